Source: an optimization exercise on an open RTL-to-GDS flow (aim: small area). Production flows keep margins and buffers that such runs may drop.
At most, simulation tests tie the RTL to the original design; equivalence was not proved.
Runs are listed by start time; runs that overlapped did not see each other's results, and the first one shown may already differ from the original design.
Some runs may be left out. An edit can pass the tests and still lose a function that they never use.
No functional check of the RTL was part of runs 7 and 8.
Power and IR drop assume default switching activity.

$ cat design/flow/design.v
module WS2812_module #(
	parameter FAMILY          = "LIFCL",
	parameter LED_COUNT       = 32,
	parameter CLOCK_FREQUENCY = 38000000
)
(
	input wire				clk_i,
	input wire				resetn_i,
	output reg				led_ctl_o,					 
	output reg				int_o,						 
	output wire				debug_o,
	input wire				apb_penable_i,				 
	input wire				apb_psel_i,					 
	input wire				apb_pwrite_i,				 
	input wire [5:0]  	apb_paddr_i,
	input wire [31:0]	apb_pwdata_i,
	output reg [31:0]	apb_prdata_o,
	output reg				apb_pslverr_o,				 
	output reg				apb_pready_o
);
reg [7:0]  led_number;									 
reg [23:0] led_colour[LED_COUNT - 1:0];			 
reg         auto_send;
reg         int_enable;
reg         trigger_transmit;
reg         led_sending;
reg [8:0]  clk_counter;
reg [8:0]  led_counter;
reg [8:0]  led_bit_counter;
reg [8:0]  clock_counter;
localparam STATUS_REG    = 6'h0;		 
localparam CONTROL_REG   = 6'h4;		 
localparam COLOUR_WR_REG = 6'h8;		 
localparam COLOUR_RD_REG = 6'hC;		 
localparam [8:0] CLOCK_DIVIDER = CLOCK_FREQUENCY / 2380000;
reg [1:0] SM_APB;
localparam sm_idle   = 2'b00;
localparam sm_access = 2'b01;
always @(posedge clk_i or negedge resetn_i) begin
	if (~resetn_i) begin
		SM_APB <= sm_idle;
		apb_prdata_o     <= 32'b0;
		apb_pready_o     <= 1'b0;
		apb_pslverr_o    <= 1'b0;
		auto_send        <= 1'b1;
		int_enable       <= 1'b0;
		trigger_transmit <= 1'b0;
		led_number       <= 8'h0;
	end
	else begin
		case (SM_APB)
			sm_idle:
				begin
					if (led_sending)
						trigger_transmit <= 1'b0;
					if (apb_psel_i && apb_penable_i) begin
						SM_APB <= sm_access;
						apb_pready_o <= 1'b1;
						if (apb_pwrite_i) begin
							case (apb_paddr_i)
								STATUS_REG:
									apb_pslverr_o <= 1'b1;														 
								CONTROL_REG:
									begin
										auto_send <= apb_pwdata_i[0];
										int_enable <= apb_pwdata_i[2];
										if (apb_pwdata_i[1])
											trigger_transmit <= 1'b1;
									end
								COLOUR_WR_REG:
									begin
										trigger_transmit <= auto_send;										 
										if (apb_pwdata_i[31:24] < LED_COUNT)								 
											led_colour[apb_pwdata_i[31:24]] <= apb_pwdata_i[23:0];		 
									end
								COLOUR_RD_REG:
									led_number <= apb_pwdata_i[31:24];										 
							endcase
						end
						else begin
							case (apb_paddr_i)
								STATUS_REG:
									apb_prdata_o  <= {31'b0, led_sending};
								CONTROL_REG:
									apb_prdata_o  <= 32'b0 | (int_enable << 2) | (auto_send << 0);
								COLOUR_WR_REG:
									apb_pslverr_o <= 1'b1;														 
								COLOUR_RD_REG:
									apb_prdata_o  <= {led_number, (led_number < LED_COUNT) ? led_colour[led_number] : 24'h0};			 
							endcase
						end			
					end
				end
			sm_access:
				begin
					apb_pslverr_o <= 1'b0;
					apb_pready_o <= 1'b0;
					SM_APB <= sm_idle;
				end
		endcase
	end
end
reg [2:0] SM_Led;
localparam sm_led_idle   = 3'b000;
localparam sm_led_phase1 = 3'b001;			 
localparam sm_led_phase2 = 3'b010;			 
localparam sm_led_phase3 = 3'b011;			 
localparam sm_led_reset  = 3'b100;			 
always @(posedge clk_i or negedge resetn_i) begin
	if (~resetn_i) begin
		led_ctl_o <= 1'b0;
		led_counter <= 8'b0;
		led_bit_counter <= 8'b0;
		clock_counter <= CLOCK_DIVIDER;
		int_o <= 1'b0;
		led_sending <= 1'b0;
		SM_Led <= sm_led_idle;
	end
	else begin
		int_o <= 1'b0;				 
		if (SM_Led == sm_led_idle && trigger_transmit) begin
			led_bit_counter <= 8'd23;
			led_counter <= 8'b0;
			led_ctl_o <= 1'b1;
			SM_Led <= sm_led_phase2;
			clock_counter <= CLOCK_DIVIDER;
			led_sending <= 1'b1;
		end
		else
			if (led_sending) begin
				if (clock_counter == 8'h0) begin
					clock_counter <= CLOCK_DIVIDER;
					case (SM_Led)
						sm_led_phase1:
							begin
								led_ctl_o <= 1'b1;
								SM_Led <= sm_led_phase2;
							end
						sm_led_phase2:
							begin
								led_ctl_o <= led_colour[led_counter][led_bit_counter];		 
								led_bit_counter <= led_bit_counter - 8'b1;
								SM_Led <= sm_led_phase3;
								if (led_bit_counter <= 8'h0) begin
									if (led_counter == LED_COUNT - 1'b1) begin					 
										SM_Led <= sm_led_reset;
									end
									else begin
										led_bit_counter <= 8'd23;
										led_counter <= led_counter + 8'b1;							 
									end
								end
							end
						sm_led_phase3:
							begin
								led_ctl_o <= 1'b0;
								SM_Led <= sm_led_phase1;
							end
						sm_led_reset:
							begin
								led_ctl_o <= 1'b0;
								led_counter <= led_counter + 1'b1;
								if (led_counter == 250) begin										 
									led_sending <= 1'b0;
									int_o <= int_enable;													 
									SM_Led <= sm_led_idle;
								end
							end
					endcase
				end
				else begin
					clock_counter <= clock_counter - 8'h1;			
				end
			end
	end
end
assign debug_o = auto_send;
endmodule
$ cat design/flow/run.sh
#!/bin/bash
# synth_recipe.tcl (not shown) runs the flow's synth.tcl, then flattens the netlist and writes it again
# the make line also repeats each setting of config.mk as NAME=value (left out here)
make -C /OpenROAD-flow-scripts/flow DESIGN_CONFIG=/design/flow/config.mk WORK_HOME=/design/flow/orfs CLKGATE_MAP_FILE= SYNTH_SCRIPT=/design/flow/synth_recipe.tcl finish
$ cat design/flow/config.mk
export PLATFORM = sky130hd
export DESIGN_NAME = WS2812_module
export DESIGN_NICKNAME = WS2812_module
export VERILOG_FILES = /design/flow/design.v
export SDC_FILE = /design/flow/constraint.sdc
export NUM_CORES = 4
export LEC_CHECK = 0
export CAP_MARGIN = 20
export CORE_MARGIN = 2
export CORE_UTILIZATION = 30
export SLEW_MARGIN = 20
$ cat design/flow/constraint.sdc
create_clock -name core_clock -period 26.0 [get_ports {clk_i}]
set_input_delay 5.2000 -clock core_clock [delete_from_list [all_inputs] [get_ports {clk_i}]]
set_output_delay 5.2000 -clock core_clock [all_outputs]
set_load 0.01 [all_outputs]
==> results of run 1 <==
==> registers in the layout (all words and copies together) (netlist names), 3 cells and up <==
signal	count
led_bit_counter	9
led_colour	768
SM_Led	3
clock_counter	9
led_counter	9
apb_prdata_o	32
led_number	8
==> logic make-up after synthesis <==
kind of cell | synth area share
xor+xnor | 0.002612
flops | 0.6784
mux | 0.01628
fa+ha+maj | 0.002714
simple gates | 0.09574
compound gates | 0.1821
buf+inv | 0.02212
==> final timing paths <==
check	startpoint	to	cells past startpoint
max in group asynchronous	resetn_i	apb_prdata_o[28]$_DFFE_PN0P_	2
worst min register to register	apb_prdata_o[8]$_DFFE_PN0P_	apb_prdata_o[8]$_DFFE_PN0P_	2
worst max-delay path	apb_paddr_i[1]	led_colour[27][23]$_DFFE_PP_	7
min in group asynchronous	resetn_i	led_counter[5]$_DFFE_PN0P_	1
worst max register to register	led_counter[2]$_DFFE_PN0P_	led_ctl_o$_DFFE_PN0P_	12
worst min-delay path	apb_prdata_o[8]$_DFFE_PN0P_	apb_prdata_o[8]$_DFFE_PN0P_	2
==> layout make-up <==
cell class | count | share of cell area
flip-flops and latches | 846 | 0.5711
multi-input cells | 1694 | 0.2678
clock buffers | 102 | 0.05409
well taps | 1625 | 0.04639
repair buffers | 207 | 0.04102
clock inverters | 61 | 0.01773
inverters | 14 | 0.001199
diodes | 12 | 0.0006851
==> power by group <==
part | internal, mW | switching, mW | leakage [nW]
clock | 0.818 | 0.567 | 1.54
sequential | 1.50 | 0.0138 | 7.92
combinational | 0.0539 | 0.150 | 4.52
total | 2.37 | 0.732 | 14.0
==> stage by stage <==
step                      hold WS [ps]  cell area [um2]
after detailed placement         471.4            40620
final                            480.4            43830
after floorplan                  462.8            36880
after global placement           465.4            40550
after global routing             508.7            43810
after CTS                        485.4            43770
==> per-layer routing <==
metal / global-route usage / share of wire / wire (um) / up-vias
met4: 0.1819 / 0.083 / 15320 / 28
met2: 0.3892 / 0.39 / 72580 / 3671
li1: - / - / - / 11490
met1: 0.3399 / 0.33 / 61510 / 15120
met5: 0.01962 / 0.0027 / 506 / -
met3: 0.1530 / 0.19 / 34770 / 1073
==> worst max-delay path, delay by kind of cell <==
| family | cells | cell delay [ps] |
|---|---|---|
| buffers and inverters | 2 | 960 |
| and+or+nand+nor | 5 | 2700 |
==> layout by cell type (no fill, tap or decap), drive strengths merged, types with 8 or more instances in the layout <==
cell           count
mux2i             15
buf              141
nor4              35
or3               10
o2111ai            8
nor2             119
nand3             44
nand2            300
a221oi            75
mux2              38
o21ai             76
a22o              51
ha                 8
inv               19
bufinv            16
clkinv            38
edfxtp           768
a22oi            501
a222oi            13
clkdlybuf4s50     66
nand4             69
a211oi             9
nand2b            16
o22ai              9
nor4bb            11
and2               9
dfrtp             73
a32oi             17
a2111oi           10
nor2b             13
diode             12
clkbuf           102
a32o              13
nor3              41
o211ai            26
a21oi             57
and4b             11
==> impl_metrics.env, run 1 <==
export IMPL_final_max_slew_violation_count=0
export IMPL_path_clk_slew_ps=60
export IMPL_maxCapViolCount=0
export IMPL_required_ps=26300
export IMPL_dp_slack_ps=16990
export IMPL_cts_root_buf="clkbuf_16"
export IMPL_p_leak_nw=13.98
export IMPL_post_cts_buffers=0
export IMPL_place_gp_congestion=0.9785
export IMPL_clock_fmax_mhz=116.4
export IMPL_async_flop_share=0.09220
export IMPL_wl_per_cell_um=40.49
export IMPL_max_stage_delay_ps=910
export IMPL_cts_sinks=846
export IMPL_end_kind="register"
export IMPL_drtPass1Iterations=10
export IMPL_drc=0
export IMPL_grt_max_degree=64
export IMPL_yosysMostFrequentCell="edfxtp_1"
export IMPL_crit_type="input pin to register"
export IMPL_tritoncts="built"
export IMPL_num_vias=31380
export IMPL_clk_insertion_delay_late_ps=660
export IMPL_worst_slack_ps=17410
export IMPL_postSynthAreaPerCell_um2=13.41
export IMPL_tightest_slew_ps=1337
export IMPL_startpoint_type="input pin"
export IMPL_synth_nets=2801
export IMPL_rows=128
export IMPL_dp_cells=4383
export IMPL_fillers=11490
export IMPL_synth_area_um2=36880
export IMPL_yosysTopAreaCell="edfxtp_1"
export IMPL_h_tree_depth=3
export IMPL_hold_viol_final=0
export IMPL_cts_hold_buffers_added=0
export IMPL_layout_drive_gt1_share=0.1457
export IMPL_utilization=0.3596
export IMPL_antenna_found_initial=21
export IMPL_cp_max_fo=13
export IMPL_postSynthCellCount=2750
export IMPL_irDropWorstVdd_mv=0.05416
export IMPL_setup_viol=0
export IMPL_die_w_um=354.6
export IMPL_rsz0062_at_grt="false"
export IMPL_multiInputGateArea_um2=11740
export IMPL_initial_core_util=0.3026
export IMPL_synthTopCellsByCount="768 x edfxtp_1, 501 x a22oi_1, 300 x nand2_1, 171 x clkbuf_1, 119 x nor2_1"
export IMPL_grt_total_usage=0.2831
export IMPL_yosys_warnings=2
export IMPL_grt_pass1_vias=29550
export IMPL_final_cells=4561
export IMPL_hold_path_class="register to register"
export IMPL_worst_r2r_setup_slack_ps=20400
export IMPL_hpwl_mm=108.4
export IMPL_vias_per_cell=6.879
export IMPL_chipHeight_um=354.6
export IMPL_routed_wl_mm=184.7
export IMPL_clock_skew_ps=26.05
export IMPL_synth_seq_area_share=0.6784
export IMPL_ys_flop_type="edfxtp_1"
export IMPL_arrival_ps=8890
export IMPL_final_seq_area_um2=25030
export IMPL_synth_seq_cells=846
export IMPL_cts_resized=0
export IMPL_power_total_mw=3.099
export IMPL_overflow=0
export IMPL_drtIter0Drc=7103
export IMPL_path_cells="clkdlybuf4s50_1, nor4_1, nand2b_1, nor3_1, nand3_1, nor2_4, buf_4"
export IMPL_fin_nets=2903
export IMPL_ioPinCount=80
export IMPL_synth_edf_count=768
export IMPL_cts_inserted_buffers=89
export IMPL_pwr_density_cell_nw_per_um2=70.70
export IMPL_clockBufferDepth=3
export IMPL_min_period_over_period=0.3305
export IMPL_ant_nets=0
export IMPL_slew_headroom=0.1062
export IMPL_synth_top_area_share=0.6253
export IMPL_status="no timing/DRC/antenna violations"
export IMPL_areaGrowthSynthToFinish_pct=18.85
export IMPL_layout_min_cycle_time_ps=8593
export IMPL_dieArea_um2=125800
export IMPL_portBuffers=79
export IMPL_grt_pass1_wl_mm=246.7
export IMPL_yosys_top_cells_area="edfxtp_1 63%, a22oi_1 10%, dfrtp_1 5.0%, nand2_1 3.1%, a221oi_1 1.8%"
export IMPL_fin_setup_tns_ps=0
export IMPL_synth_cell_types=75
export IMPL_core_area_um2=121900
export IMPL_cp_slowest_cell="nor2_4"
==> inputs of run 2 (changes only) <==
==> design/flow/design.v (replaced) <==
module WS2812_module #(
	parameter FAMILY          = "LIFCL",
	parameter LED_COUNT       = 32,
	parameter CLOCK_FREQUENCY = 38000000
)
(
	input wire				clk_i,
	input wire				resetn_i,
	output reg				led_ctl_o,					 
	output reg				int_o,						 
	output wire				debug_o,
	input wire				apb_penable_i,				 
	input wire				apb_psel_i,					 
	input wire				apb_pwrite_i,				 
	input wire [5:0]  	apb_paddr_i,
	input wire [31:0]	apb_pwdata_i,
	output reg [31:0]	apb_prdata_o,
	output reg				apb_pslverr_o,				 
	output reg				apb_pready_o
);
reg [7:0]   led_number;
reg         auto_send;
reg         int_enable;
reg         trigger_transmit;
reg         led_sending;
reg         sending_q;									 
reg         nb;											 
reg [23:0]  shadow;										 
reg         fetch_pend;									 
reg [1:0]   phase;										 
reg [3:0]   cc;
reg [4:0]   bitc;
reg [4:0]   ledc;
wire strobe  = resetn_i & apb_psel_i & apb_penable_i & ~apb_pready_o;	 
wire wr      = strobe & apb_pwrite_i;
wire wr_ctrl = wr & (apb_paddr_i == 6'h4);
wire wr_col  = wr & (apb_paddr_i == 6'h8);
wire wr_num  = wr & (apb_paddr_i == 6'hC);
always @(posedge clk_i or negedge resetn_i) begin
	if (~resetn_i) begin
		apb_pready_o     <= 1'b0;
		auto_send        <= 1'b1;
		int_enable       <= 1'b0;
		trigger_transmit <= 1'b0;
		led_number       <= 8'h0;
	end
	else begin
		apb_pready_o <= strobe;
		if (wr_ctrl) begin
			auto_send  <= apb_pwdata_i[0];
			int_enable <= apb_pwdata_i[2];
		end
		if (wr_num)
			led_number <= apb_pwdata_i[31:24];
		if (~apb_pready_o) begin
			if (led_sending)
				trigger_transmit <= 1'b0;
			if (wr_ctrl & apb_pwdata_i[1])
				trigger_transmit <= 1'b1;
			if (wr_col)
				trigger_transmit <= auto_send;
		end
	end
end
wire col_we = wr_col & (apb_pwdata_i[31:29] == 3'b0);
reg [767:0] slots;					 
reg [23:0]  wbuf;						 
reg [4:0]   wtgt;						 
reg [1:0]   ph3;						 
reg         ph2;						 
always @(posedge clk_i) begin
	ph3 <= ph3[1] ? 2'd0 : ph3 + 2'd1;
	ph2 <= ~ph2;
	if (col_we) begin
		wbuf <= apb_pwdata_i[23:0];
		wtgt <= apb_pwdata_i[28:24];
	end
end
wire [10:0] ins, ins_n;
ws2812_ins u_ins (.wtgt(wtgt), .ph3(ph3), .ph2(ph2), .ins(ins), .ins_n(ins_n));
always @(posedge clk_i) begin
	slots[0 +: 24] <= ({24{ins[0]}} & wbuf) | ({24{ins_n[0]}} & slots[48 +: 24]);
	slots[24 +: 24] <= slots[0 +: 24];
	slots[48 +: 24] <= slots[24 +: 24];
end
always @(posedge clk_i) begin
	slots[72 +: 24] <= ({24{ins[1]}} & wbuf) | ({24{ins_n[1]}} & slots[120 +: 24]);
	slots[96 +: 24] <= slots[72 +: 24];
	slots[120 +: 24] <= slots[96 +: 24];
end
always @(posedge clk_i) begin
	slots[144 +: 24] <= ({24{ins[2]}} & wbuf) | ({24{ins_n[2]}} & slots[192 +: 24]);
	slots[168 +: 24] <= slots[144 +: 24];
	slots[192 +: 24] <= slots[168 +: 24];
end
always @(posedge clk_i) begin
	slots[216 +: 24] <= ({24{ins[3]}} & wbuf) | ({24{ins_n[3]}} & slots[264 +: 24]);
	slots[240 +: 24] <= slots[216 +: 24];
	slots[264 +: 24] <= slots[240 +: 24];
end
always @(posedge clk_i) begin
	slots[288 +: 24] <= ({24{ins[4]}} & wbuf) | ({24{ins_n[4]}} & slots[336 +: 24]);
	slots[312 +: 24] <= slots[288 +: 24];
	slots[336 +: 24] <= slots[312 +: 24];
end
always @(posedge clk_i) begin
	slots[360 +: 24] <= ({24{ins[5]}} & wbuf) | ({24{ins_n[5]}} & slots[408 +: 24]);
	slots[384 +: 24] <= slots[360 +: 24];
	slots[408 +: 24] <= slots[384 +: 24];
end
always @(posedge clk_i) begin
	slots[432 +: 24] <= ({24{ins[6]}} & wbuf) | ({24{ins_n[6]}} & slots[480 +: 24]);
	slots[456 +: 24] <= slots[432 +: 24];
	slots[480 +: 24] <= slots[456 +: 24];
end
always @(posedge clk_i) begin
	slots[504 +: 24] <= ({24{ins[7]}} & wbuf) | ({24{ins_n[7]}} & slots[552 +: 24]);
	slots[528 +: 24] <= slots[504 +: 24];
	slots[552 +: 24] <= slots[528 +: 24];
end
always @(posedge clk_i) begin
	slots[576 +: 24] <= ({24{ins[8]}} & wbuf) | ({24{ins_n[8]}} & slots[624 +: 24]);
	slots[600 +: 24] <= slots[576 +: 24];
	slots[624 +: 24] <= slots[600 +: 24];
end
always @(posedge clk_i) begin
	slots[648 +: 24] <= ({24{ins[9]}} & wbuf) | ({24{ins_n[9]}} & slots[696 +: 24]);
	slots[672 +: 24] <= slots[648 +: 24];
	slots[696 +: 24] <= slots[672 +: 24];
end
always @(posedge clk_i) begin
	slots[720 +: 24] <= ({24{ins[10]}} & wbuf) | ({24{ins_n[10]}} & slots[744 +: 24]);
	slots[744 +: 24] <= slots[720 +: 24];
end
reg        v_apb, v_led;
always @* begin
	case (led_number[4:0])
		5'd0: v_apb = (ph3 == 2'd0);
		5'd1: v_apb = (ph3 == 2'd2);
		5'd2: v_apb = (ph3 == 2'd1);
		5'd3: v_apb = (ph3 == 2'd0);
		5'd4: v_apb = (ph3 == 2'd2);
		5'd5: v_apb = (ph3 == 2'd1);
		5'd6: v_apb = (ph3 == 2'd0);
		5'd7: v_apb = (ph3 == 2'd2);
		5'd8: v_apb = (ph3 == 2'd1);
		5'd9: v_apb = (ph3 == 2'd0);
		5'd10: v_apb = (ph3 == 2'd2);
		5'd11: v_apb = (ph3 == 2'd1);
		5'd12: v_apb = (ph3 == 2'd0);
		5'd13: v_apb = (ph3 == 2'd2);
		5'd14: v_apb = (ph3 == 2'd1);
		5'd15: v_apb = (ph3 == 2'd0);
		5'd16: v_apb = (ph3 == 2'd2);
		5'd17: v_apb = (ph3 == 2'd1);
		5'd18: v_apb = (ph3 == 2'd0);
		5'd19: v_apb = (ph3 == 2'd2);
		5'd20: v_apb = (ph3 == 2'd1);
		5'd21: v_apb = (ph3 == 2'd0);
		5'd22: v_apb = (ph3 == 2'd2);
		5'd23: v_apb = (ph3 == 2'd1);
		5'd24: v_apb = (ph3 == 2'd0);
		5'd25: v_apb = (ph3 == 2'd2);
		5'd26: v_apb = (ph3 == 2'd1);
		5'd27: v_apb = (ph3 == 2'd0);
		5'd28: v_apb = (ph3 == 2'd2);
		5'd29: v_apb = (ph3 == 2'd1);
		5'd30: v_apb = (ph2 == 1'b0);
		5'd31: v_apb = (ph2 == 1'b1);
		default: v_apb = 1'b0;
	endcase
end
always @* begin
	case (ledc)
		5'd0: v_led = (ph3 == 2'd0);
		5'd1: v_led = (ph3 == 2'd2);
		5'd2: v_led = (ph3 == 2'd1);
		5'd3: v_led = (ph3 == 2'd0);
		5'd4: v_led = (ph3 == 2'd2);
		5'd5: v_led = (ph3 == 2'd1);
		5'd6: v_led = (ph3 == 2'd0);
		5'd7: v_led = (ph3 == 2'd2);
		5'd8: v_led = (ph3 == 2'd1);
		5'd9: v_led = (ph3 == 2'd0);
		5'd10: v_led = (ph3 == 2'd2);
		5'd11: v_led = (ph3 == 2'd1);
		5'd12: v_led = (ph3 == 2'd0);
		5'd13: v_led = (ph3 == 2'd2);
		5'd14: v_led = (ph3 == 2'd1);
		5'd15: v_led = (ph3 == 2'd0);
		5'd16: v_led = (ph3 == 2'd2);
		5'd17: v_led = (ph3 == 2'd1);
		5'd18: v_led = (ph3 == 2'd0);
		5'd19: v_led = (ph3 == 2'd2);
		5'd20: v_led = (ph3 == 2'd1);
		5'd21: v_led = (ph3 == 2'd0);
		5'd22: v_led = (ph3 == 2'd2);
		5'd23: v_led = (ph3 == 2'd1);
		5'd24: v_led = (ph3 == 2'd0);
		5'd25: v_led = (ph3 == 2'd2);
		5'd26: v_led = (ph3 == 2'd1);
		5'd27: v_led = (ph3 == 2'd0);
		5'd28: v_led = (ph3 == 2'd2);
		5'd29: v_led = (ph3 == 2'd1);
		5'd30: v_led = (ph2 == 1'b0);
		5'd31: v_led = (ph2 == 1'b1);
		default: v_led = 1'b0;
	endcase
end
wire       num_ok    = (led_number[7:5] == 3'b0);
wire       apb_valid = ~num_ok | v_apb | (led_number[4:0] == wtgt);
wire       fetch_now = fetch_pend & apb_valid;
wire [4:0] rd_word   = fetch_now ? led_number[4:0] : ledc;
wire       rd_ok     = ~fetch_now | num_ok;
wire       rd_wbuf   = rd_ok & (rd_word == wtgt);
reg  [3:0] rd_ring;
always @* begin
	case (rd_word)
		5'd0: rd_ring = 4'd0;
		5'd1: rd_ring = 4'd0;
		5'd2: rd_ring = 4'd0;
		5'd3: rd_ring = 4'd1;
		5'd4: rd_ring = 4'd1;
		5'd5: rd_ring = 4'd1;
		5'd6: rd_ring = 4'd2;
		5'd7: rd_ring = 4'd2;
		5'd8: rd_ring = 4'd2;
		5'd9: rd_ring = 4'd3;
		5'd10: rd_ring = 4'd3;
		5'd11: rd_ring = 4'd3;
		5'd12: rd_ring = 4'd4;
		5'd13: rd_ring = 4'd4;
		5'd14: rd_ring = 4'd4;
		5'd15: rd_ring = 4'd5;
		5'd16: rd_ring = 4'd5;
		5'd17: rd_ring = 4'd5;
		5'd18: rd_ring = 4'd6;
		5'd19: rd_ring = 4'd6;
		5'd20: rd_ring = 4'd6;
		5'd21: rd_ring = 4'd7;
		5'd22: rd_ring = 4'd7;
		5'd23: rd_ring = 4'd7;
		5'd24: rd_ring = 4'd8;
		5'd25: rd_ring = 4'd8;
		5'd26: rd_ring = 4'd8;
		5'd27: rd_ring = 4'd9;
		5'd28: rd_ring = 4'd9;
		5'd29: rd_ring = 4'd9;
		5'd30: rd_ring = 4'd10;
		5'd31: rd_ring = 4'd10;
		default: rd_ring = 4'd0;
	endcase
end
wire [11:0] rd_sel;
wire [23:0] word_out;
assign rd_sel[0] = rd_ok & ~rd_wbuf & (rd_ring == 4'd0);
assign rd_sel[1] = rd_ok & ~rd_wbuf & (rd_ring == 4'd1);
assign rd_sel[2] = rd_ok & ~rd_wbuf & (rd_ring == 4'd2);
assign rd_sel[3] = rd_ok & ~rd_wbuf & (rd_ring == 4'd3);
assign rd_sel[4] = rd_ok & ~rd_wbuf & (rd_ring == 4'd4);
assign rd_sel[5] = rd_ok & ~rd_wbuf & (rd_ring == 4'd5);
assign rd_sel[6] = rd_ok & ~rd_wbuf & (rd_ring == 4'd6);
assign rd_sel[7] = rd_ok & ~rd_wbuf & (rd_ring == 4'd7);
assign rd_sel[8] = rd_ok & ~rd_wbuf & (rd_ring == 4'd8);
assign rd_sel[9] = rd_ok & ~rd_wbuf & (rd_ring == 4'd9);
assign rd_sel[10] = rd_ok & ~rd_wbuf & (rd_ring == 4'd10);
assign rd_sel[11] = rd_wbuf;
genvar gb;
generate
	for (gb = 0; gb < 24; gb = gb + 1) begin : g_rd
		wire [11:0] d;
		assign d[0] = slots[24*0 + gb];
		assign d[1] = slots[24*3 + gb];
		assign d[2] = slots[24*6 + gb];
		assign d[3] = slots[24*9 + gb];
		assign d[4] = slots[24*12 + gb];
		assign d[5] = slots[24*15 + gb];
		assign d[6] = slots[24*18 + gb];
		assign d[7] = slots[24*21 + gb];
		assign d[8] = slots[24*24 + gb];
		assign d[9] = slots[24*27 + gb];
		assign d[10] = slots[24*30 + gb];
		assign d[11] = wbuf[gb];
		ws2812_rd_bit u_rd (.sel(rd_sel), .d(d), .y(word_out[gb]));
	end
endgenerate
wire wt_hit = col_we & (apb_pwdata_i[28:24] == led_number[4:0]) & num_ok;
always @(posedge clk_i or negedge resetn_i) begin
	if (~resetn_i)
		fetch_pend <= 1'b1;
	else if (wr_num)
		fetch_pend <= 1'b1;
	else if (fetch_now | wt_hit)
		fetch_pend <= 1'b0;
end
always @(posedge clk_i) begin
	if (wt_hit)
		shadow <= apb_pwdata_i[23:0];
	else if (fetch_now)
		shadow <= word_out;
	sending_q <= led_sending;
end
always @* begin
	apb_prdata_o     = {led_number, shadow} & {32{apb_paddr_i[3]}};
	apb_prdata_o[0]  = (apb_paddr_i[3] & shadow[0]) | (~apb_paddr_i[3] & (apb_paddr_i[2] ? auto_send : sending_q));
	apb_prdata_o[2]  = (apb_paddr_i[3] & shadow[2]) | (~apb_paddr_i[3] & apb_paddr_i[2] & int_enable);
	apb_pslverr_o    = apb_pwrite_i ? (apb_paddr_i == 6'h0) : (apb_paddr_i == 6'h8);
end
wire led_ok  = ~fetch_now & (v_led | (ledc == wtgt));		 
wire cur_bit = word_out[bitc];
always @(posedge clk_i)
	if (led_ok)
		nb <= cur_bit;
wire led_bit = led_ok ? cur_bit : nb;
wire tick     = (cc == 4'h0);
wire start    = ~led_sending & trigger_transmit;
wire last_bit = (bitc == 5'd0);
wire gap_end  = (ledc == 5'd9) & (bitc == 5'd20);
always @(posedge clk_i or negedge resetn_i) begin
	if (~resetn_i) begin
		led_ctl_o   <= 1'b0;
		int_o       <= 1'b0;
		led_sending <= 1'b0;
	end
	else begin
		int_o <= 1'b0;
		if (start) begin
			led_ctl_o   <= 1'b1;
			led_sending <= 1'b1;
		end
		else if (led_sending & tick) begin
			case (phase)
				2'd1: led_ctl_o <= 1'b1;
				2'd2: led_ctl_o <= led_bit;
				2'd3: led_ctl_o <= 1'b0;
				2'd0: begin
					led_ctl_o <= 1'b0;
					if (gap_end) begin
						led_sending <= 1'b0;
						int_o       <= int_enable;
					end
				end
			endcase
		end
	end
end
always @(posedge clk_i) begin
	if (start) begin
		phase <= 2'd2;
		cc    <= 4'd15;
		bitc  <= 5'd23;
		ledc  <= 5'd0;
	end
	else if (led_sending) begin
		cc <= cc - 4'd1;
		if (tick) begin
			case (phase)
				2'd1: phase <= 2'd2;
				2'd2: phase <= (last_bit && ledc == 5'd31) ? 2'd0 : 2'd3;
				2'd3: phase <= 2'd1;
				default: ;
			endcase
			if (phase == 2'd2 || phase == 2'd0) begin
				bitc <= last_bit ? 5'd23 : bitc - 5'd1;
				if (last_bit)
					ledc <= ledc + 5'd1;
			end
		end
	end
end
assign debug_o = auto_send;
endmodule
module ws2812_rd_bit (
	input wire [11:0] sel,
	input wire [11:0] d,
	output wire       y
);
assign y = |(sel & d);
endmodule
module ws2812_ins (
	input wire [4:0] wtgt,
	input wire [1:0] ph3,
	input wire       ph2,
	output wire [10:0] ins,
	output wire [10:0] ins_n
);
reg        w_last;
reg  [3:0] w_ring;
always @* begin
	case (wtgt)
		5'd0: w_last = (ph3 == 2'd2);
		5'd1: w_last = (ph3 == 2'd1);
		5'd2: w_last = (ph3 == 2'd0);
		5'd3: w_last = (ph3 == 2'd2);
		5'd4: w_last = (ph3 == 2'd1);
		5'd5: w_last = (ph3 == 2'd0);
		5'd6: w_last = (ph3 == 2'd2);
		5'd7: w_last = (ph3 == 2'd1);
		5'd8: w_last = (ph3 == 2'd0);
		5'd9: w_last = (ph3 == 2'd2);
		5'd10: w_last = (ph3 == 2'd1);
		5'd11: w_last = (ph3 == 2'd0);
		5'd12: w_last = (ph3 == 2'd2);
		5'd13: w_last = (ph3 == 2'd1);
		5'd14: w_last = (ph3 == 2'd0);
		5'd15: w_last = (ph3 == 2'd2);
		5'd16: w_last = (ph3 == 2'd1);
		5'd17: w_last = (ph3 == 2'd0);
		5'd18: w_last = (ph3 == 2'd2);
		5'd19: w_last = (ph3 == 2'd1);
		5'd20: w_last = (ph3 == 2'd0);
		5'd21: w_last = (ph3 == 2'd2);
		5'd22: w_last = (ph3 == 2'd1);
		5'd23: w_last = (ph3 == 2'd0);
		5'd24: w_last = (ph3 == 2'd2);
		5'd25: w_last = (ph3 == 2'd1);
		5'd26: w_last = (ph3 == 2'd0);
		5'd27: w_last = (ph3 == 2'd2);
		5'd28: w_last = (ph3 == 2'd1);
		5'd29: w_last = (ph3 == 2'd0);
		5'd30: w_last = (ph2 == 1'b1);
		5'd31: w_last = (ph2 == 1'b0);
		default: w_last = 1'b0;
	endcase
end
always @* begin
	case (wtgt)
		5'd0: w_ring = 4'd0;
		5'd1: w_ring = 4'd0;
		5'd2: w_ring = 4'd0;
		5'd3: w_ring = 4'd1;
		5'd4: w_ring = 4'd1;
		5'd5: w_ring = 4'd1;
		5'd6: w_ring = 4'd2;
		5'd7: w_ring = 4'd2;
		5'd8: w_ring = 4'd2;
		5'd9: w_ring = 4'd3;
		5'd10: w_ring = 4'd3;
		5'd11: w_ring = 4'd3;
		5'd12: w_ring = 4'd4;
		5'd13: w_ring = 4'd4;
		5'd14: w_ring = 4'd4;
		5'd15: w_ring = 4'd5;
		5'd16: w_ring = 4'd5;
		5'd17: w_ring = 4'd5;
		5'd18: w_ring = 4'd6;
		5'd19: w_ring = 4'd6;
		5'd20: w_ring = 4'd6;
		5'd21: w_ring = 4'd7;
		5'd22: w_ring = 4'd7;
		5'd23: w_ring = 4'd7;
		5'd24: w_ring = 4'd8;
		5'd25: w_ring = 4'd8;
		5'd26: w_ring = 4'd8;
		5'd27: w_ring = 4'd9;
		5'd28: w_ring = 4'd9;
		5'd29: w_ring = 4'd9;
		5'd30: w_ring = 4'd10;
		5'd31: w_ring = 4'd10;
		default: w_ring = 4'd0;
	endcase
end
genvar gr;
generate
	for (gr = 0; gr < 11; gr = gr + 1) begin : g_ins
		assign ins[gr]   = w_last & (w_ring == gr);
		assign ins_n[gr] = ~ins[gr];
	end
endgenerate
endmodule
--- a/design/flow/config.mk
+++ b/design/flow/config.mk
@@ -9,3 +9,4 @@
 export CORE_MARGIN = 2
-export CORE_UTILIZATION = 30
+export CORE_UTILIZATION = 60
 export SLEW_MARGIN = 20
+export SYNTH_HIERARCHICAL = 1
==> impl_metrics.env, run 2 <==
export IMPL_cts_resized=0
export IMPL_synth_top_area_share=0.6138
export IMPL_cts_sinks=858
export IMPL_post_cts_buffers=0
export IMPL_ioPinCount=80
export IMPL_clock_skew_ps=23.93
export IMPL_place_gp_congestion=0.7923
export IMPL_dieArea_um2=44560
export IMPL_stdcell_area_um2=29580
export IMPL_p_sw_frac=0.2459
export IMPL_startpoint_type="input pin"
export IMPL_rsz0062_at_grt="false"
export IMPL_grt_pass1_wl_mm=96.68
export IMPL_synth_seq_area_share=0.6913
export IMPL_setup_viol=0
export IMPL_synth_area_um2=25730
export IMPL_final_max_slew_violation_count=0
export IMPL_yosys_warnings=8
export IMPL_synth_seq_cells=858
export IMPL_p_int_mw=2.079
export IMPL_fillers=2954
export IMPL_chipHeight_um=211.1
export IMPL_ant_nets=0
export IMPL_die_w_um=211.1
export IMPL_synth_cell_types=81
export IMPL_diodes=0
export IMPL_utilization=0.7020
export IMPL_overflow=0
export IMPL_clkPwrFrac=0.400
export IMPL_pwr_density_cell_nw_per_um2=93.21
export IMPL_h_tree_depth=3
export IMPL_path_clk_slew_ps=60
export IMPL_fin_nets=1984
export IMPL_cts_hold_buffers_added=0
export IMPL_core_area_um2=42130
export IMPL_tritoncts="built"
export IMPL_cts_root_buf="clkbuf_16"
export IMPL_routed_wl_mm=63.82
export IMPL_num_vias=15310
export IMPL_yosysTopAreaCell="dfxtp_1"
export IMPL_arrival_ps=6650
export IMPL_clk_insertion_delay_late_ps=620
export IMPL_antenna_found_initial=0
export IMPL_clockBufferDepth=3
export IMPL_grt_pass1_vias=15580
export IMPL_cts_inserted_buffers=79
export IMPL_p_leak_nw=11.98
export IMPL_layout_min_cycle_time_ps=11850
export IMPL_irDropWorstVdd_mv=0.05623
export IMPL_synth_edf_count=53
export IMPL_hold_viol_final=0
export IMPL_yosysMostFrequentCell="dfxtp_1"
export IMPL_synthTopCellsByCount="789 x dfxtp_1, 336 x a22o_1, 84 x clkbuf_1, 72 x a221oi_2, 53 x edfxtp_1"
export IMPL_synth_nets=1899
export IMPL_end_kind="primary output"
export IMPL_grt_max_degree=39
export IMPL_crit_type="input pin to primary output"
export IMPL_areaGrowthSynthToFinish_pct=14.94
export IMPL_maxCapViolCount=0
export IMPL_drc=0
export IMPL_vias_per_cell=6.073
export IMPL_postSynthCellCount=1842
export IMPL_rows=75
export IMPL_mostFrequentLayoutCell="dfxtp_1"
export IMPL_portBuffers=79
export IMPL_postSynthAreaPerCell_um2=13.97
export IMPL_slew_headroom=0.2786
export IMPL_ys_flop_type="dfxtp_1"
export IMPL_initial_core_util=0.6107
export IMPL_drtIter0Drc=1180
export IMPL_min_period_over_period=0.4558
export IMPL_grt_total_usage=0.2898
export IMPL_hold_path_class="register to register"
export IMPL_cp_max_fo=2
export IMPL_async_flop_share=0.01865
export IMPL_fin_setup_tns_ps=0
export IMPL_status="no timing/DRC/antenna violations"
export IMPL_post_dp_cell_area_um2=27130
export IMPL_yosys_top_cells_area="dfxtp_1 61%, a22o_1 11%, edfxtp_1 6.2%, a221oi_2 4.2%, mux2_2 1.6%"
export IMPL_final_cell_mix="789 x dfxtp_1, 336 x a22o_1, 80 x clkbuf_16"
export IMPL_drtPass1Iterations=5
export IMPL_tightest_slew_ps=1082
export IMPL_power_frac_comb=0.103
export IMPL_sequentialPowerShare=0.497
export IMPL_clock_fmax_mhz=84.39
export IMPL_required_ps=20800
export IMPL_layout_drive_gt1_share=0.1635
export IMPL_hpwl_mm=36.71
export IMPL_wl_per_cell_um=25.31
export IMPL_largest_reg_flops=768
export IMPL_switchingPower_mw=0.6780
run 2: worst max-delay path, stage by stage:
cell,delay (ps)
clkdlybuf4s50_1,400
nor4_1,330
nand2_1,90
nor2_1,90
clkdlybuf4s50_1,540
run 2: final timing paths:
kind	start	endpoint	slack [ps]	cells past startpoint
max	apb_paddr_i[1]	apb_pslverr_o	14150	5
min	slots[479]$_DFF_P_	slots[503]$_DFF_P_	310	0
max reg2reg	wtgt[3]$_DFFE_PP_	led_ctl_o$_DFFE_PN0P_	19210	19
min reg2reg	slots[479]$_DFF_P_	slots[503]$_DFF_P_	310	0
max in group asynchronous	resetn_i	led_number[1]$_DFFE_PN0P_	20450	1
min in group asynchronous	resetn_i	trigger_transmit$_DFFE_PN0P_	5050	1
run 2: area by class of cell:
cell class / instances / area [um2] / area share
sequential: 858 / 17790 / 0.6014
inverter: 24 / 90.09 / 0.003046
timing repair buffer: 114 / 1049 / 0.03545
clock inverter: 19 / 206.4 / 0.006980
tap: 539 / 674.4 / 0.02280
multi-input combinational: 850 / 7518 / 0.2542
clock buffer: 117 / 2251 / 0.07610
run 2: logic make-up (layout without fill, tap and decap cells):
group | Yosys count | count (layout) | share of synthesized area
fa+ha+maj | 14 | 14 | 0.006807
flops | 858 | 858 | 0.6913
xor+xnor | 33 | 33 | 0.01123
compound gates | 514 | 514 | 0.1870
buf+inv | 134 | 274 | 0.02324
simple gates | 231 | 231 | 0.05232
mux | 58 | 58 | 0.02815
run 2: power by group through the flow:
| stage | clock (mW) | sequential (mW) | combinational [mW] |
|---|---|---|---|
| after floorplan | 0 | 1.38 | 0.187 |
| after detailed placement | 0 | 1.40 | 0.281 |
| after global placement | 0 | 1.40 | 0.276 |
| after global routing | 1.17 | 1.37 | 0.302 |
| after CTS | 1.11 | 1.37 | 0.282 |
| final | 1.10 | 1.37 | 0.283 |
run 2: per-stage QoR:
stage | hold WS, ps | std cells | setup slack [ps] | power [mW]
floorplan | 309.6 | 1842 | 14940 | 1.568
global placement | 309.5 | 2385 | 13480 | 1.676
detailed placement | 312.1 | 2385 | 13430 | 1.682
CTS | 317.6 | 2521 | 13430 | 2.766
global route | 323.7 | 2521 | 14060 | 2.843
finish | 312.4 | 2521 | 14150 | 2.757
run 2: layer usage:
layer / up-vias / track usage / part of all wire
met2: 500 / 0.4564 / 0.45
met5: - / 0 / 0
met1: 7715 / 0.4077 / 0.46
li1: 6982 / - / -
met3: 113 / 0.05962 / 0.062
met4: 0 / 0.08086 / 0.021
run 2: Yosys stat by module (local to each module, per instance):
module / cells inside / area [um2] / flops+latches
ws2812_rd_bit: 7 / 76.32 / 0
ws2812_ins: 96 / 718.2 / 0
WS2812_module: 1578 / 23180 / 858
==> inputs of run 3 (changes only) <==
--- a/design/flow/config.mk
+++ b/design/flow/config.mk
@@ -10,2 +10,5 @@
 export CORE_UTILIZATION = 60
+export CTS_BUF_LIST = sky130_fd_sc_hd__clkbuf_8
+export CTS_CLUSTER_DIAMETER = 60
+export CTS_CLUSTER_SIZE = 20
 export SLEW_MARGIN = 20
==> impl_metrics.env, run 3 <==
export IMPL_final_max_slew_violation_count=0
export IMPL_synth_top_area_share=0.6138
export IMPL_yosysMostFrequentCell="dfxtp_1"
export IMPL_place_gp_congestion=0.7923
export IMPL_grt_total_usage=0.2846
export IMPL_p_int_mw=1.643
export IMPL_grt_max_degree=39
export IMPL_yosys_top_cells_area="dfxtp_1 61%, a22o_1 11%, edfxtp_1 6.2%, a221oi_2 4.2%, mux2_2 1.6%"
export IMPL_synthTopCellsByCount="789 x dfxtp_1, 336 x a22o_1, 84 x clkbuf_1, 72 x a221oi_2, 53 x edfxtp_1"
export IMPL_fin_setup_tns_ps=0
export IMPL_p_leak_nw=11.21
export IMPL_pwr_density_cell_nw_per_um2=79.86
export IMPL_post_cts_buffers=0
export IMPL_synth_edf_count=53
export IMPL_layout_min_cycle_time_ps=11850
export IMPL_clk_insertion_delay_late_ps=690
export IMPL_switchingPower_mw=0.5874
export IMPL_overflow=0
export IMPL_path_clk_slew_ps=110
export IMPL_worstHoldPathCells=0
export IMPL_grt_pass1_wl_mm=95.13
export IMPL_routed_wl_mm=62.39
export IMPL_antenna_found_initial=0
export IMPL_postSynthAreaPerCell_um2=13.97
export IMPL_rows=75
export IMPL_cts_hold_buffers_added=0
export IMPL_dieArea_um2=44560
export IMPL_portBuffers=79
export IMPL_synth_seq_cells=858
export IMPL_hold_path_class="register to register"
export IMPL_die_w_um=211.1
export IMPL_synth_nets=1899
export IMPL_rsz0062_at_grt="false"
export IMPL_areaGrowthSynthToFinish_pct=8.538
export IMPL_min_from="slots[254]$_DFF_P_"
export IMPL_hpwl_mm=36.71
export IMPL_clock_fmax_mhz=84.40
export IMPL_clock_skew_ps=32.17
export IMPL_rr_startpoint="wtgt[3]$_DFFE_PP_"
export IMPL_slew_headroom=0.2690
export IMPL_irDropWorstVdd_mv=0.05740
export IMPL_maxCapViolCount=0
export IMPL_grt_pass1_vias=15170
export IMPL_layout_drive_gt1_share=0.1435
export IMPL_ioPinCount=80
export IMPL_synth_seq_area_share=0.6913
export IMPL_final_cell_mix="789 x dfxtp_1, 336 x a22o_1, 78 x clkdlybuf4s50_1"
export IMPL_postSynthCellCount=1842
export IMPL_end_kind="primary output"
export IMPL_sequentialPowerShare=0.614
export IMPL_required_ps=20800
export IMPL_dp_slack_ps=13430
export IMPL_tightest_slew_ps=1096
export IMPL_async_flop_share=0.01865
export IMPL_dp_cells=2385
export IMPL_status="no timing/DRC/antenna violations"
export IMPL_cts_root_buf="clkbuf_8"
export IMPL_ant_nets=0
export IMPL_power_frac_comb=0.128
export IMPL_cts_sinks=858
export IMPL_core_area_um2=42130
export IMPL_fillers=3145
export IMPL_crit_type="input pin to primary output"
export IMPL_setup_viol=0
export IMPL_initial_core_util=0.6107
export IMPL_vias_per_cell=6.136
export IMPL_synth_cell_types=81
export IMPL_drc=0
export IMPL_reg2reg_to="led_ctl_o$_DFFE_PN0P_"
export IMPL_wl_per_cell_um=25.48
export IMPL_mostFrequentLayoutCell="dfxtp_1"
export IMPL_clkPwrFrac=0.258
export IMPL_clockBufferDepth=3
export IMPL_worst_slack_ps=14150
export IMPL_num_vias=15030
export IMPL_yosys_warnings=8
export IMPL_tritoncts="built"
export IMPL_whs_endpoint="slots[278]$_DFF_P_"
export IMPL_worst_r2r_setup_slack_ps=19220
export IMPL_cts_inserted_buffers=50
export IMPL_chipHeight_um=211.1
export IMPL_drtPass1Iterations=5
export IMPL_final_cells=2449
export IMPL_h_tree_depth=2
export IMPL_hold_viol_final=0
export IMPL_reg2regPathDepth=19
export IMPL_synth_area_um2=25730
export IMPL_largest_reg_flops=768
export IMPL_p_sw_frac=0.2634
export IMPL_cp_max_fo=2
export IMPL_cts_resized=0
export IMPL_ys_flop_type="dfxtp_1"
export IMPL_arrival_ps=6650
export IMPL_fin_nets=1955
export IMPL_diodes=0
export IMPL_startpoint_type="input pin"
export IMPL_yosysTopAreaCell="dfxtp_1"
export IMPL_timing_hold_ws_ps=321.9
export IMPL_min_period_over_period=0.4557
export IMPL_utilization=0.6629
export IMPL_drtIter0Drc=1165
[run 3: cell counts after synthesis]
No cell type changed its count.
[run 3: through the flow]
stage	total power, mW	cell area (um2)
2_1_floorplan	1.568	25730
3_5_place_dp	1.682	27130
4_1_cts	2.240	27940
6_report	2.231	27930
3_3_place_gp	1.676	27130
5_1_grt	2.313	27930
[run 3: how the worst max path moves through the flow]
stage | startpoint | slack, ps | to | depth (start not counted)
floorplan | apb_paddr_i[3] | 14940 | apb_prdata_o[23] | 3
global placement | apb_paddr_i[3] | 13480 | apb_pslverr_o | 5
detailed placement | apb_paddr_i[3] | 13430 | apb_pslverr_o | 5
CTS | apb_paddr_i[3] | 13430 | apb_pslverr_o | 5
global route | apb_paddr_i[1] | 14060 | apb_pslverr_o | 5
finish | apb_paddr_i[1] | 14150 | apb_pslverr_o | 5
[run 3: critical path, stage by stage]
cell	delay [ps]
clkdlybuf4s50_1	400
nor4_1	330
nand2_1	90
nor2_1	90
clkdlybuf4s50_1	540
[run 3: cell families (layout without fill, tap and decap cells)]
kind of cell | count (synthesis) | after routing | share of synthesized area
multiplexers | 58 | 58 | 0.02815
flip-flops | 858 | 858 | 0.6913
AO/OA/AOI/OAI | 514 | 514 | 0.1870
AND/OR/NAND/NOR | 231 | 231 | 0.05232
adder cells (fa/ha/maj) | 14 | 14 | 0.006807
buffers and inverters | 134 | 202 | 0.02324
XOR/XNOR | 33 | 33 | 0.01123
[run 3: layout make-up]
type | count | area [um2] | area share
flip-flops and latches | 858 | 17790 | 0.6369
multi-input cells | 850 | 7518 | 0.2692
repair buffers | 114 | 1049 | 0.03754
clock buffers | 52 | 715.7 | 0.02562
well taps | 539 | 674.4 | 0.02415
clock inverters | 12 | 93.84 | 0.003360
inverters | 24 | 90.09 | 0.003225
[run 3: power by group through the flow]
stage	Clock (mW)	Sequential (mW)	Combinational, mW
floorplan	0	1.38	0.187
global placement	0	1.40	0.276
detailed placement	0	1.40	0.281
CTS	0.588	1.37	0.281
global route	0.637	1.37	0.302
finish	0.576	1.37	0.285
[run 3: modules after synthesis (local to each module, per instance)]
module	cells inside	flip-flops and latches	area [um2]	copies in the design
WS2812_module	1578	858	23180	1
ws2812_ins	96	0	718.2	1
ws2812_rd_bit	7	0	76.32	24
[run 3: routing by layer]
| metal | vias up | part of all wire | GRT usage |
|---|---|---|---|
| met4 | 0 | 0.020 | 0.07261 |
| met1 | 7604 | 0.46 | 0.4061 |
| met2 | 434 | 0.45 | 0.4469 |
| met3 | 93 | 0.062 | 0.05575 |
| li1 | 6895 | - | - |
| met5 | - | 0 | 0 |
==> inputs of run 4 (changes only) <==
==> design/flow/design.v (replaced) <==
module WS2812_module #(
	parameter FAMILY          = "LIFCL",
	parameter LED_COUNT       = 32,
	parameter CLOCK_FREQUENCY = 38000000
)
(
	input wire				clk_i,
	input wire				resetn_i,
	output reg				led_ctl_o,					 
	output reg				int_o,						 
	output wire				debug_o,
	input wire				apb_penable_i,				 
	input wire				apb_psel_i,					 
	input wire				apb_pwrite_i,				 
	input wire [5:0]  	apb_paddr_i,
	input wire [31:0]	apb_pwdata_i,
	output reg [31:0]	apb_prdata_o,
	output reg				apb_pslverr_o,				 
	output reg				apb_pready_o
);
reg [7:0]   led_number;
reg         auto_send;
reg         int_enable;
reg         trigger_transmit;
reg         led_sending;
reg         sending_q;									 
reg         nb;											 
reg [23:0]  shadow;										 
reg         fetch_pend;									 
reg [1:0]   phase;										 
reg [3:0]   cc;
reg [4:0]   bitc;
reg [3:0]   lr;											 
reg [1:0]   lj;											 
wire strobe  = resetn_i & apb_psel_i & apb_penable_i & ~apb_pready_o;	 
wire wr      = strobe & apb_pwrite_i;
wire wr_ctrl = wr & (apb_paddr_i == 6'h4);
wire wr_col  = wr & (apb_paddr_i == 6'h8);
wire wr_num  = wr & (apb_paddr_i == 6'hC);
wire col_we  = wr_col & (apb_pwdata_i[31:29] == 3'b0);
always @(posedge clk_i or negedge resetn_i) begin
	if (~resetn_i) begin
		apb_pready_o     <= 1'b0;
		auto_send        <= 1'b1;
		int_enable       <= 1'b0;
		trigger_transmit <= 1'b0;
		led_number       <= 8'h0;
	end
	else begin
		apb_pready_o <= strobe;
		if (wr_ctrl) begin
			auto_send  <= apb_pwdata_i[0];
			int_enable <= apb_pwdata_i[2];
		end
		if (wr_num)
			led_number <= apb_pwdata_i[31:24];
		if (~apb_pready_o) begin
			if (led_sending)
				trigger_transmit <= 1'b0;
			if (wr_ctrl & apb_pwdata_i[1])
				trigger_transmit <= 1'b1;
			if (wr_col)
				trigger_transmit <= auto_send;
		end
	end
end
reg [767:0] slots;										 
reg [23:0]  wbuf;										 
reg [3:0]   wr_r;										 
reg [1:0]   wr_j;										 
reg [1:0]   ph3;										 
reg         ph2;										 
function [5:0] coord;
	input [4:0] x;
	case (x)
		5'd0: coord = {4'd0, 2'd0};
		5'd1: coord = {4'd0, 2'd1};
		5'd2: coord = {4'd0, 2'd2};
		5'd3: coord = {4'd1, 2'd0};
		5'd4: coord = {4'd1, 2'd1};
		5'd5: coord = {4'd1, 2'd2};
		5'd6: coord = {4'd2, 2'd0};
		5'd7: coord = {4'd2, 2'd1};
		5'd8: coord = {4'd2, 2'd2};
		5'd9: coord = {4'd3, 2'd0};
		5'd10: coord = {4'd3, 2'd1};
		5'd11: coord = {4'd3, 2'd2};
		5'd12: coord = {4'd4, 2'd0};
		5'd13: coord = {4'd4, 2'd1};
		5'd14: coord = {4'd4, 2'd2};
		5'd15: coord = {4'd5, 2'd0};
		5'd16: coord = {4'd5, 2'd1};
		5'd17: coord = {4'd5, 2'd2};
		5'd18: coord = {4'd6, 2'd0};
		5'd19: coord = {4'd6, 2'd1};
		5'd20: coord = {4'd6, 2'd2};
		5'd21: coord = {4'd7, 2'd0};
		5'd22: coord = {4'd7, 2'd1};
		5'd23: coord = {4'd7, 2'd2};
		5'd24: coord = {4'd8, 2'd0};
		5'd25: coord = {4'd8, 2'd1};
		5'd26: coord = {4'd8, 2'd2};
		5'd27: coord = {4'd9, 2'd0};
		5'd28: coord = {4'd9, 2'd1};
		5'd29: coord = {4'd9, 2'd2};
		5'd30: coord = {4'd10, 2'd0};
		5'd31: coord = {4'd10, 2'd1};
	endcase
endfunction
always @(posedge clk_i) begin
	ph3 <= ph3[1] ? 2'd0 : ph3 + 2'd1;
	ph2 <= ~ph2;
	if (col_we) begin
		wbuf         <= apb_pwdata_i[23:0];
		{wr_r, wr_j} <= coord(apb_pwdata_i[28:24]);
	end
end
wire [10:0] ins, ins_n;
ws2812_ins u_ins (.wr_r(wr_r), .wr_j(wr_j), .ph3(ph3), .ph2(ph2), .ins(ins), .ins_n(ins_n));
always @(posedge clk_i) begin
	slots[0 +: 24] <= ({24{ins[0]}} & wbuf) | ({24{ins_n[0]}} & slots[48 +: 24]);
	slots[24 +: 24] <= slots[0 +: 24];
	slots[48 +: 24] <= slots[24 +: 24];
end
always @(posedge clk_i) begin
	slots[72 +: 24] <= ({24{ins[1]}} & wbuf) | ({24{ins_n[1]}} & slots[120 +: 24]);
	slots[96 +: 24] <= slots[72 +: 24];
	slots[120 +: 24] <= slots[96 +: 24];
end
always @(posedge clk_i) begin
	slots[144 +: 24] <= ({24{ins[2]}} & wbuf) | ({24{ins_n[2]}} & slots[192 +: 24]);
	slots[168 +: 24] <= slots[144 +: 24];
	slots[192 +: 24] <= slots[168 +: 24];
end
always @(posedge clk_i) begin
	slots[216 +: 24] <= ({24{ins[3]}} & wbuf) | ({24{ins_n[3]}} & slots[264 +: 24]);
	slots[240 +: 24] <= slots[216 +: 24];
	slots[264 +: 24] <= slots[240 +: 24];
end
always @(posedge clk_i) begin
	slots[288 +: 24] <= ({24{ins[4]}} & wbuf) | ({24{ins_n[4]}} & slots[336 +: 24]);
	slots[312 +: 24] <= slots[288 +: 24];
	slots[336 +: 24] <= slots[312 +: 24];
end
always @(posedge clk_i) begin
	slots[360 +: 24] <= ({24{ins[5]}} & wbuf) | ({24{ins_n[5]}} & slots[408 +: 24]);
	slots[384 +: 24] <= slots[360 +: 24];
	slots[408 +: 24] <= slots[384 +: 24];
end
always @(posedge clk_i) begin
	slots[432 +: 24] <= ({24{ins[6]}} & wbuf) | ({24{ins_n[6]}} & slots[480 +: 24]);
	slots[456 +: 24] <= slots[432 +: 24];
	slots[480 +: 24] <= slots[456 +: 24];
end
always @(posedge clk_i) begin
	slots[504 +: 24] <= ({24{ins[7]}} & wbuf) | ({24{ins_n[7]}} & slots[552 +: 24]);
	slots[528 +: 24] <= slots[504 +: 24];
	slots[552 +: 24] <= slots[528 +: 24];
end
always @(posedge clk_i) begin
	slots[576 +: 24] <= ({24{ins[8]}} & wbuf) | ({24{ins_n[8]}} & slots[624 +: 24]);
	slots[600 +: 24] <= slots[576 +: 24];
	slots[624 +: 24] <= slots[600 +: 24];
end
always @(posedge clk_i) begin
	slots[648 +: 24] <= ({24{ins[9]}} & wbuf) | ({24{ins_n[9]}} & slots[696 +: 24]);
	slots[672 +: 24] <= slots[648 +: 24];
	slots[696 +: 24] <= slots[672 +: 24];
end
always @(posedge clk_i) begin
	slots[720 +: 24] <= ({24{ins[10]}} & wbuf) | ({24{ins_n[10]}} & slots[744 +: 24]);
	slots[744 +: 24] <= slots[720 +: 24];
end
wire [5:0] ln      = coord(led_number[4:0]);
wire       num_ok  = (led_number[7:5] == 3'b0);
wire       v_apb   = (ln[5:2] == 4'd10) ? (ph2 == ln[0]) : (ph3 == {ln[0], ln[1]});
wire       v_led   = (lr == 4'd10) ? (ph2 == lj[0]) : (ph3 == {lj[0], lj[1]});
wire       fetch_now = fetch_pend & (~num_ok | v_apb);
wire [3:0] sel_r   = fetch_now ? ln[5:2] : lr;
wire [1:0] sel_j   = fetch_now ? ln[1:0] : lj;
wire       rd_ok   = ~fetch_now | num_ok;
wire       rd_wbuf = rd_ok & (sel_r == wr_r) & (sel_j == wr_j);
wire [11:0] rd_sel;
wire [23:0] word_out;
assign rd_sel[0] = rd_ok & ~rd_wbuf & (sel_r == 4'd0);
assign rd_sel[1] = rd_ok & ~rd_wbuf & (sel_r == 4'd1);
assign rd_sel[2] = rd_ok & ~rd_wbuf & (sel_r == 4'd2);
assign rd_sel[3] = rd_ok & ~rd_wbuf & (sel_r == 4'd3);
assign rd_sel[4] = rd_ok & ~rd_wbuf & (sel_r == 4'd4);
assign rd_sel[5] = rd_ok & ~rd_wbuf & (sel_r == 4'd5);
assign rd_sel[6] = rd_ok & ~rd_wbuf & (sel_r == 4'd6);
assign rd_sel[7] = rd_ok & ~rd_wbuf & (sel_r == 4'd7);
assign rd_sel[8] = rd_ok & ~rd_wbuf & (sel_r == 4'd8);
assign rd_sel[9] = rd_ok & ~rd_wbuf & (sel_r == 4'd9);
assign rd_sel[10] = rd_ok & ~rd_wbuf & (sel_r == 4'd10);
assign rd_sel[11] = rd_wbuf;
genvar gb;
generate
	for (gb = 0; gb < 24; gb = gb + 1) begin : g_rd
		wire [11:0] d;
		assign d[0] = slots[0 + gb];
		assign d[1] = slots[72 + gb];
		assign d[2] = slots[144 + gb];
		assign d[3] = slots[216 + gb];
		assign d[4] = slots[288 + gb];
		assign d[5] = slots[360 + gb];
		assign d[6] = slots[432 + gb];
		assign d[7] = slots[504 + gb];
		assign d[8] = slots[576 + gb];
		assign d[9] = slots[648 + gb];
		assign d[10] = slots[720 + gb];
		assign d[11] = wbuf[gb];
		ws2812_rd_bit u_rd (.sel(rd_sel), .d(d), .y(word_out[gb]));
	end
endgenerate
wire wt_hit = col_we & (apb_pwdata_i[28:24] == led_number[4:0]) & num_ok;
always @(posedge clk_i or negedge resetn_i) begin
	if (~resetn_i)
		fetch_pend <= 1'b1;
	else if (wr_num)
		fetch_pend <= 1'b1;
	else if (fetch_now | wt_hit)
		fetch_pend <= 1'b0;
end
wire [23:0] shadow_d;
ws2812_sh_d u_shd (.wt(wt_hit), .fe(~wt_hit & fetch_now), .pwd(apb_pwdata_i[23:0]), .wo(word_out), .y(shadow_d));
always @(posedge clk_i) begin
	if (wt_hit | fetch_now)
		shadow <= shadow_d;
	sending_q <= led_sending;
end
always @* begin
	apb_prdata_o     = {led_number, shadow} & {32{apb_paddr_i[3]}};
	apb_prdata_o[0]  = (apb_paddr_i[3] & shadow[0]) | (~apb_paddr_i[3] & (apb_paddr_i[2] ? auto_send : sending_q));
	apb_prdata_o[2]  = (apb_paddr_i[3] & shadow[2]) | (~apb_paddr_i[3] & apb_paddr_i[2] & int_enable);
	apb_pslverr_o    = apb_pwrite_i ? (apb_paddr_i == 6'h0) : (apb_paddr_i == 6'h8);
end
wire led_ok  = ~fetch_now & (v_led | rd_wbuf);				 
wire cur_bit = word_out[bitc];
always @(posedge clk_i)
	if (led_ok)
		nb <= cur_bit;
wire led_bit = led_ok ? cur_bit : nb;
wire tick      = (cc == 4'h0);
wire start     = ~led_sending & trigger_transmit;
wire last_bit  = (bitc == 5'd0);
wire last_led  = (lr == 4'd10) & (lj == 2'd1);				 
wire gap_end   = (lr == 4'd3) & (lj == 2'd0) & (bitc == 5'd20);	 
always @(posedge clk_i or negedge resetn_i) begin
	if (~resetn_i) begin
		led_ctl_o   <= 1'b0;
		int_o       <= 1'b0;
		led_sending <= 1'b0;
	end
	else begin
		int_o <= 1'b0;
		if (start) begin
			led_ctl_o   <= 1'b1;
			led_sending <= 1'b1;
		end
		else if (led_sending & tick) begin
			case (phase)
				2'd1: led_ctl_o <= 1'b1;
				2'd2: led_ctl_o <= led_bit;
				2'd3: led_ctl_o <= 1'b0;
				2'd0: begin
					led_ctl_o <= 1'b0;
					if (gap_end) begin
						led_sending <= 1'b0;
						int_o       <= int_enable;
					end
				end
			endcase
		end
	end
end
always @(posedge clk_i) begin
	if (start) begin
		phase <= 2'd2;
		cc    <= 4'd15;
		bitc  <= 5'd23;
		lr    <= 4'd0;
		lj    <= 2'd0;
	end
	else if (led_sending) begin
		cc <= cc - 4'd1;
		if (tick) begin
			case (phase)
				2'd1: phase <= 2'd2;
				2'd2: phase <= (last_bit & last_led) ? 2'd0 : 2'd3;
				2'd3: phase <= 2'd1;
				default: ;
			endcase
			if (phase == 2'd2 || phase == 2'd0) begin
				bitc <= last_bit ? 5'd23 : bitc - 5'd1;
				if (last_bit) begin
					if (last_led) begin
						lr <= 4'd0;
						lj <= 2'd0;
					end
					else if (lj == 2'd2) begin
						lr <= lr + 4'd1;
						lj <= 2'd0;
					end
					else
						lj <= lj + 2'd1;
				end
			end
		end
	end
end
assign debug_o = auto_send;
endmodule
module ws2812_rd_bit (
	input wire [11:0] sel,
	input wire [11:0] d,
	output wire        y
);
wire [3:0] n;
ws2812_aoi222 u0 (.a(sel[0]), .b(d[0]), .c(sel[1]), .d(d[1]), .e(sel[2]),  .f(d[2]),  .y(n[0]));
ws2812_aoi222 u1 (.a(sel[3]), .b(d[3]), .c(sel[4]), .d(d[4]), .e(sel[5]),  .f(d[5]),  .y(n[1]));
ws2812_aoi222 u2 (.a(sel[6]), .b(d[6]), .c(sel[7]), .d(d[7]), .e(sel[8]),  .f(d[8]),  .y(n[2]));
ws2812_aoi222 u3 (.a(sel[9]), .b(d[9]), .c(sel[10]), .d(d[10]), .e(sel[11]), .f(d[11]), .y(n[3]));
assign y = ~&n;
endmodule
module ws2812_aoi222 (input wire a, b, c, d, e, f, output wire y);
assign y = ~((a & b) | (c & d) | (e & f));
endmodule
module ws2812_sh_d (
	input wire        wt,
	input wire        fe,
	input wire [23:0] pwd,
	input wire [23:0] wo,
	output wire [23:0] y
);
assign y = ({24{wt}} & pwd) | ({24{fe}} & wo);
endmodule
module ws2812_ins (
	input wire [3:0] wr_r,
	input wire [1:0] wr_j,
	input wire [1:0] ph3,
	input wire       ph2,
	output wire [10:0] ins,
	output wire [10:0] ins_n
);
wire last3 = (ph3 == {~wr_j[0] & ~wr_j[1], wr_j[0]});
wire last2 = (ph2 != wr_j[0]);
assign ins[0] = (wr_r == 4'd0) & last3;
assign ins[1] = (wr_r == 4'd1) & last3;
assign ins[2] = (wr_r == 4'd2) & last3;
assign ins[3] = (wr_r == 4'd3) & last3;
assign ins[4] = (wr_r == 4'd4) & last3;
assign ins[5] = (wr_r == 4'd5) & last3;
assign ins[6] = (wr_r == 4'd6) & last3;
assign ins[7] = (wr_r == 4'd7) & last3;
assign ins[8] = (wr_r == 4'd8) & last3;
assign ins[9] = (wr_r == 4'd9) & last3;
assign ins[10] = (wr_r == 4'd10) & last2;
assign ins_n = ~ins;
endmodule
==> impl_metrics.env, run 4 <==
export IMPL_status="no timing/DRC/antenna violations"
export IMPL_core_area_um2=40650
export IMPL_chipHeight_um=206.4
export IMPL_wl_met3_mm=5.632
export IMPL_synth_cell_types=73
export IMPL_postSynthCellCount=1773
export IMPL_yosysMostFrequentCell="dfxtp_1"
export IMPL_postSynthAreaPerCell_um2=13.87
export IMPL_h_tree_depth=2
export IMPL_cts_resized=0
export IMPL_rows=74
export IMPL_synth_seq_area_share=0.7256
export IMPL_grt_max_degree=38
export IMPL_fin_setup_tns_ps=0
export IMPL_path_common_cell="clkdlybuf4s50_1"
export IMPL_highest_layer="met4"
export IMPL_rsz0062_at_grt="false"
export IMPL_arrival_ps=6720
export IMPL_ioPinCount=80
export IMPL_tritoncts="built"
export IMPL_overflow=0
export IMPL_irDropWorstVdd_mv=0.04242
export IMPL_ys_flop_type="dfxtp_1"
export IMPL_tightest_slew_ps=925.1
export IMPL_yosysTopAreaCell="dfxtp_1"
export IMPL_post_cts_buffers=0
export IMPL_cts_root_buf="clkbuf_8"
export IMPL_mostFrequentLayoutCell="dfxtp_1"
export IMPL_grt_pass1_vias=14840
export IMPL_synth_top_area_share=0.6432
export IMPL_ant_nets=0
export IMPL_hold_viol_final=0
export IMPL_antenna_found_initial=1
export IMPL_end_kind="primary output"
export IMPL_fin_nets=1906
export IMPL_areaGrowthSynthToFinish_pct=9.170
export IMPL_portBuffers=79
export IMPL_synth_edf_count=54
export IMPL_hpwl_mm=35.67
export IMPL_die_w_um=206.4
export IMPL_wl_per_cell_um=26.93
export IMPL_min_period_over_period=0.4583
export IMPL_dp_slack_ps=13340
export IMPL_drc=0
export IMPL_layout_min_cycle_time_ps=11920
export IMPL_drtPass1Iterations=6
export IMPL_p_leak_nw=10.55
export IMPL_hold_path_class="register to register"
export IMPL_cts_sinks=860
export IMPL_startpoint_type="input pin"
export IMPL_layout_drive_gt1_share=0.08097
export IMPL_grt_total_usage=0.3051
export IMPL_cts_inserted_buffers=51
export IMPL_required_ps=20800
export IMPL_pwr_density_cell_nw_per_um2=78.11
export IMPL_largest_reg_flops=768
export IMPL_clk_insertion_delay_late_ps=700
export IMPL_crit_type="input pin to primary output"
export IMPL_clock_fmax_mhz=83.93
export IMPL_drt_met1_wl_mm=28.38
export IMPL_max_stage_delay_ps=570
export IMPL_synthTopCellsByCount="790 x dfxtp_1, 285 x a22o_1, 96 x a222oi_1, 86 x clkbuf_1, 54 x edfxtp_1"
export IMPL_fillers=2978
export IMPL_path_cells="clkdlybuf4s50_1, nor2b_1, a22o_1, clkdlybuf4s50_1"
export IMPL_cp_max_fo=6
export IMPL_path_clk_slew_ps=110
export IMPL_yosys_warnings=7
export IMPL_drtIter0Drc=1648
export IMPL_wl_met2_mm=28.90
export IMPL_initial_core_util=0.6049
export IMPL_num_vias=15070
export IMPL_worst_slack_ps=14080
export IMPL_grt_pass1_wl_mm=94.90
export IMPL_synth_nets=1833
export IMPL_clockBufferDepth=3
export IMPL_setup_viol=0
export IMPL_synth_area_um2=24590
export IMPL_cp_slowest_cell="clkdlybuf4s50_1"
export IMPL_timing_hold_ws_ps=318.8
export IMPL_final_cell_mix="790 x dfxtp_1, 285 x a22o_1, 96 x a222oi_1"
export IMPL_dieArea_um2=42610
export IMPL_synth_seq_cells=860
export IMPL_async_flop_share=0.01860
export IMPL_yosys_top_cells_area="dfxtp_1 64%, a22o_1 10%, edfxtp_1 6.6%, a222oi_1 3.9%, dfrtp_1 1.4%"
export IMPL_maxCapViolCount=0
export IMPL_place_gp_congestion=0.8689
export IMPL_power_total_mw=2.097
export IMPL_vias_per_cell=6.282
export IMPL_slew_headroom=0.3820
export IMPL_clock_skew_ps=37.17
export IMPL_final_max_slew_violation_count=0
export IMPL_routed_wl_mm=64.57
export IMPL_cts_hold_buffers_added=0
run 4: cell count changes after synthesis, moves of 7 or more:
cell      change
nand2_1       +9
buf_2         -8
a222oi_1     +96
a22o_1       -51
nand3_1       -9
a21boi_1      -8
o21ai_1       -7
a221oi_2     -71
nor3b_1       -8
mux2_2       -29
nor2_1       +17
nand4_1      +25
and3_1        +9
run 4: critical path, delay by kind of cell:
kind	cells	cell delay [ps]
buffers and inverters	2	1110
AOI/OAI and AO/OA	1	160
and+or+nand+nor	1	240
run 4: path summary, 6_finish.rpt:
kind                                           startpoint                         to  slack [ps]  depth (start not counted)
worst max-delay path                       apb_paddr_i[2]            apb_prdata_o[2]       14080                          4
worst min-delay path                   slots[469]$_DFF_P_         slots[493]$_DFF_P_         320                          0
worst max register to register  led_number[1]$_DFFE_PN0P_      led_ctl_o$_DFFE_PN0P_       18290                         23
worst min register to register         slots[469]$_DFF_P_         slots[493]$_DFF_P_         320                          0
max in group asynchronous                        resetn_i  led_number[1]$_DFFE_PN0P_       20500                          1
min in group asynchronous                        resetn_i    led_sending$_DFFE_PN0P_        4980                          1
run 4: area by class of cell:
type                            count  area (um2)  share of cell area
Sequential cell                   860       17840              0.6646
Multi-Input combinational cell    792        6294              0.2345
Timing Repair Buffer              116        1064             0.03962
Clock buffer                       55       757.0             0.02820
Tap cell                          532       665.6             0.02480
Clock inverter                     17       126.4            0.004708
Inverter                           25       93.84            0.003496
Antenna cell                        1       2.502          0.00009323
run 4: cells by family (layout without fill, tap and decap cells):
logic type / Yosys count / count (layout) / synth area share
flops: 860 / 860 / 0.7256
buf+inv: 121 / 213 / 0.02056
xor+xnor: 27 / 27 / 0.009923
mux: 23 / 23 / 0.01333
simple gates: 253 / 253 / 0.05409
fa+ha+maj: 17 / 17 / 0.008651
other cells: 0 / 1 / 0
compound gates: 472 / 472 / 0.1679
run 4: modules after synthesis, one instance, submodules excluded:
module	copies in the design	cells
WS2812_module	1	1588
ws2812_aoi222	96	1
ws2812_ins	1	37
ws2812_rd_bit	24	1
ws2812_sh_d	1	28
run 4: power by group:
| group | total (mW) | switching (mW) | internal [mW] |
|---|---|---|---|
| Sequential | 1.37 | 0.0242 | 1.34 |
| Clock | 0.596 | 0.397 | 0.199 |
| Combinational | 0.131 | 0.0767 | 0.0546 |
| Total | 2.10 | 0.498 | 1.60 |
run 4: per-stage QoR:
| stage | cell area, um2 | cells | utilization |
|---|---|---|---|
| 2_1_floorplan | 24590 | 1773 | - |
| 3_3_place_gp | 25960 | 2325 | 0.6387 |
| 3_5_place_dp | 25960 | 2325 | 0.6387 |
| 4_1_cts | 26840 | 2397 | 0.6604 |
| 5_1_grt | 26840 | 2397 | 0.6603 |
| 6_report | 26840 | 2398 | 0.6604 |
run 4: metal layers:
metal / track usage / vias up
met5: 0 / -
met4: 0.09082 / 0
met3: 0.06039 / 132
met2: 0.4724 / 713
met1: 0.4349 / 7471
li1: - / 6749
==> inputs of run 5 (changes only) <==
==> design/flow/flow/run.sh (new file) <==
#!/bin/bash
# The standard layout (standard.sh, all ORFS steps), with two changes:
#  - port buffers are buf_1 instead of the flow's default choice;
#  - CTS inserts no dummy loads.
# Each tool's output is in the ORFS logs under orfs/logs; make's output in standard.log.
set -e
export BUFFER_PORTS_ARGS="-buffer_cell sky130_fd_sc_hd__buf_1"
export CTS_ARGS="-sink_clustering_enable -repair_clock_nets -dont_use_dummy_load -buf_list sky130_fd_sc_hd__clkbuf_8 -sink_clustering_size 20 -sink_clustering_max_diameter 60"
bash standard.sh > standard.log 2>&1
==> design/flow/standard.sh (new file) <==
#!/bin/bash
# synth_recipe.tcl (not shown) runs the flow's synth.tcl, then flattens the netlist and writes it again
# the make line also repeats each setting of config.mk as NAME=value (left out here)
make -C /OpenROAD-flow-scripts/flow DESIGN_CONFIG=/design/flow/config.mk WORK_HOME=/design/flow/orfs CLKGATE_MAP_FILE= SYNTH_SCRIPT=/design/flow/synth_recipe.tcl "${@:-finish}"
removed: design/flow/run.sh
==> impl_metrics.env, run 5 <==
export IMPL_status="no timing/DRC/antenna violations"
export IMPL_worst_r2r_setup_slack_ps=18230
export IMPL_post_cts_buffers=0
export IMPL_ys_flop_type="dfxtp_1"
export IMPL_dieArea_um2=42610
export IMPL_utilization=0.6438
export IMPL_clk_insertion_delay_late_ps=690
export IMPL_cts_resized=0
export IMPL_cp_slowest_cell="buf_1"
export IMPL_grt_pass1_vias=14740
export IMPL_grt_max_degree=32
export IMPL_yosys_warnings=7
export IMPL_chipHeight_um=206.4
export IMPL_areaGrowthSynthToFinish_pct=6.427
export IMPL_min_period_over_period=0.4461
export IMPL_clock_fmax_mhz=86.21
export IMPL_vias_per_cell=6.290
export IMPL_slew_headroom=0.3555
export IMPL_end_kind="primary output"
export IMPL_num_vias=14940
export IMPL_synth_area_um2=24590
export IMPL_cp_top_family="buffers and inverters"
export IMPL_fillers=3089
export IMPL_path_clk_slew_ps=110
export IMPL_h_tree_depth=2
export IMPL_die_w_um=206.4
export IMPL_clockBufferDepth=3
export IMPL_crit_buf_inv=3
export IMPL_overflow=0
export IMPL_wl_per_cell_um=26.80
export IMPL_tightest_slew_ps=966.8
export IMPL_final_max_slew_violation_count=0
export IMPL_p_leak_nw=10.22
export IMPL_hold_viol_final=0
export IMPL_routed_wl_mm=63.67
export IMPL_mostFrequentLayoutCell="dfxtp_1"
export IMPL_antenna_found_initial=1
export IMPL_clock_skew_ps=104.5
export IMPL_postSynthAreaPerCell_um2=13.87
export IMPL_synth_seq_area_share=0.7256
export IMPL_rsz0062_at_grt="false"
export IMPL_pwr_density_cell_nw_per_um2=77.92
export IMPL_cp_max_fo=22
export IMPL_drtIter0Drc=1772
export IMPL_yosysMostFrequentCell="dfxtp_1"
export IMPL_fin_setup_tns_ps=0
export IMPL_cts_hold_buffers_added=0
export IMPL_multiInputGateArea_um2=6299
export IMPL_max_stage_delay_ps=510
export IMPL_hold_path_class="register to register"
export IMPL_hpwl_mm=35.43
export IMPL_required_ps=20800
export IMPL_final_cell_mix="790 x dfxtp_1, 285 x a22o_1, 96 x a222oi_1"
export IMPL_place_gp_congestion=0.8483
export IMPL_synth_edf_count=54
export IMPL_portBuffers=79
export IMPL_cts_root_buf="clkbuf_8"
export IMPL_synth_nets=1833
export IMPL_core_area_um2=40650
export IMPL_final_seq_area_um2=17840
export IMPL_ioPinCount=80
export IMPL_maxCapViolCount=0
export IMPL_async_flop_share=0.01860
export IMPL_yosysTopAreaCell="dfxtp_1"
export IMPL_postSynthCellCount=1773
export IMPL_synthTopCellsByCount="790 x dfxtp_1, 285 x a22o_1, 96 x a222oi_1, 86 x clkbuf_1, 54 x edfxtp_1"
export IMPL_cts_sinks=860
export IMPL_layout_drive_gt1_share=0.07430
export IMPL_startpoint_type="input pin"
export IMPL_path_common_cell="buf_1"
export IMPL_synth_top_area_share=0.6432
export IMPL_grt_total_usage=0.3011
export IMPL_synth_cell_types=73
export IMPL_largest_reg_flops=768
export IMPL_layout_min_cycle_time_ps=11600
export IMPL_drtPass1Iterations=6
export IMPL_path_cells="buf_1, buf_4, and2_1, buf_1"
export IMPL_irDropWorstVdd_mv=0.05034
export IMPL_yosys_top_cells_area="dfxtp_1 64%, a22o_1 10%, edfxtp_1 6.6%, a222oi_1 3.9%, dfrtp_1 1.4%"
export IMPL_fin_nets=1906
export IMPL_synth_seq_cells=860
export IMPL_grt_pass1_wl_mm=93.59
export IMPL_diodes=0
export IMPL_initial_core_util=0.6049
export IMPL_crit_type="input pin to primary output"
export IMPL_arrival_ps=6400
export IMPL_rows=74
export IMPL_cts_inserted_buffers=50
export IMPL_setup_viol=0
export IMPL_drc=0
export IMPL_ant_nets=0
export IMPL_tritoncts="built"
[run 5: cell counts after synthesis]
No cell type changed its count.
[run 5: modules after synthesis (local to each module, per instance)]
| module | times used | flops+latches | area [um2] | cells inside |
|---|---|---|---|---|
| WS2812_module | 1 | 860 | 22990 | 1588 |
| ws2812_sh_d | 1 | 0 | 260.2 | 28 |
| ws2812_ins | 1 | 0 | 222.7 | 37 |
| ws2812_aoi222 | 96 | 0 | 10.01 | 1 |
| ws2812_rd_bit | 24 | 0 | 6.256 | 1 |
[run 5: area by class of cell]
cell class,instances,share of cell area
multi-input combinational,792,0.2407
timing repair buffer,117,0.02223
inverter,25,0.003586
clock buffer,50,0.02630
tap,532,0.02544
sequential,860,0.6817
[run 5: cells by family (layout without fill, tap and decap cells)]
kind of cell             Yosys count  count (layout)  synth area share
AO/OA/AOI/OAI                    472             472            0.1679
AND/OR/NAND/NOR                  253             253           0.05409
buffers and inverters            121             192           0.02056
adder cells (fa/ha/maj)           17              17          0.008651
multiplexers                      23              23           0.01333
flip-flops                       860             860            0.7256
XOR/XNOR                          27              27          0.009923
[run 5: metrics by stage]
stage / setup slack [ps] / power (mW) / instance area (um2) / hold slack, ps / cells
global route: 14250 / 2.108 / 26170 / 292.2 / 2376
CTS: 14380 / 2.048 / 26170 / 283.7 / 2376
finish: 14400 / 2.039 / 26170 / 277.1 / 2376
detailed placement: 14380 / 1.520 / 25480 / 312.1 / 2326
floorplan: 14940 / 1.470 / 24590 / 309.6 / 1773
global placement: 14450 / 1.517 / 25470 / 309.7 / 2326
[run 5: worst paths after layout]
path | start | endpoint | depth (start not counted)
hold / removal | slots[186]$_DFF_P_ | slots[210]$_DFF_P_ | 0
setup / recovery | apb_paddr_i[3] | apb_prdata_o[21] | 4
setup reg to reg | led_number[1]$_DFFE_PN0P_ | led_ctl_o$_DFFE_PN0P_ | 23
min in group asynchronous | resetn_i | trigger_transmit$_DFFE_PN0P_ | 2
hold reg to reg | slots[186]$_DFF_P_ | slots[210]$_DFF_P_ | 0
max in group asynchronous | resetn_i | fetch_pend$_DFFE_PN1P_ | 2
[run 5: power breakdown]
part           leakage (nW)  switching, mW  internal, mW
Clock                 0.359          0.374         0.174
Combinational          2.71         0.0758        0.0464
Sequential             7.15         0.0241          1.34
[run 5: per-layer routing]
metal | part of all wire | track usage
met2 | 0.44 | 0.4683
met1 | 0.44 | 0.4171
met3 | 0.083 | 0.07285
met4 | 0.029 | 0.09260
met5 | 0.00014 | 0
==> inputs of run 6 (changes only) <==
--- a/design/flow/flow/run.sh
+++ b/design/flow/flow/run.sh
@@ -3,3 +3,3 @@
 #  - port buffers are buf_1 instead of the flow's default choice;
-#  - CTS inserts no dummy loads.
+#  - CTS settings below (no dummy loads).
 # Each tool's output is in the ORFS logs under orfs/logs; make's output in standard.log.
==> design/flow/config.mk (replaced) <==
export PLATFORM = sky130hd
export DESIGN_NAME = WS2812_module
export DESIGN_NICKNAME = WS2812_module
export VERILOG_FILES = /design/flow/design.v
export SDC_FILE = /design/flow/constraint.sdc
export NUM_CORES = 4
export LEC_CHECK = 0
export CAP_MARGIN = 0
export CORE_MARGIN = 2
export CORE_UTILIZATION = 60
export SLEW_MARGIN = 0
export SYNTH_HIERARCHICAL = 1
==> impl_metrics.env, run 6 <==
export IMPL_initial_core_util=0.6049
export IMPL_fin_nets=1906
export IMPL_fin_setup_tns_ps=0
export IMPL_arrival_ps=6400
export IMPL_diodes=0
export IMPL_power_frac_comb=0.060
export IMPL_postSynthCellCount=1773
export IMPL_slew_headroom=0.1806
export IMPL_p_leak_nw=10.22
export IMPL_ioPinCount=80
export IMPL_h_tree_depth=2
export IMPL_grt_total_usage=0.3019
export IMPL_reg2regPathDepth=23
export IMPL_yosys_top_cells_area="dfxtp_1 64%, a22o_1 10%, edfxtp_1 6.6%, a222oi_1 3.9%, dfrtp_1 1.4%"
export IMPL_grt_pass1_vias=14630
export IMPL_startpoint_type="input pin"
export IMPL_path_depth=5
export IMPL_clk_insertion_delay_late_ps=690
export IMPL_synth_top_family_by_area="compound AO/OA/AOI/OAI gates"
export IMPL_yosys_area_share_adder=0.008651
export IMPL_rsz0062_at_grt="false"
export IMPL_clock_fmax_mhz=86.23
export IMPL_tightest_slew_ps=1228
export IMPL_cts_hold_buffers_added=0
export IMPL_final_max_slew_violation_count=0
export IMPL_core_area_um2=40650
export IMPL_yosysTopAreaCell="dfxtp_1"
export IMPL_overflow=0
export IMPL_synth_edf_count=54
export IMPL_status="no timing/DRC/antenna violations"
export IMPL_yosys_warnings=7
export IMPL_place_gp_congestion=0.8483
export IMPL_layout_min_cycle_time_ps=11600
export IMPL_cts_resized=0
export IMPL_synth_seq_area_share=0.7256
export IMPL_synthSimpleGateAreaFrac=0.05409
export IMPL_hold_viol_final=0
export IMPL_synth_cell_types=73
export IMPL_maxCapViolCount=0
export IMPL_synth_top_area_share=0.6432
export IMPL_num_vias=14840
export IMPL_path_cells="buf_1, buf_4, nand2_1, o21ai_0, buf_1"
export IMPL_chipHeight_um=206.4
export IMPL_path_clk_slew_ps=110
export IMPL_routed_wl_mm=63.78
export IMPL_tritoncts="built"
export IMPL_synth_xor_area_frac=0.009923
export IMPL_rows=74
export IMPL_grt_max_degree=32
export IMPL_grt_pass1_wl_mm=93.67
export IMPL_clkPwrFrac=0.269
export IMPL_layout_drive_gt1_share=0.07430
export IMPL_postSynthAreaPerCell_um2=13.87
export IMPL_fillers=3087
export IMPL_die_w_um=206.4
export IMPL_synth_area_um2=24590
export IMPL_worstHoldPathCells=0
export IMPL_clock_skew_ps=94.15
export IMPL_pwr_density_cell_nw_per_um2=77.97
export IMPL_synth_compound_area_frac=0.1679
export IMPL_synth_seq_cells=860
export IMPL_p_int_mw=1.565
export IMPL_wl_per_cell_um=26.84
export IMPL_drc=0
export IMPL_yosysMostFrequentCell="dfxtp_1"
export IMPL_cts_inserted_buffers=50
export IMPL_p_sw_frac=0.2329
export IMPL_portBuffers=79
export IMPL_ys_flop_type="dfxtp_1"
export IMPL_final_cell_mix="790 x dfxtp_1, 285 x a22o_1, 96 x a222oi_1"
export IMPL_cp_max_fo=22
export IMPL_ant_nets=0
export IMPL_drtIter0Drc=1719
export IMPL_switchingPower_mw=0.4750
export IMPL_timing_hold_ws_ps=292.7
export IMPL_vias_per_cell=6.246
export IMPL_irDropWorstVdd_mv=0.05228
export IMPL_mostFrequentLayoutCell="dfxtp_1"
export IMPL_synthTopCellsByCount="790 x dfxtp_1, 285 x a22o_1, 96 x a222oi_1, 86 x clkbuf_1, 54 x edfxtp_1"
export IMPL_crit_buf_inv=3
export IMPL_drtPass1Iterations=6
export IMPL_synth_nets=1833
export IMPL_cp_slowest_cell="buf_1"
export IMPL_cp_top_family="buffers and inverters"
export IMPL_largest_reg_flops=768
export IMPL_clockBufferDepth=3
export IMPL_crit_type="input pin to primary output"
export IMPL_synth_mux_area_frac=0.01333
export IMPL_cts_sinks=860
export IMPL_required_ps=20800
export IMPL_setup_viol=0
export IMPL_end_kind="primary output"
export IMPL_antenna_found_initial=0
export IMPL_min_period_over_period=0.4461
export IMPL_post_cts_buffers=0
export IMPL_areaGrowthSynthToFinish_pct=6.407
export IMPL_sequentialPowerShare=0.671
export IMPL_async_flop_share=0.01860
export IMPL_hold_path_class="register to register"
export IMPL_max_stage_delay_ps=510
export IMPL_cts_root_buf="clkbuf_8"
export IMPL_hpwl_mm=35.44
export IMPL_path_common_cell="buf_1"
export IMPL_dieArea_um2=42610
[run 6: routing by layer]
layer  global-route usage  part of all wire
met5                    0                 0
met4              0.08571             0.026
met3              0.07915             0.094
met2               0.4652              0.44
met1               0.4212              0.44
[run 6: worst paths after layout]
kind / slack [ps] / endpoint / start
worst min-delay path: 290 / slots[430]$_DFF_P_ / slots[406]$_DFF_P_
worst min register to register: 290 / slots[430]$_DFF_P_ / slots[406]$_DFF_P_
worst max register to register: 18180 / led_ctl_o$_DFFE_PN0P_ / led_number[1]$_DFFE_PN0P_
worst max-delay path: 14400 / apb_prdata_o[0] / apb_paddr_i[3]
max in group asynchronous: 21230 / fetch_pend$_DFFE_PN1P_ / resetn_i
min in group asynchronous: 4490 / led_sending$_DFFE_PN0P_ / resetn_i
[run 6: power by group through the flow]
stage / registers, mW / clock network [mW] / logic (mW)
6_report: 1.37 / 0.549 / 0.122
2_1_floorplan: 1.38 / 0 / 0.0876
5_1_grt: 1.37 / 0.605 / 0.134
3_3_place_gp: 1.40 / 0 / 0.118
4_1_cts: 1.37 / 0.558 / 0.121
3_5_place_dp: 1.40 / 0 / 0.120
[run 6: Yosys stat by module (local to each module, per instance)]
module	cell area, um2	times used
WS2812_module	22990	1
ws2812_sh_d	260.2	1
ws2812_ins	222.7	1
ws2812_aoi222	10.01	96
ws2812_rd_bit	6.256	24
[run 6: logic make-up (layout without fill, tap and decap cells)]
| group | after synthesis | count (layout) |
|---|---|---|
| mux | 23 | 23 |
| buf+inv | 121 | 192 |
| compound gates | 472 | 472 |
| fa+ha+maj | 17 | 17 |
| flops | 860 | 860 |
| simple gates | 253 | 253 |
| xor+xnor | 27 | 27 |
[run 6: through the flow]
step                        util  std cells  area (um2)  power [mW]  setup WS (ps)
after floorplan                -       1773       24590       1.470          14940
after global placement    0.6267       2326       25470       1.517          14450
after detailed placement  0.6267       2326       25470       1.520          14380
after CTS                 0.6437       2376       26160       2.048          14370
after global routing      0.6437       2376       26160       2.111          14260
final                     0.6437       2376       26160       2.040          14400
[run 6: final cells by class]
type / instances / area [um2] / area share
timing repair buffer: 117 / 581.8 / 0.02224
clock buffer: 50 / 688.2 / 0.02630
tap: 532 / 665.6 / 0.02544
sequential: 860 / 17840 / 0.6819
inverter: 25 / 93.84 / 0.003587
multi-input combinational: 792 / 6294 / 0.2406
==> inputs of run 7 (changes only) <==
--- a/design/flow/design.v
+++ b/design/flow/design.v
@@ -27,3 +27,3 @@
 reg         nb;											 
-reg [23:0]  shadow;										 
+reg [23:0]  shadow_n;									 
 reg         fetch_pend;									 
@@ -224,7 +224,7 @@
 end
-wire [23:0] shadow_d;
-ws2812_sh_d u_shd (.wt(wt_hit), .fe(~wt_hit & fetch_now), .pwd(apb_pwdata_i[23:0]), .wo(word_out), .y(shadow_d));
+wire [23:0] shadow_d_n;
+ws2812_sh_d u_shd (.wt(wt_hit), .fe(~wt_hit & fetch_now), .pwd(apb_pwdata_i[23:0]), .wo(word_out), .y_n(shadow_d_n));
 always @(posedge clk_i) begin
 	if (wt_hit | fetch_now)
-		shadow <= shadow_d;
+		shadow_n <= shadow_d_n;
 	sending_q <= led_sending;
@@ -232,5 +232,5 @@
 always @* begin
-	apb_prdata_o     = {led_number, shadow} & {32{apb_paddr_i[3]}};
-	apb_prdata_o[0]  = (apb_paddr_i[3] & shadow[0]) | (~apb_paddr_i[3] & (apb_paddr_i[2] ? auto_send : sending_q));
-	apb_prdata_o[2]  = (apb_paddr_i[3] & shadow[2]) | (~apb_paddr_i[3] & apb_paddr_i[2] & int_enable);
+	apb_prdata_o     = {led_number, ~shadow_n} & {32{apb_paddr_i[3]}};
+	apb_prdata_o[0]  = (apb_paddr_i[3] & ~shadow_n[0]) | (~apb_paddr_i[3] & (apb_paddr_i[2] ? auto_send : sending_q));
+	apb_prdata_o[2]  = (apb_paddr_i[3] & ~shadow_n[2]) | (~apb_paddr_i[3] & apb_paddr_i[2] & int_enable);
 	apb_pslverr_o    = apb_pwrite_i ? (apb_paddr_i == 6'h0) : (apb_paddr_i == 6'h8);
@@ -333,5 +333,5 @@
 	input wire [23:0] wo,
-	output wire [23:0] y
+	output wire [23:0] y_n
 );
-assign y = ({24{wt}} & pwd) | ({24{fe}} & wo);
+assign y_n = ~(({24{wt}} & pwd) | ({24{fe}} & wo));
 endmodule
--- a/design/flow/config.mk
+++ b/design/flow/config.mk
@@ -7,6 +7,6 @@
 export LEC_CHECK = 0
-export CAP_MARGIN = 0
+export CAP_MARGIN = 20
 export CORE_MARGIN = 2
 export CORE_UTILIZATION = 60
-export SLEW_MARGIN = 0
+export SLEW_MARGIN = 20
 export SYNTH_HIERARCHICAL = 1
==> impl_metrics.env, run 7 <==
export IMPL_status="no timing/DRC/antenna violations"
export IMPL_yosysMostFrequentCell="dfxtp_1"
export IMPL_drc=0
export IMPL_clk_insertion_delay_late_ps=680
export IMPL_final_max_slew_violation_count=0
export IMPL_stdcell_area_um2=26130
export IMPL_chipHeight_um=206.3
export IMPL_place_gp_congestion=0.8418
export IMPL_worstHoldPathCells=0
export IMPL_tightest_slew_ps=1165
export IMPL_p_leak_nw=10.08
export IMPL_synth_mux_area_frac=0.01243
export IMPL_setup_viol=0
export IMPL_wl_per_cell_um=26.72
export IMPL_yosys_warnings=7
export IMPL_required_ps=20800
export IMPL_fin_setup_tns_ps=0
export IMPL_cts_root_buf="clkbuf_8"
export IMPL_die_w_um=206.3
export IMPL_irDropWorstVdd_mv=0.05347
export IMPL_antenna_found_initial=0
export IMPL_final_seq_area_um2=17840
export IMPL_min_period_over_period=0.4480
export IMPL_drtPass1Iterations=8
export IMPL_ioPinCount=80
export IMPL_path_clk_slew_ps=110
export IMPL_yosysTopAreaCell="dfxtp_1"
export IMPL_yosys_area_share_adder=0.008663
export IMPL_end_kind="primary output"
export IMPL_vias_per_cell=6.297
export IMPL_power_total_mw=2.038
export IMPL_portBuffers=79
export IMPL_postSynthAreaPerCell_um2=13.80
export IMPL_num_vias=14990
export IMPL_post_cts_buffers=0
export IMPL_final_cell_mix="790 x dfxtp_1, 264 x a22o_1, 96 x a222oi_1"
export IMPL_clock_skew_ps=95.52
export IMPL_clock_fmax_mhz=85.86
export IMPL_cts_inserted_buffers=50
export IMPL_yosys_top_cells_area="dfxtp_1 64%, a22o_1 9.4%, edfxtp_1 6.6%, a222oi_1 3.9%, dfrtp_1 1.4%"
export IMPL_largest_reg_flops=768
export IMPL_synthSimpleGateAreaFrac=0.05524
export IMPL_tritoncts="built"
export IMPL_ant_nets=0
export IMPL_rr_startpoint="led_number[3]$_DFFE_PN0P_"
export IMPL_multiInputGateArea_um2=6260
export IMPL_synth_nets=1839
export IMPL_layout_drive_gt1_share=0.07089
export IMPL_core_area_um2=40650
export IMPL_clockBufferDepth=3
export IMPL_synth_seq_area_share=0.7266
export IMPL_dieArea_um2=42560
export IMPL_routed_wl_mm=63.62
export IMPL_async_flop_share=0.01860
export IMPL_mostFrequentLayoutCell="dfxtp_1"
export IMPL_synth_xor_area_frac=0.009937
export IMPL_synthTopCellsByCount="790 x dfxtp_1, 264 x a22o_1, 96 x a222oi_1, 87 x clkbuf_1, 54 x edfxtp_1"
export IMPL_cp_max_fo=37
export IMPL_synth_top_family_by_area="compound AO/OA/AOI/OAI gates"
export IMPL_min_from="slots[479]$_DFF_P_"
export IMPL_crit_type="input pin to primary output"
export IMPL_reg2regPathDepth=21
export IMPL_grt_total_usage=0.3001
export IMPL_timing_hold_ws_ps=299.8
export IMPL_post_dp_cell_area_um2=25440
export IMPL_grt_pass1_vias=14560
export IMPL_synth_compound_area_frac=0.1666
export IMPL_fillers=3088
export IMPL_grt_pass1_wl_mm=93.15
export IMPL_maxCapViolCount=0
export IMPL_synth_edf_count=54
export IMPL_worst_slack_ps=14350
export IMPL_dp_slack_ps=14350
export IMPL_reg2reg_to="led_ctl_o$_DFFE_PN0P_"
export IMPL_cts_hold_buffers_added=0
export IMPL_synth_cell_types=72
export IMPL_grt_max_degree=38
export IMPL_cp_slowest_cell="clkbuf_2"
export IMPL_pwr_density_cell_nw_per_um2=77.99
export IMPL_initial_core_util=0.6041
export IMPL_postSynthCellCount=1779
export IMPL_drtIter0Drc=1587
export IMPL_rows=74
export IMPL_startpoint_type="input pin"
export IMPL_hpwl_mm=36.45
export IMPL_h_tree_depth=2
export IMPL_startpoint="apb_paddr_i[3]"
export IMPL_hold_path_class="register to register"
export IMPL_path_cells="clkbuf_2, xor2_1, nand2_1, nor2_1, buf_1"
export IMPL_cts_sinks=860
export IMPL_cts_resized=0
export IMPL_hold_viol_final=0
export IMPL_max_stage_delay_ps=720
export IMPL_layout_min_cycle_time_ps=11650
export IMPL_rsz0062_at_grt="false"
export IMPL_synth_top_area_share=0.6441
export IMPL_synth_area_um2=24550
export IMPL_synth_seq_cells=860
export IMPL_areaGrowthSynthToFinish_pct=6.416
export IMPL_ys_flop_type="dfxtp_1"
export IMPL_arrival_ps=6450
export IMPL_whs_endpoint="slots[503]$_DFF_P_"
export IMPL_overflow=0
export IMPL_slew_headroom=0.2227
export IMPL_fin_nets=1910
export IMPL_worst_r2r_setup_slack_ps=17700
run 7: worst max-delay path, delay by kind of cell:
kind / cells / cell delay, ps
and+or+nand+nor: 2 / 160
xor gates and xnor gates: 1 / 210
buffers and inverters: 2 / 870
run 7: per-module statistics from Yosys, one instance, submodules excluded:
| module | cell area [um2] | cells inside | times used |
|---|---|---|---|
| ws2812_sh_d | 217.7 | 28 | 1 |
| ws2812_ins | 222.7 | 37 | 1 |
| WS2812_module | 23000 | 1594 | 1 |
| ws2812_rd_bit | 6.256 | 1 | 24 |
| ws2812_aoi222 | 10.01 | 1 | 96 |
run 7: worst max path at each step:
stage                      end  slack [ps]  cells past startpoint
2_1_floorplan  apb_prdata_o[2]       14800                      3
3_3_place_gp     apb_pslverr_o       14360                      5
3_5_place_dp     apb_pslverr_o       14350                      5
4_1_cts          apb_pslverr_o       14350                      5
5_1_grt          apb_pslverr_o       14230                      5
6_report         apb_pslverr_o       14350                      5
run 7: final cells by class:
type                            instances  area share
Sequential cell                       860      0.6828
Multi-Input combinational cell        796      0.2396
Clock buffer                           50     0.02634
Tap cell                              532     0.02548
Timing Repair Buffer                  116     0.02203
Inverter                               26    0.003735
Antenna cell                            1  0.00009577
run 7: through the flow:
stage / cells / utilization
after floorplan: 1779 / -
after global placement: 2330 / 0.6258
after detailed placement: 2330 / 0.6258
after CTS: 2380 / 0.6428
after global routing: 2380 / 0.6428
final: 2381 / 0.6428
run 7: kinds of logic (layout without fill, tap and decap cells):
kind of cell | Yosys count | in the layout
AO/OA/AOI/OAI | 472 | 472
adder cells (fa/ha/maj) | 17 | 17
buffers and inverters | 123 | 192
multiplexers | 21 | 21
flip-flops | 860 | 860
XOR/XNOR | 27 | 27
other | 0 | 1
AND/OR/NAND/NOR | 259 | 259
run 7: report_power, final:
group	switching, mW	leakage [nW]	internal, mW	total, mW
Combinational	0.0731	2.63	0.0455	0.119
Clock	0.373	0.360	0.174	0.547
Sequential	0.0285	7.10	1.34	1.37
run 7: per-layer routing:
metal | track usage | vias to the layer above | share of wire
met1 | 0.4406 | 7581 | 0.46
met3 | 0.05030 | 106 | 0.071
met2 | 0.4627 | 553 | 0.45
li1 | - | 6754 | -
met5 | 0 | - | 0
met4 | 0.07832 | 0 | 0.022
==> inputs of run 8 (changes only) <==
--- a/design/flow/config.mk
+++ b/design/flow/config.mk
@@ -9,3 +9,4 @@
 export CORE_MARGIN = 2
-export CORE_UTILIZATION = 60
+export CORE_UTILIZATION = 80
+export PLACE_DENSITY = 0.85
 export SLEW_MARGIN = 20
==> impl_metrics.env, run 8 <==
export IMPL_yosysTopAreaCell="dfxtp_1"
export IMPL_final_cell_mix="790 x dfxtp_1, 264 x a22o_1, 96 x a222oi_1"
export IMPL_slew_headroom=0.2456
export IMPL_clock_skew_ps=94.50
export IMPL_portBuffers=79
export IMPL_synthTopCellsByCount="790 x dfxtp_1, 264 x a22o_1, 96 x a222oi_1, 87 x clkbuf_1, 54 x edfxtp_1"
export IMPL_place_gp_congestion=0.9194
export IMPL_yosys_top_cells_area="dfxtp_1 64%, a22o_1 9.4%, edfxtp_1 6.6%, a222oi_1 3.9%, dfrtp_1 1.4%"
export IMPL_postSynthAreaPerCell_um2=13.80
export IMPL_drtPass1Iterations=9
export IMPL_synth_cell_types=72
export IMPL_postSynthCellCount=1779
export IMPL_fillers=1544
export IMPL_grt_total_usage=0.3969
export IMPL_cts_resized=0
export IMPL_rsz0062_at_grt="false"
export IMPL_p_leak_nw=10.02
export IMPL_cp_max_fo=37
export IMPL_irDropWorstVdd_mv=0.07206
export IMPL_setup_viol=0
export IMPL_diodes=0
export IMPL_h_tree_depth=2
export IMPL_hold_viol_final=0
export IMPL_drc=0
export IMPL_fin_nets=1898
export IMPL_clock_fmax_mhz=85.92
export IMPL_clk_insertion_delay_late_ps=640
export IMPL_startpoint="apb_paddr_i[3]"
export IMPL_yosysMostFrequentCell="dfxtp_1"
export IMPL_startpoint_type="input pin"
export IMPL_overflow=0
export IMPL_num_vias=15680
export IMPL_layout_min_cycle_time_ps=11640
export IMPL_dp_cells=2182
export IMPL_final_seq_area_um2=17840
export IMPL_drtIter0Drc=2470
export IMPL_final_max_slew_violation_count=0
export IMPL_synth_seq_cells=860
export IMPL_crit_type="input pin to primary output"
export IMPL_post_cts_buffers=0
export IMPL_wl_per_cell_um=28.49
export IMPL_core_area_um2=30430
export IMPL_async_flop_share=0.01860
export IMPL_arrival_ps=6440
export IMPL_tightest_slew_ps=1130
export IMPL_tritoncts="built"
export IMPL_clockBufferDepth=3
export IMPL_ant_nets=0
export IMPL_ys_flop_type="dfxtp_1"
export IMPL_rr_startpoint="led_number[1]$_DFFE_PN0P_"
export IMPL_synth_top_area_share=0.6441
export IMPL_antenna_found_initial=2
export IMPL_min_from="slots[177]$_DFF_P_"
export IMPL_initial_core_util=0.8069
export IMPL_largest_reg_flops=768
export IMPL_stdcell_area_um2=25900
export IMPL_dieArea_um2=32110
export IMPL_maxCapViolCount=0
export IMPL_required_ps=20800
export IMPL_grt_max_degree=38
export IMPL_cts_sinks=860
export IMPL_synth_edf_count=54
export IMPL_post_dp_cell_area_um2=25210
export IMPL_grt_pass1_wl_mm=93.38
export IMPL_multiInputGateArea_um2=6292
export IMPL_grt_pass1_vias=15580
export IMPL_fin_setup_tns_ps=0
export IMPL_vias_per_cell=7.024
export IMPL_chipHeight_um=179.2
export IMPL_cts_hold_buffers_added=0
export IMPL_areaGrowthSynthToFinish_pct=5.483
export IMPL_path_clk_slew_ps=120
export IMPL_power_total_mw=2.029
export IMPL_routed_wl_mm=63.58
export IMPL_die_w_um=179.2
export IMPL_rows=64
export IMPL_utilization=0.8512
export IMPL_synth_seq_area_share=0.7266
export IMPL_hpwl_mm=35.67
export IMPL_min_period_over_period=0.4477
export IMPL_synth_area_um2=24550
export IMPL_layout_drive_gt1_share=0.07081
export IMPL_cts_inserted_buffers=49
export IMPL_ioPinCount=80
export IMPL_pwr_density_cell_nw_per_um2=78.32
export IMPL_cts_root_buf="clkbuf_8"
export IMPL_final_cells=2232
export IMPL_end_kind="primary output"
export IMPL_hold_path_class="register to register"
export IMPL_status="no timing/DRC/antenna violations"
export IMPL_synth_nets=1839
export IMPL_mostFrequentLayoutCell="dfxtp_1"
export IMPL_yosys_warnings=7
==> run 8: cell types whose count changed in the layout (fill, tap and decap cells not counted) <==
cell | previous run | this run
or3_1 | 3 | 4
and3_2 | 0 | 7
and3_1 | 13 | 6
nand3_1 | 23 | 18
diode_2 | 1 | 0
or3_2 | 1 | 0
nand3_2 | 0 | 5
buf_8 | 0 | 1
buf_4 | 37 | 25
clkbuf_8 | 50 | 49
==> run 8: kinds of logic (layout without fill, tap and decap cells) <==
| group | count (synthesis) | in the layout | share of synthesized area |
|---|---|---|---|
| compound gates | 472 | 472 | 0.1666 |
| flops | 860 | 860 | 0.7266 |
| xor+xnor | 27 | 27 | 0.009937 |
| fa+ha+maj | 17 | 17 | 0.008663 |
| simple gates | 259 | 259 | 0.05524 |
| buf+inv | 123 | 180 | 0.02059 |
| mux | 21 | 21 | 0.01243 |
==> run 8: stage by stage <==
stage          hold slack (ps)  setup WS, ps
6_report                 297.2         14360
5_1_grt                  292.7         14230
4_1_cts                  282.7         14380
3_5_place_dp             312.1         14380
3_3_place_gp             309.9         14440
2_1_floorplan            309.6         14800
==> run 8: where the power goes <==
| part | internal [mW] | switching (mW) | total [mW] | leakage, nW |
|---|---|---|---|---|
| logic | 0.0456 | 0.0747 | 0.120 | 2.57 |
| clock network | 0.171 | 0.366 | 0.537 | 0.352 |
| registers | 1.34 | 0.0277 | 1.37 | 7.10 |
| total | 1.56 | 0.469 | 2.03 | 10.0 |
==> run 8: metal layers <==
layer,global-route usage,wire length [um],vias to the layer above
met5,0,13,-
met4,0.1687,2767,2
met3,0.1009,7614,230
met2,0.6280,29070,1080
met1,0.5242,24110,7649
li1,-,-,6717
==> run 8: critical path, cell delays in order <==
cell and delay, ps:
clkbuf_2 700, xor2_1 210, nand2_1 80, nor2_1 90
buf_1 160
==> run 8: worst paths after layout <==
kind	to	cells after the start	slack (ps)
worst max-delay path	apb_pslverr_o	5	14360
worst min-delay path	slots[201]$_DFF_P_	0	300
worst max register to register	led_ctl_o$_DFFE_PN0P_	22	18490
worst min register to register	slots[201]$_DFF_P_	0	300
max in group asynchronous	int_enable$_DFFE_PN0P_	1	20730
min in group asynchronous	apb_pready_o$_DFF_PN0_	1	4660
==> run 8: area by class of cell <==
type,count,area share
tap,396,0.01913
multi-input combinational,796,0.2429
timing repair buffer,105,0.01932
clock buffer,49,0.02604
sequential,860,0.6888
inverter,26,0.003768
==> run 8: modules after synthesis, one instance, submodules excluded <==
module	cell area, um2	flip-flops and latches
ws2812_sh_d	217.7	0
ws2812_ins	222.7	0
ws2812_aoi222	10.01	0
ws2812_rd_bit	6.256	0
WS2812_module	23000	860
==> inputs of run 9 (changes only) <==
--- a/design/flow/design.v
+++ b/design/flow/design.v
@@ -32,4 +32,3 @@
 reg [4:0]   bitc;
-reg [3:0]   lr;											 
-reg [1:0]   lj;											 
+reg [4:0]   ledc;										 
 wire strobe  = resetn_i & apb_psel_i & apb_penable_i & ~apb_pready_o;	 
@@ -74,36 +73,8 @@
 	input [4:0] x;
-	case (x)
-		5'd0: coord = {4'd0, 2'd0};
-		5'd1: coord = {4'd0, 2'd1};
-		5'd2: coord = {4'd0, 2'd2};
-		5'd3: coord = {4'd1, 2'd0};
-		5'd4: coord = {4'd1, 2'd1};
-		5'd5: coord = {4'd1, 2'd2};
-		5'd6: coord = {4'd2, 2'd0};
-		5'd7: coord = {4'd2, 2'd1};
-		5'd8: coord = {4'd2, 2'd2};
-		5'd9: coord = {4'd3, 2'd0};
-		5'd10: coord = {4'd3, 2'd1};
-		5'd11: coord = {4'd3, 2'd2};
-		5'd12: coord = {4'd4, 2'd0};
-		5'd13: coord = {4'd4, 2'd1};
-		5'd14: coord = {4'd4, 2'd2};
-		5'd15: coord = {4'd5, 2'd0};
-		5'd16: coord = {4'd5, 2'd1};
-		5'd17: coord = {4'd5, 2'd2};
-		5'd18: coord = {4'd6, 2'd0};
-		5'd19: coord = {4'd6, 2'd1};
-		5'd20: coord = {4'd6, 2'd2};
-		5'd21: coord = {4'd7, 2'd0};
-		5'd22: coord = {4'd7, 2'd1};
-		5'd23: coord = {4'd7, 2'd2};
-		5'd24: coord = {4'd8, 2'd0};
-		5'd25: coord = {4'd8, 2'd1};
-		5'd26: coord = {4'd8, 2'd2};
-		5'd27: coord = {4'd9, 2'd0};
-		5'd28: coord = {4'd9, 2'd1};
-		5'd29: coord = {4'd9, 2'd2};
-		5'd30: coord = {4'd10, 2'd0};
-		5'd31: coord = {4'd10, 2'd1};
-	endcase
+	if (x[1:0] != 2'd3)
+		coord = {1'b0, x[4:2], x[1:0]};
+	else if (x[3:2] != 2'd3)
+		coord = {3'b100, x[4], x[3:2]};
+	else
+		coord = {4'd10, 1'b0, x[4]};
 endfunction
@@ -176,6 +147,7 @@
 wire       v_apb   = (ln[5:2] == 4'd10) ? (ph2 == ln[0]) : (ph3 == {ln[0], ln[1]});
-wire       v_led   = (lr == 4'd10) ? (ph2 == lj[0]) : (ph3 == {lj[0], lj[1]});
+wire [5:0] lc      = coord(ledc);
+wire       v_led   = (lc[5:2] == 4'd10) ? (ph2 == lc[0]) : (ph3 == {lc[0], lc[1]});
 wire       fetch_now = fetch_pend & (~num_ok | v_apb);
-wire [3:0] sel_r   = fetch_now ? ln[5:2] : lr;
-wire [1:0] sel_j   = fetch_now ? ln[1:0] : lj;
+wire [3:0] sel_r   = fetch_now ? ln[5:2] : lc[5:2];
+wire [1:0] sel_j   = fetch_now ? ln[1:0] : lc[1:0];
 wire       rd_ok   = ~fetch_now | num_ok;
@@ -246,4 +218,4 @@
 wire last_bit  = (bitc == 5'd0);
-wire last_led  = (lr == 4'd10) & (lj == 2'd1);				 
-wire gap_end   = (lr == 4'd3) & (lj == 2'd0) & (bitc == 5'd20);	 
+wire last_led  = (ledc == 5'd31);
+wire gap_end   = (ledc == 5'd9) & (bitc == 5'd20);				 
 always @(posedge clk_i or negedge resetn_i) begin
@@ -281,4 +253,3 @@
 		bitc  <= 5'd23;
-		lr    <= 4'd0;
-		lj    <= 2'd0;
+		ledc  <= 5'd0;
 	end
@@ -295,14 +266,4 @@
 				bitc <= last_bit ? 5'd23 : bitc - 5'd1;
-				if (last_bit) begin
-					if (last_led) begin
-						lr <= 4'd0;
-						lj <= 2'd0;
-					end
-					else if (lj == 2'd2) begin
-						lr <= lr + 4'd1;
-						lj <= 2'd0;
-					end
-					else
-						lj <= lj + 2'd1;
-				end
+				if (last_bit)
+					ledc <= ledc + 5'd1;
 			end
==> impl_metrics.env, run 9 <==
export IMPL_startpoint_type="input pin"
export IMPL_cp_max_fo=37
export IMPL_cp_top_family="buffers and inverters"
export IMPL_drc=0
export IMPL_grt_total_usage=0.4046
export IMPL_arrival_ps=6420
export IMPL_clockBufferDepth=3
export IMPL_wl_per_cell_um=29.81
export IMPL_final_cell_mix="789 x dfxtp_1, 264 x a22o_1, 96 x a222oi_1"
export IMPL_ioPinCount=80
export IMPL_die_w_um=177.5
export IMPL_synth_edf_count=54
export IMPL_clock_fmax_mhz=86.04
export IMPL_p_leak_nw=9.880
export IMPL_async_flop_share=0.01863
export IMPL_synthTopCellsByCount="789 x dfxtp_1, 264 x a22o_1, 96 x a222oi_1, 78 x clkbuf_1, 54 x edfxtp_1"
export IMPL_grt_pass1_vias=15230
export IMPL_postSynthCellCount=1690
export IMPL_vias_per_cell=7.076
export IMPL_tightest_slew_ps=1135
export IMPL_routed_wl_mm=63.91
export IMPL_overflow=0
export IMPL_fin_nets=1809
export IMPL_core_area_um2=29640
export IMPL_grt_max_degree=38
export IMPL_areaGrowthSynthToFinish_pct=5.648
export IMPL_antenna_found_initial=2
export IMPL_grt_pass1_wl_mm=93.32
export IMPL_synth_nets=1743
export IMPL_largest_reg_flops=768
export IMPL_cts_inserted_buffers=49
export IMPL_ant_nets=0
export IMPL_drtPass1Iterations=8
export IMPL_cp_slowest_cell="clkbuf_2"
export IMPL_clk_insertion_delay_late_ps=630
export IMPL_min_period_over_period=0.4470
export IMPL_slew_headroom=0.2417
export IMPL_multiInputGateArea_um2=5884
export IMPL_hold_path_class="register to register"
export IMPL_synth_top_area_share=0.6559
export IMPL_cts_root_buf="clkbuf_8"
export IMPL_chipHeight_um=177.5
export IMPL_fin_setup_tns_ps=0
export IMPL_cts_hold_buffers_added=0
export IMPL_required_ps=20800
export IMPL_layout_drive_gt1_share=0.08267
export IMPL_portBuffers=79
export IMPL_timing_hold_ws_ps=298.7
export IMPL_yosysMostFrequentCell="dfxtp_1"
export IMPL_final_max_slew_violation_count=0
export IMPL_clock_skew_ps=118.5
export IMPL_crit_buf_inv=2
export IMPL_yosys_top_cells_area="dfxtp_1 66%, a22o_1 9.6%, edfxtp_1 6.7%, a222oi_1 4.0%, dfrtp_1 1.5%"
export IMPL_synth_seq_area_share=0.7400
export IMPL_post_cts_buffers=0
export IMPL_hold_viol_final=0
export IMPL_tritoncts="built"
export IMPL_synth_seq_cells=859
export IMPL_mostFrequentLayoutCell="dfxtp_1"
export IMPL_max_stage_delay_ps=690
export IMPL_place_gp_congestion=0.8879
export IMPL_rows=63
export IMPL_dieArea_um2=31510
export IMPL_irDropWorstVdd_mv=0.06296
export IMPL_cts_resized=0
export IMPL_yosysTopAreaCell="dfxtp_1"
export IMPL_diodes=0
export IMPL_path_cells="clkbuf_2, xor2_1, nand2_1, nor2_1, buf_1"
export IMPL_layout_min_cycle_time_ps=11620
export IMPL_drtIter0Drc=2219
export IMPL_h_tree_depth=2
export IMPL_initial_core_util=0.8125
export IMPL_pwr_density_cell_nw_per_um2=77.06
export IMPL_crit_type="input pin to primary output"
export IMPL_fillers=1416
export IMPL_path_clk_slew_ps=120
export IMPL_setup_viol=0
export IMPL_end_kind="primary output"
export IMPL_maxCapViolCount=0
export IMPL_yosys_warnings=7
export IMPL_rsz0062_at_grt="false"
export IMPL_postSynthAreaPerCell_um2=14.25
export IMPL_synth_area_um2=24080
export IMPL_final_seq_area_um2=17820
export IMPL_num_vias=15170
export IMPL_synth_cell_types=74
export IMPL_status="no timing/DRC/antenna violations"
export IMPL_cts_sinks=859
export IMPL_ys_flop_type="dfxtp_1"
export IMPL_hpwl_mm=35.63
## run 9: cell types whose count changed after synthesis, moves of 7 or more
| cell | delta |
|---|---|
| nor3_1 | -7 |
| o21ai_0 | -10 |
| nor2_1 | -15 |
| ha_1 | -7 |
| nand2_1 | -16 |
| clkbuf_1 | -9 |
| a21oi_1 | -7 |
## run 9: modules after synthesis (local to each module, per instance)
module | area [um2] | flip-flops and latches
WS2812_module | 22530 | 859
ws2812_aoi222 | 10.01 | 0
ws2812_ins | 222.7 | 0
ws2812_rd_bit | 6.256 | 0
ws2812_sh_d | 217.7 | 0
## run 9: path summary, 6_finish.rpt
kind                                      startpoint               endpoint  slack, ps  cells after the start
hold / removal                    slots[243]$_DFF_P_     slots[267]$_DFF_P_        300                      0
hold reg to reg                   slots[243]$_DFF_P_     slots[267]$_DFF_P_        300                      0
min in group asynchronous                   resetn_i        int_o$_DFF_PN0_       4680                      1
setup reg to reg           led_number[0]$_DFFE_PN0P_  led_ctl_o$_DFFE_PN0P_      19740                     19
setup / recovery                      apb_paddr_i[3]          apb_pslverr_o      14380                      5
max in group asynchronous                   resetn_i  led_ctl_o$_DFFE_PN0P_      20720                      1
## run 9: power breakdown
group / total, mW / internal, mW / switching, mW
Sequential: 1.36 / 1.34 / 0.0191
Combinational: 0.0660 / 0.0269 / 0.0392
Clock: 0.537 / 0.171 / 0.366
Total: 1.96 / 1.54 / 0.424
## run 9: final cells by class
class                      instances  share of cell area
sequential                       859              0.7004
multi-input combinational        720              0.2313
clock buffer                      49             0.02651
timing repair buffer             105             0.01952
tap                              390             0.01918
inverter                          21            0.003098
## run 9: logic make-up (layout without fill, tap and decap cells)
kind of cell             count (synthesis)  in the layout  share of synthesized area
AO/OA/AOI/OAI                          445            445                     0.1622
flip-flops                             859            859                     0.7400
adder cells (fa/ha/maj)                 10             10                   0.005196
AND/OR/NAND/NOR                        224            224                    0.05305
buffers and inverters                  111            175                    0.01954
XOR/XNOR                                21             21                   0.007638
multiplexers                            20             20                    0.01247
## run 9: routing by layer
layer | wire length (um) | track usage | vias to the layer above
met1 | 24150 | 0.5463 | 7409
met5 | 0 | 0 | -
li1 | - | - | 6393
met2 | 28840 | 0.6284 | 1107
met3 | 7475 | 0.08419 | 261
met4 | 3443 | 0.2005 | 0
## run 9: stage by stage
| stage | cells | power [mW] | setup WS (ps) | util | cell area [um2] |
|---|---|---|---|---|---|
| after floorplan | 1690 | 1.423 | 14800 | - | 24080 |
| after global placement | 2094 | 1.447 | 14420 | 0.8351 | 24750 |
| after detailed placement | 2095 | 1.451 | 14390 | 0.8357 | 24770 |
| after CTS | 2144 | 1.957 | 14380 | 0.8584 | 25440 |
| after global routing | 2144 | 2.009 | 14310 | 0.8584 | 25440 |
| final | 2144 | 1.961 | 14380 | 0.8584 | 25440 |
## run 9: worst register-to-register path, stage by stage (launching register included)
cell and delay (ps):
dfrtp_1 600, and2_1 260, a41o_1 250, nand2_2 140, nand2_2 150, mux2i_2 380, xor2_1 200, o31ai_1 400
nand2b_1 300, nor2_2 180, buf_4 320, a222oi_1 480, nand4_1 260, mux4_2 610, mux4_2 510, mux2i_1 190
nand2_1 80, or4_1 420, and3_4 200, o21a_1 180
==> inputs of run 10 (changes only) <==
--- a/design/flow/config.mk
+++ b/design/flow/config.mk
@@ -9,4 +9,3 @@
 export CORE_MARGIN = 2
-export CORE_UTILIZATION = 80
-export PLACE_DENSITY = 0.85
+export CORE_UTILIZATION = 60
 export SLEW_MARGIN = 20
==> impl_metrics.env, run 10 <==
export IMPL_clkPwrFrac=0.280
export IMPL_antenna_found_initial=0
export IMPL_synth_cell_types=74
export IMPL_fin_setup_tns_ps=0
export IMPL_ioPinCount=80
export IMPL_routed_wl_mm=62.62
export IMPL_hold_path_class="register to register"
export IMPL_yosys_top_cells_area="dfxtp_1 66%, a22o_1 9.6%, edfxtp_1 6.7%, a222oi_1 4.0%, dfrtp_1 1.5%"
export IMPL_synth_edf_count=54
export IMPL_reg2regPathDepth=19
export IMPL_worst_slack_ps=14340
export IMPL_final_cell_mix="789 x dfxtp_1, 264 x a22o_1, 96 x a222oi_1"
export IMPL_min_period_over_period=0.4485
export IMPL_grt_pass1_vias=14070
export IMPL_rows=73
export IMPL_cts_inserted_buffers=51
export IMPL_h_tree_depth=2
export IMPL_status="no timing/DRC/antenna violations"
export IMPL_core_area_um2=39640
export IMPL_hpwl_mm=33.86
export IMPL_place_gp_congestion=0.7986
export IMPL_post_cts_buffers=0
export IMPL_switchingPower_mw=0.4347
export IMPL_path_cells="clkbuf_2, xor2_1, nand2_1, nor2_1, buf_1"
export IMPL_sequentialPowerShare=0.688
export IMPL_drc=0
export IMPL_path_clk_slew_ps=110
export IMPL_utilization=0.6484
export IMPL_clockBufferDepth=3
export IMPL_stdcell_area_um2=25700
export IMPL_tightest_slew_ps=1097
export IMPL_min_from="slots[433]$_DFF_P_"
export IMPL_synth_nets=1743
export IMPL_cts_hold_buffers_added=0
export IMPL_vias_per_cell=6.287
export IMPL_hold_viol_final=0
export IMPL_setup_viol=0
export IMPL_grt_pass1_wl_mm=91.49
export IMPL_synth_seq_area_share=0.7400
export IMPL_die_w_um=204.3
export IMPL_max_stage_delay_ps=700
export IMPL_portBuffers=79
export IMPL_clock_fmax_mhz=85.75
export IMPL_dp_slack_ps=14290
export IMPL_pwr_density_cell_nw_per_um2=76.94
export IMPL_drtIter0Drc=1527
export IMPL_p_sw_frac=0.2198
export IMPL_wl_per_cell_um=27.31
export IMPL_dieArea_um2=41750
export IMPL_p_int_mw=1.543
export IMPL_ant_nets=0
export IMPL_diodes=0
export IMPL_crit_type="input pin to primary output"
export IMPL_layout_drive_gt1_share=0.08541
export IMPL_synth_top_area_share=0.6559
export IMPL_required_ps=20800
export IMPL_worstHoldPathCells=0
export IMPL_tritoncts="built"
export IMPL_overflow=0
export IMPL_yosysMostFrequentCell="dfxtp_1"
export IMPL_slew_headroom=0.2678
export IMPL_synthTopCellsByCount="789 x dfxtp_1, 264 x a22o_1, 96 x a222oi_1, 78 x clkbuf_1, 54 x edfxtp_1"
export IMPL_dp_cells=2240
export IMPL_chipHeight_um=204.3
export IMPL_largest_reg_flops=768
export IMPL_initial_core_util=0.6075
export IMPL_rsz0062_at_grt="false"
export IMPL_cts_root_buf="clkbuf_8"
export IMPL_postSynthCellCount=1690
export IMPL_ys_flop_type="dfxtp_1"
export IMPL_cts_resized=0
export IMPL_timing_hold_ws_ps=274.4
export IMPL_grt_max_degree=38
export IMPL_arrival_ps=6460
export IMPL_startpoint_type="input pin"
export IMPL_areaGrowthSynthToFinish_pct=6.729
export IMPL_rr_startpoint="led_number[3]$_DFFE_PN0P_"
export IMPL_fin_nets=1823
export IMPL_cp_max_fo=37
export IMPL_layout_min_cycle_time_ps=11660
export IMPL_yosys_warnings=7
export IMPL_num_vias=14420
export IMPL_mostFrequentLayoutCell="dfxtp_1"
export IMPL_clk_insertion_delay_late_ps=710
export IMPL_post_dp_cell_area_um2=24970
export IMPL_yosysTopAreaCell="dfxtp_1"
export IMPL_maxCapViolCount=0
export IMPL_synth_seq_cells=859
export IMPL_cp_slowest_cell="clkbuf_2"
export IMPL_final_cells=2293
export IMPL_power_total_mw=1.978
export IMPL_synth_area_um2=24080
export IMPL_p_leak_nw=9.962
export IMPL_startpoint="apb_paddr_i[3]"
export IMPL_drtPass1Iterations=6
export IMPL_end_kind="primary output"
export IMPL_async_flop_share=0.01863
export IMPL_power_frac_comb=0.032
export IMPL_irDropWorstVdd_mv=0.05690
export IMPL_final_max_slew_violation_count=0
export IMPL_cts_sinks=859
export IMPL_clock_skew_ps=96.24
export IMPL_postSynthAreaPerCell_um2=14.25
export IMPL_grt_total_usage=0.3002
==> run 10: changes by cell type in the layout (fill, tap and decap cells not counted) <==
| cell | before | now |
|---|---|---|
| and3_2 | 7 | 1 |
| clkbuf_8 | 49 | 51 |
| buf_6 | 1 | 0 |
| nand3_1 | 17 | 19 |
| buf_4 | 25 | 36 |
| nor2_2 | 8 | 12 |
| and3_1 | 6 | 12 |
| nor2_4 | 4 | 0 |
| buf_8 | 0 | 2 |
| nand3_2 | 2 | 0 |
==> run 10: worst paths after layout <==
kind | end | slack, ps
setup / recovery | apb_pslverr_o | 14340
hold / removal | slots[457]$_DFF_P_ | 270
setup reg to reg | led_ctl_o$_DFFE_PN0P_ | 19770
hold reg to reg | slots[457]$_DFF_P_ | 270
max in group asynchronous | led_number[2]$_DFFE_PN0P_ | 20770
min in group asynchronous | int_o$_DFF_PN0_ | 4660
==> run 10: cells by family (layout without fill, tap and decap cells) <==
family | Yosys count | count (layout) | synth area share
xor+xnor | 21 | 21 | 0.007638
buf+inv | 111 | 189 | 0.01954
compound gates | 445 | 445 | 0.1622
fa+ha+maj | 10 | 10 | 0.005196
flops | 859 | 859 | 0.7400
mux | 20 | 20 | 0.01247
simple gates | 224 | 224 | 0.05305
==> run 10: area by class of cell <==
cell class	count	area (um2)
sequential	859	17820
fill	3011	13940
multi-input combinational	720	5847
clock buffer	51	701.9
tap	525	656.9
timing repair buffer	117	598.1
inverter	21	78.83
==> run 10: routing by layer <==
metal  GRT usage  routed length (um)  vias to the layer above  share of wire
li1            -                   -                     6429              -
met1      0.4372               27740                     7237           0.44
met2      0.4510               27530                      628           0.44
met3     0.05867                5389                      122          0.086
met4      0.1007                1959                        0          0.031
met5           0                   0                        -              0
==> run 10: critical path: cells and delay by family <==
family	cells	cell delay (ps)
buf+inv	2	860
simple gates	2	180
xor+xnor	1	210
==> run 10: per-module statistics from Yosys (local to each module, per instance) <==
module / flip-flops and latches / times used
WS2812_module: 859 / 1
ws2812_ins: 0 / 1
ws2812_sh_d: 0 / 1
ws2812_aoi222: 0 / 96
ws2812_rd_bit: 0 / 24
==> run 10: power groups by stage <==
stage / Clock [mW] / Sequential, mW / Combinational (mW)
floorplan: 0 / 1.37 / 0.0488
global placement: 0 / 1.39 / 0.0614
detailed placement: 0 / 1.39 / 0.0632
CTS: 0.560 / 1.36 / 0.0636
global route: 0.607 / 1.36 / 0.0703
finish: 0.554 / 1.36 / 0.0639
==> inputs of run 11 (changes only) <==
--- a/design/flow/flow/run.sh
+++ b/design/flow/flow/run.sh
@@ -7,3 +7,3 @@
 export BUFFER_PORTS_ARGS="-buffer_cell sky130_fd_sc_hd__buf_1"
-export CTS_ARGS="-sink_clustering_enable -repair_clock_nets -dont_use_dummy_load -buf_list sky130_fd_sc_hd__clkbuf_8 -sink_clustering_size 20 -sink_clustering_max_diameter 60"
+export CTS_ARGS="-sink_clustering_enable -repair_clock_nets -dont_use_dummy_load -buf_list sky130_fd_sc_hd__clkbuf_8 -sink_clustering_size 18 -sink_clustering_max_diameter 50"
 bash standard.sh > standard.log 2>&1
--- a/design/flow/config.mk
+++ b/design/flow/config.mk
@@ -9,3 +9,4 @@
 export CORE_MARGIN = 2
-export CORE_UTILIZATION = 60
+export CORE_UTILIZATION = 80
+export PLACE_DENSITY = 0.85
 export SLEW_MARGIN = 20
==> impl_metrics.env, run 11 <==
export IMPL_power_total_mw=1.981
export IMPL_arrival_ps=6420
export IMPL_clk_insertion_delay_late_ps=660
export IMPL_path_cells="clkbuf_2, xor2_1, nand2_1, nor2_1, buf_1"
export IMPL_h_tree_depth=2
export IMPL_cp_slowest_cell="clkbuf_2"
export IMPL_final_cell_mix="789 x dfxtp_1, 264 x a22o_1, 96 x a222oi_1"
export IMPL_wl_per_cell_um=29.76
export IMPL_worst_slack_ps=14380
export IMPL_dieArea_um2=31510
export IMPL_yosysMostFrequentCell="dfxtp_1"
export IMPL_cp_max_fo=37
export IMPL_portBuffers=79
export IMPL_hold_path_class="register to register"
export IMPL_grt_pass1_vias=15270
export IMPL_max_stage_delay_ps=690
export IMPL_largest_reg_flops=768
export IMPL_clockBufferDepth=3
export IMPL_final_max_slew_violation_count=0
export IMPL_setup_viol=0
export IMPL_synth_seq_cells=859
export IMPL_end_kind="primary output"
export IMPL_diodes=0
export IMPL_grt_pass1_wl_mm=93.38
export IMPL_slew_headroom=0.2507
export IMPL_ant_nets=0
export IMPL_synth_seq_area_share=0.7400
export IMPL_grt_total_usage=0.4054
export IMPL_num_vias=15260
export IMPL_cts_root_buf="clkbuf_8"
export IMPL_synth_cell_types=74
export IMPL_required_ps=20800
export IMPL_irDropWorstVdd_mv=0.06140
export IMPL_sequentialPowerShare=0.685
export IMPL_maxCapViolCount=0
export IMPL_yosysTopAreaCell="dfxtp_1"
export IMPL_pwr_density_cell_nw_per_um2=77.66
export IMPL_antenna_found_initial=0
export IMPL_ioPinCount=80
export IMPL_startpoint_type="input pin"
export IMPL_fin_setup_tns_ps=0
export IMPL_ys_flop_type="dfxtp_1"
export IMPL_cts_inserted_buffers=54
export IMPL_async_flop_share=0.01863
export IMPL_vias_per_cell=7.102
export IMPL_synth_area_um2=24080
export IMPL_clock_fmax_mhz=86.07
export IMPL_drtPass1Iterations=8
export IMPL_yosys_top_cells_area="dfxtp_1 66%, a22o_1 9.6%, edfxtp_1 6.7%, a222oi_1 4.0%, dfrtp_1 1.5%"
export IMPL_synth_nets=1743
export IMPL_final_cells=2149
export IMPL_hpwl_mm=35.63
export IMPL_tritoncts="built"
export IMPL_synthTopCellsByCount="789 x dfxtp_1, 264 x a22o_1, 96 x a222oi_1, 78 x clkbuf_1, 54 x edfxtp_1"
export IMPL_synth_edf_count=54
export IMPL_layout_drive_gt1_share=0.08528
export IMPL_p_int_mw=1.552
export IMPL_switchingPower_mw=0.4290
export IMPL_cts_hold_buffers_added=0
export IMPL_clkPwrFrac=0.281
export IMPL_dp_cells=2095
export IMPL_synth_top_area_share=0.6559
export IMPL_fin_nets=1814
export IMPL_clock_skew_ps=100.7
export IMPL_fillers=1393
export IMPL_multiInputGateArea_um2=5884
export IMPL_overflow=0
export IMPL_postSynthAreaPerCell_um2=14.25
export IMPL_dp_slack_ps=14390
export IMPL_die_w_um=177.5
export IMPL_power_frac_comb=0.033
export IMPL_mostFrequentLayoutCell="dfxtp_1"
export IMPL_rsz0062_at_grt="false"
export IMPL_drc=0
export IMPL_crit_type="input pin to primary output"
export IMPL_yosys_warnings=7
export IMPL_cts_sinks=859
export IMPL_p_sw_frac=0.2165
export IMPL_rows=63
export IMPL_routed_wl_mm=63.95
export IMPL_post_cts_buffers=0
export IMPL_min_period_over_period=0.4469
export IMPL_grt_max_degree=38
export IMPL_utilization=0.8607
export IMPL_p_leak_nw=9.916
export IMPL_tightest_slew_ps=1121
export IMPL_postSynthCellCount=1690
export IMPL_core_area_um2=29640
export IMPL_initial_core_util=0.8125
export IMPL_cts_resized=0
export IMPL_final_seq_area_um2=17820
export IMPL_path_clk_slew_ps=100
export IMPL_layout_min_cycle_time_ps=11620
export IMPL_chipHeight_um=177.5
export IMPL_place_gp_congestion=0.8879
export IMPL_hold_viol_final=0
export IMPL_areaGrowthSynthToFinish_pct=5.933
export IMPL_status="no timing/DRC/antenna violations"
export IMPL_drtIter0Drc=2219
run 11: final timing paths:
kind	startpoint	slack (ps)	depth (start not counted)	to
min in group asynchronous	resetn_i	4690	1	trigger_transmit$_DFFE_PN0P_
min	slots[315]$_DFF_P_	280	0	slots[339]$_DFF_P_
max	apb_paddr_i[3]	14380	5	apb_pslverr_o
max reg2reg	led_number[0]$_DFFE_PN0P_	19760	19	led_ctl_o$_DFFE_PN0P_
min reg2reg	slots[315]$_DFF_P_	280	0	slots[339]$_DFF_P_
max in group asynchronous	resetn_i	20770	1	int_enable$_DFFE_PN0P_
run 11: routing by layer:
layer	share of wire	vias up	track usage
met5	0	-	0
met4	0.053	0	0.2008
met3	0.12	258	0.1022
met2	0.45	1116	0.6282
met1	0.37	7475	0.5367
li1	-	6414	-
run 11: stage by stage:
| stage | hold slack, ps | area, um2 |
|---|---|---|
| 3_5_place_dp | 312.1 | 24770 |
| 6_report | 278.4 | 25510 |
| 3_3_place_gp | 309.7 | 24750 |
| 4_1_cts | 285.5 | 25510 |
| 5_1_grt | 280.2 | 25510 |
| 2_1_floorplan | 309.6 | 24080 |
run 11: power groups by stage:
stage / clock network [mW] / logic (mW) / registers, mW
6_report: 0.558 / 0.0658 / 1.36
5_1_grt: 0.601 / 0.0706 / 1.36
4_1_cts: 0.556 / 0.0639 / 1.36
3_5_place_dp: 0 / 0.0636 / 1.39
3_3_place_gp: 0 / 0.0598 / 1.39
2_1_floorplan: 0 / 0.0488 / 1.37
run 11: per-module statistics from Yosys, one instance, submodules excluded:
module         flip-flops and latches  copies in the design  cells
ws2812_aoi222                       0                    96      1
WS2812_module                     859                     1   1505
ws2812_ins                          0                     1     37
ws2812_sh_d                         0                     1     28
ws2812_rd_bit                       0                    24      1
run 11: kinds of logic (layout without fill, tap and decap cells):
| kind of cell | after synthesis | after routing | synth area share |
|---|---|---|---|
| AO/OA/AOI/OAI | 445 | 445 | 0.1622 |
| XOR/XNOR | 21 | 21 | 0.007638 |
| adder cells (fa/ha/maj) | 10 | 10 | 0.005196 |
| buffers and inverters | 111 | 180 | 0.01954 |
| flip-flops | 859 | 859 | 0.7400 |
| multiplexers | 20 | 20 | 0.01247 |
| AND/OR/NAND/NOR | 224 | 224 | 0.05305 |
run 11: layout make-up:
class,count,share of cell area
Inverter,21,0.003090
Clock buffer,54,0.02913
Timing Repair Buffer,105,0.01947
Sequential cell,859,0.6985
Tap cell,390,0.01913
Multi-Input combinational cell,720,0.2307
run 11: critical path, delay by kind of cell:
family	cells	cell delay, ps
and+or+nand+nor	2	170
xor gates and xnor gates	1	200
buffers and inverters	2	840
==> inputs of run 12 (changes only) <==
--- a/design/flow/design.v
+++ b/design/flow/design.v
@@ -187,2 +187,4 @@
 endgenerate
+wire a3_n;												 
+ws2812_inv u_a3n (.a(apb_paddr_i[3]), .y(a3_n));
 wire wt_hit = col_we & (apb_pwdata_i[28:24] == led_number[4:0]) & num_ok;
@@ -197,6 +199,6 @@
 wire [23:0] shadow_d_n;
-ws2812_sh_d u_shd (.wt(wt_hit), .fe(~wt_hit & fetch_now), .pwd(apb_pwdata_i[23:0]), .wo(word_out), .y_n(shadow_d_n));
+ws2812_sh_d u_shd (.wt(wt_hit), .fe(~wt_hit & fetch_now), .hold(~wt_hit & ~fetch_now),
+                   .pwd(apb_pwdata_i[23:0]), .wo(word_out), .cur(~shadow_n), .y_n(shadow_d_n));
 always @(posedge clk_i) begin
-	if (wt_hit | fetch_now)
-		shadow_n <= shadow_d_n;
+	shadow_n <= shadow_d_n;
 	sending_q <= led_sending;
@@ -204,5 +206,5 @@
 always @* begin
-	apb_prdata_o     = {led_number, ~shadow_n} & {32{apb_paddr_i[3]}};
-	apb_prdata_o[0]  = (apb_paddr_i[3] & ~shadow_n[0]) | (~apb_paddr_i[3] & (apb_paddr_i[2] ? auto_send : sending_q));
-	apb_prdata_o[2]  = (apb_paddr_i[3] & ~shadow_n[2]) | (~apb_paddr_i[3] & apb_paddr_i[2] & int_enable);
+	apb_prdata_o     = {led_number & ~{8{a3_n}}, ~(shadow_n | {24{a3_n}})};
+	apb_prdata_o[0]  = ~(shadow_n[0] | a3_n) | (a3_n & (apb_paddr_i[2] ? auto_send : sending_q));
+	apb_prdata_o[2]  = ~(shadow_n[2] | a3_n) | (a3_n & apb_paddr_i[2] & int_enable);
 	apb_pslverr_o    = apb_pwrite_i ? (apb_paddr_i == 6'h0) : (apb_paddr_i == 6'h8);
@@ -292,7 +294,12 @@
 	input wire        fe,
+	input wire        hold,
 	input wire [23:0] pwd,
 	input wire [23:0] wo,
+	input wire [23:0] cur,
 	output wire [23:0] y_n
 );
-assign y_n = ~(({24{wt}} & pwd) | ({24{fe}} & wo));
+assign y_n = ~(({24{wt}} & pwd) | ({24{fe}} & wo) | ({24{hold}} & cur));
+endmodule
+module ws2812_inv (input wire a, output wire y);
+assign y = ~a;
 endmodule
--- a/design/flow/flow/run.sh
+++ b/design/flow/flow/run.sh
@@ -7,3 +7,3 @@
 export BUFFER_PORTS_ARGS="-buffer_cell sky130_fd_sc_hd__buf_1"
-export CTS_ARGS="-sink_clustering_enable -repair_clock_nets -dont_use_dummy_load -buf_list sky130_fd_sc_hd__clkbuf_8 -sink_clustering_size 18 -sink_clustering_max_diameter 50"
+export CTS_ARGS="-sink_clustering_enable -repair_clock_nets -dont_use_dummy_load -buf_list sky130_fd_sc_hd__clkbuf_8 -sink_clustering_size 20 -sink_clustering_max_diameter 50"
 bash standard.sh > standard.log 2>&1
==> impl_metrics.env, run 12 <==
export IMPL_ant_nets=0
export IMPL_grt_use_met1=0.5265
export IMPL_postSynthCellCount=1721
export IMPL_mostFrequentLayoutCell="dfxtp_1"
export IMPL_max_stage_delay_ps=460
export IMPL_yosys_warnings=7
export IMPL_num_vias=15220
export IMPL_path_clk_slew_ps=110
export IMPL_synth_cell_types=65
export IMPL_portBuffers=79
export IMPL_cts_inserted_buffers=51
export IMPL_p_leak_nw=10.18
export IMPL_synth_area_um2=23940
export IMPL_drc=0
export IMPL_fin_nets=1845
export IMPL_path_common_cell="buf_1"
export IMPL_clock_fmax_mhz=84.67
export IMPL_dieArea_um2=31330
export IMPL_cts_hold_buffers_added=0
export IMPL_grtUsageMet2=0.6425
export IMPL_grt_pass1_wl_mm=93.29
export IMPL_yosys_area_share_adder=0.005226
export IMPL_grt_pass1_vias=15380
export IMPL_layout_min_cycle_time_ps=11810
export IMPL_ys_flop_type="dfxtp_1"
export IMPL_overflow=0
export IMPL_synth_edf_count=30
export IMPL_worst_slack_ps=14190
export IMPL_dp_slack_ps=14270
export IMPL_diodes=0
export IMPL_final_cells=2180
export IMPL_antenna_found_initial=0
export IMPL_cts_root_buf="clkbuf_8"
export IMPL_core_area_um2=29560
export IMPL_chipHeight_um=177.0
export IMPL_vias_per_cell=6.983
export IMPL_die_w_um=177.0
export IMPL_busiest_layer="met2"
export IMPL_layout_drive_gt1_share=0.07374
export IMPL_clockBufferDepth=3
export IMPL_synth_top_family_by_area="compound AO/OA/AOI/OAI gates"
export IMPL_initial_core_util=0.8099
export IMPL_post_cts_buffers=0
export IMPL_hold_viol_final=0
export IMPL_use_met3=0.09923
export IMPL_stdcell_area_um2=25350
export IMPL_timing_hold_ws_ps=313.1
export IMPL_synth_seq_area_share=0.7343
export IMPL_crit_type="input pin to primary output"
export IMPL_final_max_slew_violation_count=0
export IMPL_synth_xor_area_frac=0.006951
export IMPL_yosysTopAreaCell="dfxtp_1"
export IMPL_postSynthAreaPerCell_um2=13.91
export IMPL_min_period_over_period=0.4543
export IMPL_async_flop_share=0.01863
export IMPL_utilization=0.8576
export IMPL_cp_max_fo=29
export IMPL_post_dp_cell_area_um2=24650
export IMPL_status="no timing/DRC/antenna violations"
export IMPL_ioPinCount=80
export IMPL_grt_total_usage=0.4047
export IMPL_drtPass1Iterations=9
export IMPL_synthTopCellsByCount="813 x dfxtp_1, 264 x a22o_1, 120 x a222oi_1, 80 x clkbuf_1, 62 x nor2_1"
export IMPL_setup_viol=0
export IMPL_clk_insertion_delay_late_ps=630
export IMPL_synth_compound_area_frac=0.1644
export IMPL_place_gp_congestion=0.8801
export IMPL_dp_cells=2129
export IMPL_synth_mux_area_frac=0.01458
export IMPL_cp_slowest_cell="buf_4"
export IMPL_tritoncts="built"
export IMPL_final_cell_mix="813 x dfxtp_1, 264 x a22o_1, 120 x a222oi_1"
export IMPL_maxCapViolCount=0
export IMPL_pwr_density_cell_nw_per_um2=77.97
export IMPL_largest_reg_flops=768
export IMPL_tightest_slew_ps=1148
export IMPL_path_cells="buf_1, inv_1, buf_4, nand3_1, o21ai_0, buf_1"
export IMPL_synth_top_area_share=0.6798
export IMPL_rsz0062_at_grt="false"
export IMPL_cts_resized=0
export IMPL_clock_skew_ps=82.12
export IMPL_hold_path_class="register to register"
export IMPL_fin_setup_tns_ps=0
export IMPL_startpoint_type="input pin"
export IMPL_arrival_ps=6610
export IMPL_wl_per_cell_um=29.05
export IMPL_power_total_mw=1.977
export IMPL_yosysMostFrequentCell="dfxtp_1"
export IMPL_yosys_top_cells_area="dfxtp_1 68%, a22o_1 9.7%, a222oi_1 5.0%, edfxtp_1 3.8%, dfrtp_1 1.5%"
export IMPL_synthSimpleGateAreaFrac=0.05158
export IMPL_end_kind="primary output"
export IMPL_h_tree_depth=2
export IMPL_drtIter0Drc=2064
export IMPL_required_ps=20800
export IMPL_areaGrowthSynthToFinish_pct=5.890
export IMPL_slew_headroom=0.2301
export IMPL_synth_nets=1774
export IMPL_grt_max_degree=31
export IMPL_cts_sinks=859
export IMPL_synth_seq_cells=859
export IMPL_rows=63
export IMPL_hpwl_mm=35.11
export IMPL_irDropWorstVdd_mv=0.06325
export IMPL_routed_wl_mm=63.33
run 12: worst max-delay path, delay by kind of cell:
| family | cells | cell delay [ps] |
|---|---|---|
| AOI/OAI and AO/OA | 1 | 120 |
| buffers and inverters | 4 | 1140 |
| and+or+nand+nor | 1 | 140 |
run 12: power by group:
part | internal (mW) | leakage (nW) | total (mW) | switching (mW)
Sequential | 1.34 | 7.15 | 1.36 | 0.0239
Clock | 0.177 | 0.367 | 0.546 | 0.369
Combinational | 0.0305 | 2.67 | 0.0695 | 0.0389
run 12: cells by family (layout without fill, tap and decap cells):
family	Yosys count	count (layout)
fa+ha+maj	10	10
flops	859	859
mux	25	25
simple gates	230	230
xor+xnor	19	19
buf+inv	134	203
compound gates	444	444
run 12: final timing paths:
check / from / end / slack, ps / depth (start not counted)
min in group asynchronous: resetn_i / trigger_transmit$_DFFE_PN0P_ / 4670 / 1
worst max register to register: led_number[4]$_DFFE_PN0P_ / led_ctl_o$_DFFE_PN0P_ / 18490 / 21
worst min register to register: slots[243]$_DFF_P_ / slots[267]$_DFF_P_ / 310 / 0
worst min-delay path: slots[243]$_DFF_P_ / slots[267]$_DFF_P_ / 310 / 0
worst max-delay path: apb_paddr_i[3] / apb_prdata_o[2] / 14190 / 6
max in group asynchronous: resetn_i / led_number[3]$_DFFE_PN0P_ / 20720 / 1
run 12: Yosys stat by module (local to each module, per instance):
| module | flops+latches | times used | cells | cell area, um2 |
|---|---|---|---|---|
| WS2812_module | 859 | 1 | 1533 | 22310 |
| ws2812_aoi222 | 0 | 96 | 1 | 10.01 |
| ws2812_ins | 0 | 1 | 37 | 222.7 |
| ws2812_inv | 0 | 1 | 1 | 3.754 |
| ws2812_rd_bit | 0 | 24 | 1 | 6.256 |
| ws2812_sh_d | 0 | 1 | 30 | 295.3 |
run 12: routing by layer:
metal  vias to the layer above  part of all wire
met1                      7421              0.38
met5                         -                 0
li1                       6513                 -
met4                         0             0.052
met2                      1054              0.46
met3                       235              0.12
run 12: area by class of cell:
cell class	count	area, um2
fill	1493	4209
multi-input combinational	728	5894
inverter	42	157.7
timing repair buffer	110	529.3
clock buffer	51	701.9
sequential	859	17580
tap	390	488.0
==> inputs of run 13 (changes only) <==
--- a/design/flow/flow/run.sh
+++ b/design/flow/flow/run.sh
@@ -7,3 +7,3 @@
 export BUFFER_PORTS_ARGS="-buffer_cell sky130_fd_sc_hd__buf_1"
-export CTS_ARGS="-sink_clustering_enable -repair_clock_nets -dont_use_dummy_load -buf_list sky130_fd_sc_hd__clkbuf_8 -sink_clustering_size 20 -sink_clustering_max_diameter 50"
+export CTS_ARGS="-sink_clustering_enable -repair_clock_nets -dont_use_dummy_load -buf_list sky130_fd_sc_hd__clkbuf_8 -sink_clustering_size 18 -sink_clustering_max_diameter 50"
 bash standard.sh > standard.log 2>&1
==> impl_metrics.env, run 13 <==
export IMPL_status="no timing/DRC/antenna violations"
export IMPL_final_cell_mix="813 x dfxtp_1, 264 x a22o_1, 120 x a222oi_1"
export IMPL_cts_hold_buffers_added=0
export IMPL_initial_core_util=0.8099
export IMPL_synth_nets=1774
export IMPL_whs_endpoint="slots[212]$_DFF_P_"
export IMPL_diodes=0
export IMPL_grt_max_degree=31
export IMPL_startpoint_type="input pin"
export IMPL_areaGrowthSynthToFinish_pct=6.120
export IMPL_tightest_slew_ps=964.8
export IMPL_synth_seq_cells=859
export IMPL_crit_type="input pin to primary output"
export IMPL_clk_insertion_delay_late_ps=640
export IMPL_pwr_density_cell_nw_per_um2=78.35
export IMPL_h_tree_depth=2
export IMPL_chipHeight_um=177.0
export IMPL_maxCapViolCount=0
export IMPL_wl_per_cell_um=28.94
export IMPL_cp_max_fo=29
export IMPL_layout_drive_gt1_share=0.07637
export IMPL_num_vias=15340
export IMPL_synth_edf_count=30
export IMPL_clockBufferDepth=3
export IMPL_arrival_ps=6640
export IMPL_power_total_mw=1.991
export IMPL_synth_seq_area_share=0.7343
export IMPL_layout_min_cycle_time_ps=11840
export IMPL_grtUsageMet2=0.6373
export IMPL_cts_inserted_buffers=55
export IMPL_fin_setup_tns_ps=0
export IMPL_hold_path_class="register to register"
export IMPL_postSynthCellCount=1721
export IMPL_dieArea_um2=31330
export IMPL_reg2reg_to="led_ctl_o$_DFFE_PN0P_"
export IMPL_ioPinCount=80
export IMPL_p_leak_nw=10.22
export IMPL_slew_headroom=0.3568
export IMPL_rr_startpoint="led_number[4]$_DFFE_PN0P_"
export IMPL_min_period_over_period=0.4555
export IMPL_rows=63
export IMPL_mostFrequentLayoutCell="dfxtp_1"
export IMPL_hold_viol_final=0
export IMPL_overflow=0
export IMPL_drc=0
export IMPL_yosys_warnings=7
export IMPL_vias_per_cell=7.022
export IMPL_ant_nets=0
export IMPL_hpwl_mm=35.11
export IMPL_irDropWorstVdd_mv=0.06125
export IMPL_reg2regPathDepth=21
export IMPL_synth_top_area_share=0.6798
export IMPL_drtPass1Iterations=8
export IMPL_path_clk_slew_ps=110
export IMPL_postSynthAreaPerCell_um2=13.91
export IMPL_tritoncts="built"
export IMPL_worst_r2r_setup_slack_ps=18410
export IMPL_grt_pass1_wl_mm=92.60
export IMPL_worst_slack_ps=14160
export IMPL_portBuffers=79
export IMPL_end_kind="primary output"
export IMPL_core_area_um2=29560
export IMPL_clock_skew_ps=92.59
export IMPL_yosysTopAreaCell="dfxtp_1"
export IMPL_grt_use_met1=0.5338
export IMPL_setup_viol=0
export IMPL_cts_root_buf="clkbuf_8"
export IMPL_drtIter0Drc=2262
export IMPL_min_from="slots[188]$_DFF_P_"
export IMPL_grt_pass1_vias=15150
export IMPL_timing_hold_ws_ps=313.5
export IMPL_fin_nets=1849
export IMPL_yosys_top_cells_area="dfxtp_1 68%, a22o_1 9.7%, a222oi_1 5.0%, edfxtp_1 3.8%, dfrtp_1 1.5%"
export IMPL_async_flop_share=0.01863
export IMPL_synth_cell_types=65
export IMPL_grt_total_usage=0.4016
export IMPL_rsz0062_at_grt="false"
export IMPL_largest_reg_flops=768
export IMPL_utilization=0.8595
export IMPL_ys_flop_type="dfxtp_1"
export IMPL_final_max_slew_violation_count=0
export IMPL_place_gp_congestion=0.8801
export IMPL_synthTopCellsByCount="813 x dfxtp_1, 264 x a22o_1, 120 x a222oi_1, 80 x clkbuf_1, 62 x nor2_1"
export IMPL_use_met3=0.09300
export IMPL_antenna_found_initial=0
export IMPL_die_w_um=177.0
export IMPL_routed_wl_mm=63.21
export IMPL_post_cts_buffers=0
export IMPL_busiest_layer="met2"
export IMPL_required_ps=20800
export IMPL_dp_slack_ps=14270
export IMPL_clock_fmax_mhz=84.43
export IMPL_cts_sinks=859
export IMPL_yosysMostFrequentCell="dfxtp_1"
export IMPL_worstHoldPathCells=0
export IMPL_cts_resized=0
export IMPL_synth_area_um2=23940
[run 13: final cells by class]
type | instances | area, um2
sequential | 859 | 17580
multi-input combinational | 728 | 5894
fill | 1466 | 4154
clock buffer | 55 | 757.0
timing repair buffer | 110 | 529.3
tap | 390 | 488.0
inverter | 42 | 157.7
[run 13: per-layer routing]
| layer | wire length, um | vias to the layer above |
|---|---|---|
| met5 | 0 | - |
| met1 | 23780 | 7477 |
| met4 | 2776 | 0 |
| met3 | 7563 | 217 |
| li1 | - | 6526 |
| met2 | 29090 | 1115 |
[run 13: how the worst max path moves through the flow]
stage,startpoint,to,cells past startpoint
6_report,apb_paddr_i[3],apb_prdata_o[2],6
4_1_cts,apb_paddr_i[3],apb_prdata_o[2],6
5_1_grt,apb_paddr_i[3],apb_prdata_o[2],6
2_1_floorplan,apb_paddr_i[3],apb_prdata_o[0],3
3_5_place_dp,apb_paddr_i[3],apb_prdata_o[2],6
3_3_place_gp,apb_paddr_i[3],apb_prdata_o[0],5
[run 13: Yosys stat by module, one instance, submodules excluded]
module         cells inside  flip-flops and latches
WS2812_module          1533                     859
ws2812_aoi222             1                       0
ws2812_ins               37                       0
ws2812_inv                1                       0
ws2812_rd_bit             1                       0
ws2812_sh_d              30                       0
[run 13: power by group]
part           internal (mW)  switching, mW  total [mW]
clock network          0.190          0.371       0.561
logic                 0.0305         0.0389      0.0695
registers               1.34         0.0237        1.36
[run 13: metrics by stage]
| step | cells | area, um2 |
|---|---|---|
| 3_3_place_gp | 2129 | 24640 |
| 2_1_floorplan | 1721 | 23940 |
| 6_report | 2184 | 25410 |
| 3_5_place_dp | 2129 | 24650 |
| 4_1_cts | 2184 | 25410 |
| 5_1_grt | 2184 | 25410 |
[run 13: cell families (layout without fill, tap and decap cells)]
family / after synthesis / after routing / share of synthesized area
adders and majority gates: 10 / 10 / 0.005226
AOI/OAI and AO/OA: 444 / 444 / 0.1644
DFF: 859 / 859 / 0.7343
and+or+nand+nor: 230 / 230 / 0.05158
muxes: 25 / 25 / 0.01458
buffers and inverters: 134 / 207 / 0.02300
xor gates and xnor gates: 19 / 19 / 0.006951
[run 13: worst max-delay path: stages]
cell and delay, ps:
buf_1 150, inv_1 370, buf_4 480, nand3_1 140
o21ai_0 120, buf_1 180
==> inputs of run 14 (changes only) <==
--- a/design/flow/flow/run.sh
+++ b/design/flow/flow/run.sh
@@ -7,3 +7,3 @@
 export BUFFER_PORTS_ARGS="-buffer_cell sky130_fd_sc_hd__buf_1"
-export CTS_ARGS="-sink_clustering_enable -repair_clock_nets -dont_use_dummy_load -buf_list sky130_fd_sc_hd__clkbuf_8 -sink_clustering_size 18 -sink_clustering_max_diameter 50"
+export CTS_ARGS="-sink_clustering_enable -repair_clock_nets -dont_use_dummy_load -buf_list sky130_fd_sc_hd__clkbuf_16 -sink_clustering_size 30 -sink_clustering_max_diameter 45"
 bash standard.sh > standard.log 2>&1
==> impl_metrics.env, run 14 <==
export IMPL_final_cell_mix="813 x dfxtp_1, 264 x a22o_1, 120 x a222oi_1"
export IMPL_final_max_slew_violation_count=0
export IMPL_antenna_found_initial=1
export IMPL_end_kind="primary output"
export IMPL_routed_wl_mm=70.75
export IMPL_grt_pass1_wl_mm=99.84
export IMPL_reg2reg_to="led_ctl_o$_DFFE_PN0P_"
export IMPL_hold_path_class="register to register"
export IMPL_slew_headroom=0.2824
export IMPL_min_from="slots[673]$_DFF_P_"
export IMPL_worst_slack_ps=14160
export IMPL_ant_nets=0
export IMPL_grt_max_degree=31
export IMPL_worstHoldPathCells=0
export IMPL_cts_resized=0
export IMPL_cts_hold_buffers_added=0
export IMPL_utilization=0.8754
export IMPL_clk_insertion_delay_late_ps=600
export IMPL_synth_cell_types=65
export IMPL_max_stage_delay_ps=480
export IMPL_h_tree_depth=2
export IMPL_async_flop_share=0.01863
export IMPL_die_w_um=177.0
export IMPL_chipHeight_um=177.0
export IMPL_clock_fmax_mhz=84.49
export IMPL_path_common_cell="buf_1"
export IMPL_rr_startpoint="led_number[4]$_DFFE_PN0P_"
export IMPL_cts_sinks=859
export IMPL_tightest_slew_ps=1076
export IMPL_synth_area_um2=23940
export IMPL_overflow=0
export IMPL_synth_seq_area_share=0.7343
export IMPL_hpwl_mm=35.11
export IMPL_tritoncts="built"
export IMPL_path_clk_slew_ps=100
export IMPL_dp_slack_ps=14270
export IMPL_crit_type="input pin to primary output"
export IMPL_startpoint_type="input pin"
export IMPL_crit_buf_inv=4
export IMPL_wl_per_cell_um=32.48
export IMPL_status="no timing/DRC/antenna violations"
export IMPL_core_area_um2=29560
export IMPL_rsz0062_at_grt="false"
export IMPL_fin_nets=1843
export IMPL_yosys_top_cells_area="dfxtp_1 68%, a22o_1 9.7%, a222oi_1 5.0%, edfxtp_1 3.8%, dfrtp_1 1.5%"
export IMPL_cp_max_fo=29
export IMPL_num_vias=16040
export IMPL_postSynthCellCount=1721
export IMPL_cts_root_buf="clkbuf_16"
export IMPL_synth_edf_count=30
export IMPL_yosysTopAreaCell="dfxtp_1"
export IMPL_p_leak_nw=10.42
export IMPL_yosys_warnings=7
export IMPL_synth_seq_cells=859
export IMPL_clock_skew_ps=87.06
export IMPL_min_period_over_period=0.4552
export IMPL_post_dp_cell_area_um2=24650
export IMPL_arrival_ps=6640
export IMPL_irDropWorstVdd_mv=0.06182
export IMPL_vias_per_cell=7.365
export IMPL_drtPass1Iterations=8
export IMPL_grt_total_usage=0.4363
export IMPL_maxCapViolCount=0
export IMPL_setup_viol=0
export IMPL_drtIter0Drc=2310
export IMPL_post_cts_buffers=0
export IMPL_path_cells="buf_1, inv_1, buf_4, nand3_1, o21ai_0, buf_1"
export IMPL_synth_nets=1774
export IMPL_clockBufferDepth=3
export IMPL_drc=0
export IMPL_largest_reg_flops=768
export IMPL_fin_setup_tns_ps=0
export IMPL_cp_slowest_cell="buf_4"
export IMPL_hold_viol_final=0
export IMPL_rows=63
export IMPL_cp_top_family="buffers and inverters"
export IMPL_diodes=0
export IMPL_areaGrowthSynthToFinish_pct=8.090
export IMPL_whs_endpoint="slots[697]$_DFF_P_"
export IMPL_synthTopCellsByCount="813 x dfxtp_1, 264 x a22o_1, 120 x a222oi_1, 80 x clkbuf_1, 62 x nor2_1"
export IMPL_postSynthAreaPerCell_um2=13.91
export IMPL_stdcell_area_um2=25880
export IMPL_grt_pass1_vias=16160
export IMPL_layout_min_cycle_time_ps=11840
export IMPL_cts_inserted_buffers=48
export IMPL_reg2regPathDepth=21
export IMPL_place_gp_congestion=0.8801
export IMPL_pwr_density_cell_nw_per_um2=83.49
export IMPL_worst_r2r_setup_slack_ps=18350
export IMPL_required_ps=20800
export IMPL_dieArea_um2=31330
export IMPL_mostFrequentLayoutCell="dfxtp_1"
export IMPL_portBuffers=79
export IMPL_initial_core_util=0.8099
export IMPL_yosysMostFrequentCell="dfxtp_1"
export IMPL_ioPinCount=80
export IMPL_timing_hold_ws_ps=287.5
export IMPL_ys_flop_type="dfxtp_1"
export IMPL_synth_top_area_share=0.6798
export IMPL_layout_drive_gt1_share=0.07271
run 14: cell counts after synthesis:
No cell type changed its count.
run 14: how the worst max path moves through the flow:
stage	start	to	slack (ps)	depth (start not counted)
3_5_place_dp	apb_paddr_i[3]	apb_prdata_o[2]	14270	6
3_3_place_gp	apb_paddr_i[3]	apb_prdata_o[0]	14350	5
4_1_cts	apb_paddr_i[3]	apb_prdata_o[2]	14250	6
2_1_floorplan	apb_paddr_i[3]	apb_prdata_o[0]	14890	3
6_report	apb_paddr_i[3]	apb_prdata_o[2]	14160	6
5_1_grt	apb_paddr_i[3]	apb_prdata_o[2]	14110	6
run 14: kinds of logic (layout without fill, tap and decap cells):
group,after synthesis,after routing,share of synthesized area
buffers and inverters,134,201,0.02300
DFF,859,859,0.7343
muxes,25,25,0.01458
AOI/OAI and AO/OA,444,444,0.1644
xor gates and xnor gates,19,19,0.006951
and+or+nand+nor,230,230,0.05158
adders and majority gates,10,10,0.005226
run 14: metal layers:
layer | GRT usage | vias up | routed length [um] | part of all wire
met4 | 0.2335 | 0 | 4435 | 0.063
met5 | 0 | - | 0 | 0
li1 | - | 6538 | - | -
met3 | 0.1117 | 356 | 8604 | 0.12
met1 | 0.5459 | 7785 | 24760 | 0.35
met2 | 0.7009 | 1363 | 32940 | 0.47
run 14: cell type report:
class                      count  area, um2
clock buffer                  48       1201
inverter                      42      157.7
sequential                   859      17580
tap                          390      488.0
timing repair buffer         111      556.8
fill                        1308       3682
multi-input combinational    728       5894
run 14: worst reg2reg max path: stages (launching register included):
cell	delay (ps)
dfrtp_1	510
and3b_1	240
or4_4	480
o211a_1	230
o21a_1	260
or4_4	490
a2111oi_2	540
nor4b_4	270
buf_4	470
nand3b_1	310
nor3_4	170
buf_4	310
a222oi_1	500
nand4_1	390
mux4_2	600
mux4_2	500
mux2i_1	280
nand2_1	100
a2111oi_0	400
mux2i_1	120
and3_1	180
o21a_1	180
run 14: modules after synthesis, one instance, submodules excluded:
module | area (um2) | flip-flops and latches | cells | copies in the design
ws2812_rd_bit | 6.256 | 0 | 1 | 24
ws2812_sh_d | 295.3 | 0 | 30 | 1
ws2812_ins | 222.7 | 0 | 37 | 1
ws2812_inv | 3.754 | 0 | 1 | 1
ws2812_aoi222 | 10.01 | 0 | 1 | 96
WS2812_module | 22310 | 859 | 1533 | 1
run 14: where the power goes:
group | switching [mW] | internal (mW)
Combinational | 0.0409 | 0.0307
Clock | 0.400 | 0.328
Sequential | 0.0236 | 1.34
Total | 0.465 | 1.70
run 14: metrics by stage:
stage / power [mW] / cells
6_report: 2.160 / 2178
3_5_place_dp: 1.457 / 2129
4_1_cts: 2.148 / 2177
3_3_place_gp: 1.453 / 2129
2_1_floorplan: 1.430 / 1721
5_1_grt: 2.207 / 2178
==> inputs of run 15 (changes only) <==
--- a/design/flow/flow/run.sh
+++ b/design/flow/flow/run.sh
@@ -7,3 +7,3 @@
 export BUFFER_PORTS_ARGS="-buffer_cell sky130_fd_sc_hd__buf_1"
-export CTS_ARGS="-sink_clustering_enable -repair_clock_nets -dont_use_dummy_load -buf_list sky130_fd_sc_hd__clkbuf_16 -sink_clustering_size 30 -sink_clustering_max_diameter 45"
+export CTS_ARGS="-sink_clustering_enable -repair_clock_nets -dont_use_dummy_load -buf_list {sky130_fd_sc_hd__clkbuf_4 sky130_fd_sc_hd__clkbuf_8} -sink_clustering_size 18 -sink_clustering_max_diameter 50"
 bash standard.sh > standard.log 2>&1
==> impl_metrics.env, run 15 <==
export IMPL_initial_core_util=0.8099
export IMPL_p_leak_nw=10.22
export IMPL_final_cell_mix="813 x dfxtp_1, 264 x a22o_1, 120 x a222oi_1"
export IMPL_rsz0062_at_grt="false"
export IMPL_clock_skew_ps=92.59
export IMPL_power_frac_comb=0.035
export IMPL_status="no timing/DRC/antenna violations"
export IMPL_clock_fmax_mhz=84.43
export IMPL_synthTopCellsByCount="813 x dfxtp_1, 264 x a22o_1, 120 x a222oi_1, 80 x clkbuf_1, 62 x nor2_1"
export IMPL_largest_reg_flops=768
export IMPL_grtUsageMet2=0.6373
export IMPL_grt_total_usage=0.4016
export IMPL_grt_use_met1=0.5338
export IMPL_wl_per_cell_um=28.94
export IMPL_postSynthCellCount=1721
export IMPL_layout_min_cycle_time_ps=11840
export IMPL_busiest_layer="met2"
export IMPL_stdcell_area_um2=25410
export IMPL_synth_area_um2=23940
export IMPL_drtIter0Drc=2262
export IMPL_fillers=1466
export IMPL_drtPass1Iterations=8
export IMPL_dieArea_um2=31330
export IMPL_vias_per_cell=7.022
export IMPL_utilization=0.8595
export IMPL_path_clk_slew_ps=110
export IMPL_min_period_over_period=0.4555
export IMPL_post_dp_cell_area_um2=24650
export IMPL_synth_seq_area_share=0.7343
export IMPL_yosys_top_cells_area="dfxtp_1 68%, a22o_1 9.7%, a222oi_1 5.0%, edfxtp_1 3.8%, dfrtp_1 1.5%"
export IMPL_hold_viol_final=0
export IMPL_worst_slack_ps=14160
export IMPL_areaGrowthSynthToFinish_pct=6.120
export IMPL_p_int_mw=1.557
export IMPL_clockBufferDepth=3
export IMPL_ant_nets=0
export IMPL_yosysMostFrequentCell="dfxtp_1"
export IMPL_final_max_slew_violation_count=0
export IMPL_synth_seq_cells=859
export IMPL_drc=0
export IMPL_async_flop_share=0.01863
export IMPL_dp_slack_ps=14270
export IMPL_setup_viol=0
export IMPL_postSynthAreaPerCell_um2=13.91
export IMPL_irDropWorstVdd_mv=0.06125
export IMPL_mostFrequentLayoutCell="dfxtp_1"
export IMPL_switchingPower_mw=0.4334
export IMPL_startpoint_type="input pin"
export IMPL_tightest_slew_ps=964.8
export IMPL_clkPwrFrac=0.282
export IMPL_tritoncts="built"
export IMPL_fin_setup_tns_ps=0
export IMPL_sequentialPowerShare=0.683
export IMPL_routed_wl_mm=63.21
export IMPL_power_total_mw=1.991
export IMPL_num_vias=15340
export IMPL_hold_path_class="register to register"
export IMPL_place_gp_congestion=0.8801
export IMPL_diodes=0
export IMPL_end_kind="primary output"
export IMPL_synth_edf_count=30
export IMPL_cp_max_fo=29
export IMPL_cts_sinks=859
export IMPL_arrival_ps=6640
export IMPL_ys_flop_type="dfxtp_1"
export IMPL_cts_root_buf="clkbuf_8"
export IMPL_cts_hold_buffers_added=0
export IMPL_yosysTopAreaCell="dfxtp_1"
export IMPL_yosys_warnings=7
export IMPL_fin_nets=1849
export IMPL_hpwl_mm=35.11
export IMPL_p_sw_frac=0.2177
export IMPL_required_ps=20800
export IMPL_crit_type="input pin to primary output"
export IMPL_grt_pass1_vias=15150
export IMPL_slew_headroom=0.3568
export IMPL_overflow=0
export IMPL_clk_insertion_delay_late_ps=640
export IMPL_final_cells=2184
export IMPL_chipHeight_um=177.0
export IMPL_h_tree_depth=2
export IMPL_core_area_um2=29560
export IMPL_pwr_density_cell_nw_per_um2=78.35
export IMPL_dp_cells=2129
export IMPL_cts_inserted_buffers=55
export IMPL_ioPinCount=80
export IMPL_maxCapViolCount=0
export IMPL_die_w_um=177.0
export IMPL_antenna_found_initial=0
export IMPL_rows=63
export IMPL_cts_resized=0
export IMPL_use_met3=0.09300
export IMPL_synth_top_area_share=0.6798
export IMPL_grt_pass1_wl_mm=92.60
export IMPL_layout_drive_gt1_share=0.07637
export IMPL_portBuffers=79
export IMPL_post_cts_buffers=0
export IMPL_timing_hold_ws_ps=313.5
export IMPL_grt_max_degree=31
export IMPL_synth_nets=1774
export IMPL_synth_cell_types=65
[run 15: routing by layer]
| layer | wire (um) | up-vias |
|---|---|---|
| li1 | - | 6526 |
| met1 | 23780 | 7477 |
| met2 | 29090 | 1115 |
| met3 | 7563 | 217 |
| met4 | 2776 | 0 |
| met5 | 0 | - |
[run 15: worst max-delay path: stages]
cell and delay, ps:
buf_1 150, inv_1 370, buf_4 480, nand3_1 140, o21ai_0 120, buf_1 180
[run 15: area by class of cell]
type                    count  area, um2  share of cell area
flip-flops and latches    859      17580              0.6919
clock buffers              55      757.0             0.02980
inverters                  42      157.7            0.006205
multi-input cells         728       5894              0.2320
well taps                 390      488.0             0.01921
repair buffers            110      529.3             0.02083
[run 15: Yosys stat by module, one instance, submodules excluded]
module / flip-flops and latches / cells inside
ws2812_aoi222: 0 / 1
WS2812_module: 859 / 1533
ws2812_ins: 0 / 37
ws2812_rd_bit: 0 / 1
ws2812_inv: 0 / 1
ws2812_sh_d: 0 / 30
[run 15: power groups by stage]
stage	clock network (mW)	registers (mW)	logic (mW)
after floorplan	0	1.37	0.0550
after global placement	0	1.39	0.0637
after detailed placement	0	1.39	0.0676
after CTS	0.559	1.36	0.0680
after global routing	0.604	1.36	0.0755
final	0.561	1.36	0.0695
[run 15: kinds of logic (layout without fill, tap and decap cells)]
kind of cell / count (synthesis) / in the layout / synth area share
XOR/XNOR: 19 / 19 / 0.006951
AO/OA/AOI/OAI: 444 / 444 / 0.1644
flip-flops: 859 / 859 / 0.7343
multiplexers: 25 / 25 / 0.01458
AND/OR/NAND/NOR: 230 / 230 / 0.05158
buffers and inverters: 134 / 207 / 0.02300
adder cells (fa/ha/maj): 10 / 10 / 0.005226
[run 15: final timing paths]
path | from | to | slack [ps] | depth (start not counted)
setup / recovery | apb_paddr_i[3] | apb_prdata_o[2] | 14160 | 6
hold / removal | slots[188]$_DFF_P_ | slots[212]$_DFF_P_ | 310 | 0
setup reg to reg | led_number[4]$_DFFE_PN0P_ | led_ctl_o$_DFFE_PN0P_ | 18410 | 21
hold reg to reg | slots[188]$_DFF_P_ | slots[212]$_DFF_P_ | 310 | 0
max in group asynchronous | resetn_i | led_number[3]$_DFFE_PN0P_ | 20730 | 1
min in group asynchronous | resetn_i | int_enable$_DFFE_PN0P_ | 4650 | 1
==> inputs of run 16 (changes only) <==
--- a/design/flow/design.v
+++ b/design/flow/design.v
@@ -39,2 +39,4 @@
 wire col_we  = wr_col & (apb_pwdata_i[31:29] == 3'b0);
+wire [7:0] led_number_d;
+ws2812_ld #(8) u_ld_num (.ld(wr_num), .ld_n(~wr_num), .d(apb_pwdata_i[31:24]), .q(led_number), .y(led_number_d));
 always @(posedge clk_i or negedge resetn_i) begin
@@ -53,4 +55,3 @@
 		end
-		if (wr_num)
-			led_number <= apb_pwdata_i[31:24];
+		led_number <= led_number_d;
 		if (~apb_pready_o) begin
@@ -80,2 +81,5 @@
 endfunction
+wire [29:0] wbuf_d;
+ws2812_ld #(30) u_ld_wbuf (.ld(col_we), .ld_n(~col_we), .d({apb_pwdata_i[23:0], coord(apb_pwdata_i[28:24])}),
+                          .q({wbuf, wr_r, wr_j}), .y(wbuf_d));
 always @(posedge clk_i) begin
@@ -83,6 +87,3 @@
 	ph2 <= ~ph2;
-	if (col_we) begin
-		wbuf         <= apb_pwdata_i[23:0];
-		{wr_r, wr_j} <= coord(apb_pwdata_i[28:24]);
-	end
+	{wbuf, wr_r, wr_j} <= wbuf_d;
 end
@@ -302,2 +303,11 @@
 endmodule
+module ws2812_ld #(parameter W = 1) (
+	input wire         ld,
+	input wire         ld_n,
+	input wire [W-1:0] d,
+	input wire [W-1:0] q,
+	output wire [W-1:0] y
+);
+assign y = ({W{ld}} & d) | ({W{ld_n}} & q);
+endmodule
 module ws2812_inv (input wire a, output wire y);
--- a/design/flow/flow/run.sh
+++ b/design/flow/flow/run.sh
@@ -7,3 +7,3 @@
 export BUFFER_PORTS_ARGS="-buffer_cell sky130_fd_sc_hd__buf_1"
-export CTS_ARGS="-sink_clustering_enable -repair_clock_nets -dont_use_dummy_load -buf_list {sky130_fd_sc_hd__clkbuf_4 sky130_fd_sc_hd__clkbuf_8} -sink_clustering_size 18 -sink_clustering_max_diameter 50"
+export CTS_ARGS="-sink_clustering_enable -repair_clock_nets -dont_use_dummy_load -buf_list sky130_fd_sc_hd__clkbuf_8 -sink_clustering_size 19 -sink_clustering_max_diameter 45"
 bash standard.sh > standard.log 2>&1
==> impl_metrics.env, run 16 <==
export IMPL_status="no timing/DRC/antenna violations"
export IMPL_drc=0
export IMPL_layout_min_cycle_time_ps=11390
export IMPL_max_stage_delay_ps=380
export IMPL_path_cells="buf_1, inv_1, buf_4, mux2i_1, buf_1"
export IMPL_drtPass1Iterations=7
export IMPL_crit_type="input pin to primary output"
export IMPL_core_area_um2=29560
export IMPL_synth_top_area_share=0.7063
export IMPL_tightest_slew_ps=1116
export IMPL_final_cells=2214
export IMPL_postSynthAreaPerCell_um2=13.63
export IMPL_cts_hold_buffers_added=0
export IMPL_clockBufferDepth=3
export IMPL_synth_edf_count=0
export IMPL_required_ps=20800
export IMPL_rsz0062_at_grt="false"
export IMPL_cp_slowest_cell="buf_4"
export IMPL_overflow=0
export IMPL_hold_path_class="register to register"
export IMPL_yosysMostFrequentCell="dfxtp_1"
export IMPL_initial_core_util=0.8083
export IMPL_maxCapViolCount=0
export IMPL_synth_seq_area_share=0.7232
export IMPL_grt_total_usage=0.4005
export IMPL_clk_insertion_delay_late_ps=640
export IMPL_hold_viol_final=0
export IMPL_grt_max_degree=34
export IMPL_rows=63
export IMPL_yosysTopAreaCell="dfxtp_1"
export IMPL_p_leak_nw=9.979
export IMPL_post_cts_buffers=0
export IMPL_startpoint_type="input pin"
export IMPL_slew_headroom=0.2540
export IMPL_ant_nets=0
export IMPL_irDropWorstVdd_mv=0.06658
export IMPL_clock_fmax_mhz=87.81
export IMPL_grt_pass1_vias=15550
export IMPL_largest_reg_flops=768
export IMPL_synth_nets=1806
export IMPL_areaGrowthSynthToFinish_pct=6.079
export IMPL_end_kind="primary output"
export IMPL_post_dp_cell_area_um2=24560
export IMPL_async_flop_share=0.01863
export IMPL_ys_flop_type="dfxtp_1"
export IMPL_layout_drive_gt1_share=0.07237
export IMPL_dp_cells=2158
export IMPL_cts_resized=0
export IMPL_synth_cell_types=61
export IMPL_timing_hold_ws_ps=248.5
export IMPL_setup_viol=0
export IMPL_ioPinCount=80
export IMPL_clock_skew_ps=76.10
export IMPL_postSynthCellCount=1753
export IMPL_stdcell_area_um2=25350
export IMPL_cts_sinks=859
export IMPL_mostFrequentLayoutCell="dfxtp_1"
export IMPL_num_vias=15630
export IMPL_fin_setup_tns_ps=0
export IMPL_wl_per_cell_um=28.64
export IMPL_crit_buf_inv=4
export IMPL_drtIter0Drc=2308
export IMPL_synth_seq_cells=859
export IMPL_portBuffers=79
export IMPL_cp_top_family="buffers and inverters"
export IMPL_h_tree_depth=2
export IMPL_cts_inserted_buffers=55
export IMPL_antenna_found_initial=1
export IMPL_vias_per_cell=7.058
export IMPL_final_max_slew_violation_count=0
export IMPL_dieArea_um2=31270
export IMPL_min_period_over_period=0.4380
export IMPL_final_cell_mix="843 x dfxtp_1, 302 x a22o_1, 120 x a222oi_1"
export IMPL_path_clk_slew_ps=110
export IMPL_pwr_density_cell_nw_per_um2=78.15
export IMPL_power_total_mw=1.981
export IMPL_place_gp_congestion=0.8796
export IMPL_die_w_um=176.8
export IMPL_grt_pass1_wl_mm=93.56
export IMPL_cts_root_buf="clkbuf_8"
export IMPL_yosys_top_cells_area="dfxtp_1 71%, a22o_1 11%, a222oi_1 5.0%, dfrtp_1 1.5%, clkbuf_1 1.3%"
export IMPL_arrival_ps=6190
export IMPL_hpwl_mm=36.14
export IMPL_cp_max_fo=33
export IMPL_chipHeight_um=176.8
export IMPL_diodes=0
export IMPL_tritoncts="built"
export IMPL_yosys_warnings=7
export IMPL_synth_area_um2=23890
export IMPL_path_common_cell="buf_1"
export IMPL_synthTopCellsByCount="843 x dfxtp_1, 302 x a22o_1, 120 x a222oi_1, 80 x clkbuf_1, 52 x nor2_1"
export IMPL_routed_wl_mm=63.42
export IMPL_fin_nets=1879
==> run 16: cell types whose count changed after synthesis, moves of 4 or more <==
cell	before	now
a22o_1	264	302
dfxtp_1	813	843
edfxtp_1	30	0
inv_1	42	46
mux2_2	9	2
mux2i_1	9	5
nand3_1	19	26
nor2_1	62	52
o211ai_1	7	3
o21ai_0	10	14
==> run 16: logic make-up (layout without fill, tap and decap cells) <==
| group | count (synthesis) | after routing | synth area share |
|---|---|---|---|
| flops | 859 | 859 | 0.7232 |
| xor+xnor | 19 | 19 | 0.006964 |
| simple gates | 225 | 225 | 0.04996 |
| fa+ha+maj | 10 | 10 | 0.005236 |
| mux | 14 | 14 | 0.009635 |
| compound gates | 483 | 483 | 0.1793 |
| buf+inv | 143 | 214 | 0.02576 |
==> run 16: worst paths after layout <==
path,depth (start not counted),from,slack (ps),to
min reg2reg,0,slots[97]$_DFF_P_,250,slots[121]$_DFF_P_
max in group asynchronous,2,resetn_i,21200,auto_send$_DFFE_PN1P_
max reg2reg,19,led_number[0]$_DFF_PN0_,20030,led_ctl_o$_DFFE_PN0P_
min in group asynchronous,2,resetn_i,4540,led_number[0]$_DFF_PN0_
max,5,apb_paddr_i[3],14610,apb_prdata_o[0]
min,0,slots[97]$_DFF_P_,250,slots[121]$_DFF_P_
==> run 16: report_power, final <==
group          total (mW)  internal [mW]  switching [mW]
sequential           1.35           1.33          0.0186
clock               0.564          0.190           0.373
combinational      0.0721         0.0264          0.0457
total                1.98           1.54           0.438
==> run 16: stage by stage <==
stage,util,setup WS [ps]
after floorplan,-,14890
after global placement,0.8309,14650
after detailed placement,0.8309,14610
after CTS,0.8566,14620
after global routing,0.8575,14520
final,0.8575,14610
==> run 16: per-layer routing <==
metal | share of wire | global-route usage
met1 | 0.38 | 0.5275
met2 | 0.46 | 0.6408
met3 | 0.11 | 0.08054
met4 | 0.046 | 0.1928
met5 | 0.00019 | 0
==> run 16: per-module statistics from Yosys (local to each module, per instance), excerpt <==
module         copies in the design  cells
WS2812_module                     1   1519
ws2812_aoi222                    96      1
ws2812_ins                        1     37
ws2812_inv                        1      1
ws2812_rd_bit                    24      1
ws2812_sh_d                       1     30
==> run 16: cell type report <==
cell class / count / area [um2]
clock buffers: 55 / 757.0
fillers: 1468 / 4213
inverters: 46 / 172.7
multi-input cells: 751 / 6078
flip-flops and latches: 859 / 17280
well taps: 390 / 488.0
repair buffers: 113 / 571.8
==> inputs of run 17 (changes only) <==
--- a/design/flow/flow/run.sh
+++ b/design/flow/flow/run.sh
@@ -7,3 +7,3 @@
 export BUFFER_PORTS_ARGS="-buffer_cell sky130_fd_sc_hd__buf_1"
-export CTS_ARGS="-sink_clustering_enable -repair_clock_nets -dont_use_dummy_load -buf_list sky130_fd_sc_hd__clkbuf_8 -sink_clustering_size 19 -sink_clustering_max_diameter 45"
+export CTS_ARGS="-sink_clustering_enable -repair_clock_nets -dont_use_dummy_load -buf_list sky130_fd_sc_hd__clkbuf_8 -sink_clustering_size 18 -sink_clustering_max_diameter 50"
 bash standard.sh > standard.log 2>&1
==> impl_metrics.env, run 17 <==
export IMPL_hold_viol_final=0
export IMPL_rows=63
export IMPL_drc=0
export IMPL_worst_slack_ps=14600
export IMPL_portBuffers=79
export IMPL_diodes=0
export IMPL_clock_skew_ps=67.68
export IMPL_die_w_um=176.8
export IMPL_drtIter0Drc=2260
export IMPL_ant_nets=0
export IMPL_async_flop_share=0.01863
export IMPL_yosysTopAreaCell="dfxtp_1"
export IMPL_setup_viol=0
export IMPL_cts_sinks=859
export IMPL_largest_reg_flops=768
export IMPL_overflow=0
export IMPL_postSynthCellCount=1753
export IMPL_hold_path_class="register to register"
export IMPL_rsz0062_at_grt="false"
export IMPL_chipHeight_um=176.8
export IMPL_yosys_top_cells_area="dfxtp_1 71%, a22o_1 11%, a222oi_1 5.0%, dfrtp_1 1.5%, clkbuf_1 1.3%"
export IMPL_clock_fmax_mhz=87.72
export IMPL_wl_per_cell_um=28.43
export IMPL_tritoncts="built"
export IMPL_postSynthAreaPerCell_um2=13.63
export IMPL_final_max_slew_violation_count=0
export IMPL_clockBufferDepth=3
export IMPL_startpoint_type="input pin"
export IMPL_final_cell_mix="843 x dfxtp_1, 302 x a22o_1, 120 x a222oi_1"
export IMPL_vias_per_cell=7.042
export IMPL_ys_flop_type="dfxtp_1"
export IMPL_grt_max_degree=34
export IMPL_h_tree_depth=2
export IMPL_clk_insertion_delay_late_ps=640
export IMPL_cts_inserted_buffers=55
export IMPL_arrival_ps=6200
export IMPL_cts_hold_buffers_added=0
export IMPL_synth_nets=1806
export IMPL_grt_pass1_vias=15390
export IMPL_irDropWorstVdd_mv=0.07262
export IMPL_post_cts_buffers=0
export IMPL_grt_pass1_wl_mm=93.01
export IMPL_synth_edf_count=0
export IMPL_synth_top_area_share=0.7063
export IMPL_dp_slack_ps=14610
export IMPL_tightest_slew_ps=1058
export IMPL_synth_area_um2=23890
export IMPL_fin_setup_tns_ps=0
export IMPL_synth_cell_types=61
export IMPL_hpwl_mm=36.14
export IMPL_synth_seq_area_share=0.7232
export IMPL_yosys_warnings=7
export IMPL_slew_headroom=0.2931
export IMPL_cts_resized=0
export IMPL_core_area_um2=29560
export IMPL_dieArea_um2=31270
export IMPL_drtPass1Iterations=8
export IMPL_crit_type="input pin to primary output"
export IMPL_cp_max_fo=33
export IMPL_pwr_density_cell_nw_per_um2=78.14
export IMPL_p_leak_nw=9.979
export IMPL_yosysMostFrequentCell="dfxtp_1"
export IMPL_path_clk_slew_ps=110
export IMPL_required_ps=20800
export IMPL_power_total_mw=1.981
export IMPL_min_period_over_period=0.4385
export IMPL_fin_nets=1879
export IMPL_status="no timing/DRC/antenna violations"
export IMPL_antenna_found_initial=0
export IMPL_end_kind="primary output"
export IMPL_areaGrowthSynthToFinish_pct=6.079
export IMPL_layout_drive_gt1_share=0.07237
export IMPL_ioPinCount=80
export IMPL_synth_seq_cells=859
export IMPL_synthTopCellsByCount="843 x dfxtp_1, 302 x a22o_1, 120 x a222oi_1, 80 x clkbuf_1, 52 x nor2_1"
export IMPL_mostFrequentLayoutCell="dfxtp_1"
export IMPL_maxCapViolCount=0
export IMPL_initial_core_util=0.8083
export IMPL_cts_root_buf="clkbuf_8"
export IMPL_routed_wl_mm=62.94
export IMPL_place_gp_congestion=0.8796
export IMPL_grt_total_usage=0.3992
export IMPL_utilization=0.8575
export IMPL_layout_min_cycle_time_ps=11400
export IMPL_num_vias=15590
run 17: cell counts in the layout (fill, tap and decap cells not counted):
Identical to the previous run, type by type.
run 17: final cells by class:
type / count / area (um2)
fill: 1472 / 4213
inverter: 46 / 172.7
timing repair buffer: 113 / 571.8
multi-input combinational: 751 / 6078
clock buffer: 55 / 757.0
sequential: 859 / 17280
tap: 390 / 488.0
run 17: final timing paths:
path,start,end,slack (ps),cells after the start
max,apb_paddr_i[3],apb_prdata_o[0],14600,5
min,slots[96]$_DFF_P_,slots[120]$_DFF_P_,290,0
max reg2reg,led_number[0]$_DFF_PN0_,led_ctl_o$_DFFE_PN0P_,20000,19
min reg2reg,slots[96]$_DFF_P_,slots[120]$_DFF_P_,290,0
max in group asynchronous,resetn_i,auto_send$_DFFE_PN1P_,21220,2
min in group asynchronous,resetn_i,led_number[4]$_DFF_PN0_,4530,2
run 17: where the power goes:
part           total (mW)  internal [mW]  leakage, nW  switching (mW)
Clock               0.564          0.190        0.395           0.374
Combinational      0.0712         0.0263         2.58          0.0449
Sequential           1.35           1.33         7.00          0.0185
Total                1.98           1.54         9.98           0.438
run 17: cells by family (layout without fill, tap and decap cells):
logic type,Yosys count,count (layout),share of synthesized area
flip-flops,859,859,0.7232
AO/OA/AOI/OAI,483,483,0.1793
AND/OR/NAND/NOR,225,225,0.04996
buffers and inverters,143,214,0.02576
XOR/XNOR,19,19,0.006964
multiplexers,14,14,0.009635
adder cells (fa/ha/maj),10,10,0.005236
run 17: per-module statistics from Yosys (local to each module, per instance), a selection:
| module | cell area, um2 | flops+latches | copies in the design | cells |
|---|---|---|---|---|
| ws2812_ins | 222.7 | 0 | 1 | 37 |
| ws2812_rd_bit | 6.256 | 0 | 24 | 1 |
| ws2812_aoi222 | 10.01 | 0 | 96 | 1 |
| WS2812_module | 21860 | 859 | 1 | 1519 |
| ws2812_sh_d | 295.3 | 0 | 1 | 30 |
| ws2812_inv | 3.754 | 0 | 1 | 1 |
run 17: per-stage QoR:
stage	hold slack, ps	instance area [um2]	std cells
3_3_place_gp	310.1	24560	2158
4_1_cts	278.8	25320	2213
6_report	286.2	25350	2214
5_1_grt	281.8	25350	2214
2_1_floorplan	309.6	23890	1753
3_5_place_dp	312.1	24560	2158
run 17: critical path, stage by stage:
cell     delay (ps)
buf_1           140
inv_1            80
buf_4           380
mux2i_1         230
buf_1           170
run 17: per-layer routing:
metal,global-route usage,vias up,part of all wire
met5,0,-,0
met4,0.1915,0,0.051
met3,0.08290,234,0.11
met2,0.6309,1054,0.45
met1,0.5312,7636,0.39
li1,-,6668,-
==> inputs of run 18 (changes only) <==
--- a/design/flow/config.mk
+++ b/design/flow/config.mk
@@ -10,2 +10,4 @@
 export CORE_UTILIZATION = 80
+export GPL_ROUTABILITY_DRIVEN = 0
+export GPL_TIMING_DRIVEN = 0
 export PLACE_DENSITY = 0.85
==> impl_metrics.env, run 18 <==
export IMPL_grt_pass1_wl_mm=95.71
export IMPL_cts_inserted_buffers=54
export IMPL_hold_path_class="register to register"
export IMPL_ioPinCount=80
export IMPL_synth_area_um2=23890
export IMPL_setup_viol=0
export IMPL_yosys_warnings=7
export IMPL_yosysTopAreaCell="dfxtp_1"
export IMPL_path_common_cell="buf_1"
export IMPL_routed_wl_mm=64.68
export IMPL_drtIter0Drc=2271
export IMPL_overflow=0
export IMPL_synth_nets=1806
export IMPL_async_flop_share=0.01863
export IMPL_drc=0
export IMPL_reg2regPathDepth=22
export IMPL_rr_startpoint="ledc[0]$_SDFFE_PP0P_"
export IMPL_yosysMostFrequentCell="dfxtp_1"
export IMPL_postSynthAreaPerCell_um2=13.63
export IMPL_rows=63
export IMPL_cp_max_fo=10
export IMPL_end_kind="primary output"
export IMPL_reg2reg_to="led_ctl_o$_DFFE_PN0P_"
export IMPL_required_ps=20800
export IMPL_areaGrowthSynthToFinish_pct=7.891
export IMPL_grt_total_usage=0.4107
export IMPL_portBuffers=78
export IMPL_clk_insertion_delay_late_ps=650
export IMPL_synth_top_family_by_area="compound AO/OA/AOI/OAI gates"
export IMPL_final_max_slew_violation_count=0
export IMPL_arrival_ps=6630
export IMPL_hold_viol_final=0
export IMPL_slew_headroom=0.3539
export IMPL_synth_seq_cells=859
export IMPL_synth_top_area_share=0.7063
export IMPL_crit_buf_inv=4
export IMPL_clock_fmax_mhz=84.50
export IMPL_p_leak_nw=10.12
export IMPL_synth_compound_area_frac=0.1793
export IMPL_synth_xor_area_frac=0.006964
export IMPL_rsz0062_at_grt="false"
export IMPL_synth_cell_types=61
export IMPL_tightest_slew_ps=963.9
export IMPL_hpwl_mm=42.57
export IMPL_worst_slack_ps=14170
export IMPL_tritoncts="built"
export IMPL_status="no timing/DRC/antenna violations"
export IMPL_core_area_um2=29560
export IMPL_clock_skew_ps=82.25
export IMPL_postSynthCellCount=1753
export IMPL_synthSimpleGateAreaFrac=0.04996
export IMPL_drtPass1Iterations=8
export IMPL_clockBufferDepth=3
export IMPL_grt_pass1_vias=16200
export IMPL_chipHeight_um=176.8
export IMPL_largest_reg_flops=768
export IMPL_layout_drive_gt1_share=0.06667
export IMPL_h_tree_depth=2
export IMPL_irDropWorstVdd_mv=0.05944
export IMPL_max_stage_delay_ps=590
export IMPL_cp_top_family="buffers and inverters"
export IMPL_path_clk_slew_ps=110
export IMPL_cp_slowest_cell="clkbuf_1"
export IMPL_yosys_top_cells_area="dfxtp_1 71%, a22o_1 11%, a222oi_1 5.0%, dfrtp_1 1.5%, clkbuf_1 1.3%"
export IMPL_cts_sinks=859
export IMPL_worst_r2r_setup_slack_ps=19860
export IMPL_initial_core_util=0.8083
export IMPL_min_period_over_period=0.4552
export IMPL_vias_per_cell=7.028
export IMPL_synthTopCellsByCount="843 x dfxtp_1, 302 x a22o_1, 120 x a222oi_1, 80 x clkbuf_1, 52 x nor2_1"
export IMPL_grt_max_degree=25
export IMPL_timing_hold_ws_ps=292.7
export IMPL_cts_root_buf="clkbuf_8"
export IMPL_cts_resized=0
export IMPL_crit_type="input pin to primary output"
export IMPL_fin_nets=1960
export IMPL_yosys_area_share_adder=0.005236
export IMPL_cts_hold_buffers_added=0
export IMPL_synth_mux_area_frac=0.009635
export IMPL_startpoint_type="input pin"
export IMPL_whs_endpoint="slots[705]$_DFF_P_"
export IMPL_pwr_density_cell_nw_per_um2=76.68
export IMPL_ys_flop_type="dfxtp_1"
export IMPL_dieArea_um2=31270
export IMPL_synth_edf_count=0
export IMPL_worstHoldPathCells=0
export IMPL_post_cts_buffers=0
export IMPL_layout_min_cycle_time_ps=11830
export IMPL_diodes=0
export IMPL_num_vias=16130
export IMPL_antenna_found_initial=1
export IMPL_maxCapViolCount=0
export IMPL_final_cell_mix="843 x dfxtp_1, 302 x a22o_1, 120 x a222oi_1"
export IMPL_dp_slack_ps=14240
export IMPL_path_cells="buf_1, inv_1, clkbuf_1, nor2_1, buf_1"
export IMPL_ant_nets=0
export IMPL_fin_setup_tns_ps=0
export IMPL_synth_seq_area_share=0.7232
export IMPL_die_w_um=176.8
export IMPL_wl_per_cell_um=28.18
export IMPL_mostFrequentLayoutCell="dfxtp_1"
export IMPL_min_from="slots[681]$_DFF_P_"
[run 18: cell counts after synthesis]
No cell type changed its count.
[run 18: per-layer routing]
layer / routed length [um] / GRT usage / vias to the layer above
met1: 24780 / 0.5424 / 7846
met5: 12 / 0 / -
met3: 6751 / 0.07904 / 292
li1: - / - / 6828
met4: 4123 / 0.2369 / 2
met2: 29020 / 0.6398 / 1162
[run 18: cell families after synthesis]
logic type / after synthesis
AO/OA/AOI/OAI: 483
flip-flops: 859
buffers and inverters: 143
multiplexers: 14
adder cells (fa/ha/maj): 10
AND/OR/NAND/NOR: 225
XOR/XNOR: 19
[run 18: per-module statistics from Yosys (local to each module, per instance), a selection]
module         flops+latches  area (um2)  cells  times used
ws2812_rd_bit              0       6.256      1          24
ws2812_sh_d                0       295.3     30           1
ws2812_aoi222              0       10.01      1          96
ws2812_ins                 0       222.7     37           1
WS2812_module            859       21860   1519           1
ws2812_inv                 0       3.754      1           1
[run 18: final cells by class]
| class | instances | area, um2 |
|---|---|---|
| Clock buffer | 54 | 743.2 |
| Inverter | 46 | 172.7 |
| Timing Repair Buffer | 98 | 565.5 |
| Fill cell | 1391 | 3780 |
| Buffer | 97 | 442.9 |
| Tap cell | 390 | 488.0 |
| Sequential cell | 859 | 17280 |
| Multi-Input combinational cell | 751 | 6088 |
[run 18: worst max-delay path by stage]
stage	start	to	slack, ps	depth (start not counted)
after floorplan	apb_paddr_i[3]	apb_prdata_o[0]	14890	3
after global placement	apb_paddr_i[3]	apb_prdata_o[22]	14260	5
after detailed placement	apb_paddr_i[3]	apb_prdata_o[22]	14240	5
after CTS	apb_paddr_i[3]	apb_prdata_o[22]	14230	5
after global routing	apb_paddr_i[3]	apb_prdata_o[13]	14180	5
final	apb_paddr_i[3]	apb_prdata_o[13]	14170	5
[run 18: per-stage QoR]
| step | util | instances | power, mW | instance area [um2] |
|---|---|---|---|---|
| floorplan | - | 1753 | 1.415 | 23890 |
| global placement | 0.8348 | 2221 | 1.438 | 24670 |
| detailed placement | 0.8470 | 2241 | 1.443 | 25040 |
| CTS | 0.8721 | 2295 | 1.968 | 25780 |
| global route | 0.8721 | 2295 | 2.027 | 25780 |
| finish | 0.8721 | 2295 | 1.977 | 25780 |
[run 18: worst register-to-register path: stages (launching register included)]
cell and delay, ps:
dfxtp_1 450, ha_1 180, clkbuf_1 360, nand2b_1 130
nand2_1 100, nor4_1 50, a211o_1 330, or3_4 370
a221oi_4 300, a31oi_1 190, nand3_1 260, nor3_2 200
buf_6 200, buf_4 190, a222oi_1 660, nand4_1 290
mux4_2 550, mux4_2 470, inv_1 60, o22ai_1 70
nor2_1 120, a21oi_2 80, o41a_1 400
[run 18: report_power, final]
part / switching (mW) / internal, mW
Sequential: 0.00876 / 1.33
Combinational: 0.0536 / 0.0267
Clock: 0.374 / 0.187
Total: 0.437 / 1.54
==> inputs of run 19 (changes only) <==
--- a/design/flow/config.mk
+++ b/design/flow/config.mk
@@ -9,6 +9,4 @@
 export CORE_MARGIN = 2
-export CORE_UTILIZATION = 80
-export GPL_ROUTABILITY_DRIVEN = 0
-export GPL_TIMING_DRIVEN = 0
-export PLACE_DENSITY = 0.85
+export CORE_UTILIZATION = 85
+export PLACE_DENSITY = 0.92
 export SLEW_MARGIN = 20
==> impl_metrics.env, run 19 <==
export IMPL_routed_wl_mm=71.77
export IMPL_num_vias=16830
export IMPL_dp_cells=2151
export IMPL_slew_headroom=0.2861
export IMPL_path_common_cell="buf_1"
export IMPL_core_area_um2=27710
export IMPL_place_gp_congestion=0.9775
export IMPL_ant_nets=0
export IMPL_hpwl_mm=38.60
export IMPL_cts_root_buf="clkbuf_8"
export IMPL_vias_per_cell=7.627
export IMPL_status="no timing/DRC/antenna violations"
export IMPL_hold_path_class="register to register"
export IMPL_cp_slowest_cell="inv_2"
export IMPL_ioPinCount=80
export IMPL_layout_drive_gt1_share=0.07217
export IMPL_cts_resized=0
export IMPL_synth_area_um2=23890
export IMPL_diodes=0
export IMPL_async_flop_share=0.01863
export IMPL_h_tree_depth=2
export IMPL_cts_hold_buffers_added=0
export IMPL_post_cts_buffers=0
export IMPL_yosysMostFrequentCell="dfxtp_1"
export IMPL_yosysTopAreaCell="dfxtp_1"
export IMPL_cp_max_fo=33
export IMPL_synth_edf_count=0
export IMPL_grt_pass1_wl_mm=104.6
export IMPL_crit_buf_inv=3
export IMPL_pwr_density_cell_nw_per_um2=78.68
export IMPL_postSynthAreaPerCell_um2=13.63
export IMPL_tightest_slew_ps=1065
export IMPL_yosys_warnings=7
export IMPL_power_total_mw=1.995
export IMPL_rsz0062_at_grt="false"
export IMPL_drtIter0Drc=3531
export IMPL_dp_slack_ps=14110
export IMPL_dieArea_um2=29470
export IMPL_drc=0
export IMPL_antenna_found_initial=1
export IMPL_final_cells=2207
export IMPL_startpoint_type="input pin"
export IMPL_initial_core_util=0.8624
export IMPL_layout_min_cycle_time_ps=11590
export IMPL_arrival_ps=6390
export IMPL_die_w_um=171.7
export IMPL_chipHeight_um=171.7
export IMPL_clockBufferDepth=3
export IMPL_synth_seq_area_share=0.7232
export IMPL_grt_pass1_vias=17200
export IMPL_rows=61
export IMPL_cts_inserted_buffers=55
export IMPL_synth_cell_types=61
export IMPL_fillers=924
export IMPL_min_period_over_period=0.4457
export IMPL_max_stage_delay_ps=540
export IMPL_path_cells="buf_1, inv_2, mux2i_1, buf_1"
export IMPL_largest_reg_flops=768
export IMPL_final_max_slew_violation_count=0
export IMPL_clk_insertion_delay_late_ps=660
export IMPL_synth_seq_cells=859
export IMPL_synth_xor_area_frac=0.006964
export IMPL_path_clk_slew_ps=110
export IMPL_yosys_top_cells_area="dfxtp_1 71%, a22o_1 11%, a222oi_1 5.0%, dfrtp_1 1.5%, clkbuf_1 1.3%"
export IMPL_ys_flop_type="dfxtp_1"
export IMPL_clock_fmax_mhz=86.29
export IMPL_overflow=0
export IMPL_areaGrowthSynthToFinish_pct=6.106
export IMPL_synth_top_area_share=0.7063
export IMPL_grt_total_usage=0.4861
export IMPL_synthSimpleGateAreaFrac=0.04996
export IMPL_grt_max_degree=34
export IMPL_irDropWorstVdd_mv=0.06987
export IMPL_final_cell_mix="843 x dfxtp_1, 302 x a22o_1, 120 x a222oi_1"
export IMPL_cts_sinks=859
export IMPL_setup_viol=0
export IMPL_drtPass1Iterations=10
export IMPL_clock_skew_ps=100.6
export IMPL_portBuffers=79
export IMPL_p_leak_nw=10.00
export IMPL_synth_mux_area_frac=0.009635
export IMPL_synth_nets=1806
export IMPL_fin_nets=1884
export IMPL_synthTopCellsByCount="843 x dfxtp_1, 302 x a22o_1, 120 x a222oi_1, 80 x clkbuf_1, 52 x nor2_1"
export IMPL_postSynthCellCount=1753
export IMPL_yosys_area_share_adder=0.005236
export IMPL_crit_type="input pin to primary output"
export IMPL_end_kind="primary output"
export IMPL_fin_setup_tns_ps=0
export IMPL_wl_per_cell_um=32.52
export IMPL_tritoncts="built"
export IMPL_mostFrequentLayoutCell="dfxtp_1"
export IMPL_synth_top_family_by_area="compound AO/OA/AOI/OAI gates"
export IMPL_cp_top_family="buffers and inverters"
export IMPL_hold_viol_final=0
export IMPL_synth_compound_area_frac=0.1793
export IMPL_required_ps=20800
export IMPL_maxCapViolCount=0
export IMPL_worst_slack_ps=14410
## run 19: changes by cell type in the layout (fill, tap and decap cells not counted), moves of 2 or more
cell,before,now
buf_2,6,0
inv_1,46,44
buf_16,5,1
buf_6,14,0
buf_4,12,38
nor2_4,6,0
nor2_2,0,8
clkbuf_1,80,0
nor2_1,46,44
## run 19: path summary, 6_finish.rpt
path	start	slack, ps	depth (start not counted)	end
setup reg to reg	led_number[1]$_DFF_PN0_	19850	19	led_ctl_o$_DFFE_PN0P_
min in group asynchronous	resetn_i	4730	1	int_o$_DFF_PN0_
max in group asynchronous	resetn_i	20690	1	led_number[5]$_DFF_PN0_
setup / recovery	apb_paddr_i[3]	14410	4	apb_prdata_o[0]
hold / removal	slots[611]$_DFF_P_	280	0	slots[635]$_DFF_P_
hold reg to reg	slots[611]$_DFF_P_	280	0	slots[635]$_DFF_P_
## run 19: final cells by class
cell class              count  area, um2  area share
flip-flops and latches    859      17280      0.6815
repair buffers            118      609.3     0.02403
inverters                  46      172.7    0.006810
well taps                 378      473.0     0.01865
multi-input cells         751       6062      0.2391
clock buffers              55      757.0     0.02986
## run 19: report_power, final
| part | leakage, nW | switching (mW) | internal (mW) |
|---|---|---|---|
| logic | 2.60 | 0.0475 | 0.0266 |
| clock network | 0.395 | 0.384 | 0.190 |
| registers | 7.00 | 0.0200 | 1.33 |
| total | 10.0 | 0.451 | 1.54 |
## run 19: modules after synthesis, one instance, submodules excluded, excerpt
module,area [um2],cells inside,times used
ws2812_aoi222,10.01,1,96
ws2812_rd_bit,6.256,1,24
WS2812_module,21860,1519,1
ws2812_ins,222.7,37,1
ws2812_inv,3.754,1,1
ws2812_sh_d,295.3,30,1
## run 19: per-layer routing
| metal | part of all wire | wire, um | global-route usage | vias up |
|---|---|---|---|---|
| met1 | 0.33 | 23990 | 0.5898 | 7926 |
| met3 | 0.15 | 10650 | 0.1641 | 554 |
| met4 | 0.085 | 6065 | 0.3618 | 2 |
| met2 | 0.43 | 31050 | 0.7213 | 1670 |
| met5 | 0.00014 | 10 | 0.02087 | - |
| li1 | - | - | - | 6680 |
## run 19: kinds of logic after synthesis
group / after synthesis
flip-flops: 859
buffers and inverters: 143
AND/OR/NAND/NOR: 225
multiplexers: 14
XOR/XNOR: 19
adder cells (fa/ha/maj): 10
AO/OA/AOI/OAI: 483
## run 19: stage by stage
stage | instance area, um2 | hold WS (ps) | utilization
2_1_floorplan | 23890 | 309.6 | -
3_3_place_gp | 24570 | 309.8 | 0.8868
3_5_place_dp | 24570 | 312.1 | 0.8868
4_1_cts | 25330 | 274.0 | 0.9141
5_1_grt | 25350 | 276.0 | 0.9151
6_report | 25350 | 278.5 | 0.9151
==> inputs of run 20 (changes only) <==
--- a/design/flow/flow/run.sh
+++ b/design/flow/flow/run.sh
@@ -7,3 +7,3 @@
 export BUFFER_PORTS_ARGS="-buffer_cell sky130_fd_sc_hd__buf_1"
-export CTS_ARGS="-sink_clustering_enable -repair_clock_nets -dont_use_dummy_load -buf_list sky130_fd_sc_hd__clkbuf_8 -sink_clustering_size 18 -sink_clustering_max_diameter 50"
+export CTS_ARGS="-sink_clustering_enable -repair_clock_nets -dont_use_dummy_load -buf_list sky130_fd_sc_hd__clkbuf_8 -sink_clustering_size 24 -sink_clustering_max_diameter 35"
 bash standard.sh > standard.log 2>&1
--- a/design/flow/config.mk
+++ b/design/flow/config.mk
@@ -9,4 +9,4 @@
 export CORE_MARGIN = 2
-export CORE_UTILIZATION = 85
-export PLACE_DENSITY = 0.92
+export CORE_UTILIZATION = 80
+export PLACE_DENSITY = 0.85
 export SLEW_MARGIN = 20
==> impl_metrics.env, run 20 <==
export IMPL_status="no timing/DRC/antenna violations"
export IMPL_chipHeight_um=176.8
export IMPL_maxCapViolCount=0
export IMPL_wl_met3_mm=7.160
export IMPL_synth_top_area_share=0.7063
export IMPL_overflow=0
export IMPL_synth_seq_area_share=0.7232
export IMPL_grt_pass1_wl_mm=95.67
export IMPL_ant_nets=0
export IMPL_fin_nets=1901
export IMPL_cp_slowest_cell="buf_4"
export IMPL_grt_total_usage=0.4121
export IMPL_clock_skew_ps=103.1
export IMPL_routed_wl_mm=64.65
export IMPL_power_total_mw=2.081
export IMPL_sequentialPowerShare=0.647
export IMPL_core_area_um2=29560
export IMPL_path_cells="buf_1, inv_1, buf_4, mux2i_1, buf_1"
export IMPL_p_sw_frac=0.2210
export IMPL_highest_layer="met5"
export IMPL_synth_edf_count=0
export IMPL_drc=0
export IMPL_post_cts_buffers=0
export IMPL_postSynthAreaPerCell_um2=13.63
export IMPL_yosysTopAreaCell="dfxtp_1"
export IMPL_tightest_slew_ps=1185
export IMPL_portBuffers=79
export IMPL_hold_viol_final=0
export IMPL_slew_headroom=0.2051
export IMPL_dieArea_um2=31270
export IMPL_p_leak_nw=10.13
export IMPL_hold_path_class="register to register"
export IMPL_max_stage_delay_ps=380
export IMPL_grt_max_degree=34
export IMPL_pwr_density_cell_nw_per_um2=81.18
export IMPL_synth_cell_types=61
export IMPL_switchingPower_mw=0.4599
export IMPL_ioPinCount=80
export IMPL_antenna_found_initial=2
export IMPL_layout_drive_gt1_share=0.08342
export IMPL_largest_reg_flops=768
export IMPL_cts_sinks=859
export IMPL_cts_root_buf="clkbuf_8"
export IMPL_clock_fmax_mhz=87.76
export IMPL_irDropWorstVdd_mv=0.06585
export IMPL_synth_nets=1806
export IMPL_vias_per_cell=7.076
export IMPL_wl_per_cell_um=28.91
export IMPL_arrival_ps=6200
export IMPL_synth_area_um2=23890
export IMPL_rsz0062_at_grt="false"
export IMPL_clkPwrFrac=0.319
export IMPL_path_common_cell="buf_1"
export IMPL_stdcell_area_um2=25640
export IMPL_synthTopCellsByCount="843 x dfxtp_1, 302 x a22o_1, 120 x a222oi_1, 80 x clkbuf_1, 52 x nor2_1"
export IMPL_layout_min_cycle_time_ps=11400
export IMPL_power_frac_comb=0.035
export IMPL_diodes=0
export IMPL_startpoint_type="input pin"
export IMPL_mostFrequentLayoutCell="dfxtp_1"
export IMPL_clockBufferDepth=3
export IMPL_yosys_top_cells_area="dfxtp_1 71%, a22o_1 11%, a222oi_1 5.0%, dfrtp_1 1.5%, clkbuf_1 1.3%"
export IMPL_synth_seq_cells=859
export IMPL_hpwl_mm=36.14
export IMPL_postSynthCellCount=1753
export IMPL_drtPass1Iterations=8
export IMPL_initial_core_util=0.8083
export IMPL_min_period_over_period=0.4383
export IMPL_post_dp_cell_area_um2=24560
export IMPL_drtIter0Drc=2283
export IMPL_yosysMostFrequentCell="dfxtp_1"
export IMPL_final_cell_mix="843 x dfxtp_1, 302 x a22o_1, 120 x a222oi_1"
export IMPL_h_tree_depth=3
export IMPL_path_clk_slew_ps=100
export IMPL_fin_setup_tns_ps=0
export IMPL_p_int_mw=1.621
export IMPL_cp_max_fo=33
export IMPL_tritoncts="built"
export IMPL_setup_viol=0
export IMPL_place_gp_congestion=0.8796
export IMPL_rows=63
export IMPL_clk_insertion_delay_late_ps=640
export IMPL_cts_resized=0
export IMPL_ys_flop_type="dfxtp_1"
export IMPL_required_ps=20800
export IMPL_crit_buf_inv=4
export IMPL_num_vias=15820
export IMPL_crit_type="input pin to primary output"
export IMPL_wl_met2_mm=29.33
export IMPL_cp_top_family="buffers and inverters"
export IMPL_yosys_warnings=7
export IMPL_async_flop_share=0.01863
export IMPL_die_w_um=176.8
export IMPL_drt_met1_wl_mm=24.49
export IMPL_areaGrowthSynthToFinish_pct=7.289
export IMPL_grt_pass1_vias=15940
export IMPL_cts_hold_buffers_added=0
export IMPL_end_kind="primary output"
export IMPL_cts_inserted_buffers=78
export IMPL_final_max_slew_violation_count=0
run 20: stage by stage:
| stage | setup WS (ps) | hold slack (ps) | utilization | std cells |
|---|---|---|---|---|
| after global placement | 14650 | 310.1 | 0.8309 | 2158 |
| after floorplan | 14890 | 309.6 | - | 1753 |
| after detailed placement | 14610 | 312.1 | 0.8309 | 2158 |
| final | 14610 | 268.2 | 0.8673 | 2236 |
| after global routing | 14520 | 252.4 | 0.8673 | 2236 |
| after CTS | 14610 | 261.2 | 0.8673 | 2236 |
run 20: worst paths after layout:
kind | depth (start not counted) | slack [ps] | to | from
setup / recovery | 5 | 14610 | apb_prdata_o[0] | apb_paddr_i[3]
hold / removal | 0 | 270 | slots[51]$_DFF_P_ | slots[27]$_DFF_P_
setup reg to reg | 19 | 20070 | led_ctl_o$_DFFE_PN0P_ | led_number[5]$_DFF_PN0_
hold reg to reg | 0 | 270 | slots[51]$_DFF_P_ | slots[27]$_DFF_P_
max in group asynchronous | 2 | 21190 | auto_send$_DFFE_PN1P_ | resetn_i
min in group asynchronous | 2 | 4540 | led_sending$_DFFE_PN0P_ | resetn_i
run 20: modules after synthesis, one instance, submodules excluded, a selection:
module / times used / area, um2 / flip-flops and latches
ws2812_sh_d: 1 / 295.3 / 0
WS2812_module: 1 / 21860 / 859
ws2812_aoi222: 96 / 10.01 / 0
ws2812_rd_bit: 24 / 6.256 / 0
ws2812_inv: 1 / 3.754 / 0
ws2812_ins: 1 / 222.7 / 0
run 20: layout make-up:
type	count	area [um2]
Clock buffer	78	1074
Timing Repair Buffer	112	544.3
Multi-Input combinational cell	751	6078
Inverter	46	172.7
Sequential cell	859	17280
Tap cell	390	488.0
Fill cell	1406	3924
run 20: kinds of logic after synthesis:
| family | share of synthesized area |
|---|---|
| compound gates | 0.1793 |
| xor+xnor | 0.006964 |
| fa+ha+maj | 0.005236 |
| buf+inv | 0.02576 |
| flops | 0.7232 |
| mux | 0.009635 |
| simple gates | 0.04996 |
run 20: layer usage:
layer / up-vias / GRT usage
li1: 6703 / -
met3: 300 / 0.09815
met2: 1167 / 0.6491
met1: 7651 / 0.5294
met5: - / 0
met4: 2 / 0.2266
run 20: worst reg2reg max path, cell delays in order (launching register included):
cell	delay [ps]
dfrtp_1	400
nor3_2	440
o31ai_4	180
and2_1	240
nor4b_1	500
or3_1	170
and4b_1	290
a31oi_1	200
nand3_1	280
nor2_2	190
buf_4	300
a222oi_1	470
nand4_1	300
mux4_2	640
mux4_2	500
inv_1	70
o22ai_1	70
nor2_1	120
a21oi_2	90
o41a_1	400
run 20: power by group through the flow:
stage | logic, mW | registers, mW | clock network, mW
2_1_floorplan | 0.0510 | 1.36 | 0
3_3_place_gp | 0.0664 | 1.37 | 0
3_5_place_dp | 0.0692 | 1.37 | 0
4_1_cts | 0.0703 | 1.34 | 0.661
5_1_grt | 0.0773 | 1.35 | 0.712
6_report | 0.0719 | 1.35 | 0.664
==> inputs of run 21 (changes only) <==
--- a/design/flow/flow/run.sh
+++ b/design/flow/flow/run.sh
@@ -7,3 +7,3 @@
 export BUFFER_PORTS_ARGS="-buffer_cell sky130_fd_sc_hd__buf_1"
-export CTS_ARGS="-sink_clustering_enable -repair_clock_nets -dont_use_dummy_load -buf_list sky130_fd_sc_hd__clkbuf_8 -sink_clustering_size 24 -sink_clustering_max_diameter 35"
+export CTS_ARGS="-sink_clustering_enable -repair_clock_nets -dont_use_dummy_load -buf_list sky130_fd_sc_hd__clkbuf_8 -tree_buf sky130_fd_sc_hd__clkbuf_4 -sink_clustering_size 18 -sink_clustering_max_diameter 50"
 bash standard.sh > standard.log 2>&1
==> impl_metrics.env, run 21 <==
export IMPL_startpoint_type="input pin"
export IMPL_drtIter0Drc=2260
export IMPL_cts_resized=0
export IMPL_layout_min_cycle_time_ps=11400
export IMPL_cts_root_buf="clkbuf_8"
export IMPL_tritoncts="built"
export IMPL_wl_met3_mm=6.723
export IMPL_arrival_ps=6200
export IMPL_chipHeight_um=176.8
export IMPL_synth_area_um2=23890
export IMPL_required_ps=20800
export IMPL_mostFrequentLayoutCell="dfxtp_1"
export IMPL_synth_seq_cells=859
export IMPL_ant_nets=0
export IMPL_areaGrowthSynthToFinish_pct=6.079
export IMPL_ioPinCount=80
export IMPL_antenna_found_initial=0
export IMPL_drt_met1_wl_mm=24.65
export IMPL_startpoint="apb_paddr_i[3]"
export IMPL_synth_cell_types=61
export IMPL_dieArea_um2=31270
export IMPL_min_from="slots[96]$_DFF_P_"
export IMPL_max_stage_delay_ps=380
export IMPL_grt_pass1_vias=15390
export IMPL_clock_fmax_mhz=87.72
export IMPL_final_cells=2214
export IMPL_worst_r2r_setup_slack_ps=20000
export IMPL_yosysTopAreaCell="dfxtp_1"
export IMPL_vias_per_cell=7.042
export IMPL_slew_headroom=0.2931
export IMPL_utilization=0.8575
export IMPL_cts_inserted_buffers=55
export IMPL_status="no timing/DRC/antenna violations"
export IMPL_fillers=1472
export IMPL_crit_type="input pin to primary output"
export IMPL_grt_pass1_wl_mm=93.01
export IMPL_ys_flop_type="dfxtp_1"
export IMPL_synth_top_area_share=0.7063
export IMPL_yosysMostFrequentCell="dfxtp_1"
export IMPL_hold_viol_final=0
export IMPL_layout_drive_gt1_share=0.07237
export IMPL_yosys_warnings=7
export IMPL_postSynthCellCount=1753
export IMPL_setup_viol=0
export IMPL_hpwl_mm=36.14
export IMPL_wl_met2_mm=28.38
export IMPL_min_period_over_period=0.4385
export IMPL_path_common_cell="buf_1"
export IMPL_cp_top_family="buffers and inverters"
export IMPL_dp_cells=2158
export IMPL_drtPass1Iterations=8
export IMPL_rows=63
export IMPL_final_cell_mix="843 x dfxtp_1, 302 x a22o_1, 120 x a222oi_1"
export IMPL_drc=0
export IMPL_rsz0062_at_grt="false"
export IMPL_async_flop_share=0.01863
export IMPL_cts_hold_buffers_added=0
export IMPL_postSynthAreaPerCell_um2=13.63
export IMPL_h_tree_depth=2
export IMPL_timing_hold_ws_ps=286.2
export IMPL_final_max_slew_violation_count=0
export IMPL_end_kind="primary output"
export IMPL_place_gp_congestion=0.8796
export IMPL_irDropWorstVdd_mv=0.07262
export IMPL_fin_setup_tns_ps=0
export IMPL_clk_insertion_delay_late_ps=640
export IMPL_path_cells="buf_1, inv_1, buf_4, mux2i_1, buf_1"
export IMPL_cts_sinks=859
export IMPL_yosys_top_cells_area="dfxtp_1 71%, a22o_1 11%, a222oi_1 5.0%, dfrtp_1 1.5%, clkbuf_1 1.3%"
export IMPL_num_vias=15590
export IMPL_hold_path_class="register to register"
export IMPL_synth_seq_area_share=0.7232
export IMPL_grt_total_usage=0.3992
export IMPL_highest_layer="met4"
export IMPL_synth_nets=1806
export IMPL_post_cts_buffers=0
export IMPL_pwr_density_cell_nw_per_um2=78.14
export IMPL_synth_edf_count=0
export IMPL_wl_per_cell_um=28.43
export IMPL_clock_skew_ps=67.68
export IMPL_cp_max_fo=33
export IMPL_largest_reg_flops=768
export IMPL_p_leak_nw=9.979
export IMPL_diodes=0
export IMPL_tightest_slew_ps=1058
export IMPL_synthTopCellsByCount="843 x dfxtp_1, 302 x a22o_1, 120 x a222oi_1, 80 x clkbuf_1, 52 x nor2_1"
export IMPL_routed_wl_mm=62.94
export IMPL_cp_slowest_cell="buf_4"
export IMPL_fin_nets=1879
export IMPL_maxCapViolCount=0
export IMPL_die_w_um=176.8
export IMPL_initial_core_util=0.8083
export IMPL_grt_max_degree=34
export IMPL_overflow=0
export IMPL_crit_buf_inv=4
export IMPL_portBuffers=79
export IMPL_path_clk_slew_ps=110
export IMPL_clockBufferDepth=3
export IMPL_rr_startpoint="led_number[0]$_DFF_PN0_"
export IMPL_core_area_um2=29560
run 21: cell counts after synthesis:
No cell type changed its count.
run 21: Yosys stat by module, one instance, submodules excluded, excerpt:
module | area [um2] | copies in the design | flops+latches
ws2812_ins | 222.7 | 1 | 0
ws2812_aoi222 | 10.01 | 96 | 0
ws2812_inv | 3.754 | 1 | 0
ws2812_sh_d | 295.3 | 1 | 0
ws2812_rd_bit | 6.256 | 24 | 0
WS2812_module | 21860 | 1 | 859
run 21: worst paths after layout:
kind | endpoint | depth (start not counted)
setup reg to reg | led_ctl_o$_DFFE_PN0P_ | 19
min in group asynchronous | led_number[4]$_DFF_PN0_ | 2
hold / removal | slots[120]$_DFF_P_ | 0
setup / recovery | apb_prdata_o[0] | 5
max in group asynchronous | auto_send$_DFFE_PN1P_ | 2
hold reg to reg | slots[120]$_DFF_P_ | 0
run 21: cells by family after synthesis:
group / count (synthesis) / synth area share
AOI/OAI and AO/OA: 483 / 0.1793
xor gates and xnor gates: 19 / 0.006964
adders and majority gates: 10 / 0.005236
buffers and inverters: 143 / 0.02576
DFF: 859 / 0.7232
muxes: 14 / 0.009635
and+or+nand+nor: 225 / 0.04996
run 21: layer usage:
layer	vias to the layer above	global-route usage
li1	6668	-
met1	7636	0.5312
met2	1054	0.6309
met3	234	0.08290
met4	0	0.1915
met5	-	0
run 21: final cells by class:
cell class	instances	area [um2]	share of cell area
Clock buffer	55	757.0	0.02986
Inverter	46	172.7	0.006812
Multi-Input combinational cell	751	6078	0.2398
Sequential cell	859	17280	0.6817
Tap cell	390	488.0	0.01925
Timing Repair Buffer	113	571.8	0.02256
run 21: per-stage QoR:
step | setup WS [ps] | power (mW) | area, um2
after global routing | 14520 | 2.032 | 25350
after floorplan | 14890 | 1.415 | 23890
after detailed placement | 14610 | 1.444 | 24560
final | 14600 | 1.981 | 25350
after CTS | 14620 | 1.975 | 25320
after global placement | 14650 | 1.440 | 24560
run 21: report_power, final:
part / internal [mW] / switching [mW] / leakage [nW]
logic: 0.0263 / 0.0449 / 2.58
clock network: 0.190 / 0.374 / 0.395
registers: 1.33 / 0.0185 / 7.00
total: 1.54 / 0.438 / 9.98
==> inputs of run 22 (changes only) <==
==> design/flow/flow/run.sh (replaced) <==
#!/bin/bash
# The standard layout (standard.sh, all ORFS steps), with two changes:
#  - port buffers are buf_1 instead of the flow's default choice;
#  - CTS settings below (no dummy loads).
# Each tool's output is in the ORFS logs under orfs/logs; make's output in standard.log.
set -e
export BUFFER_PORTS_ARGS="-buffer_cell sky130_fd_sc_hd__buf_1"
export CTS_ARGS="-sink_clustering_enable -repair_clock_nets -dont_use_dummy_load -buf_list sky130_fd_sc_hd__clkbuf_8 -sink_clustering_size 17 -sink_clustering_max_diameter 60"
bash standard.sh > standard.log 2>&1
==> impl_metrics.env, run 22 <==
export IMPL_grt_pass1_vias=15540
export IMPL_cts_resized=0
export IMPL_slew_headroom=0.2152
export IMPL_end_kind="primary output"
export IMPL_initial_core_util=0.8083
export IMPL_status="no timing/DRC/antenna violations"
export IMPL_p_leak_nw=9.967
export IMPL_dieArea_um2=31270
export IMPL_layout_drive_gt1_share=0.07237
export IMPL_post_cts_buffers=0
export IMPL_synth_top_family_by_area="compound AO/OA/AOI/OAI gates"
export IMPL_drtIter0Drc=2225
export IMPL_arrival_ps=6190
export IMPL_hold_viol_final=0
export IMPL_synth_cell_types=61
export IMPL_min_period_over_period=0.4380
export IMPL_synth_mux_area_frac=0.009635
export IMPL_hpwl_mm=36.14
export IMPL_synth_seq_area_share=0.7232
export IMPL_clock_fmax_mhz=87.81
export IMPL_fin_nets=1879
export IMPL_yosys_area_share_adder=0.005236
export IMPL_cts_sinks=859
export IMPL_synth_compound_area_frac=0.1793
export IMPL_cts_root_buf="clkbuf_8"
export IMPL_clkPwrFrac=0.286
export IMPL_areaGrowthSynthToFinish_pct=6.032
export IMPL_fin_setup_tns_ps=0
export IMPL_synthSimpleGateAreaFrac=0.04996
export IMPL_async_flop_share=0.01863
export IMPL_setup_viol=0
export IMPL_tightest_slew_ps=1170
export IMPL_p_int_mw=1.546
export IMPL_synth_edf_count=0
export IMPL_postSynthCellCount=1753
export IMPL_fillers=1482
export IMPL_switchingPower_mw=0.4371
export IMPL_dp_cells=2158
export IMPL_postSynthAreaPerCell_um2=13.63
export IMPL_mostFrequentLayoutCell="dfxtp_1"
export IMPL_grt_pass1_wl_mm=93.47
export IMPL_final_cells=2215
export IMPL_pwr_density_cell_nw_per_um2=78.27
export IMPL_drtPass1Iterations=8
export IMPL_routed_wl_mm=63.11
export IMPL_irDropWorstVdd_mv=0.05953
export IMPL_wl_per_cell_um=28.49
export IMPL_chipHeight_um=176.8
export IMPL_antenna_found_initial=1
export IMPL_portBuffers=79
export IMPL_clk_insertion_delay_late_ps=660
export IMPL_num_vias=15690
export IMPL_yosysTopAreaCell="dfxtp_1"
export IMPL_cts_hold_buffers_added=0
export IMPL_rsz0062_at_grt="false"
export IMPL_ioPinCount=80
export IMPL_required_ps=20800
export IMPL_yosys_warnings=7
export IMPL_yosysMostFrequentCell="dfxtp_1"
export IMPL_tritoncts="built"
export IMPL_ant_nets=0
export IMPL_path_clk_slew_ps=100
export IMPL_h_tree_depth=2
export IMPL_sequentialPowerShare=0.678
export IMPL_core_area_um2=29560
export IMPL_synth_seq_cells=859
export IMPL_grt_total_usage=0.3991
export IMPL_grt_max_degree=34
export IMPL_clock_skew_ps=97.96
export IMPL_cp_max_fo=33
export IMPL_rows=63
export IMPL_synthTopCellsByCount="843 x dfxtp_1, 302 x a22o_1, 120 x a222oi_1, 80 x clkbuf_1, 52 x nor2_1"
export IMPL_maxCapViolCount=0
export IMPL_hold_path_class="register to register"
export IMPL_power_frac_comb=0.036
export IMPL_synth_top_area_share=0.7063
export IMPL_place_gp_congestion=0.8796
export IMPL_crit_type="input pin to primary output"
export IMPL_synth_area_um2=23890
export IMPL_drc=0
export IMPL_largest_reg_flops=768
export IMPL_synth_xor_area_frac=0.006964
export IMPL_final_cell_mix="843 x dfxtp_1, 302 x a22o_1, 120 x a222oi_1"
export IMPL_ys_flop_type="dfxtp_1"
export IMPL_clockBufferDepth=3
export IMPL_overflow=0
export IMPL_final_max_slew_violation_count=0
export IMPL_cts_inserted_buffers=56
export IMPL_power_total_mw=1.983
export IMPL_die_w_um=176.8
export IMPL_yosys_top_cells_area="dfxtp_1 71%, a22o_1 11%, a222oi_1 5.0%, dfrtp_1 1.5%, clkbuf_1 1.3%"
export IMPL_p_sw_frac=0.2204
export IMPL_startpoint_type="input pin"
export IMPL_worst_r2r_setup_slack_ps=20030
export IMPL_vias_per_cell=7.081
export IMPL_synth_nets=1806
export IMPL_layout_min_cycle_time_ps=11390
==> run 22: cell counts after synthesis <==
No cell type changed its count.
==> run 22: worst max-delay path, stage by stage <==
cell and delay, ps:
buf_1 130, inv_1 80, buf_4 380, mux2i_1 230, buf_1 170
==> run 22: layout make-up <==
cell class                 instances  area [um2]  area share
clock buffer                      56       770.7     0.03042
multi-input combinational        751        6078      0.2399
antenna                            1       2.502  0.00009877
tap                              390       488.0     0.01926
inverter                          46       172.7    0.006815
sequential                       859       17280      0.6820
timing repair buffer             112       544.3     0.02148
==> run 22: per-stage QoR <==
stage	util	setup slack (ps)	instance area, um2	hold slack [ps]
detailed placement	0.8309	14610	24560	312.1
floorplan	-	14890	23890	309.6
global route	0.8570	14520	25330	238.0
global placement	0.8309	14650	24560	310.1
CTS	0.8570	14610	25330	238.9
finish	0.8571	14610	25340	245.4
==> run 22: cell families after synthesis <==
| family | count (synthesis) |
|---|---|
| simple gates | 225 |
| mux | 14 |
| fa+ha+maj | 10 |
| xor+xnor | 19 |
| compound gates | 483 |
| buf+inv | 143 |
| flops | 859 |
==> run 22: modules after synthesis, one instance, submodules excluded, a selection <==
module | cells inside | area [um2] | copies in the design
ws2812_sh_d | 30 | 295.3 | 1
ws2812_ins | 37 | 222.7 | 1
ws2812_aoi222 | 1 | 10.01 | 96
ws2812_inv | 1 | 3.754 | 1
WS2812_module | 1519 | 21860 | 1
ws2812_rd_bit | 1 | 6.256 | 24
==> run 22: final timing paths <==
kind | from | endpoint | depth (start not counted)
worst max-delay path | apb_paddr_i[3] | apb_prdata_o[0] | 5
worst min-delay path | slots[242]$_DFF_P_ | slots[266]$_DFF_P_ | 0
worst max register to register | led_number[0]$_DFF_PN0_ | led_ctl_o$_DFFE_PN0P_ | 19
worst min register to register | slots[242]$_DFF_P_ | slots[266]$_DFF_P_ | 0
max in group asynchronous | resetn_i | auto_send$_DFFE_PN1P_ | 2
min in group asynchronous | resetn_i | led_number[0]$_DFF_PN0_ | 2
==> run 22: power by group through the flow <==
stage	Sequential [mW]	Clock (mW)	Combinational [mW]
finish	1.34	0.567	0.0711
CTS	1.34	0.564	0.0700
floorplan	1.36	0	0.0510
global placement	1.37	0	0.0664
global route	1.35	0.610	0.0767
detailed placement	1.37	0	0.0692
==> run 22: per-layer routing <==
metal  vias to the layer above  routed length, um  track usage
met5                         -                 12            0
met2                      1105              28240       0.6247
met1                      7620              24100       0.5292
met4                         2               3461       0.2039
li1                       6678                  -            -
met3                       280               7286      0.08591

## port drivers added, routing unchanged
The results above use ideal ports. As a check the final layouts listed here were re-extracted and re-timed, cells and wires unchanged. Step 1 assumes that a clkbuf_16 drives the clock port and a buf_2 every other input. Step 2 adds t to the input delays and takes it off the output delays; t is the mean of the earliest and latest rising clock arrival at the registers after step 1. Input paths then give back, and output paths get back, about the clock's delay inside the block. Three values: ideal ports, drivers, drivers and shift; two values: the first two.
| run | shift t [ns] | setup slack, ns | worst setup path at the end | worst slew at a driven data input, ns |
|---|---|---|---|---|
| run 1 | 0.726 | 17.408 / 17.454 / 16.728 | input to register | 0.15 |
| run 2 | 0.663 | 14.150 / 14.125 / 14.125 | input to output | 0.04 |
| run 3 | 0.724 | 14.152 / 14.127 / 14.127 | input to output | 0.04 |
| run 4 | 0.735 | 14.085 / 14.062 / 14.062 | input to output | 0.05 |
| run 5 | 0.692 | 14.401 / 14.376 / 14.376 | input to output | 0.05 |
| run 6 | 0.697 | 14.403 / 14.379 / 14.379 | input to output | 0.05 |
| run 7 | 0.691 | 14.353 / 14.332 / 14.332 | input to output | 0.05 |
| run 8 | 0.645 | 14.361 / 14.338 / 14.338 | input to output | 0.08 |
| run 9 | 0.624 | 14.377 / 14.354 / 14.354 | input to output | 0.05 |
| run 10 | 0.714 | 14.338 / 14.318 / 14.318 | input to output | 0.07 |
| run 11 | 0.664 | 14.381 / 14.358 / 14.358 | input to output | 0.06 |
| run 12 | 0.643 | 14.189 / 14.170 / 14.170 | input to output | 0.04 |
| run 13 | 0.645 | 14.157 / 14.137 / 14.137 | input to output | 0.04 |
| run 14 | 0.607 | 14.164 / 14.145 / 14.145 | input to output | 0.04 |
| run 15 | 0.645 | 14.157 / 14.137 / 14.137 | input to output | 0.04 |
| run 16 | 0.651 | 14.612 / 14.579 / 14.579 | input to output | 0.04 |
| run 17 | 0.662 | 14.600 / 14.566 / 14.566 | input to output | 0.04 |
| run 18 | 0.660 | 14.166 / 14.141 / 14.141 | input to output | 0.06 |
| run 19 | 0.660 | 14.411 / 14.389 / 14.389 | input to output | 0.05 |
| run 20 | 0.639 | 14.605 / 14.573 / 14.573 | input to output | 0.04 |
| run 21 | 0.662 | 14.600 / 14.566 / 14.566 | input to output | 0.04 |
| run 22 | 0.658 | 14.611 / 14.578 / 14.578 | input to output | 0.04 |
After both steps setup and hold are still met in every run listed. The setup slack of run 1, which loses most, moves by +0.046 ns with the drivers and by -0.680 ns with both steps.
